Background: an optimization exercise with open tools, aiming at small area. Do not read the settings as production practice. Where RTL was checked, it was by simulation tests only, not by an equivalence proof against the original. Runs are listed by start time; runs that overlapped did not see each other's results, and the first one shown may already differ from the original design. The series may have gaps, and a smaller design here may also do less where the tests do not look. For runs 6 to 8, 14 and 16, only the layout was checked, not whether the RTL still works. Power is estimated from default activity; no workload was simulated.

<file path="flow/config.mk">
export PLATFORM = sky130hd
export DESIGN_NAME = Attention_top
export DESIGN_NICKNAME = Attention_top
export VERILOG_FILES = /design/flow/design.v
export SDC_FILE = /design/flow/constraint.sdc
export NUM_CORES = 4
export LEC_CHECK = 0
export CAP_MARGIN = 20
export CORE_MARGIN = 2
export CORE_UTILIZATION = 40
export SLEW_MARGIN = 20
</file>
<file path="flow/run.sh">
#!/bin/bash
# synth_recipe.tcl (not shown) runs the flow's synth.tcl, then flattens the netlist and writes it again
# the make line also repeats each setting of config.mk as NAME=value (left out here)
make -C /OpenROAD-flow-scripts/flow DESIGN_CONFIG=/design/flow/config.mk WORK_HOME=/design/flow/orfs CLKGATE_MAP_FILE= SYNTH_SCRIPT=/design/flow/synth_recipe.tcl finish
</file>
<file path="flow/design.v">
module Booth_Encoder #(
    parameter radix = 3
) (
    input [radix-1:0] input_num,
    output reg [5-1:0] NUM_CODE  
);
    always @(*) begin
        case (input_num)
            3'b000, 3'b111: NUM_CODE = 5'b10000;
            3'b001, 3'b010: NUM_CODE = 5'b00010;
            3'b101, 3'b110: NUM_CODE = 5'b00001;
            3'b011: NUM_CODE = 5'b01000;
            3'b100: NUM_CODE = 5'b00100;
        endcase
    end
endmodule
`timescale 1ns / 1ps
module Booth_MUL #(
    parameter INPUT_WIDTH = 8,
    parameter NUM_CODE_WIDTH = 5,
    parameter MATRIX_SIZE = 3,
    parameter OUTPUT_WIDTH=$clog2(MATRIX_SIZE*(2**INPUT_WIDTH))-1
) (
    input clk,reset_n,
    input signed [INPUT_WIDTH-1:0] input_q,
    input [NUM_CODE_WIDTH-1:0] NUM_CODE,
    input signed [OUTPUT_WIDTH-1:0] input_partialmul,
    output signed [OUTPUT_WIDTH-1:0] partialmul_out,
    output signed [INPUT_WIDTH-1:0] input_q_next
);
    wire signed [OUTPUT_WIDTH-1:0] input_partialmul_opshift;
    assign input_partialmul_opshift = input_partialmul <<< 2;
    reg signed [OUTPUT_WIDTH-1:0] pipeline_reg_input_partialmul_opshift;
    reg signed [INPUT_WIDTH-1:0] pipeline_reg_input_q;
    reg [NUM_CODE_WIDTH-1:0] pipeline_reg_NUM_CODE;
    reg signed [OUTPUT_WIDTH-1:0] partialmul_out_inner;
    wire signed [OUTPUT_WIDTH-1:0] q_ext, q_rev_ext;
    assign q_ext = pipeline_reg_input_q;
    assign q_rev_ext = -q_ext;
    always @(posedge clk or negedge reset_n) begin
        if (!reset_n)begin
            pipeline_reg_input_partialmul_opshift<=0;
            pipeline_reg_input_q<=0;
            pipeline_reg_NUM_CODE<=0;
        end
        else begin
            pipeline_reg_input_partialmul_opshift<=input_partialmul_opshift;
            pipeline_reg_input_q<=input_q;
            pipeline_reg_NUM_CODE<=NUM_CODE;
        end
    end
    reg signed [INPUT_WIDTH-1:0] input_q_state2;
    always @(posedge clk or negedge reset_n) begin
        if (!reset_n) begin
            partialmul_out_inner<=0;
            input_q_state2<=0;
        end
        else begin
            case (pipeline_reg_NUM_CODE)
                5'b01000:partialmul_out_inner<=(q_ext<<<1)+pipeline_reg_input_partialmul_opshift;
                5'b00100:partialmul_out_inner<=(q_rev_ext<<<1)+pipeline_reg_input_partialmul_opshift;
                5'b00010:partialmul_out_inner<=q_ext+pipeline_reg_input_partialmul_opshift;
                5'b00001:partialmul_out_inner<=q_rev_ext+pipeline_reg_input_partialmul_opshift;
                default:partialmul_out_inner<=pipeline_reg_input_partialmul_opshift;
            endcase
            input_q_state2<=pipeline_reg_input_q;
        end
    end
    assign input_q_next=input_q_state2;
    assign partialmul_out=partialmul_out_inner;
endmodule
`timescale 1ns / 1ps
module Booth_top #(
    parameter INPUT_WIDTH = 8,
    parameter NUM_CODE_WIDTH = 5,
    parameter MATRIX_SIZE = 3,
    parameter OUTPUT_WIDTH=$clog2(MATRIX_SIZE*(2**INPUT_WIDTH))-1
) (
    input clk,
    input reset_n,
    input signed [INPUT_WIDTH-1:0] input_q,
    input signed [INPUT_WIDTH-1:0] input_k,
    input signed [OUTPUT_WIDTH-1:0] left_final_partialmul_out,  
    output reg signed [OUTPUT_WIDTH-1:0] final_partialmul_out
);
    wire [NUM_CODE_WIDTH-1:0] NUM_CODE_0, NUM_CODE_1, NUM_CODE_2, NUM_CODE_3;
    wire signed [OUTPUT_WIDTH-1:0] partialmul_out_0;
    wire signed [OUTPUT_WIDTH-1:0] partialmul_out_1;
    wire signed [OUTPUT_WIDTH-1:0] partialmul_out_2;
    wire signed [OUTPUT_WIDTH-1:0] partialmul_out_3;
    wire signed [INPUT_WIDTH-1:0] q_next_0;
    wire signed [INPUT_WIDTH-1:0] q_next_1;
    wire signed [INPUT_WIDTH-1:0] q_next_2;
    Booth_Encoder booth_enc0 (
        .input_num($unsigned(input_k[7:5])),
        .NUM_CODE(NUM_CODE_0)
    );
    Booth_Encoder booth_enc1 (
        .input_num($unsigned(input_k[5:3])),
        .NUM_CODE(NUM_CODE_1)
    );
    Booth_Encoder booth_enc2 (
        .input_num($unsigned(input_k[3:1])),
        .NUM_CODE(NUM_CODE_2)
    );
    Booth_Encoder booth_enc3 (
        .input_num({$unsigned(input_k[1:0]), 1'b0}),
        .NUM_CODE(NUM_CODE_3)
    );
    Booth_MUL #(.MATRIX_SIZE(MATRIX_SIZE), .OUTPUT_WIDTH(OUTPUT_WIDTH),
                .INPUT_WIDTH(INPUT_WIDTH), .NUM_CODE_WIDTH(NUM_CODE_WIDTH)) Booth_MUL_0 (
        .clk(clk),
        .reset_n(reset_n),
        .input_q(input_q),
        .NUM_CODE(NUM_CODE_0),
        .input_partialmul({OUTPUT_WIDTH{1'b0}}),
        .partialmul_out(partialmul_out_0),
        .input_q_next(q_next_0)
    );
    Booth_MUL #(.MATRIX_SIZE(MATRIX_SIZE), .OUTPUT_WIDTH(OUTPUT_WIDTH),
                .INPUT_WIDTH(INPUT_WIDTH), .NUM_CODE_WIDTH(NUM_CODE_WIDTH)) Booth_MUL_1 (
        .clk(clk),
        .reset_n(reset_n),
        .input_q(q_next_0),
        .NUM_CODE(NUM_CODE_1),
        .input_partialmul(partialmul_out_0),
        .partialmul_out(partialmul_out_1),
        .input_q_next(q_next_1)
    );
    Booth_MUL #(.MATRIX_SIZE(MATRIX_SIZE), .OUTPUT_WIDTH(OUTPUT_WIDTH),
                .INPUT_WIDTH(INPUT_WIDTH), .NUM_CODE_WIDTH(NUM_CODE_WIDTH)) Booth_MUL_2 (
        .clk(clk),
        .reset_n(reset_n),
        .input_q(q_next_1),
        .NUM_CODE(NUM_CODE_2),
        .input_partialmul(partialmul_out_1),
        .partialmul_out(partialmul_out_2),
        .input_q_next(q_next_2)
    );
    Booth_MUL #(.MATRIX_SIZE(MATRIX_SIZE), .OUTPUT_WIDTH(OUTPUT_WIDTH),
                .INPUT_WIDTH(INPUT_WIDTH), .NUM_CODE_WIDTH(NUM_CODE_WIDTH)) Booth_MUL_3 (
        .clk(clk),
        .reset_n(reset_n),
        .input_q(q_next_2),
        .NUM_CODE(NUM_CODE_3),
        .input_partialmul(partialmul_out_2),
        .partialmul_out(partialmul_out_3),
        .input_q_next()
    );
    always @(posedge clk or negedge reset_n) begin
        if (!reset_n) final_partialmul_out <= 0;
        else final_partialmul_out <= partialmul_out_3 + left_final_partialmul_out;
    end
endmodule
module PE_Array #(
    parameter INPUT_WIDTH = 8,
    parameter NUM_CODE_WIDTH = 5,
    parameter MATRIX_SIZE = 3,
    parameter OUTPUT_WIDTH=$clog2(MATRIX_SIZE*(2**INPUT_WIDTH))-1
)(
    input clk,
    input reset_n,
    input [INPUT_WIDTH*MATRIX_SIZE-1:0] input_q,  
    input [INPUT_WIDTH*MATRIX_SIZE*MATRIX_SIZE-1:0] input_k,  
    output [OUTPUT_WIDTH*MATRIX_SIZE-1:0] final_partialmul_out   
);
    wire [OUTPUT_WIDTH*MATRIX_SIZE*(MATRIX_SIZE+1)-1:0] psum;
    genvar i, j;
    generate
        for (i = 0; i < MATRIX_SIZE; i = i + 1) begin : row
            assign psum[OUTPUT_WIDTH*(i*(MATRIX_SIZE+1))+:OUTPUT_WIDTH] = {OUTPUT_WIDTH{1'b0}};
            for (j = 0; j < MATRIX_SIZE; j = j + 1) begin : col
                Booth_top #(
                    .INPUT_WIDTH(INPUT_WIDTH),
                    .NUM_CODE_WIDTH(NUM_CODE_WIDTH),
                    .MATRIX_SIZE(MATRIX_SIZE),
                    .OUTPUT_WIDTH(OUTPUT_WIDTH)
                ) pe (
                    .clk(clk),
                    .reset_n(reset_n),
                    .input_q(input_q[INPUT_WIDTH*(MATRIX_SIZE-j)-1-:INPUT_WIDTH]),  
                    .input_k(input_k[INPUT_WIDTH*(MATRIX_SIZE*MATRIX_SIZE-MATRIX_SIZE*i-j)-1-:INPUT_WIDTH]),  
                    .left_final_partialmul_out(psum[OUTPUT_WIDTH*(i*(MATRIX_SIZE+1)+j)+:OUTPUT_WIDTH]),  
                    .final_partialmul_out(psum[OUTPUT_WIDTH*(i*(MATRIX_SIZE+1)+j+1)+:OUTPUT_WIDTH])  
                );
                if(j==MATRIX_SIZE-1) assign final_partialmul_out[(MATRIX_SIZE-i)*OUTPUT_WIDTH-1-:OUTPUT_WIDTH]=psum[OUTPUT_WIDTH*(i*(MATRIX_SIZE+1)+j+1)+:OUTPUT_WIDTH];
            end
        end
    endgenerate
endmodule
module Array_control#(
    parameter INPUT_WIDTH = 8,
    parameter NUM_CODE_WIDTH = 5,
    parameter MATRIX_SIZE = 3,
    parameter ADDR_WIDTH = $clog2(MATRIX_SIZE**2<<2),
    parameter OUTPUT_WIDTH=$clog2(MATRIX_SIZE*(2**INPUT_WIDTH))-1
)(
    input start,clk,reset_n,
    input        [INPUT_WIDTH*MATRIX_SIZE-1:0]      buffer_input_q, 
    input        [INPUT_WIDTH*MATRIX_SIZE*MATRIX_SIZE-1:0]           buffer_input_k,
    output       job_start,
    output reg         buffer_read_K_EN,
    output             buffer_read_Q_EN,
    output reg      write_enable,
    output reg     [ADDR_WIDTH-1:0]        write_addr,
    output     [ADDR_WIDTH-1:0]        buffer_Q_addr,
    output   [MATRIX_SIZE*OUTPUT_WIDTH-1:0]             QK_RESULT
);
localparam IDLE=1'b0;
localparam ROLLING=1'b1;
localparam PIPE_LATENCY = 1 + 2*4 + 1 + (MATRIX_SIZE-1);
localparam LAST_CNT = PIPE_LATENCY + MATRIX_SIZE - 1;
reg state;
reg [5:0] cnt;
assign job_start = (state==IDLE) & start;
assign buffer_read_Q_EN = (state==ROLLING) && (cnt < 2*MATRIX_SIZE-1);
assign buffer_Q_addr = cnt[ADDR_WIDTH-1:0];
wire [OUTPUT_WIDTH*MATRIX_SIZE-1:0] final_partialmul_out;
    PE_Array #(
        .INPUT_WIDTH(INPUT_WIDTH),
        .NUM_CODE_WIDTH(NUM_CODE_WIDTH),
        .MATRIX_SIZE(MATRIX_SIZE),
        .OUTPUT_WIDTH(OUTPUT_WIDTH)
    ) pe_array_inst (
        .clk(clk),
        .reset_n(reset_n),
        .input_q(buffer_input_q),
        .input_k(buffer_input_k),
        .final_partialmul_out(final_partialmul_out)
    );
assign QK_RESULT=final_partialmul_out;
always @(posedge clk or negedge reset_n) begin
    if(!reset_n)begin
        state<=IDLE;
        cnt<=0;
        buffer_read_K_EN<=0;
        write_enable<=0;
        write_addr<=0;
    end
    else case (state)
    IDLE: begin
        write_enable<=0;
        if(start) begin
            state<=ROLLING;
            cnt<=0;
            buffer_read_K_EN<=1;
        end
    end
    ROLLING:begin
        cnt<=cnt+1;
        buffer_read_K_EN<=0;
        if(cnt>=PIPE_LATENCY-1 && cnt<LAST_CNT) begin
            write_enable<=1;
            write_addr<=cnt-(PIPE_LATENCY-1);
        end
        else write_enable<=0;
        if(cnt==LAST_CNT-1) state<=IDLE;
    end
    endcase
end
endmodule
module matrix_buffer #(
    parameter INPUT_WIDTH = 8,
    parameter MATRIX_SIZE = 3,
    parameter ADDR_WIDTH = $clog2(MATRIX_SIZE**2 << 2)
)(
    input clk,
    input reset_n,
    input K_V_read_EN, K_V_write_EN, K_V_clear,
    input signed [INPUT_WIDTH*MATRIX_SIZE-1:0] MATRIX_INPUT,
    output reg signed [INPUT_WIDTH*MATRIX_SIZE*MATRIX_SIZE-1:0] MATRIX_OUTPUT  
);
    integer i, j;
    reg signed [INPUT_WIDTH*MATRIX_SIZE-1:0] BUFFER [MATRIX_SIZE-1:0];
    reg [ADDR_WIDTH-1:0] K_offset;
    always @(posedge clk or negedge reset_n) begin
        if (~reset_n) begin
            MATRIX_OUTPUT <= 0;
            K_offset <= 0;
           for (j = 0; j < MATRIX_SIZE; j = j + 1) begin
               BUFFER[j] <= {MATRIX_SIZE*INPUT_WIDTH{1'b0}};
           end
        end
        else begin
            if (K_V_read_EN) begin
                for (i = 0; i < MATRIX_SIZE; i = i + 1) begin
                    MATRIX_OUTPUT[(MATRIX_SIZE-i) * INPUT_WIDTH * MATRIX_SIZE -1 -: MATRIX_SIZE * INPUT_WIDTH] <= BUFFER[i];
                end
            end
            if (K_V_clear) K_offset <= 0;
            else if (K_V_write_EN) begin
                if (K_offset < MATRIX_SIZE) BUFFER[K_offset] <= MATRIX_INPUT;
                K_offset <= K_offset + 1;  
            end
        end
    end
endmodule
module row_buffer #(
    parameter INPUT_WIDTH = 8,          
    parameter MATRIX_SIZE = 3,          
    parameter ADDR_WIDTH = $clog2(MATRIX_SIZE**2<<2)  
)(
    input clk,
    input reset_n,
    input write_en, clear,                            
    input [MATRIX_SIZE*INPUT_WIDTH-1:0] ROW_INPUT,
    input read_en,                                      
    input [ADDR_WIDTH-1:0] read_addr,                   
    output reg [MATRIX_SIZE*INPUT_WIDTH-1:0] read_data       
);
    localparam DEPTH = 2*MATRIX_SIZE-1;
    reg [MATRIX_SIZE*INPUT_WIDTH-1:0] buffer_data [DEPTH-1:0];  
    reg [ADDR_WIDTH-1:0] offset;
    integer j;
    always @(posedge clk or negedge  reset_n) begin
        if (~reset_n) begin
           for (j = 0; j < DEPTH; j = j + 1) begin
               buffer_data[j] <= {MATRIX_SIZE*INPUT_WIDTH{1'b0}};
           end
            offset <= 0;
            read_data <= {MATRIX_SIZE*INPUT_WIDTH{1'b0}};
        end
        else begin
            if (clear) offset <= 0;
            else if (write_en) begin
                for (j = 0; j < MATRIX_SIZE; j = j + 1) begin
                    if (offset + j < DEPTH)
                        buffer_data[offset + j][(MATRIX_SIZE - j) * INPUT_WIDTH - 1 -: INPUT_WIDTH]
                            <= ROW_INPUT[(MATRIX_SIZE - j) * INPUT_WIDTH - 1 -: INPUT_WIDTH];
                end
                offset <= offset + 1;  
            end
            if (read_en) begin
                if (read_addr < DEPTH) read_data <= buffer_data[read_addr];
            end
        end
    end
endmodule
module OutputBuffer #(
    parameter MATRIX_SIZE = 3,
    parameter INPUT_WIDTH=8,
    parameter ADDR_WIDTH = $clog2(MATRIX_SIZE**2<<2),
    parameter OUTPUT_WIDTH = $clog2(MATRIX_SIZE*(2**INPUT_WIDTH))-1
)(
    input clk,
    input reset_n,
    input read_en,
    input [ADDR_WIDTH-1:0] READ_ADDR,
    input write_enable,
    input [ADDR_WIDTH-1:0] write_addr,
    input [OUTPUT_WIDTH*MATRIX_SIZE-1:0] QK_RESULT ,  
    output reg [MATRIX_SIZE*OUTPUT_WIDTH-1:0] QK_RESULT_READ
);
reg [OUTPUT_WIDTH-1:0] BUFFER [MATRIX_SIZE-1:0][MATRIX_SIZE-1:0];  
integer i,j;
always @(posedge clk or negedge  reset_n) begin
    if (~reset_n) begin
        QK_RESULT_READ<=0;
        for(i=0;i<MATRIX_SIZE;i=i+1) for(j=0;j<MATRIX_SIZE;j=j+1) BUFFER[i][j]<=0;
    end else begin
        if(write_enable) begin
            for(i=0;i<MATRIX_SIZE;i=i+1)
                if(write_addr<MATRIX_SIZE)
                    BUFFER[i][write_addr]<=QK_RESULT[(MATRIX_SIZE-i)*OUTPUT_WIDTH-1-:OUTPUT_WIDTH];
        end
        if(read_en && READ_ADDR<MATRIX_SIZE) begin
            for (i = 0; i < MATRIX_SIZE; i = i + 1) begin
                QK_RESULT_READ[(MATRIX_SIZE-i) * OUTPUT_WIDTH -1 -: OUTPUT_WIDTH] <= BUFFER[READ_ADDR][i]; 
            end
        end
    end
end
endmodule
module Attention_top #(
    parameter INPUT_WIDTH = 8,
    parameter NUM_CODE_WIDTH = 5,
    parameter MATRIX_SIZE = 3,
    parameter ADDR_WIDTH = $clog2(MATRIX_SIZE**2<<2),
    parameter OUTPUT_WIDTH = $clog2(MATRIX_SIZE*(2**INPUT_WIDTH))-1
)(
    input clk,
    input reset_n,
    input start,
    input softmax_req,DATA_write_EN,
    input  [INPUT_WIDTH*MATRIX_SIZE-1:0] Q_INPUT,
    input [INPUT_WIDTH*MATRIX_SIZE-1:0] MATRIX_INPUT,
    output reg [MATRIX_SIZE*OUTPUT_WIDTH-1:0] Output_RESULT,
    input output_req
);
wire [ADDR_WIDTH-1:0] Q_S_addr, write_addr;
wire [MATRIX_SIZE*OUTPUT_WIDTH-1:0] QK_RESULT;
wire write_enable;
wire job_start;
wire [INPUT_WIDTH*MATRIX_SIZE*MATRIX_SIZE-1:0] MATRIX_OUTPUT;
wire [OUTPUT_WIDTH*MATRIX_SIZE-1:0] output_buffer_READ_VALUE;
wire [INPUT_WIDTH*MATRIX_SIZE-1:0] Q_S_date;
wire K_V_read_EN;
wire Q_S_read_EN;
reg output_buffer_READ_EN;
reg [ADDR_WIDTH-1:0] output_buffer_READ_ADDR;
reg [ADDR_WIDTH-1:0] output_READ_ADDR;
    Array_control #(
        .INPUT_WIDTH(INPUT_WIDTH),
        .NUM_CODE_WIDTH(NUM_CODE_WIDTH),
        .MATRIX_SIZE(MATRIX_SIZE),
        .ADDR_WIDTH(ADDR_WIDTH),
        .OUTPUT_WIDTH(OUTPUT_WIDTH)
    ) array_control_inst (
        .start(start),
        .clk(clk),
        .reset_n(reset_n),
        .buffer_input_q(Q_S_date),
        .buffer_input_k(MATRIX_OUTPUT),
        .job_start(job_start),
        .buffer_read_K_EN(K_V_read_EN),
        .buffer_read_Q_EN(Q_S_read_EN),
        .write_enable(write_enable),
        .write_addr(write_addr),
        .buffer_Q_addr(Q_S_addr),
        .QK_RESULT(QK_RESULT)
    );
    matrix_buffer #(
        .INPUT_WIDTH(INPUT_WIDTH),
        .MATRIX_SIZE(MATRIX_SIZE),
        .ADDR_WIDTH(ADDR_WIDTH)
    ) matrix_buffer_inst (
        .clk(clk),
        .reset_n(reset_n),
        .K_V_read_EN(K_V_read_EN),
        .K_V_write_EN(DATA_write_EN),
        .K_V_clear(job_start),
        .MATRIX_INPUT(MATRIX_INPUT),
        .MATRIX_OUTPUT(MATRIX_OUTPUT)
    );
    row_buffer #(
        .INPUT_WIDTH(INPUT_WIDTH),
        .MATRIX_SIZE(MATRIX_SIZE),
        .ADDR_WIDTH(ADDR_WIDTH)
    ) row_buffer_inst (
        .clk(clk),
        .reset_n(reset_n),
        .write_en(DATA_write_EN),
        .clear(job_start),
        .ROW_INPUT(Q_INPUT),
        .read_en(Q_S_read_EN),
        .read_addr(Q_S_addr),
        .read_data(Q_S_date)
    );
    OutputBuffer #(
        .MATRIX_SIZE(MATRIX_SIZE),
        .INPUT_WIDTH(INPUT_WIDTH),
        .ADDR_WIDTH(ADDR_WIDTH),
        .OUTPUT_WIDTH(OUTPUT_WIDTH)
    ) output_buffer_inst (
        .clk(clk),
        .reset_n(reset_n),
        .write_enable(write_enable),
        .write_addr(write_addr),
        .QK_RESULT(QK_RESULT),
        .read_en(output_buffer_READ_EN),
        .READ_ADDR(output_buffer_READ_ADDR),
        .QK_RESULT_READ(output_buffer_READ_VALUE)
    );
    always @(posedge clk or negedge reset_n) begin
        if(~reset_n) begin
            output_READ_ADDR<=0;
            output_buffer_READ_EN<=0;
            output_buffer_READ_ADDR<=0;
            Output_RESULT<=0;
        end
        else if(output_req) begin
            output_buffer_READ_EN<=1;
            output_buffer_READ_ADDR<=output_READ_ADDR;
            output_READ_ADDR<=output_READ_ADDR+1;
            Output_RESULT<=output_buffer_READ_VALUE;
        end
        else begin
            output_READ_ADDR<=0;
            output_buffer_READ_EN<=0;
            Output_RESULT<=0;
        end
    end
endmodule
</file>
<file path="flow/constraint.sdc">
create_clock -name core_clock -period 5.0 [get_ports {clk}]
set_input_delay 1.0000 -clock core_clock [delete_from_list [all_inputs] [get_ports {clk}]]
set_output_delay 1.0000 -clock core_clock [all_outputs]
set_load 0.01 [all_outputs]
</file>
==> results.json, run 1 <==
{
  "num_rows": 139,
  "tightest_slew_ns": 1.05,
  "powerDensity_nw_per_um2": 681,
  "synth.net_count": 5567,
  "yosys_register_bits": 1234,
  "cp_max_fo": 18,
  "wirelength_um": 137000,
  "synth_common_cells": "dfrtp_1, nand2_1, nor2_1",
  "synth_area_leaders": "dfrtp_1, mux2_2, ha_1",
  "path_clk_slew_ns": 0.06,
  "via_per_inst": 5.42,
  "timing.rr.start": "output_buffer_READ_ADDR[0]",
  "crit_slowest_cell": "ha_1",
  "die_w_um": 385,
  "yosysWarningCount": 11,
  "slew_headroom_pct": 30.1,
  "cp.required_ns": 5.62,
  "core-area_sq_um": 144000,
  "cts_tree": "yes",
  "status": "timing/DRC/antenna clean",
  "synth_top_area_share_pct": 53.2,
  "nFillCells": 13100,
  "ant_nets": 0,
  "grt_pass1_vias": 39600,
  "critical-path-top-delay-family": "adder cells",
  "diodes": 0,
  "globalRouteOverflowTotal": 0,
  "dp_cells": 7079,
  "worst_ep_arrival_time_ns": 4.65,
  "holdCritPathClass": "in -> async",
  "grt_pass1_wl_um": 221000,
  "dp_hpwl_um": 98900,
  "synth_cell_type_count": 88,
  "grt_util_all_layers_pct": 18.6,
  "fmax_mhz": 248,
  "setup_viol": 0,
  "grt_max_degree": 139,
  "ir_worst_vdd_mv": 0.368,
  "skew_ns": 0.0568,
  "grt-busiest-layer": "met2",
  "syn_to_final_growth_pct": 14.0,
  "end_kind": "register",
  "design_area_sq_um": 66200,
  "grt_use_met1_pct": 24.3,
  "cts_hold_buf": 0,
  "rsz0062_at_grt": "no",
  "routabilityCongestion": 0.913,
  "drcViolationCount": 0,
  "drive_gt1_share_pct": 13.1,
  "insertion_delay_ns": 0.80,
  "finalCritPeriodShare_pct": 80.7,
  "yosys.area.top_type": "dfrtp_1",
  "htreeDepth": 4,
  "hold_viol": 0,
  "synthFlopType": "dfrtp_1",
  "first_pass_iters": 12,
  "syn-cell-area_sq_um": 58100,
  "netlist_instances": 5229,
  "wire_per_inst_um": 18.6,
  "antenna_found_initial": 5,
  "cts_buffer_depth": 3,
  "syn_area_per_cell_sq_um": 11.1,
  "path_class": "reg -> reg",
  "slowest_delay_ns": 0.59,
  "start_kind": "register",
  "clockRootBuffer": "clkbuf_16",
  "post-route-min-period_ns": 4.03,
  "whs_ns": 0.278,
  "first_iter_violations": 2870,
  "stdcell_count": 7332,
  "crit_chain": "inv_1, ha_1, inv_1, fa_1, ha_1, buf_4, nor2b_1, a21boi_0, a31oi_1, o41ai_1, nand3_1, nor3_1, o22ai_1",
  "die_h_um": 385,
  "yosysMostFrequentCell": "dfrtp_1",
  "die_area_sq_um": 148000,
  "worst-path-buf-inv": 3,
  "ioPinCount": 81,
  "dpl_cell_area_sq_um": 61200,
  "ys_seq_area_share_pct": 53.2,
  "multi_input_area_sq_um": 25400,
  "grt_use_met2_pct": 31.4,
  "cts_sinks": 1234,
  "report.final.slew_viol_count": 0,
  "start_util_pct": 40.4,
  "seqCellArea_sq_um": 30900,
  "cts_buffers": 137,
  "via_count": 39800,
  "synth_edf_count": 0,
  "cts_setup_buffers": 0,
  "startpoint": "output_buffer_READ_ADDR[0]",
  "cts_resized": 0,
  "p_leak_uw": 0.0303,
  "io_buffers": 79,
  "grtUsageMet3_pct": 2.99,
  "nets": 5653,
  "postSynth.asyncResetShare_pct": 100,
  "maxCapViolCount": 0,
  "setup_tns_ns": 0
}
final timing paths:
path	to	slack [ns]	cells after the start
max	output_buffer_inst.QK_RESULT_READ[24]	0.97	13
min	asynchronous set/reset pin	0.28	1
max reg2reg	output_buffer_inst.QK_RESULT_READ[24]	0.97	13
min reg2reg	register	0.33	0
max in group asynchronous	asynchronous set/reset pin	3.52	2
min in group core_clock	register	0.33	0
power by group:
group / internal, uW / switching, uW
registers: 14000 / 3830
logic: 7240 / 9280
clock network: 6450 / 4310
kinds of logic after synthesis:
family          count (synthesis)  synth area share (%)
compound gates               1259                  14.4
xor+xnor                      244                  3.86
fa+ha+maj                     284                  6.56
buf+inv                       468                  3.14
flops                        1234                  53.2
mux                           350                  6.72
simple gates                 1390                  12.2
final cells by class:
class	count	share of cell area, %
clock inverter	66	1.67
clock buffer	187	5.91
inverter	254	1.44
multi-input combinational	3527	38.4
timing repair buffer	161	2.37
sequential	1234	46.6
tap	1903	3.60
per-stage QoR:
stage	util (%)	total power (uW)	setup WS [ns]
after floorplan	-	29200	1.64
after global placement	42.5	34000	1.01
after detailed placement	42.5	34500	1.00
after CTS	46.0	45400	0.996
after global routing	46.0	48500	0.628
final	46.0	45100	0.967
per-layer routing:
layer | vias up | part of all wire [%]
li1 | 18900 | -
met3 | 247 | 4.2
met5 | - | 0.034
met1 | 19700 | 44
met2 | 965 | 49
met4 | 8 | 3.1
placed cells by master, fill, tap and decap left out, types with 38 or more instances in the layout:
master / instances
a21o_1: 66
a21oi_1: 364
a221o_1: 42
a221oi_1: 47
a222oi_1: 53
a22o_1: 38
a22oi_1: 108
a31oi_1: 55
and2_1: 112
buf_4: 70
clkbuf_16: 137
clkdlybuf4s50_1: 78
dfrtp_1: 1233
ha_1: 249
inv_1: 254
mux2_2: 320
nand2_1: 397
nand3_1: 92
nor2_1: 366
nor2b_1: 97
nor3_1: 50
nor4_1: 40
o21ai_0: 217
o22ai_1: 55
xnor2_1: 157
xor2_1: 79
==> run 2, diff against run 1 <==
==> flow/design.v (replaced) <==
module Attention_top #(
    parameter INPUT_WIDTH = 8,
    parameter NUM_CODE_WIDTH = 5,
    parameter MATRIX_SIZE = 3,
    parameter ADDR_WIDTH = $clog2(MATRIX_SIZE**2<<2),
    parameter OUTPUT_WIDTH = $clog2(MATRIX_SIZE*(2**INPUT_WIDTH))-1
)(
    input clk,
    input reset_n,
    input start,
    input softmax_req,DATA_write_EN,
    input  [INPUT_WIDTH*MATRIX_SIZE-1:0] Q_INPUT,
    input [INPUT_WIDTH*MATRIX_SIZE-1:0] MATRIX_INPUT,
    output [MATRIX_SIZE*OUTPUT_WIDTH-1:0] Output_RESULT,
    input output_req
);
    reg [3:0] cnt;           
    reg [2:0] ph;            
    reg       oreq_d;
    reg [2:0] osel;          
    wire [2:0] jsel;
    assign jsel[0] = (cnt == 4'd1) | (cnt == 4'd2) | (cnt == 4'd3);
    assign jsel[1] = (cnt == 4'd4) | (cnt == 4'd5) | (cnt == 4'd6);
    assign jsel[2] = (cnt == 4'd7) | (cnt == 4'd8) | (cnt == 4'd9);
    wire clr = jsel[0];
    always @(posedge clk or negedge reset_n) begin
        if (!reset_n) begin
            cnt <= 4'd0;
            oreq_d <= 1'b0;
        end else begin
            if (start) cnt <= 4'd1;
            else if (cnt == 4'd9) cnt <= 4'd0;
            else if (cnt != 4'd0) cnt <= cnt + 4'd1;
            oreq_d <= output_req;
        end
    end
    always @(posedge clk) begin
        ph <= start ? 3'b100 : {ph[1:0], ph[2]};
        if (output_req & ~oreq_d) osel <= ph;
    end
    reg [23:0] qw0, qw1, qw2;
    always @(posedge clk) begin
        if (DATA_write_EN) begin
            qw0 <= Q_INPUT;
            qw1 <= qw0;
            qw2 <= qw1;
        end
    end
    reg [7:0] kc0 [0:2];    
    reg [7:0] kc1 [0:2];
    reg [7:0] kc2 [0:2];
    always @(posedge clk) begin
        if (DATA_write_EN | jsel[0]) begin
            kc0[0] <= kc0[1]; kc0[1] <= kc0[2]; kc0[2] <= MATRIX_INPUT[23:16];
        end
        if (DATA_write_EN | jsel[1]) begin
            kc1[0] <= kc1[1]; kc1[1] <= kc1[2]; kc1[2] <= MATRIX_INPUT[15:8];
        end
        if (DATA_write_EN | jsel[2]) begin
            kc2[0] <= kc2[1]; kc2[1] <= kc2[2]; kc2[2] <= MATRIX_INPUT[7:0];
        end
    end
    wire [7:0] kop = ({8{jsel[0]}} & kc0[0]) | ({8{jsel[1]}} & kc1[0]) | ({8{jsel[2]}} & kc2[0]);
    function [7:0] qsel;
        input [23:0] w;
        input [2:0] s;
        qsel = ({8{s[0]}} & w[23:16]) | ({8{s[1]}} & w[15:8]) | ({8{s[2]}} & w[7:0]);
    endfunction
    wire [7:0] q0op = qsel(qw2, jsel);
    wire [7:0] q1op = qsel(qw1, jsel);
    wire [7:0] q2op = qsel(qw0, jsel);
    reg [26:0] rs0, rs1, rs2;
    wire [8:0] a0 = rs2[26:18] & {9{~clr}};
    wire [8:0] a1 = rs2[17:9]  & {9{~clr}};
    wire [8:0] a2 = rs2[8:0]   & {9{~clr}};
    wire signed [8:0] ks  = {kop[7], kop};
    wire signed [8:0] q0s = {q0op[7], q0op};
    wire signed [8:0] q1s = {q1op[7], q1op};
    wire signed [8:0] q2s = {q2op[7], q2op};
    wire [8:0] p0 = ks * q0s;
    wire [8:0] p1 = ks * q1s;
    wire [8:0] p2 = ks * q2s;
    always @(posedge clk) begin
        rs0 <= {a0 + p0, a1 + p1, a2 + p2};
        rs1 <= rs0;
        rs2 <= rs1;
    end
    assign Output_RESULT = ({27{osel[0]}} & rs0) | ({27{osel[1]}} & rs1) | ({27{osel[2]}} & rs2);
endmodule
--- a/flow/config.mk
+++ b/flow/config.mk
@@ -5,7 +5,8 @@
 export SDC_FILE = /design/flow/constraint.sdc
 export NUM_CORES = 4
 export LEC_CHECK = 0
+export ABC_AREA = 1
 export CAP_MARGIN = 20
 export CORE_MARGIN = 2
-export CORE_UTILIZATION = 40
+export CORE_UTILIZATION = 60
 export SLEW_MARGIN = 20
==> results.json, run 2 <==
{
  "status": "finished with violations",
  "so_faults": "negative setup slack",
  "cp.required_ns": 5.42,
  "grt_pass1_vias": 8109,
  "die_w_um": 145,
  "finalCritPeriodShare_pct": 106,
  "crit_chain": "nor2_4, nor2_4, buf_12, buf_8, a22o_1, a21oi_2, buf_6, buf_4, nand2_1, fa_1, fa_1, inv_1, fa_1, fa_1, fa_1, ha_4, a21oi_4, xor2_2, inv_1, nand2_1, nand2_1, nand2_1, nand2_1, xor2_1",
  "first_pass_iters": 5,
  "crit_slowest_cell": "fa_1",
  "first_iter_violations": 390,
  "insertion_delay_ns": 0.53,
  "synth.net_count": 1364,
  "path_clk_slew_ns": 0.06,
  "dpl_cell_area_sq_um": 13800,
  "synthFlopType": "edfxtp_1",
  "maxCapViolCount": 0,
  "post-route-min-period_ns": 5.31,
  "grt_max_degree": 73,
  "powerDensity_nw_per_um2": 584,
  "cts_buffers": 24,
  "core-area_sq_um": 19500,
  "rsz0062_at_grt": "yes",
  "cp_max_fo": 8,
  "syn_to_final_growth_pct": 25.1,
  "ys_seq_area_share_pct": 51.9,
  "design_area_sq_um": 15000,
  "globalRouteOverflowTotal": 0,
  "syn-cell-area_sq_um": 12000,
  "cts_buffer_depth": 3,
  "skew_ns": 0.0149,
  "slew_headroom_pct": 28.6,
  "drive_gt1_share_pct": 16.7,
  "path_class": "reg -> reg",
  "synth_common_cells": "nand2_1, inv_1, edfxtp_1",
  "dp_cells": 1588,
  "netlist_instances": 1169,
  "synth_edf_count": 147,
  "end_kind": "register",
  "synth_cell_type_count": 37,
  "stdcell_count": 1641,
  "nets": 1555,
  "via_count": 8121,
  "fin_ws_ns": -0.312,
  "layout_common_cells": "nand2_1, inv_1, edfxtp_1, buf_4, dfxtp_1",
  "num_rows": 51,
  "ant_nets": 0,
  "routabilityCongestion": 0.870,
  "cts_tree": "yes",
  "synth_area_leaders": "edfxtp_1, dfxtp_1, fa_1",
  "dp_hpwl_um": 17600,
  "layout_commonest_cell": "nand2_1",
  "largest_registers": "rs0 (27), rs1 (27), rs2 (27)",
  "grt_util_all_layers_pct": 23.5,
  "synth_top_area_share_pct": 36.9,
  "fmax_mhz": 188,
  "ir_worst_vdd_mv": 0.360,
  "syn_area_per_cell_sq_um": 10.2,
  "via_per_inst": 4.95,
  "clockRootBuffer": "clkbuf_16",
  "yosys_register_bits": 236,
  "fin_total_pwr_uw": 8750,
  "start_kind": "register",
  "reg2reg_slack_ns": -0.31,
  "ioPinCount": 81,
  "die_h_um": 145,
  "report.final.slew_viol_count": 0,
  "cts_sinks": 236,
  "drcViolationCount": 0,
  "die_area_sq_um": 21100,
  "tightest_slew_ns": 1.07,
  "antenna_found_initial": 0,
  "wire_per_inst_um": 14.9,
  "setup_viol": 2,
  "yosys.area.top_type": "edfxtp_1",
  "start_util_pct": 61.3,
  "diodes": 0,
  "io_buffers": 79,
  "yosysMostFrequentCell": "nand2_1",
  "slowest_delay_ns": 0.58,
  "pre_cts_ws_ns": -0.335,
  "worst_ep_arrival_time_ns": 5.74,
  "yosysWarningCount": 4,
  "wirelength_um": 24400,
  "hold_viol": 0,
  "p_leak_uw": 0.00715,
  "holdCritPathClass": "reg -> reg",
  "htreeDepth": 1,
  "grt_pass1_wl_um": 39700,
  "postSynth.asyncResetShare_pct": 2.12
}
run 2: what timing repair did:
| item | CTS | global route |
|---|---|---|
| pin swaps | 12 | 27 |
| gates resized for setup | 36 | 42 |
| setup endpoints to repair | 3 | 4 |
| endpoints found under the hold margin | 0 | 0 |
| hold buffers | 0 | 0 |
| gates cloned | 1 | 0 |
| buffers inserted | 6 | 5 |
run 2: area by class of cell:
class | count | area (sq um)
inverter | 194 | 737
clock buffer | 31 | 627
clock inverter | 11 | 109
multi-input combinational | 711 | 5220
timing repair buffer | 193 | 1740
fill | 1377 | 4540
tap | 265 | 332
sequential | 236 | 6220
run 2: worst paths after layout:
check                      startpoint  endpoint  depth (start not counted)
min                           rs1[17]   rs2[17]                          0
min reg2reg                   rs1[17]   rs2[17]                          0
max in group asynchronous     reset_n    cnt[1]                          1
min in group asynchronous     reset_n    oreq_d                          1
max reg2reg                    cnt[0]   rs0[26]                         24
max                            cnt[0]   rs0[26]                         24
run 2: through the flow:
| step | hold WS (ns) | util [%] | TNS (ns) |
|---|---|---|---|
| 2_1_floorplan | 0.331 | - | -0.00556 |
| 3_3_place_gp | 0.332 | 70.6 | -0.666 |
| 3_5_place_dp | 0.336 | 70.6 | -0.914 |
| 4_1_cts | 0.350 | 75.6 | -0.512 |
| 5_1_grt | 0.354 | 76.8 | -1.16 |
| 6_report | 0.346 | 76.8 | -0.597 |
run 2: power by group:
group	leakage (uW)	switching [uW]	internal, uW
Clock	0.000362	716	945
Combinational	0.00457	2250	2050
Sequential	0.00222	213	2570
Total	0.00715	3180	5570
run 2: layer usage:
metal | GRT usage [%] | vias up | share of wire [%]
met4 | 6.08 | 0 | 2.4
met5 | 0 | - | 0
met3 | 3.46 | 48 | 5.3
li1 | - | 4027 | -
met2 | 40.9 | 211 | 50
met1 | 31.2 | 3835 | 42
run 2: critical path: cells and delay by family (launching register included):
family,cells,cell delay [ns]
xor gates and xnor gates,2,0.32
adders and majority gates,6,2.74
DFF,1,0.46
buffers and inverters,6,0.63
AOI/OAI and AO/OA,3,0.57
and+or+nand+nor,7,0.49
run 2: cell families after synthesis:
| kind of cell | synth area share, % |
|---|---|
| XOR/XNOR | 1.68 |
| AO/OA/AOI/OAI | 0.783 |
| AND/OR/NAND/NOR | 18.8 |
| adder cells (fa/ha/maj) | 19.6 |
| buffers and inverters | 7.23 |
| flip-flops | 51.9 |
==> run 3, diff against run 2 <==
--- a/flow/design.v
+++ b/flow/design.v
@@ -1,3 +1,153 @@
+module mac_lane (
+    input  [8:0] a,
+    input  [7:0] k,
+    input  [7:0] q,
+    output [8:0] y
+);
+    wire t1 = k[0] & q[0];
+    wire t2 = k[0] & q[1];
+    wire t3 = k[1] & q[0];
+    wire t4 = k[0] & q[2];
+    wire t5 = k[1] & q[1];
+    wire t6 = k[2] & q[0];
+    wire t7 = k[0] & q[3];
+    wire t8 = k[1] & q[2];
+    wire t9 = k[2] & q[1];
+    wire t10 = k[3] & q[0];
+    wire t11 = k[0] & q[4];
+    wire t12 = k[1] & q[3];
+    wire t13 = k[2] & q[2];
+    wire t14 = k[3] & q[1];
+    wire t15 = k[4] & q[0];
+    wire t16 = k[0] & q[5];
+    wire t17 = k[1] & q[4];
+    wire t18 = k[2] & q[3];
+    wire t19 = k[3] & q[2];
+    wire t20 = k[4] & q[1];
+    wire t21 = k[5] & q[0];
+    wire t22 = k[0] & q[6];
+    wire t23 = k[1] & q[5];
+    wire t24 = k[2] & q[4];
+    wire t25 = k[3] & q[3];
+    wire t26 = k[4] & q[2];
+    wire t27 = k[5] & q[1];
+    wire t28 = k[6] & q[0];
+    wire t29 = k[0] & q[7];
+    wire t30 = k[1] & q[6];
+    wire t31 = k[2] & q[5];
+    wire t32 = k[3] & q[4];
+    wire t33 = k[4] & q[3];
+    wire t34 = k[5] & q[2];
+    wire t35 = k[6] & q[1];
+    wire t36 = k[0] & q[7];
+    wire t37 = k[1] & q[7];
+    wire t38 = k[2] & q[6];
+    wire t39 = k[3] & q[5];
+    wire t40 = k[4] & q[4];
+    wire t41 = k[5] & q[3];
+    wire t42 = k[6] & q[2];
+    wire t43 = k[7] & q[0];
+    wire t44 = k[7] & (q[1] ^ q[0]);
+    wire t45 = a[1] ^ t2;
+    wire t46 = a[1] & t2;
+    wire t47 = a[2] ^ t4 ^ t5;
+    wire t48 = (a[2] & t4) | (a[2] & t5) | (t4 & t5);
+    wire t49 = t6 ^ t46;
+    wire t50 = t6 & t46;
+    wire t51 = a[3] ^ t7 ^ t8;
+    wire t52 = (a[3] & t7) | (a[3] & t8) | (t7 & t8);
+    wire t53 = t9 ^ t10 ^ t48;
+    wire t54 = (t9 & t10) | (t9 & t48) | (t10 & t48);
+    wire t55 = t50 ^ t51;
+    wire t56 = t50 & t51;
+    wire t57 = a[4] ^ t11 ^ t12;
+    wire t58 = (a[4] & t11) | (a[4] & t12) | (t11 & t12);
+    wire t59 = t13 ^ t14 ^ t15;
+    wire t60 = (t13 & t14) | (t13 & t15) | (t14 & t15);
+    wire t61 = t52 ^ t57 ^ t59;
+    wire t62 = (t52 & t57) | (t52 & t59) | (t57 & t59);
+    wire t63 = t56 ^ t54;
+    wire t64 = t56 & t54;
+    wire t65 = a[5] ^ t16 ^ t17;
+    wire t66 = (a[5] & t16) | (a[5] & t17) | (t16 & t17);
+    wire t67 = t18 ^ t19 ^ t20;
+    wire t68 = (t18 & t19) | (t18 & t20) | (t19 & t20);
+    wire t69 = t21 ^ t58 ^ t60;
+    wire t70 = (t21 & t58) | (t21 & t60) | (t58 & t60);
+    wire t71 = t65 ^ t67 ^ t62;
+    wire t72 = (t65 & t67) | (t65 & t62) | (t67 & t62);
+    wire t73 = t69 ^ t64;
+    wire t74 = t69 & t64;
+    wire t75 = a[6] ^ t22 ^ t23;
+    wire t76 = (a[6] & t22) | (a[6] & t23) | (t22 & t23);
+    wire t77 = t24 ^ t25 ^ t26;
+    wire t78 = (t24 & t25) | (t24 & t26) | (t25 & t26);
+    wire t79 = t27 ^ t28 ^ t66;
+    wire t80 = (t27 & t28) | (t27 & t66) | (t28 & t66);
+    wire t81 = t68 ^ t75 ^ t77;
+    wire t82 = (t68 & t75) | (t68 & t77) | (t75 & t77);
+    wire t83 = t79 ^ t70 ^ t81;
+    wire t84 = (t79 & t70) | (t79 & t81) | (t70 & t81);
+    wire t85 = t74 ^ t72;
+    wire t86 = t74 & t72;
+    wire t87 = a[7] ^ t29 ^ t30;
+    wire t88 = (a[7] & t29) | (a[7] & t30) | (t29 & t30);
+    wire t89 = t31 ^ t32 ^ t33;
+    wire t90 = (t31 & t32) | (t31 & t33) | (t32 & t33);
+    wire t91 = t34 ^ t35 ^ t43;
+    wire t92 = (t34 & t35) | (t34 & t43) | (t35 & t43);
+    wire t93 = t76 ^ t78 ^ t87;
+    wire t94 = (t76 & t78) | (t76 & t87) | (t78 & t87);
+    wire t95 = t89 ^ t91 ^ t80;
+    wire t96 = (t89 & t91) | (t89 & t80) | (t91 & t80);
+    wire t97 = t82 ^ t93 ^ t95;
+    wire t98 = (t82 & t93) | (t82 & t95) | (t93 & t95);
+    wire t99 = t84 ^ t86;
+    wire t100 = t84 & t86;
+    wire t101 = a[8] ^ t36 ^ t37;
+    wire t102 = t38 ^ t39 ^ t40;
+    wire t103 = t41 ^ t42 ^ t44;
+    wire t104 = t88 ^ t90 ^ t92;
+    wire t105 = t101 ^ t102 ^ t103;
+    wire t106 = t94 ^ t104 ^ t105;
+    wire t107 = t96 ^ t106 ^ t98;
+    wire t108 = a[0] & t1;
+    wire t109 = a[0] ^ t1;
+    wire t110 = t3 & t45;
+    wire t111 = t3 ^ t45;
+    wire t112 = t47 & t49;
+    wire t113 = t47 ^ t49;
+    wire t114 = t55 & t53;
+    wire t115 = t55 ^ t53;
+    wire t116 = t61 & t63;
+    wire t117 = t61 ^ t63;
+    wire t118 = t71 & t73;
+    wire t119 = t71 ^ t73;
+    wire t120 = t83 & t85;
+    wire t121 = t83 ^ t85;
+    wire t122 = t97 & t99;
+    wire t123 = t97 ^ t99;
+    wire t124 = t100 & t107;
+    wire t125 = t100 ^ t107;
+    wire t126 = t108 | (t109 & 1'b0);
+    wire t127 = t110 | (t111 & t126);
+    wire t128 = t112 | (t113 & t127);
+    wire t129 = t114 | (t115 & t128);
+    wire t130 = t116 | (t117 & t129);
+    wire t131 = t118 | (t119 & t130);
+    wire t132 = t120 | (t121 & t131);
+    wire t133 = t122 | (t123 & t132);
+    wire t134 = t109 ^ 1'b0;
+    wire t135 = t111 ^ t126;
+    wire t136 = t113 ^ t127;
+    wire t137 = t115 ^ t128;
+    wire t138 = t117 ^ t129;
+    wire t139 = t119 ^ t130;
+    wire t140 = t121 ^ t131;
+    wire t141 = t123 ^ t132;
+    wire t142 = t125 ^ t133;
+    assign y = {t142, t141, t140, t139, t138, t137, t136, t135, t134};
+endmodule
 module Attention_top #(
     parameter INPUT_WIDTH = 8,
     parameter NUM_CODE_WIDTH = 5,
@@ -14,23 +164,18 @@
     output [MATRIX_SIZE*OUTPUT_WIDTH-1:0] Output_RESULT,
     input output_req
 );
-    reg [3:0] cnt;           
+    reg [2:0] jsel;          
     reg [2:0] ph;            
     reg       oreq_d;
     reg [2:0] osel;          
-    wire [2:0] jsel;
-    assign jsel[0] = (cnt == 4'd1) | (cnt == 4'd2) | (cnt == 4'd3);
-    assign jsel[1] = (cnt == 4'd4) | (cnt == 4'd5) | (cnt == 4'd6);
-    assign jsel[2] = (cnt == 4'd7) | (cnt == 4'd8) | (cnt == 4'd9);
     wire clr = jsel[0];
     always @(posedge clk or negedge reset_n) begin
         if (!reset_n) begin
-            cnt <= 4'd0;
+            jsel <= 3'b000;
             oreq_d <= 1'b0;
         end else begin
-            if (start) cnt <= 4'd1;
-            else if (cnt == 4'd9) cnt <= 4'd0;
-            else if (cnt != 4'd0) cnt <= cnt + 4'd1;
+            if (start) jsel <= 3'b001;
+            else if (ph[1]) jsel <= {jsel[1:0], 1'b0};
             oreq_d <= output_req;
         end
     end
@@ -73,15 +218,12 @@
     wire [8:0] a0 = rs2[26:18] & {9{~clr}};
     wire [8:0] a1 = rs2[17:9]  & {9{~clr}};
     wire [8:0] a2 = rs2[8:0]   & {9{~clr}};
-    wire signed [8:0] ks  = {kop[7], kop};
-    wire signed [8:0] q0s = {q0op[7], q0op};
-    wire signed [8:0] q1s = {q1op[7], q1op};
-    wire signed [8:0] q2s = {q2op[7], q2op};
-    wire [8:0] p0 = ks * q0s;
-    wire [8:0] p1 = ks * q1s;
-    wire [8:0] p2 = ks * q2s;
-    always @(posedge clk) begin
-        rs0 <= {a0 + p0, a1 + p1, a2 + p2};
+    wire [8:0] y0, y1, y2;
+    mac_lane lane0 (.a(a0), .k(kop), .q(q0op), .y(y0));
+    mac_lane lane1 (.a(a1), .k(kop), .q(q1op), .y(y1));
+    mac_lane lane2 (.a(a2), .k(kop), .q(q2op), .y(y2));
+    always @(posedge clk) begin
+        rs0 <= {y0, y1, y2};
         rs1 <= rs0;
         rs2 <= rs1;
     end
--- a/flow/config.mk
+++ b/flow/config.mk
@@ -6,7 +6,8 @@
 export NUM_CORES = 4
 export LEC_CHECK = 0
 export ABC_AREA = 1
-export CAP_MARGIN = 20
+export CAP_MARGIN = 0
 export CORE_MARGIN = 2
-export CORE_UTILIZATION = 60
-export SLEW_MARGIN = 20
+export CORE_UTILIZATION = 70
+export CTS_BUF_LIST = sky130_fd_sc_hd__clkbuf_4
+export SLEW_MARGIN = 0
==> results.json, run 3 <==
{
  "start_util_pct": 71.9,
  "cts_hold_buf": 0,
  "syn_to_final_growth_pct": 20.9,
  "die_h_um": 132,
  "finalCritPeriodShare_pct": 98.0,
  "slowest_delay_ns": 0.51,
  "path_clk_slew_ns": 0.08,
  "wire_per_inst_um": 16.0,
  "reg2reg_slack_ns": 0.10,
  "first_iter_violations": 529,
  "critical-path-top-delay-family": "adder cells",
  "core-area_sq_um": 16000,
  "path_class": "reg -> reg",
  "ir_worst_vdd_mv": 0.328,
  "post-route-min-period_ns": 4.90,
  "maxCapViolCount": 0,
  "htreeDepth": 2,
  "yosysMostFrequentCell": "nand2_1",
  "via_per_inst": 5.18,
  "worst_ep_arrival_time_ns": 5.48,
  "routabilityCongestion": 0.894,
  "powerDensity_nw_per_um2": 454,
  "switching_share_pct": 33.2,
  "nets": 1422,
  "r2r_cells": 23,
  "synth_edf_count": 147,
  "ys_seq_area_share_pct": 53.9,
  "grt_max_degree": 41,
  "nFillCells": 814,
  "setup_viol": 0,
  "drcViolationCount": 0,
  "ioPinCount": 81,
  "rsz0062_at_grt": "yes",
  "end_kind": "register",
  "timing.rr.start": "jsel[0]",
  "wirelength_um": 24400,
  "cts_buffers": 55,
  "drive_gt1_share_pct": 17.4,
  "p_int_uw": 4210,
  "p_leak_uw": 0.00664,
  "synthFlopType": "edfxtp_1",
  "start_kind": "register",
  "cp.required_ns": 5.58,
  "layout_commonest_cell": "nand2_1",
  "rr_endpoint": "rs0[17]",
  "skew_ns": 0.0552,
  "yosysWarningCount": 4,
  "synth.net_count": 1258,
  "io_buffers": 79,
  "synth_common_cells": "nand2_1, inv_1, edfxtp_1",
  "yosys_register_bits": 235,
  "ant_nets": 0,
  "cts_tree": "yes",
  "largest_registers": "rs0 (27), rs1 (27), rs2 (27)",
  "netlist_instances": 1096,
  "insertion_delay_ns": 0.70,
  "clockRootBuffer": "clkbuf_4",
  "p_clk_share_pct": 24.6,
  "grt_util_all_layers_pct": 28.1,
  "seq_power_share_pct": 42.8,
  "crit_slowest_cell": "dfrtp_2",
  "slew_headroom_pct": 27.5,
  "tightest_slew_ns": 1.09,
  "fmax_mhz": 204,
  "synth_area_leaders": "edfxtp_1, dfxtp_1, fa_1",
  "fin_util_pct": 86.9,
  "layout_common_cells": "nand2_1, inv_1, edfxtp_1, dfxtp_1, clkbuf_4",
  "fin_total_pwr_uw": 6310,
  "comb_power_share_pct": 32.7,
  "first_pass_iters": 4,
  "via_count": 7881,
  "globalRouteOverflowTotal": 0,
  "num_rows": 46,
  "postSynth.asyncResetShare_pct": 1.70,
  "syn-cell-area_sq_um": 11500,
  "grt_pass1_vias": 8171,
  "status": "timing/DRC/antenna clean",
  "die_w_um": 132,
  "worst-path-buf-inv": 5,
  "startpoint": "jsel[0]",
  "crit_chain": "buf_12, buf_12, nand2_4, nand3_4, nand2_2, inv_2, ha_4, fa_2, fa_2, fa_2, fa_2, fa_2, fa_2, fa_2, xnor2_2, xor2_2, inv_1, nand2_1, nand3_1, nand2_1, inv_1, nand3_1, nand2_1",
  "cpMostUsedCell": "fa_2",
  "cp_max_fo": 7,
  "antenna_found_initial": 1,
  "hold_viol": 0,
  "holdCritPathClass": "reg -> reg",
  "report.final.slew_viol_count": 0,
  "path_depth": 23,
  "grt_pass1_wl_um": 38400,
  "yosys.area.top_type": "edfxtp_1",
  "synth_top_area_share_pct": 38.4,
  "p_sw_uw": 2100,
  "die_area_sq_um": 17500,
  "cts_buffer_depth": 3,
  "cts_sinks": 235,
  "endpoint": "rs0[17]",
  "syn_area_per_cell_sq_um": 10.5,
  "synth_cell_type_count": 30,
  "dp_hpwl_um": 16400
}
-- run 3: what timing repair did --
action | CTS | global route
endpoints found under the setup margin | 3 | 3
setup buffers | 3 | 11
gates cloned | 0 | 2
gates resized for setup | 16 | 42
pin swaps | 11 | 34
-- run 3: area by class of cell --
type | count | area (sq um) | area share (%)
diodes | 2 | 5.00 | 0.0360
well taps | 216 | 270 | 1.94
multi-input cells | 637 | 4570 | 32.9
clock buffers | 81 | 608 | 4.37
inverters | 190 | 716 | 5.15
clock inverters | 20 | 116 | 0.837
repair buffers | 141 | 1410 | 10.2
flip-flops and latches | 235 | 6200 | 44.6
-- run 3: metal layers --
metal,vias up,share of wire [%],GRT usage (%)
met5,-,0,0
met4,0,2.3,10.8
met3,50,7.7,6.34
met2,304,51,48.2
met1,3795,39,35.2
li1,3732,-,-
-- run 3: how the worst min path moves through the flow --
stage	cells past startpoint	start	slack, ns	to
2_1_floorplan	0	rs0[0]	0.33	rs1[0]
4_1_cts	0	rs1[2]	0.34	rs2[2]
5_1_grt	0	rs1[15]	0.35	rs2[15]
3_3_place_gp	0	rs1[14]	0.33	rs2[14]
6_report	0	rs0[1]	0.34	rs1[1]
3_5_place_dp	0	rs0[3]	0.34	rs1[3]
-- run 3: cell families after synthesis --
| family | after synthesis | synth area share, % |
|---|---|---|
| DFF | 235 | 53.9 |
| buffers and inverters | 224 | 8.12 |
| and+or+nand+nor | 503 | 18.9 |
| xor gates and xnor gates | 22 | 1.68 |
| AOI/OAI and AO/OA | 4 | 0.196 |
| adders and majority gates | 108 | 17.2 |
-- run 3: stage by stage --
stage                     TNS [ns]  worst slack, ns  cells  area (sq um)  hold WS, ns
after floorplan                  0          0.00915   1096         11500        0.331
after global placement      -0.320           -0.143   1404         12800        0.332
after detailed placement    -0.577           -0.289   1404         12800        0.336
after CTS                        0           0.0123   1508         13600        0.343
after global routing       -0.0727          -0.0528   1522         13900        0.351
final                            0            0.101   1522         13900        0.341
-- run 3: power by group through the flow --
stage / combinational, uW / sequential [uW] / clock, uW
2_1_floorplan: 1320 / 2650 / 0
3_3_place_gp: 1830 / 2700 / 0
3_5_place_dp: 1920 / 2730 / 0
4_1_cts: 1970 / 2690 / 1580
5_1_grt: 2350 / 2740 / 1680
6_report: 2060 / 2700 / 1550
==> run 4, diff against run 3 <==
--- a/flow/config.mk
+++ b/flow/config.mk
@@ -6,8 +6,7 @@
 export NUM_CORES = 4
 export LEC_CHECK = 0
 export ABC_AREA = 1
-export CAP_MARGIN = 0
+export CAP_MARGIN = 20
 export CORE_MARGIN = 2
-export CORE_UTILIZATION = 70
-export CTS_BUF_LIST = sky130_fd_sc_hd__clkbuf_4
-export SLEW_MARGIN = 0
+export CORE_UTILIZATION = 60
+export SLEW_MARGIN = 20
==> results.json, run 4 <==
{
  "reg2reg_slack_ns": 0.18,
  "netlist_instances": 1096,
  "slew_headroom_pct": 30.5,
  "core-area_sq_um": 18800,
  "wire_per_inst_um": 14.8,
  "r2r_cells": 22,
  "dp_cells": 1424,
  "nets": 1380,
  "cts_sinks": 235,
  "drcViolationCount": 0,
  "yosysMostFrequentCell": "nand2_1",
  "syn_area_per_cell_sq_um": 10.5,
  "grt_pass1_vias": 7275,
  "syn-cell-area_sq_um": 11500,
  "cts_buffers": 24,
  "die_w_um": 142,
  "end_kind": "register",
  "path_clk_slew_ns": 0.06,
  "first_iter_violations": 337,
  "holdCritPathClass": "reg -> reg",
  "setup_viol": 0,
  "start_kind": "register",
  "yosys.area.top_type": "edfxtp_1",
  "io_buffers": 79,
  "synth.net_count": 1258,
  "grt_max_degree": 42,
  "clockRootBuffer": "clkbuf_16",
  "path_class": "reg -> reg",
  "num_rows": 50,
  "synth_common_cells": "nand2_1, inv_1, edfxtp_1",
  "report.final.slew_viol_count": 0,
  "ant_nets": 0,
  "nFillCells": 1379,
  "wirelength_um": 21800,
  "startpoint": "jsel[0]",
  "postSynth.asyncResetShare_pct": 1.70,
  "globalRouteOverflowTotal": 0,
  "skew_ns": 0.0107,
  "diodes": 0,
  "routabilityCongestion": 0.876,
  "whs_path_depth": 0,
  "yosys_register_bits": 235,
  "rr_endpoint": "rs0[17]",
  "rsz0062_at_grt": "yes",
  "status": "timing/DRC/antenna clean",
  "grt_pass1_wl_um": 35700,
  "hold_viol": 0,
  "cp_max_fo": 8,
  "tightest_slew_ns": 1.04,
  "maxCapViolCount": 0,
  "die_h_um": 142,
  "dp_hpwl_um": 15700,
  "p_leak_uw": 0.00649,
  "via_per_inst": 4.96,
  "synth_top_area_share_pct": 38.4,
  "fin_ws_ns": 0.181,
  "timing.rr.start": "jsel[0]",
  "drive_gt1_share_pct": 12.0,
  "insertion_delay_ns": 0.51,
  "yosysWarningCount": 4,
  "fin_util_pct": 73.2,
  "synth_edf_count": 147,
  "powerDensity_nw_per_um2": 470,
  "ys_seq_area_share_pct": 53.9,
  "ir_worst_vdd_mv": 0.369,
  "via_count": 7285,
  "synth_area_leaders": "edfxtp_1, dfxtp_1, fa_1",
  "cts_hold_buf": 0,
  "synthFlopType": "edfxtp_1",
  "cts_buffer_depth": 3,
  "synth_cell_type_count": 30,
  "start_util_pct": 61.3,
  "post-route-min-period_ns": 4.82,
  "cts_tree": "yes",
  "worst_ep_arrival_time_ns": 5.22,
  "syn_to_final_growth_pct": 19.5,
  "layout_common_cells": "nand2_1, inv_1, edfxtp_1, dfxtp_1, clkdlybuf4s50_1",
  "antenna_found_initial": 0,
  "pre_cts_ws_ns": -0.198,
  "finalCritPeriodShare_pct": 96.4,
  "die_area_sq_um": 20300,
  "grt_util_all_layers_pct": 22.7,
  "cp.required_ns": 5.40,
  "stdcell_count": 1469,
  "first_pass_iters": 6,
  "whs_ns": 0.347,
  "fmax_mhz": 208,
  "layout_commonest_cell": "nand2_1",
  "ioPinCount": 81,
  "largest_registers": "rs0 (27), rs1 (27), rs2 (27)",
  "htreeDepth": 1,
  "endpoint": "rs0[17]"
}
## run 4: metal layers
layer,track usage (%),part of all wire [%],vias to the layer above
li1,-,-,3603
met5,0,0,-
met3,3.57,5.7,28
met4,5.16,1.8,0
met1,31.3,44,3488
met2,38.4,48,166
## run 4: how the worst min path moves through the flow
stage            start      end  slack (ns)
2_1_floorplan   rs0[0]   rs1[0]        0.33
5_1_grt        rs1[13]  rs2[13]        0.35
3_3_place_gp   rs1[11]  rs2[11]        0.33
3_5_place_dp   rs0[10]  rs1[10]        0.34
4_1_cts        rs0[10]  rs1[10]        0.35
6_report       rs0[10]  rs1[10]        0.35
## run 4: logic make-up after synthesis
kind of cell	synth area share [%]
AO/OA/AOI/OAI	0.196
AND/OR/NAND/NOR	18.9
XOR/XNOR	1.68
adder cells (fa/ha/maj)	17.2
flip-flops	53.9
buffers and inverters	8.12
## run 4: power by group
group / switching [uW] / leakage (uW) / internal, uW
combinational: 1100 / 0.00389 / 898
sequential: 191 / 0.00221 / 2490
clock: 696 / 0.000384 / 1080
total: 1990 / 0.00649 / 4470
## run 4: timing repair
item,4_1_cts,5_1_grt
pin swaps,5,17
setup endpoints to repair,3,3
resized for setup,15,20
hold endpoints to repair,0,0
setup buffers,3,0
## run 4: stage by stage
step	setup TNS, ns	instance area, sq um	power, uW
2_1_floorplan	0	11500	3970
3_3_place_gp	-0.336	12800	4560
3_5_place_dp	-0.508	12800	4650
4_1_cts	0	13700	6490
5_1_grt	-0.0463	13700	6950
6_report	0	13700	6460
## run 4: area by class of cell
cell class | count | area [sq um] | share of cell area [%]
Clock buffer | 31 | 658 | 4.79
Clock inverter | 12 | 139 | 1.01
Inverter | 190 | 713 | 5.19
Multi-Input combinational cell | 637 | 4500 | 32.8
Sequential cell | 235 | 6200 | 45.1
Tap cell | 234 | 293 | 2.13
Timing Repair Buffer | 130 | 1240 | 9.00
## run 4: critical path, cell delays in order, from the launching register on
cell,delay [ns]
dfrtp_2,0.47
buf_6,0.17
nand2_1,0.10
nand3_4,0.09
buf_4,0.17
nand2_1,0.06
inv_1,0.05
fa_1,0.49
fa_2,0.42
fa_2,0.39
fa_2,0.36
fa_2,0.39
fa_2,0.36
fa_2,0.37
xnor2_2,0.15
xor2_1,0.22
inv_1,0.06
nand2_1,0.08
nand3_1,0.08
nand2_2,0.09
inv_1,0.04
nand3_1,0.05
nand2_1,0.05
==> run 5, diff against run 4 <==
--- a/flow/config.mk
+++ b/flow/config.mk
@@ -6,7 +6,8 @@
 export NUM_CORES = 4
 export LEC_CHECK = 0
 export ABC_AREA = 1
-export CAP_MARGIN = 20
+export CAP_MARGIN = 0
 export CORE_MARGIN = 2
 export CORE_UTILIZATION = 60
-export SLEW_MARGIN = 20
+export GPL_TIMING_DRIVEN = 0
+export SLEW_MARGIN = 0
==> results.json, run 5 <==
{
  "postSynth.asyncResetShare_pct": 1.70,
  "synth.net_count": 1258,
  "clockRootBuffer": "clkbuf_16",
  "cts_tree": "yes",
  "path_class": "reg -> reg",
  "synth_common_cells": "nand2_1, inv_1, edfxtp_1",
  "ir_worst_vdd_mv": 0.405,
  "drcViolationCount": 0,
  "wire_per_inst_um": 15.2,
  "setup_tns_ns": 0,
  "via_per_inst": 4.99,
  "layout_commonest_cell": "nand2_1",
  "netlist_instances": 1096,
  "die_h_um": 142,
  "setup_viol": 0,
  "num_rows": 50,
  "grt_util_all_layers_pct": 22.9,
  "powerDensity_nw_per_um2": 472,
  "synthFlopType": "edfxtp_1",
  "io_buffers": 79,
  "dp_hpwl_um": 15900,
  "yosysWarningCount": 4,
  "dp_cells": 1409,
  "cp_max_fo": 6,
  "start_kind": "register",
  "cts_buffers": 24,
  "wirelength_um": 22100,
  "rsz0062_at_grt": "yes",
  "ioPinCount": 81,
  "synth_cell_type_count": 30,
  "nets": 1374,
  "start_util_pct": 61.3,
  "insertion_delay_ns": 0.53,
  "grt_pass1_vias": 7234,
  "core-area_sq_um": 18800,
  "nFillCells": 1322,
  "syn_to_final_growth_pct": 19.4,
  "synth_edf_count": 147,
  "report.final.slew_viol_count": 0,
  "multi_input_area_sq_um": 4560,
  "path_clk_slew_ns": 0.06,
  "antenna_found_initial": 0,
  "synth_top_area_share_pct": 38.4,
  "fmax_mhz": 204,
  "design_area_sq_um": 13700,
  "globalRouteOverflowTotal": 0,
  "p_leak_uw": 0.00641,
  "cpMostUsedCell": "fa_2",
  "first_iter_violations": 399,
  "slew_headroom_pct": 31.0,
  "holdCritPathClass": "reg -> reg",
  "seqCellArea_sq_um": 6200,
  "yosys_register_bits": 235,
  "synth_area_leaders": "edfxtp_1, dfxtp_1, fa_1",
  "status": "timing/DRC/antenna clean",
  "stdcell_count": 1461,
  "layout_common_cells": "nand2_1, inv_1, edfxtp_1, dfxtp_1, clkdlybuf4s50_1",
  "diodes": 0,
  "largest_registers": "rs0 (27), rs1 (27), rs2 (27)",
  "cp.required_ns": 5.42,
  "finalCritPeriodShare_pct": 97.8,
  "tightest_slew_ns": 1.03,
  "syn_area_per_cell_sq_um": 10.5,
  "worst_ep_arrival_time_ns": 5.32,
  "crit_slowest_cell": "dfrtp_1",
  "yosys.area.top_type": "edfxtp_1",
  "yosysMostFrequentCell": "nand2_1",
  "slowest_delay_ns": 0.37,
  "post-route-min-period_ns": 4.89,
  "hold_viol": 0,
  "ys_seq_area_share_pct": 53.9,
  "fin_util_pct": 73.2,
  "die_area_sq_um": 20300,
  "htreeDepth": 1,
  "cts_hold_buf": 0,
  "dpl_cell_area_sq_um": 12600,
  "via_count": 7285,
  "first_pass_iters": 4,
  "maxCapViolCount": 0,
  "end_kind": "register",
  "die_w_um": 142,
  "cts_sinks": 235,
  "cts_buffer_depth": 3,
  "routabilityCongestion": 0.827,
  "grt_max_degree": 74,
  "ant_nets": 0,
  "grt_pass1_wl_um": 35800,
  "syn-cell-area_sq_um": 11500,
  "drive_gt1_share_pct": 12.1,
  "skew_ns": 0.00987
}
-- run 5: cell counts after synthesis --
Identical to the previous run, type by type.
-- run 5: cell type report --
type	instances	area share, %
plain buffers	30	2.00
clock inverters	13	1.21
repair buffers	94	6.70
clock buffers	28	4.48
flip-flops and latches	235	45.1
multi-input cells	637	33.2
well taps	234	2.13
inverters	190	5.19
-- run 5: stage by stage --
stage	power, uW	hold WS (ns)	setup WS (ns)
6_report	6480	0.348	0.109
5_1_grt	6940	0.349	-0.115
4_1_cts	6450	0.347	0.00818
3_5_place_dp	4610	0.336	-0.681
3_3_place_gp	4540	0.332	-0.646
2_1_floorplan	3970	0.331	0.00915
-- run 5: timing repair --
item                       in CTS  in global routing
pin swaps                      19                 28
gates resized for setup        34                 38
setup buffers                   6                  9
setup endpoints to repair       3                  3
-- run 5: cell families (layout without fill, tap and decap cells) --
group / count (synthesis) / in the layout / share of synthesized area, %
compound gates: 4 / 4 / 0.196
xor+xnor: 22 / 22 / 1.68
fa+ha+maj: 108 / 108 / 17.2
buf+inv: 224 / 355 / 8.12
flops: 235 / 235 / 53.9
simple gates: 503 / 503 / 18.9
-- run 5: routing by layer --
layer  global-route usage, %  vias to the layer above  routed length, um  share of wire, %
met5                       0                        -                  0                 0
met3                    3.03                       25                923               4.2
met1                    30.4                     3483               9710                44
met4                    6.36                        0                462               2.1
li1                        -                     3603                  -                 -
met2                    40.1                      174              11000                50
-- run 5: path summary, 6_finish.rpt --
check | startpoint | to | slack (ns) | cells after the start
worst max-delay path | jsel[0] | rs0[17] | 0.11 | 25
worst max register to register | jsel[0] | rs0[17] | 0.11 | 25
min in group asynchronous | reset_n | oreq_d | 0.68 | 1
worst min register to register | rs0[21] | rs1[21] | 0.35 | 0
worst min-delay path | rs0[21] | rs1[21] | 0.35 | 0
max in group asynchronous | reset_n | jsel[1] | 4.14 | 1
-- run 5: worst max-delay path: cells and delay by family (launching register included) --
kind	cells	cell delay, ns
buf+inv	6	0.71
xor+xnor	2	0.40
flops	1	0.37
fa+ha+maj	8	2.63
simple gates	9	0.67
-- run 5: where the power goes --
part	internal (uW)	switching [uW]	leakage (uW)	total, uW
logic	898	1160	0.00382	2050
clock network	1040	716	0.000377	1760
registers	2490	180	0.00221	2670
==> run 6, diff against run 5 <==
==> flow/design.v (replaced) <==
module booth_enc4 (
    input  [7:0] k,
    output [3:0] one,
    output [3:0] two,
    output [3:0] neg
);
    wire [8:0] kx = {k, 1'b0};
    genvar i;
    generate
        for (i = 0; i < 4; i = i + 1) begin : dig
            wire b0 = kx[2*i];
            wire b1 = kx[2*i+1];
            wire b2 = kx[2*i+2];
            assign one[i] = b1 ^ b0;
            assign two[i] = (b2 & ~b1 & ~b0) | (~b2 & b1 & b0);
            assign neg[i] = b2;
        end
    endgenerate
endmodule
module mac_lane (
    input  [8:0] a,
    input  [3:0] one,
    input  [3:0] two,
    input  [3:0] neg,
    input  [7:0] q,
    output [8:0] y
);
    wire t1 = (one[0] & q[0]) ^ neg[0];
    wire t2 = ((one[0] & q[1]) | (two[0] & q[0])) ^ neg[0];
    wire t3 = ((one[0] & q[2]) | (two[0] & q[1])) ^ neg[0];
    wire t4 = ((one[0] & q[3]) | (two[0] & q[2])) ^ neg[0];
    wire t5 = ((one[0] & q[4]) | (two[0] & q[3])) ^ neg[0];
    wire t6 = ((one[0] & q[5]) | (two[0] & q[4])) ^ neg[0];
    wire t7 = ((one[0] & q[6]) | (two[0] & q[5])) ^ neg[0];
    wire t8 = ((one[0] & q[7]) | (two[0] & q[6])) ^ neg[0];
    wire t9 = ((one[0] & q[7]) | (two[0] & q[7])) ^ neg[0];
    wire t10 = (one[1] & q[0]) ^ neg[1];
    wire t11 = ((one[1] & q[1]) | (two[1] & q[0])) ^ neg[1];
    wire t12 = ((one[1] & q[2]) | (two[1] & q[1])) ^ neg[1];
    wire t13 = ((one[1] & q[3]) | (two[1] & q[2])) ^ neg[1];
    wire t14 = ((one[1] & q[4]) | (two[1] & q[3])) ^ neg[1];
    wire t15 = ((one[1] & q[5]) | (two[1] & q[4])) ^ neg[1];
    wire t16 = ((one[1] & q[6]) | (two[1] & q[5])) ^ neg[1];
    wire t17 = (one[2] & q[0]) ^ neg[2];
    wire t18 = ((one[2] & q[1]) | (two[2] & q[0])) ^ neg[2];
    wire t19 = ((one[2] & q[2]) | (two[2] & q[1])) ^ neg[2];
    wire t20 = ((one[2] & q[3]) | (two[2] & q[2])) ^ neg[2];
    wire t21 = ((one[2] & q[4]) | (two[2] & q[3])) ^ neg[2];
    wire t22 = (one[3] & q[0]) ^ neg[3];
    wire t23 = ((one[3] & q[1]) | (two[3] & q[0])) ^ neg[3];
    wire t24 = ((one[3] & q[2]) | (two[3] & q[1])) ^ neg[3];
    wire t25 = a[0] ^ neg[0];
    wire t26 = a[0] & neg[0];
    wire t27 = a[1] ^ t26;
    wire t28 = a[1] & t26;
    wire t29 = a[2] ^ neg[1] ^ t3;
    wire t30 = (a[2] & neg[1]) | (a[2] & t3) | (neg[1] & t3);
    wire t31 = t10 ^ t28;
    wire t32 = t10 & t28;
    wire t33 = a[3] ^ t4 ^ t11;
    wire t34 = (a[3] & t4) | (a[3] & t11) | (t4 & t11);
    wire t35 = t32 ^ t30;
    wire t36 = t32 & t30;
    wire t37 = a[4] ^ neg[2] ^ t5;
    wire t38 = (a[4] & neg[2]) | (a[4] & t5) | (neg[2] & t5);
    wire t39 = t12 ^ t17 ^ t37;
    wire t40 = (t12 & t17) | (t12 & t37) | (t17 & t37);
    wire t41 = t34 ^ t36;
    wire t42 = t34 & t36;
    wire t43 = a[5] ^ t6 ^ t13;
    wire t44 = (a[5] & t6) | (a[5] & t13) | (t6 & t13);
    wire t45 = t18 ^ t38 ^ t43;
    wire t46 = (t18 & t38) | (t18 & t43) | (t38 & t43);
    wire t47 = t40 ^ t42;
    wire t48 = t40 & t42;
    wire t49 = a[6] ^ neg[3] ^ t7;
    wire t50 = (a[6] & neg[3]) | (a[6] & t7) | (neg[3] & t7);
    wire t51 = t14 ^ t19 ^ t22;
    wire t52 = (t14 & t19) | (t14 & t22) | (t19 & t22);
    wire t53 = t49 ^ t44 ^ t51;
    wire t54 = (t49 & t44) | (t49 & t51) | (t44 & t51);
    wire t55 = t46 ^ t53;
    wire t56 = t46 & t53;
    wire t57 = a[7] ^ t8 ^ t15;
    wire t58 = (a[7] & t8) | (a[7] & t15) | (t8 & t15);
    wire t59 = t20 ^ t23 ^ t50;
    wire t60 = (t20 & t23) | (t20 & t50) | (t23 & t50);
    wire t61 = t52 ^ t57 ^ t59;
    wire t62 = (t52 & t57) | (t52 & t59) | (t57 & t59);
    wire t63 = t54 ^ t56;
    wire t64 = t54 & t56;
    wire t65 = a[8] ^ t9 ^ t16;
    wire t66 = t21 ^ t24 ^ t58;
    wire t67 = t65 ^ t66 ^ t60;
    wire t68 = t62 ^ t67;
    wire t69 = t1 ^ t25;
    wire t70 = t1 & t25;
    wire t71 = t2 ^ t27 ^ t70;
    wire t72 = (t2 & t27) | (t2 & t70) | (t27 & t70);
    wire t73 = t29 ^ t31 ^ t72;
    wire t74 = (t29 & t31) | (t29 & t72) | (t31 & t72);
    wire t75 = t33 ^ t35 ^ t74;
    wire t76 = (t33 & t35) | (t33 & t74) | (t35 & t74);
    wire t77 = t39 ^ t41 ^ t76;
    wire t78 = (t39 & t41) | (t39 & t76) | (t41 & t76);
    wire t79 = t45 ^ t47 ^ t78;
    wire t80 = (t45 & t47) | (t45 & t78) | (t47 & t78);
    wire t81 = t48 ^ t55 ^ t80;
    wire t82 = (t48 & t55) | (t48 & t80) | (t55 & t80);
    wire t83 = t61 ^ t63 ^ t82;
    wire t84 = (t61 & t63) | (t61 & t82) | (t63 & t82);
    wire t85 = t64 ^ t68 ^ t84;
    assign y = {t85, t83, t81, t79, t77, t75, t73, t71, t69};
endmodule
module Attention_top #(
    parameter INPUT_WIDTH = 8,
    parameter NUM_CODE_WIDTH = 5,
    parameter MATRIX_SIZE = 3,
    parameter ADDR_WIDTH = $clog2(MATRIX_SIZE**2<<2),
    parameter OUTPUT_WIDTH = $clog2(MATRIX_SIZE*(2**INPUT_WIDTH))-1
)(
    input clk,
    input reset_n,
    input start,
    input softmax_req,DATA_write_EN,
    input  [INPUT_WIDTH*MATRIX_SIZE-1:0] Q_INPUT,
    input [INPUT_WIDTH*MATRIX_SIZE-1:0] MATRIX_INPUT,
    output [MATRIX_SIZE*OUTPUT_WIDTH-1:0] Output_RESULT,
    input output_req
);
    reg [2:0] jsel;          
    reg [2:0] ph;            
    reg       oreq_d;
    reg [2:0] osel;          
    wire clr = jsel[0];
    always @(posedge clk or negedge reset_n) begin
        if (!reset_n) begin
            jsel <= 3'b000;
            oreq_d <= 1'b0;
        end else begin
            if (start) jsel <= 3'b001;
            else if (ph[1]) jsel <= {jsel[1:0], 1'b0};
            oreq_d <= output_req;
        end
    end
    always @(posedge clk) begin
        ph <= start ? 3'b100 : {ph[1:0], ph[2]};
        if (output_req & ~oreq_d) osel <= ph;
    end
    reg [23:0] qw0, qw1, qw2;
    always @(posedge clk) begin
        if (DATA_write_EN) begin
            qw0 <= Q_INPUT;
            qw1 <= qw0;
            qw2 <= qw1;
        end
    end
    reg [7:0] kc0 [0:2];    
    reg [7:0] kc1 [0:2];
    reg [7:0] kc2 [0:2];
    always @(posedge clk) begin
        if (DATA_write_EN | jsel[0]) begin
            kc0[0] <= kc0[1]; kc0[1] <= kc0[2]; kc0[2] <= MATRIX_INPUT[23:16];
        end
        if (DATA_write_EN | jsel[1]) begin
            kc1[0] <= kc1[1]; kc1[1] <= kc1[2]; kc1[2] <= MATRIX_INPUT[15:8];
        end
        if (DATA_write_EN | jsel[2]) begin
            kc2[0] <= kc2[1]; kc2[1] <= kc2[2]; kc2[2] <= MATRIX_INPUT[7:0];
        end
    end
    wire [7:0] kop = ({8{jsel[0]}} & kc0[0]) | ({8{jsel[1]}} & kc1[0]) | ({8{jsel[2]}} & kc2[0]);
    function [7:0] qsel;
        input [23:0] w;
        input [2:0] s;
        qsel = ({8{s[0]}} & w[23:16]) | ({8{s[1]}} & w[15:8]) | ({8{s[2]}} & w[7:0]);
    endfunction
    wire [7:0] q0op = qsel(qw2, jsel);
    wire [7:0] q1op = qsel(qw1, jsel);
    wire [7:0] q2op = qsel(qw0, jsel);
    reg [26:0] rs0, rs1, rs2;
    wire [8:0] a0 = rs2[26:18] & {9{~clr}};
    wire [8:0] a1 = rs2[17:9]  & {9{~clr}};
    wire [8:0] a2 = rs2[8:0]   & {9{~clr}};
    wire [8:0] y0, y1, y2;
    wire [3:0] b_one, b_two, b_neg;
    booth_enc4 kenc (.k(kop), .one(b_one), .two(b_two), .neg(b_neg));
    mac_lane lane0 (.a(a0), .one(b_one), .two(b_two), .neg(b_neg), .q(q0op), .y(y0));
    mac_lane lane1 (.a(a1), .one(b_one), .two(b_two), .neg(b_neg), .q(q1op), .y(y1));
    mac_lane lane2 (.a(a2), .one(b_one), .two(b_two), .neg(b_neg), .q(q2op), .y(y2));
    always @(posedge clk) begin
        rs0 <= {y0, y1, y2};
        rs1 <= rs0;
        rs2 <= rs1;
    end
    assign Output_RESULT = ({27{osel[0]}} & rs0) | ({27{osel[1]}} & rs1) | ({27{osel[2]}} & rs2);
endmodule
--- a/flow/config.mk
+++ b/flow/config.mk
@@ -6,8 +6,9 @@
 export NUM_CORES = 4
 export LEC_CHECK = 0
 export ABC_AREA = 1
-export CAP_MARGIN = 0
+export CAP_MARGIN = 20
 export CORE_MARGIN = 2
 export CORE_UTILIZATION = 60
-export GPL_TIMING_DRIVEN = 0
-export SLEW_MARGIN = 0
+export CTS_CLUSTER_DIAMETER = 100
+export CTS_CLUSTER_SIZE = 30
+export SLEW_MARGIN = 20
==> results.json, run 6 <==
{
  "p_leak_uw": 0.00586,
  "insertion_delay_ns": 0.48,
  "postSynth.asyncResetShare_pct": 1.70,
  "post-route-min-period_ns": 4.79,
  "yosys.area.top_type": "edfxtp_1",
  "cts_sinks": 235,
  "syn_area_per_cell_sq_um": 10.7,
  "cp.required_ns": 5.43,
  "setup_viol": 0,
  "synth.net_count": 1186,
  "cts_buffers": 11,
  "first_iter_violations": 382,
  "maxCapViolCount": 0,
  "rsz0062_at_grt": "yes",
  "rr_endpoint": "rs0[8]",
  "drcViolationCount": 0,
  "start_kind": "register",
  "seq_power_share_pct": 40.5,
  "hold_viol": 0,
  "wire_per_inst_um": 17.0,
  "synth_fa_ha_area_share_pct": 13.2,
  "core-area_sq_um": 18100,
  "largest_registers": "rs0 (27), rs1 (27), rs2 (27)",
  "synthXorXnorAreaFrac_pct": 4.62,
  "clockRootBuffer": "clkbuf_16",
  "ys_seq_area_share_pct": 55.3,
  "htreeDepth": 1,
  "grt_pass1_vias": 7288,
  "via_per_inst": 5.28,
  "multi_input_area_sq_um": 4500,
  "timing.rr.start": "jsel[0]",
  "cts_buffer_depth": 3,
  "fmax_mhz": 209,
  "p_sw_uw": 2460,
  "grt_max_degree": 73,
  "path_class": "reg -> reg",
  "dp_hpwl_um": 17000,
  "routabilityCongestion": 0.913,
  "setup_tns_ns": 0,
  "end_kind": "register",
  "layout_common_cells": "nand2_1, edfxtp_1, inv_1, dfxtp_1, clkdlybuf4s50_1",
  "cts_hold_buf": 0,
  "yosys_register_bits": 235,
  "ir_worst_vdd_mv": 0.276,
  "num_rows": 49,
  "first_pass_iters": 5,
  "skew_ns": 0.0186,
  "die_h_um": 141,
  "die_area_sq_um": 19800,
  "die_w_um": 141,
  "report.final.slew_viol_count": 0,
  "diodes": 0,
  "synth_top_area_share_pct": 39.4,
  "holdCritPathClass": "reg -> reg",
  "grt_util_all_layers_pct": 23.8,
  "finalCritPeriodShare_pct": 95.8,
  "synth_common_cells": "nand2_1, edfxtp_1, inv_1",
  "nets": 1314,
  "powerDensity_nw_per_um2": 511,
  "layout_commonest_cell": "nand2_1",
  "via_count": 7430,
  "ioPinCount": 81,
  "pre_cts_ws_ns": -0.0378,
  "tightest_slew_ns": 1.01,
  "synthFlopType": "edfxtp_1",
  "slew_headroom_pct": 32.8,
  "antenna_found_initial": 0,
  "p_clk_share_pct": 14.7,
  "ant_nets": 0,
  "comb_power_share_pct": 44.8,
  "yosysMostFrequentCell": "nand2_1",
  "synthMuxAreaShare_pct": 0,
  "globalRouteOverflowTotal": 0,
  "hold_path.startpoint": "rs0[12]",
  "wirelength_um": 23900,
  "fin_ws_ns": 0.209,
  "grt_pass1_wl_um": 36700,
  "drive_gt1_share_pct": 15.8,
  "seqCellArea_sq_um": 6200,
  "path_clk_slew_ns": 0.11,
  "yosysWarningCount": 4,
  "synth-simple-area-share_pct": 16.1,
  "netlist_instances": 1048,
  "syn-cell-area_sq_um": 11200,
  "syn_to_final_growth_pct": 19.2,
  "switching_share_pct": 36.0,
  "p_int_uw": 4370,
  "r2r_cells": 27,
  "cts_tree": "yes",
  "synth_edf_count": 147,
  "status": "timing/DRC/antenna clean",
  "io_buffers": 79,
  "start_util_pct": 61.8,
  "whs_path_depth": 0,
  "synth-compound-area-share_pct": 4.24,
  "hold_end": "rs1[12]",
  "synth_top_family_by_area": "simple AND/OR/NAND/NOR gates",
  "reg2reg_slack_ns": 0.21,
  "nFillCells": 1287,
  "synth_area_leaders": "edfxtp_1, dfxtp_1, fa_1",
  "cp_max_fo": 8,
  "worst_ep_arrival_time_ns": 5.22,
  "synth_cell_type_count": 32
}
-- run 6: power groups by stage --
stage / Sequential [uW] / Combinational [uW] / Clock (uW)
after floorplan: 2730 / 2000 / 0
after global placement: 2780 / 2700 / 0
after detailed placement: 2800 / 2810 / 0
after CTS: 2760 / 2850 / 1020
after global routing: 2810 / 3510 / 1080
final: 2760 / 3060 / 1000
-- run 6: what timing repair did --
action,in CTS,in global routing
buffers inserted,0,18
pin swaps,0,27
resized for setup,4,86
gates cloned,0,5
setup endpoints to repair,2,3
-- run 6: worst max-delay path, stage by stage (launching register included) --
cell and delay [ns]:
dfrtp_2 0.54, nand2_2 0.13, nand3_4 0.12, buf_12 0.17, buf_4 0.16, o211ai_1 0.19, o21ai_2 0.11, fa_2 0.56
inv_1 0.05, fa_2 0.38, fa_2 0.34, inv_2 0.07, fa_2 0.20, fa_2 0.19, inv_2 0.03, fa_2 0.32
inv_2 0.07, fa_2 0.22, xnor2_2 0.12, xor2_1 0.23, inv_1 0.08, nand2_2 0.07, nand2_1 0.06, nand2_1 0.07
nand2_2 0.06, nand2_1 0.06, inv_1 0.03, nor2_1 0.09
-- run 6: through the flow --
step                      cell area [sq um]  utilization, %  power [uW]  cells  hold slack, ns
after floorplan                       11200               -        4730   1048           0.331
after global placement                12500            68.9        5480   1369           0.332
after detailed placement              12500            68.9        5610   1369           0.335
after CTS                             12800            70.7        6630   1385           0.348
after global routing                  13400            73.6        7400   1408           0.356
final                                 13400            73.6        6830   1408           0.349
-- run 6: cells by family (layout without fill, tap and decap cells) --
logic type	Yosys count	after routing
buffers and inverters	175	306
adders and majority gates	84	84
DFF	235	235
AOI/OAI and AO/OA	76	76
and+or+nand+nor	421	421
xor gates and xnor gates	57	57
-- run 6: how the worst max path moves through the flow --
stage | from | endpoint | slack (ns) | depth (start not counted)
after floorplan | jsel[0] | rs0[17] | 0.20 | 28
after global placement | jsel[0] | rs0[17] | 0.10 | 26
after detailed placement | jsel[0] | rs0[26] | -0.04 | 24
after CTS | jsel[0] | rs0[26] | 0.01 | 24
after global routing | jsel[0] | rs0[8] | -0.04 | 26
final | jsel[0] | rs0[8] | 0.21 | 27
-- run 6: area by class of cell --
class / instances / area share [%]
Sequential cell: 235 / 46.4
Inverter: 137 / 3.91
Tap cell: 229 / 2.14
Clock buffer: 16 / 2.36
Timing Repair Buffer: 153 / 11.5
Multi-Input combinational cell: 638 / 33.7
-- run 6: per-layer routing --
metal  up-vias  track usage (%)  part of all wire (%)
met5         -                0                     0
met4         0             6.84                   2.6
met3        36             4.55                   5.6
met2       215             40.0                    48
met1      3552             32.0                    43
li1       3627                -                     -
==> run 7, diff against run 6 <==
--- a/flow/design.v
+++ b/flow/design.v
@@ -132,7 +132,7 @@
     reg [2:0] ph;            
     reg       oreq_d;
     reg [2:0] osel;          
-    wire clr = jsel[0];
+    wire clr = start | (jsel[0] & ~ph[1]);
     always @(posedge clk or negedge reset_n) begin
         if (!reset_n) begin
             jsel <= 3'b000;
@@ -179,9 +179,9 @@
     wire [7:0] q1op = qsel(qw1, jsel);
     wire [7:0] q2op = qsel(qw0, jsel);
     reg [26:0] rs0, rs1, rs2;
-    wire [8:0] a0 = rs2[26:18] & {9{~clr}};
-    wire [8:0] a1 = rs2[17:9]  & {9{~clr}};
-    wire [8:0] a2 = rs2[8:0]   & {9{~clr}};
+    wire [8:0] a0 = rs2[26:18];
+    wire [8:0] a1 = rs2[17:9];
+    wire [8:0] a2 = rs2[8:0];
     wire [8:0] y0, y1, y2;
     wire [3:0] b_one, b_two, b_neg;
     booth_enc4 kenc (.k(kop), .one(b_one), .two(b_two), .neg(b_neg));
@@ -191,7 +191,7 @@
     always @(posedge clk) begin
         rs0 <= {y0, y1, y2};
         rs1 <= rs0;
-        rs2 <= rs1;
+        rs2 <= rs1 & {27{~clr}};
     end
     assign Output_RESULT = ({27{osel[0]}} & rs0) | ({27{osel[1]}} & rs1) | ({27{osel[2]}} & rs2);
 endmodule
==> results.json, run 7 <==
{
  "hold_end": "rs1[4]",
  "start_kind": "register",
  "reg2reg_slack_ns": 0.23,
  "cts_sinks": 235,
  "largest_registers": "rs0 (27), rs1 (27), rs2 (27)",
  "report.final.slew_viol_count": 0,
  "stdcell_count": 1419,
  "hold_path.startpoint": "rs0[4]",
  "diodes": 0,
  "nets": 1325,
  "grt_pass1_vias": 7085,
  "first_iter_violations": 518,
  "end_kind": "register",
  "path_class": "reg -> reg",
  "syn-cell-area_sq_um": 11100,
  "maxCapViolCount": 0,
  "dp_cells": 1386,
  "fmax_mhz": 209,
  "via_per_inst": 5.21,
  "yosysMostFrequentCell": "nand2_1",
  "antenna_found_initial": 0,
  "routabilityCongestion": 0.938,
  "slew_headroom_pct": 29.4,
  "wire_per_inst_um": 16.0,
  "synth_cell_type_count": 28,
  "htreeDepth": 1,
  "whs_path_depth": 0,
  "cts_buffers": 11,
  "dp_hpwl_um": 16500,
  "cpMostUsedCell": "inv_1",
  "finalCritPeriodShare_pct": 95.5,
  "slowest_delay_ns": 0.54,
  "wirelength_um": 22700,
  "tightest_slew_ns": 1.06,
  "syn_area_per_cell_sq_um": 10.6,
  "ant_nets": 0,
  "die_h_um": 140,
  "cp_max_fo": 8,
  "num_rows": 49,
  "worst_ep_arrival_time_ns": 5.17,
  "r2r_cells": 24,
  "status": "timing/DRC/antenna clean",
  "holdCritPathClass": "reg -> reg",
  "cts_tree": "yes",
  "synth.net_count": 1190,
  "cp.required_ns": 5.39,
  "skew_ns": 0.0324,
  "cts_hold_buf": 0,
  "crit_chain": "nand2_2, nand3_4, buf_12, buf_6, buf_4, buf_4, o21ai_2, fa_1, inv_1, fa_1, inv_1, fa_2, fa_1, inv_1, fa_1, inv_1, fa_2, xnor2_2, xor2_1, nand3_1, nand2_2, inv_1, nand3_1, nand2_1",
  "ir_worst_vdd_mv": 0.310,
  "syn_to_final_growth_pct": 18.9,
  "clockRootBuffer": "clkbuf_16",
  "first_pass_iters": 18,
  "design_area_sq_um": 13200,
  "yosysWarningCount": 4,
  "p_leak_uw": 0.00591,
  "layout_commonest_cell": "nand2_1",
  "powerDensity_nw_per_um2": 489,
  "synth_common_cells": "nand2_1, edfxtp_1, inv_1",
  "path_clk_slew_ns": 0.11,
  "synthFlopType": "edfxtp_1",
  "grt_util_all_layers_pct": 23.2,
  "grt_max_degree": 73,
  "io_buffers": 79,
  "netlist_instances": 1052,
  "globalRouteOverflowTotal": 0,
  "die_area_sq_um": 19600,
  "rr_endpoint": "rs0[17]",
  "via_count": 7397,
  "insertion_delay_ns": 0.49,
  "dpl_cell_area_sq_um": 12500,
  "drive_gt1_share_pct": 12.5,
  "setup_viol": 0,
  "synth_top_area_share_pct": 39.7,
  "ioPinCount": 81,
  "yosys_register_bits": 235,
  "drcViolationCount": 0,
  "hold_viol": 0,
  "timing.rr.start": "jsel[2]",
  "post-route-min-period_ns": 4.77,
  "layout_common_cells": "nand2_1, edfxtp_1, inv_1, dfxtp_1, clkdlybuf4s50_1",
  "start_util_pct": 61.5,
  "grt_pass1_wl_um": 36100,
  "yosys.area.top_type": "edfxtp_1",
  "cts_buffer_depth": 3,
  "postSynth.asyncResetShare_pct": 1.70,
  "synth_area_leaders": "edfxtp_1, dfxtp_1, fa_1",
  "crit_slowest_cell": "dfrtp_2",
  "synth_edf_count": 147,
  "core-area_sq_um": 18100,
  "die_w_um": 140,
  "ys_seq_area_share_pct": 55.7
}
-- run 7: layout make-up --
cell class              instances  area (sq um)
clock buffers                  15           290
clock inverters                 1          6.26
fillers                      1304          4860
inverters                     143           539
multi-input cells             643          4400
flip-flops and latches        235          6200
well taps                     229           287
repair buffers                153          1500
-- run 7: through the flow --
stage	setup TNS [ns]	hold WS (ns)	setup slack [ns]	total power, uW	util [%]
detailed placement	0	0.337	0.00204	5410	69.4
global route	-0.0418	0.346	-0.0260	7050	73.1
finish	0	0.346	0.226	6470	73.1
floorplan	0	0.331	0.0940	4580	-
global placement	0	0.333	0.0328	5320	69.4
CTS	0	0.348	0.0123	6370	71.1
-- run 7: kinds of logic after synthesis --
family	count (synthesis)	share of synthesized area (%)
AO/OA/AOI/OAI	66	3.77
AND/OR/NAND/NOR	433	16.2
XOR/XNOR	59	4.65
buffers and inverters	175	6.36
adder cells (fa/ha/maj)	84	13.3
flip-flops	235	55.7
-- run 7: how the worst max path moves through the flow --
stage | from | end | slack, ns | cells past startpoint
6_report | jsel[2] | rs0[17] | 0.23 | 24
5_1_grt | jsel[2] | rs0[17] | -0.03 | 24
4_1_cts | jsel[2] | rs0[8] | 0.01 | 24
3_5_place_dp | jsel[2] | rs0[26] | 0.002 | 25
3_3_place_gp | jsel[1] | rs0[17] | 0.03 | 24
2_1_floorplan | jsel[2] | rs0[17] | 0.09 | 24
-- run 7: metal layers --
layer  up-vias  global-route usage (%)  routed length (um)
met5         -                       0                   0
met4         0                    4.89                 620
li1       3653                       -                   -
met1      3489                    32.7                9820
met2       210                    38.9               11000
met3        45                    3.76                1220
-- run 7: worst max-delay path, delay by kind of cell, from the launching register on --
| family | cells | cell delay [ns] |
|---|---|---|
| AOI/OAI and AO/OA | 1 | 0.07 |
| xor gates and xnor gates | 2 | 0.39 |
| adders and majority gates | 6 | 2.33 |
| buffers and inverters | 9 | 0.78 |
| DFF | 1 | 0.54 |
| and+or+nand+nor | 6 | 0.56 |
-- run 7: power by group --
| part | switching (uW) | total [uW] | internal [uW] | leakage (uW) |
|---|---|---|---|---|
| Clock | 537 | 951 | 414 | 0.000145 |
| Combinational | 1590 | 2890 | 1310 | 0.00356 |
| Sequential | 166 | 2620 | 2460 | 0.00220 |
-- run 7: repair_timing --
item	CTS	global route
buffers inserted	0	13
pin swaps	0	18
cloned	0	4
gates resized for setup	4	55
endpoints found under the hold margin	0	0
setup endpoints to repair	3	3
==> run 8, diff against run 7 <==
==> flow/flow/run.sh (new file) <==
#!/bin/bash
# Own layout flow: the standard ORFS flow (standard.sh, unchanged synthesis),
# with the port buffers made of the smallest buffer cell (sky130_fd_sc_hd__buf_1)
# instead of the default choice. Every input and output port still gets a buffer.
set -euo pipefail
cd "$(dirname "$0")/.."
bash standard.sh "BUFFER_PORTS_ARGS=-buffer_cell sky130_fd_sc_hd__buf_1" finish > flow_standard.log 2>&1
==> flow/standard.sh (new file) <==
#!/bin/bash
# synth_recipe.tcl (not shown) runs the flow's synth.tcl, then flattens the netlist and writes it again
# the make line also repeats each setting of config.mk as NAME=value (left out here)
make -C /OpenROAD-flow-scripts/flow DESIGN_CONFIG=/design/flow/config.mk WORK_HOME=/design/flow/orfs CLKGATE_MAP_FILE= SYNTH_SCRIPT=/design/flow/synth_recipe.tcl "${@:-finish}"
removed: flow/run.sh
==> results.json, run 8 <==
{
  "io_buffers": 79,
  "netlist_instances": 1052,
  "via_count": 7327,
  "layout_commonest_cell": "nand2_1",
  "hold_viol": 0,
  "grt_use_met1_pct": 32.3,
  "start_util_pct": 61.5,
  "cp.required_ns": 5.38,
  "ir_worst_vdd_mv": 0.365,
  "ioPinCount": 81,
  "synth_edf_count": 147,
  "die_h_um": 140,
  "postSynth.asyncResetShare_pct": 1.70,
  "die_w_um": 140,
  "p_leak_uw": 0.00571,
  "clockRootBuffer": "clkbuf_16",
  "worst_ep_arrival_time_ns": 5.20,
  "wirelength_um": 22100,
  "cts_buffer_depth": 3,
  "maxCapViolCount": 0,
  "nets": 1327,
  "report.final.slew_viol_count": 0,
  "fin_util_pct": 70.4,
  "grt_use_met2_pct": 38.6,
  "finalCritPeriodShare_pct": 96.4,
  "skew_ns": 0.0201,
  "status": "timing/DRC/antenna clean",
  "fmax_mhz": 207,
  "whs_ns": 0.347,
  "drive_gt1_share_pct": 12.7,
  "yosys.area.top_type": "edfxtp_1",
  "start_kind": "register",
  "holdCritPathClass": "in -> async",
  "ant_nets": 0,
  "powerDensity_nw_per_um2": 499,
  "num_rows": 49,
  "path_clk_slew_ns": 0.11,
  "dpl_cell_area_sq_um": 12000,
  "cp_max_fo": 8,
  "layout_common_cells": "nand2_1, edfxtp_1, inv_1, dfxtp_1, buf_1",
  "synth_common_cells": "nand2_1, edfxtp_1, inv_1",
  "yosys_register_bits": 235,
  "diodes": 0,
  "cts_sinks": 235,
  "post-route-min-period_ns": 4.82,
  "first_iter_violations": 511,
  "synthFlopType": "edfxtp_1",
  "globalRouteOverflowTotal": 0,
  "insertion_delay_ns": 0.48,
  "core-area_sq_um": 18100,
  "pre_cts_ws_ns": -0.0828,
  "routabilityCongestion": 0.934,
  "tightest_slew_ns": 1.02,
  "setup_viol": 0,
  "design_area_sq_um": 12700,
  "path_class": "reg -> reg",
  "grt_pass1_wl_um": 35000,
  "htreeDepth": 1,
  "grt-busiest-layer": "met2",
  "grt_util_all_layers_pct": 22.7,
  "antenna_found_initial": 0,
  "syn_to_final_growth_pct": 14.5,
  "nFillCells": 1429,
  "slew_headroom_pct": 31.9,
  "grt_max_degree": 73,
  "synth.net_count": 1190,
  "grt_pass1_vias": 6885,
  "fin_ws_ns": 0.179,
  "ys_seq_area_share_pct": 55.7,
  "cts_tree": "yes",
  "yosysWarningCount": 4,
  "wire_per_inst_um": 15.6,
  "yosysMostFrequentCell": "nand2_1",
  "drcViolationCount": 0,
  "syn_area_per_cell_sq_um": 10.6,
  "synth_cell_type_count": 28,
  "first_pass_iters": 22,
  "end_kind": "register",
  "fin_total_pwr_uw": 6350,
  "dp_hpwl_um": 16200,
  "synth_top_area_share_pct": 39.7,
  "grtUsageMet3_pct": 2.39,
  "largest_registers": "rs0 (27), rs1 (27), rs2 (27)",
  "cts_buffers": 11,
  "die_area_sq_um": 19600,
  "via_per_inst": 5.15,
  "syn-cell-area_sq_um": 11100,
  "synth_area_leaders": "edfxtp_1, dfxtp_1, fa_1"
}
-- run 8: cell counts after synthesis --
No cell type changed its count.
-- run 8: cell families after synthesis --
logic type | after synthesis | share of synthesized area [%]
AND/OR/NAND/NOR | 433 | 16.2
buffers and inverters | 175 | 6.36
AO/OA/AOI/OAI | 66 | 3.77
XOR/XNOR | 59 | 4.65
adder cells (fa/ha/maj) | 84 | 13.3
flip-flops | 235 | 55.7
-- run 8: through the flow --
step	cells	setup TNS, ns
6_report	1422	0
2_1_floorplan	1052	0
4_1_cts	1406	0
5_1_grt	1422	-0.0614
3_5_place_dp	1389	-0.122
3_3_place_gp	1389	0
-- run 8: critical path, cell delays in order (launching register included) --
cell	delay, ns
dfrtp_2	0.57
buf_12	0.17
nand2_1	0.07
nand3_2	0.12
inv_1	0.07
o211ai_1	0.20
o21ai_2	0.11
fa_1	0.50
inv_1	0.04
fa_1	0.48
inv_1	0.06
fa_2	0.39
fa_1	0.38
inv_1	0.08
fa_1	0.16
inv_1	0.05
fa_1	0.38
xnor2_1	0.15
xnor2_1	0.23
xor2_1	0.21
nand3_1	0.09
nand2_1	0.09
inv_1	0.04
nand2_1	0.05
nand2_1	0.06
-- run 8: area by class of cell --
class / instances / area, sq um / area share (%)
multi-input combinational: 642 / 4380 / 34.4
tap: 229 / 287 / 2.25
clock buffer: 16 / 304 / 2.39
timing repair buffer: 156 / 1010 / 7.94
sequential: 235 / 6200 / 48.7
inverter: 143 / 542 / 4.26
clock inverter: 1 / 5.00 / 0.0393
-- run 8: final timing paths --
check | endpoint | slack [ns] | cells after the start | start
worst min-delay path | oreq_d | 0.35 | 1 | reset_n
worst max register to register | rs0[8] | 0.18 | 24 | jsel[2]
max in group asynchronous | jsel[0] | 4.43 | 1 | reset_n
min in group core_clock | rs1[19] | 0.36 | 0 | rs0[19]
worst max-delay path | rs0[8] | 0.18 | 24 | jsel[2]
worst min register to register | rs1[19] | 0.36 | 0 | rs0[19]
-- run 8: metal layers --
layer	wire, um	vias to the layer above
met3	885	20
li1	-	3656
met1	10100	3486
met2	10800	165
met5	0	-
met4	357	0
-- run 8: what timing repair did --
action,4_1_cts,5_1_grt
cloned,0,3
pin swaps,0,17
setup endpoints to repair,3,3
resized for setup,3,54
setup buffers,0,13
hold buffers,0,0
-- run 8: power by group --
part	total [uW]	leakage [uW]	switching, uW	internal (uW)
combinational	2760	0.00335	1580	1180
clock	973	0.000151	544	429
sequential	2620	0.00220	159	2460
total	6350	0.00571	2280	4060
==> run 9, diff against run 8 <==
--- a/flow/design.v
+++ b/flow/design.v
@@ -2,7 +2,7 @@
     input  [7:0] k,
     output [3:0] one,
     output [3:0] two,
-    output [3:0] neg
+    output [3:0] negn
 );
     wire [8:0] kx = {k, 1'b0};
     genvar i;
@@ -13,7 +13,7 @@
             wire b2 = kx[2*i+2];
             assign one[i] = b1 ^ b0;
             assign two[i] = (b2 & ~b1 & ~b0) | (~b2 & b1 & b0);
-            assign neg[i] = b2;
+            assign negn[i] = ~b2;
         end
     endgenerate
 endmodule
@@ -184,14 +184,14 @@
     wire [8:0] a2 = rs2[8:0];
     wire [8:0] y0, y1, y2;
     wire [3:0] b_one, b_two, b_neg;
-    booth_enc4 kenc (.k(kop), .one(b_one), .two(b_two), .neg(b_neg));
+    booth_enc4 kenc (.k(kop), .one(b_one), .two(b_two), .negn(b_neg));
     mac_lane lane0 (.a(a0), .one(b_one), .two(b_two), .neg(b_neg), .q(q0op), .y(y0));
     mac_lane lane1 (.a(a1), .one(b_one), .two(b_two), .neg(b_neg), .q(q1op), .y(y1));
     mac_lane lane2 (.a(a2), .one(b_one), .two(b_two), .neg(b_neg), .q(q2op), .y(y2));
     always @(posedge clk) begin
         rs0 <= {y0, y1, y2};
         rs1 <= rs0;
-        rs2 <= rs1 & {27{~clr}};
+        rs2 <= rs1 | {27{clr}};
     end
-    assign Output_RESULT = ({27{osel[0]}} & rs0) | ({27{osel[1]}} & rs1) | ({27{osel[2]}} & rs2);
+    assign Output_RESULT = ~(({27{osel[0]}} & rs0) | ({27{osel[1]}} & rs1) | ({27{osel[2]}} & rs2));
 endmodule
==> flow/run.sh (new file) <==
#!/bin/bash
# synth_recipe.tcl (not shown) runs the flow's synth.tcl, then flattens the netlist and writes it again
# the make line also repeats each setting of config.mk as NAME=value (left out here)
make -C /OpenROAD-flow-scripts/flow DESIGN_CONFIG=/design/flow/config.mk WORK_HOME=/design/flow/orfs CLKGATE_MAP_FILE= SYNTH_SCRIPT=/design/flow/synth_recipe.tcl finish
removed: flow/flow/run.sh
removed: flow/standard.sh
==> results.json, run 9 <==
{
  "yosysWarningCount": 4,
  "yosys_register_bits": 235,
  "end_kind": "register",
  "p_sw_uw": 2720,
  "ys_seq_area_share_pct": 55.6,
  "htreeDepth": 1,
  "path_clk_slew_ns": 0.10,
  "p_int_uw": 4620,
  "slew_headroom_pct": 30.9,
  "cp_max_fo": 15,
  "setup_viol": 0,
  "tightest_slew_ns": 1.03,
  "diodes": 0,
  "fin_util_pct": 76.6,
  "synth_common_cells": "nand2_1, edfxtp_1, inv_1",
  "num_rows": 49,
  "drcViolationCount": 0,
  "syn_area_per_cell_sq_um": 11.2,
  "start_util_pct": 61.6,
  "dp_hpwl_um": 16800,
  "cts_buffer_depth": 3,
  "fin_total_pwr_uw": 7340,
  "die_h_um": 140,
  "start_kind": "register",
  "p_clk_share_pct": 14.5,
  "comb_power_share_pct": 49.6,
  "layout_commonest_cell": "nand2_1",
  "largest_registers": "rs0 (27), rs1 (27), rs2 (27)",
  "fmax_mhz": 207,
  "ioPinCount": 81,
  "routabilityCongestion": 0.926,
  "drive_gt1_share_pct": 25.1,
  "yosysMostFrequentCell": "nand2_1",
  "dpl_cell_area_sq_um": 12800,
  "syn_to_final_growth_pct": 24.3,
  "grt_pass1_vias": 7319,
  "slowest_delay_ns": 0.56,
  "syn-cell-area_sq_um": 11100,
  "yosys.area.top_type": "edfxtp_1",
  "rsz0062_at_grt": "yes",
  "maxCapViolCount": 0,
  "grt_max_degree": 73,
  "via_per_inst": 5.23,
  "grtUsageMet3_pct": 4.55,
  "via_count": 7296,
  "path_class": "reg -> reg",
  "synth_cell_type_count": 33,
  "cts_buffers": 12,
  "switching_share_pct": 37.1,
  "grt_use_met2_pct": 39.3,
  "synth_area_leaders": "edfxtp_1, dfxtp_1, fa_1",
  "die_area_sq_um": 19700,
  "cp.required_ns": 5.37,
  "core-area_sq_um": 18100,
  "postSynth.asyncResetShare_pct": 1.70,
  "grt_pass1_wl_um": 36400,
  "cts_tree": "yes",
  "clockRootBuffer": "clkbuf_16",
  "first_pass_iters": 5,
  "cts_hold_buf": 0,
  "nFillCells": 1224,
  "ant_nets": 0,
  "finalCritPeriodShare_pct": 96.5,
  "first_iter_violations": 410,
  "wire_per_inst_um": 16.3,
  "hold_viol": 0,
  "insertion_delay_ns": 0.49,
  "worst_ep_arrival_time_ns": 5.20,
  "powerDensity_nw_per_um2": 530,
  "skew_ns": 0.0251,
  "synthFlopType": "edfxtp_1",
  "nets": 1299,
  "layout_common_cells": "nand2_1, edfxtp_1, inv_1, dfxtp_1, buf_4",
  "crit_slowest_cell": "fa_1",
  "globalRouteOverflowTotal": 0,
  "grt_use_met1_pct": 31.1,
  "setup_tns_ns": 0,
  "cts_sinks": 235,
  "whs_ns": 0.353,
  "report.final.slew_viol_count": 0,
  "grt_util_all_layers_pct": 23.6,
  "antenna_found_initial": 0,
  "synth_top_area_share_pct": 39.6,
  "die_w_um": 140,
  "seq_power_share_pct": 35.9,
  "synth.net_count": 1134,
  "synth_edf_count": 147,
  "post-route-min-period_ns": 4.82,
  "netlist_instances": 996,
  "wirelength_um": 22700,
  "status": "timing/DRC/antenna clean",
  "holdCritPathClass": "reg -> reg",
  "cpMostUsedCell": "nand2_1",
  "p_leak_uw": 0.00600,
  "io_buffers": 79,
  "ir_worst_vdd_mv": 0.437,
  "design_area_sq_um": 13900,
  "grt-busiest-layer": "met2"
}
[run 9: what timing repair did]
item | 4_1_cts | 5_1_grt
pin swaps | 6 | 74
gates resized for setup | 46 | 136
setup buffers | 4 | 10
setup endpoints to repair | 3 | 3
[run 9: kinds of logic after synthesis]
kind of cell,after synthesis,share of synthesized area [%]
and+or+nand+nor,341,13.7
DFF,235,55.6
buffers and inverters,154,5.59
AOI/OAI and AO/OA,113,6.46
adders and majority gates,84,13.3
xor gates and xnor gates,68,5.34
muxes,1,0.0898
[run 9: per-layer routing]
metal,vias up,wire (um)
li1,3602,-
met1,3474,9660
met2,174,11000
met3,46,1190
met4,0,840
met5,-,0
[run 9: area by class of cell]
type	count	area [sq um]	area share [%]
clock buffer	17	340	2.46
clock inverter	3	21.3	0.153
inverter	121	459	3.31
multi-input combinational	607	4830	34.8
sequential	235	6200	44.7
tap	229	287	2.07
timing repair buffer	184	1720	12.4
[run 9: path summary, 6_finish.rpt]
| kind | startpoint | to | cells past startpoint | slack (ns) |
|---|---|---|---|---|
| worst max-delay path | jsel[2] | rs0[8] | 28 | 0.18 |
| worst min-delay path | rs0[23] | rs1[23] | 0 | 0.35 |
| worst max register to register | jsel[2] | rs0[8] | 28 | 0.18 |
| worst min register to register | rs0[23] | rs1[23] | 0 | 0.35 |
| max in group asynchronous | reset_n | jsel[0] | 1 | 4.09 |
| min in group asynchronous | reset_n | jsel[1] | 1 | 0.71 |
[run 9: critical path: cells and delay by family, from the launching register on]
family,cells,cell delay [ns]
xor gates and xnor gates,3,0.53
buffers and inverters,6,0.61
AOI/OAI and AO/OA,1,0.08
DFF,1,0.47
adders and majority gates,6,2.10
and+or+nand+nor,12,0.93
[run 9: through the flow]
stage,instances,setup slack (ns)
floorplan,996,0.0823
global placement,1364,-0.231
detailed placement,1364,-0.397
CTS,1388,0.0000449
global route,1396,-0.121
finish,1396,0.177
[run 9: power groups by stage]
stage	Sequential, uW	Clock, uW	Combinational, uW
6_report	2640	1060	3640
5_1_grt	2680	1150	4190
4_1_cts	2640	1090	3380
3_5_place_dp	2670	0	3240
3_3_place_gp	2670	0	3150
2_1_floorplan	2620	0	2330
==> run 10, diff against run 9 <==
--- a/flow/design.v
+++ b/flow/design.v
@@ -54,39 +54,39 @@
     wire t27 = a[1] ^ t26;
     wire t28 = a[1] & t26;
     wire t29 = a[2] ^ neg[1] ^ t3;
-    wire t30 = (a[2] & neg[1]) | (a[2] & t3) | (neg[1] & t3);
+    wire t30 = (a[2] & neg[1]) | (t3 & (a[2] ^ neg[1]));
     wire t31 = t10 ^ t28;
     wire t32 = t10 & t28;
     wire t33 = a[3] ^ t4 ^ t11;
-    wire t34 = (a[3] & t4) | (a[3] & t11) | (t4 & t11);
+    wire t34 = (a[3] & t4) | (t11 & (a[3] ^ t4));
     wire t35 = t32 ^ t30;
     wire t36 = t32 & t30;
     wire t37 = a[4] ^ neg[2] ^ t5;
-    wire t38 = (a[4] & neg[2]) | (a[4] & t5) | (neg[2] & t5);
+    wire t38 = (a[4] & neg[2]) | (t5 & (a[4] ^ neg[2]));
     wire t39 = t12 ^ t17 ^ t37;
-    wire t40 = (t12 & t17) | (t12 & t37) | (t17 & t37);
+    wire t40 = (t12 & t17) | (t37 & (t12 ^ t17));
     wire t41 = t34 ^ t36;
     wire t42 = t34 & t36;
     wire t43 = a[5] ^ t6 ^ t13;
-    wire t44 = (a[5] & t6) | (a[5] & t13) | (t6 & t13);
+    wire t44 = (a[5] & t6) | (t13 & (a[5] ^ t6));
     wire t45 = t18 ^ t38 ^ t43;
-    wire t46 = (t18 & t38) | (t18 & t43) | (t38 & t43);
+    wire t46 = (t18 & t38) | (t43 & (t18 ^ t38));
     wire t47 = t40 ^ t42;
     wire t48 = t40 & t42;
     wire t49 = a[6] ^ neg[3] ^ t7;
-    wire t50 = (a[6] & neg[3]) | (a[6] & t7) | (neg[3] & t7);
+    wire t50 = (a[6] & neg[3]) | (t7 & (a[6] ^ neg[3]));
     wire t51 = t14 ^ t19 ^ t22;
-    wire t52 = (t14 & t19) | (t14 & t22) | (t19 & t22);
+    wire t52 = (t14 & t19) | (t22 & (t14 ^ t19));
     wire t53 = t49 ^ t44 ^ t51;
-    wire t54 = (t49 & t44) | (t49 & t51) | (t44 & t51);
+    wire t54 = (t49 & t44) | (t51 & (t49 ^ t44));
     wire t55 = t46 ^ t53;
     wire t56 = t46 & t53;
     wire t57 = a[7] ^ t8 ^ t15;
-    wire t58 = (a[7] & t8) | (a[7] & t15) | (t8 & t15);
+    wire t58 = (a[7] & t8) | (t15 & (a[7] ^ t8));
     wire t59 = t20 ^ t23 ^ t50;
-    wire t60 = (t20 & t23) | (t20 & t50) | (t23 & t50);
+    wire t60 = (t20 & t23) | (t50 & (t20 ^ t23));
     wire t61 = t52 ^ t57 ^ t59;
-    wire t62 = (t52 & t57) | (t52 & t59) | (t57 & t59);
+    wire t62 = (t52 & t57) | (t59 & (t52 ^ t57));
     wire t63 = t54 ^ t56;
     wire t64 = t54 & t56;
     wire t65 = a[8] ^ t9 ^ t16;
@@ -96,19 +96,19 @@
     wire t69 = t1 ^ t25;
     wire t70 = t1 & t25;
     wire t71 = t2 ^ t27 ^ t70;
-    wire t72 = (t2 & t27) | (t2 & t70) | (t27 & t70);
+    wire t72 = (t2 & t27) | (t70 & (t2 ^ t27));
     wire t73 = t29 ^ t31 ^ t72;
-    wire t74 = (t29 & t31) | (t29 & t72) | (t31 & t72);
+    wire t74 = (t29 & t31) | (t72 & (t29 ^ t31));
     wire t75 = t33 ^ t35 ^ t74;
-    wire t76 = (t33 & t35) | (t33 & t74) | (t35 & t74);
+    wire t76 = (t33 & t35) | (t74 & (t33 ^ t35));
     wire t77 = t39 ^ t41 ^ t76;
-    wire t78 = (t39 & t41) | (t39 & t76) | (t41 & t76);
+    wire t78 = (t39 & t41) | (t76 & (t39 ^ t41));
     wire t79 = t45 ^ t47 ^ t78;
-    wire t80 = (t45 & t47) | (t45 & t78) | (t47 & t78);
+    wire t80 = (t45 & t47) | (t78 & (t45 ^ t47));
     wire t81 = t48 ^ t55 ^ t80;
-    wire t82 = (t48 & t55) | (t48 & t80) | (t55 & t80);
+    wire t82 = (t48 & t55) | (t80 & (t48 ^ t55));
     wire t83 = t61 ^ t63 ^ t82;
-    wire t84 = (t61 & t63) | (t61 & t82) | (t63 & t82);
+    wire t84 = (t61 & t63) | (t82 & (t61 ^ t63));
     wire t85 = t64 ^ t68 ^ t84;
     assign y = {t85, t83, t81, t79, t77, t75, t73, t71, t69};
 endmodule
==> flow/flow/run.sh (new file) <==
#!/bin/bash
# Own layout flow: the standard ORFS flow (standard.sh, unchanged synthesis),
# with the port buffers made of the smallest buffer cell (sky130_fd_sc_hd__buf_1)
# instead of the default choice. Every input and output port still gets a buffer.
set -euo pipefail
cd "$(dirname "$0")/.."
bash standard.sh "BUFFER_PORTS_ARGS=-buffer_cell sky130_fd_sc_hd__buf_1" finish > flow_standard.log 2>&1
==> flow/standard.sh (new file) <==
#!/bin/bash
# synth_recipe.tcl (not shown) runs the flow's synth.tcl, then flattens the netlist and writes it again
# the make line also repeats each setting of config.mk as NAME=value (left out here)
make -C /OpenROAD-flow-scripts/flow DESIGN_CONFIG=/design/flow/config.mk WORK_HOME=/design/flow/orfs CLKGATE_MAP_FILE= SYNTH_SCRIPT=/design/flow/synth_recipe.tcl "${@:-finish}"
removed: flow/run.sh
==> results.json, run 10 <==
{
  "skew_ns": 0.0247,
  "diodes": 0,
  "fmax_mhz": 207,
  "design_area_sq_um": 12600,
  "syn_to_final_growth_pct": 13.9,
  "synth-compound-area-share_pct": 7.05,
  "clockRootBuffer": "clkbuf_16",
  "worst_ep_arrival_time_ns": 5.27,
  "synth_cell_type_count": 35,
  "ys_seq_area_share_pct": 56.1,
  "first_iter_violations": 397,
  "ioPinCount": 81,
  "synth-simple-area-share_pct": 12.7,
  "cp.required_ns": 5.43,
  "yosys_register_bits": 235,
  "antenna_found_initial": 0,
  "grt_util_all_layers_pct": 22.5,
  "yosysWarningCount": 4,
  "grt_max_degree": 73,
  "insertion_delay_ns": 0.48,
  "setup_tns_ns": 0,
  "cp_max_fo": 15,
  "synth_fa_ha_area_share_pct": 13.4,
  "syn_area_per_cell_sq_um": 11.3,
  "routabilityCongestion": 0.901,
  "grt_pass1_vias": 6793,
  "start_kind": "register",
  "cts_buffers": 11,
  "synthFlopType": "edfxtp_1",
  "num_rows": 49,
  "status": "timing/DRC/antenna clean",
  "ant_nets": 0,
  "cts_sinks": 235,
  "htreeDepth": 1,
  "synth_area_leaders": "edfxtp_1, dfxtp_1, fa_1",
  "synth_top_family_by_area": "adder cells",
  "die_h_um": 140,
  "synth_edf_count": 147,
  "dp_hpwl_um": 16100,
  "layout_commonest_cell": "nand2_1",
  "dpl_cell_area_sq_um": 12000,
  "path_class": "reg -> reg",
  "post-route-min-period_ns": 4.84,
  "nets": 1243,
  "syn-cell-area_sq_um": 11000,
  "start_util_pct": 61.3,
  "grt_pass1_wl_um": 34700,
  "report.final.slew_viol_count": 0,
  "wirelength_um": 21600,
  "hold_viol": 0,
  "stdcell_count": 1338,
  "synth_top_area_share_pct": 40.0,
  "core-area_sq_um": 18000,
  "yosys.area.top_type": "edfxtp_1",
  "wire_per_inst_um": 16.1,
  "end_kind": "register",
  "path_clk_slew_ns": 0.11,
  "cts_hold_buf": 0,
  "largest_registers": "rs0 (27), rs1 (27), rs2 (27)",
  "synth_common_cells": "nand2_1, edfxtp_1, inv_1",
  "setup_viol": 0,
  "netlist_instances": 977,
  "powerDensity_nw_per_um2": 520,
  "finalCritPeriodShare_pct": 96.8,
  "slew_headroom_pct": 31.0,
  "synth.net_count": 1115,
  "tightest_slew_ns": 1.03,
  "die_w_um": 140,
  "first_pass_iters": 5,
  "ir_worst_vdd_mv": 0.488,
  "cts_buffer_depth": 3,
  "globalRouteOverflowTotal": 0,
  "drive_gt1_share_pct": 16.2,
  "maxCapViolCount": 0,
  "rsz0062_at_grt": "yes",
  "die_area_sq_um": 19500,
  "via_count": 7023,
  "postSynth.asyncResetShare_pct": 1.70,
  "cts_tree": "yes",
  "synthMuxAreaShare_pct": 0,
  "dp_cells": 1314,
  "synthXorXnorAreaFrac_pct": 4.75,
  "p_leak_uw": 0.00551,
  "yosysMostFrequentCell": "nand2_1",
  "io_buffers": 79,
  "layout_common_cells": "nand2_1, edfxtp_1, inv_1, dfxtp_1, buf_1",
  "holdCritPathClass": "in -> async",
  "drcViolationCount": 0,
  "via_per_inst": 5.25
}
## run 10: cell families after synthesis
group	Yosys count
and+or+nand+nor	322
DFF	235
buffers and inverters	159
AOI/OAI and AO/OA	118
adders and majority gates	84
xor gates and xnor gates	59
## run 10: layer usage
layer | global-route usage, % | wire length, um | vias to the layer above
met3 | 3.37 | 1110 | 46
li1 | - | - | 3490
met5 | 0 | 0 | -
met2 | 36.4 | 10000 | 197
met1 | 31.6 | 9610 | 3290
met4 | 7.58 | 802 | 0
## run 10: repair_timing
action	CTS	global route
buffers inserted	2	4
pin swaps	14	25
resized for setup	21	47
cloned	0	1
setup endpoints to repair	3	3
## run 10: per-stage QoR
stage	utilization (%)	setup WS [ns]	power [uW]	hold WS (ns)
2_1_floorplan	-	0.00748	4760	0.331
3_3_place_gp	66.3	-0.152	5380	0.336
3_5_place_dp	66.3	-0.237	5490	0.339
4_1_cts	68.5	0.0196	6540	0.325
5_1_grt	69.8	-0.0787	7170	0.321
6_report	69.8	0.161	6540	0.330
## run 10: worst paths after layout
path | slack [ns] | end | cells after the start | from
setup / recovery | 0.16 | rs0[17] | 25 | jsel[1]
hold / removal | 0.33 | oreq_d | 1 | reset_n
setup reg to reg | 0.16 | rs0[17] | 25 | jsel[1]
hold reg to reg | 0.36 | rs1[10] | 0 | rs0[10]
max in group asynchronous | 4.44 | jsel[1] | 1 | reset_n
min in group core_clock | 0.36 | rs1[10] | 0 | rs0[10]
## run 10: final cells by class
class	count	area, sq um
flip-flops and latches	235	6200
fillers	1351	5440
multi-input cells	583	4390
repair buffers	146	902
inverters	128	485
clock buffers	17	319
well taps	229	287
## run 10: report_power, final
| group | total (uW) | leakage (uW) | internal [uW] | switching (uW) |
|---|---|---|---|---|
| clock network | 997 | 0.000154 | 447 | 550 |
| registers | 2640 | 0.00220 | 2470 | 165 |
| logic | 2900 | 0.00315 | 1260 | 1640 |
| total | 6540 | 0.00551 | 4180 | 2360 |
## run 10: worst max-delay path, stage by stage, from the launching register on
cell and delay, ns:
dfrtp_2 0.50, buf_4 0.16, buf_4 0.12, nand2_1 0.10
nand3_4 0.13, inv_2 0.10, nand2_2 0.07, nand2_2 0.11
buf_4 0.24, o22ai_2 0.09, xor2_1 0.16, fa_1 0.51
inv_1 0.05, fa_2 0.34, fa_2 0.40, fa_1 0.43
inv_1 0.09, fa_1 0.16, inv_1 0.05, fa_1 0.37
xor2_1 0.19, xor2_1 0.20, inv_1 0.06, nand3_1 0.07
nand2_1 0.05, inv_1 0.04
==> run 11, diff against run 10 <==
--- a/flow/config.mk
+++ b/flow/config.mk
@@ -8,7 +8,7 @@
 export ABC_AREA = 1
 export CAP_MARGIN = 20
 export CORE_MARGIN = 2
-export CORE_UTILIZATION = 60
+export CORE_UTILIZATION = 75
 export CTS_CLUSTER_DIAMETER = 100
 export CTS_CLUSTER_SIZE = 30
 export SLEW_MARGIN = 20
==> results.json, run 11 <==
{
  "syn_area_per_cell_sq_um": 11.3,
  "die_area_sq_um": 15700,
  "whs_ns": 0.340,
  "grt_pass1_vias": 7603,
  "ys_seq_area_share_pct": 56.1,
  "p_int_uw": 4160,
  "tightest_slew_ns": 1.04,
  "worst_ep_arrival_time_ns": 5.24,
  "pre_cts_ws_ns": -0.209,
  "p_leak_uw": 0.00549,
  "start_util_pct": 76.3,
  "seq_power_share_pct": 40.1,
  "antenna_found_initial": 0,
  "drcViolationCount": 0,
  "maxCapViolCount": 0,
  "setup_tns_ns": 0,
  "slowest_delay_ns": 0.47,
  "globalRouteOverflowTotal": 0,
  "yosys_register_bits": 235,
  "htreeDepth": 1,
  "cts_hold_buf": 0,
  "syn-cell-area_sq_um": 11000,
  "cts_tree": "yes",
  "slew_headroom_pct": 30.4,
  "wirelength_um": 25100,
  "ir_worst_vdd_mv": 0.432,
  "drive_gt1_share_pct": 15.9,
  "synth_common_cells": "nand2_1, edfxtp_1, inv_1",
  "skew_ns": 0.0156,
  "powerDensity_nw_per_um2": 531,
  "synth_area_leaders": "edfxtp_1, dfxtp_1, fa_1",
  "rsz0062_at_grt": "yes",
  "hold_viol": 0,
  "insertion_delay_ns": 0.48,
  "wire_per_inst_um": 19.4,
  "setup_viol": 0,
  "p_sw_uw": 2460,
  "cts_buffer_depth": 3,
  "num_rows": 44,
  "die_w_um": 125,
  "nets": 1241,
  "diodes": 0,
  "end_kind": "register",
  "grt_max_degree": 73,
  "yosysWarningCount": 4,
  "synth_top_area_share_pct": 40.0,
  "p_clk_share_pct": 14.8,
  "clockRootBuffer": "clkbuf_16",
  "finalCritPeriodShare_pct": 97.3,
  "path_clk_slew_ns": 0.11,
  "holdCritPathClass": "in -> async",
  "ioPinCount": 81,
  "io_buffers": 79,
  "cpMostUsedCell": "fa_2",
  "via_per_inst": 5.90,
  "yosysMostFrequentCell": "nand2_1",
  "status": "timing/DRC/antenna clean",
  "layout_common_cells": "nand2_1, edfxtp_1, inv_1, dfxtp_1, buf_1",
  "dp_cells": 1264,
  "netlist_instances": 977,
  "fmax_mhz": 206,
  "fin_ws_ns": 0.137,
  "dp_hpwl_um": 17100,
  "ant_nets": 0,
  "synth_edf_count": 147,
  "synthFlopType": "edfxtp_1",
  "first_iter_violations": 714,
  "largest_registers": "rs0 (27), rs1 (27), rs2 (27)",
  "die_h_um": 125,
  "crit_chain": "nand2_2, nand2_2, nor2_4, buf_12, buf_12, ha_4, ha_1, fa_2, fa_2, fa_2, fa_2, fa_2, inv_2, fa_1, inv_1, fa_2, xor2_1, xor2_1, xnor2_1, nand2_1, nand2_2, inv_1, nand2_1, nand2_1",
  "yosys.area.top_type": "edfxtp_1",
  "post-route-min-period_ns": 4.86,
  "synth.net_count": 1115,
  "stdcell_count": 1291,
  "cts_sinks": 235,
  "syn_to_final_growth_pct": 13.1,
  "routabilityCongestion": 0.981,
  "grt_pass1_wl_um": 39600,
  "layout_commonest_cell": "nand2_1",
  "postSynth.asyncResetShare_pct": 1.70,
  "report.final.slew_viol_count": 0,
  "core-area_sq_um": 14500,
  "first_pass_iters": 8,
  "cp.required_ns": 5.38,
  "grt_util_all_layers_pct": 32.5,
  "comb_power_share_pct": 45.2,
  "cp_max_fo": 5,
  "path_class": "reg -> reg",
  "cts_buffers": 11,
  "synth_cell_type_count": 35,
  "via_count": 7623,
  "start_kind": "register",
  "crit_slowest_cell": "dfrtp_2",
  "switching_share_pct": 37.2
}
-- run 11: cell count changes in the layout (fill, tap and decap cells not counted), moves of 3 or more --
cell	previous run	this run
o22ai_2	10	6
buf_4	56	51
buf_6	3	6
nand2_4	1	4
o21ai_2	6	3
o21ai_0	6	9
nand2_1	192	189
buf_12	4	7
o22ai_1	28	32
-- run 11: worst paths after layout --
kind | startpoint | endpoint | slack [ns] | cells past startpoint
worst min-delay path | reset_n | jsel[1] | 0.34 | 1
worst max-delay path | jsel[1] | rs0[26] | 0.14 | 24
worst min register to register | rs0[4] | rs1[4] | 0.36 | 0
worst max register to register | jsel[1] | rs0[26] | 0.14 | 24
min in group core_clock | rs0[4] | rs1[4] | 0.36 | 0
max in group asynchronous | reset_n | jsel[0] | 4.44 | 1
-- run 11: metal layers --
layer	share of wire [%]	routed length [um]	up-vias	GRT usage, %
met4	3.4	864	0	9.08
met2	51	12700	403	57.0
met1	38	9540	3664	42.3
met5	0	0	-	0
li1	-	-	3480	-
met3	7.8	1950	76	5.86
-- run 11: timing repair --
item | 4_1_cts | 5_1_grt
endpoints found under the setup margin | 2 | 3
resized for setup | 15 | 50
pin swaps | 12 | 28
setup buffers | 2 | 8
gates cloned | 1 | 0
-- run 11: cell type report --
class                           count  area [sq um]
Clock buffer                       16           294
Multi-Input combinational cell    583          4370
Sequential cell                   235          6200
Clock inverter                      1          7.51
Fill cell                         708          1990
Tap cell                          184           230
Timing Repair Buffer              144           903
Inverter                          128           485
-- run 11: critical path: cells and delay by family, from the launching register on --
family | cells | cell delay [ns]
buffers and inverters | 5 | 0.40
AND/OR/NAND/NOR | 7 | 0.47
XOR/XNOR | 3 | 0.61
adder cells (fa/ha/maj) | 9 | 2.82
flip-flops | 1 | 0.47
-- run 11: power by group through the flow --
stage	registers, uW	clock network, uW	logic [uW]
after floorplan	2620	0	2140
after global placement	2660	0	2670
after detailed placement	2680	0	2830
after CTS	2650	982	2900
after global routing	2690	1040	3480
final	2660	979	2990
-- run 11: logic make-up after synthesis --
group | share of synthesized area, %
AND/OR/NAND/NOR | 12.7
buffers and inverters | 6.02
flip-flops | 56.1
AO/OA/AOI/OAI | 7.05
adder cells (fa/ha/maj) | 13.4
XOR/XNOR | 4.75
-- run 11: metrics by stage --
step | total power, uW | area [sq um] | utilization [%]
after CTS | 6530 | 12300 | 84.6
after global placement | 5330 | 11900 | 82.1
after detailed placement | 5510 | 11900 | 82.1
after global routing | 7210 | 12500 | 86.3
after floorplan | 4760 | 11100 | -
final | 6630 | 12500 | 86.3
==> run 12, diff against run 11 <==
==> flow/flow/run.sh (replaced) <==
#!/bin/bash
# Own layout flow: the standard ORFS flow (standard.sh, unchanged synthesis),
# with the port buffers made of the smallest buffer cell (sky130_fd_sc_hd__buf_1)
# instead of the default choice. Every input and output port still gets a buffer.
set -euo pipefail
cd "$(dirname "$0")/.."
bash standard.sh "BUFFER_PORTS_ARGS=-buffer_cell sky130_fd_sc_hd__buf_1" RECOVER_POWER=100 finish > flow_standard.log 2>&1
==> results.json, run 12 <==
{
  "fmax_mhz": 206,
  "holdCritPathClass": "in -> async",
  "drcViolationCount": 0,
  "crit_slowest_cell": "fa_1",
  "start_util_pct": 76.3,
  "synth.net_count": 1115,
  "cts_sinks": 235,
  "ir_worst_vdd_mv": 0.439,
  "insertion_delay_ns": 0.48,
  "htreeDepth": 1,
  "reg2reg_slack_ns": 0.14,
  "die_h_um": 125,
  "start_kind": "register",
  "diodes": 0,
  "globalRouteOverflowTotal": 0,
  "clockRootBuffer": "clkbuf_16",
  "yosysMostFrequentCell": "nand2_1",
  "yosys.area.top_type": "edfxtp_1",
  "cts_buffer_depth": 3,
  "finalCritPeriodShare_pct": 97.3,
  "die_area_sq_um": 15700,
  "cts_tree": "yes",
  "rr_endpoint": "rs0[26]",
  "syn_area_per_cell_sq_um": 11.3,
  "worst_ep_arrival_time_ns": 5.24,
  "fin_util_pct": 86.2,
  "fin_total_pwr_uw": 6630,
  "powerDensity_nw_per_um2": 531,
  "tightest_slew_ns": 1.06,
  "post-route-min-period_ns": 4.86,
  "slew_headroom_pct": 29.4,
  "netlist_instances": 977,
  "die_w_um": 125,
  "cts_buffers": 11,
  "yosys_register_bits": 235,
  "num_rows": 44,
  "layout_commonest_cell": "nand2_1",
  "first_iter_violations": 768,
  "ioPinCount": 81,
  "report.final.slew_viol_count": 0,
  "setup_viol": 0,
  "grt_pass1_wl_um": 39600,
  "syn-cell-area_sq_um": 11000,
  "io_buffers": 79,
  "skew_ns": 0.0186,
  "largest_registers": "rs0 (27), rs1 (27), rs2 (27)",
  "synth_common_cells": "nand2_1, edfxtp_1, inv_1",
  "cp.required_ns": 5.38,
  "timing.rr.start": "jsel[1]",
  "nets": 1241,
  "grt_util_all_layers_pct": 32.5,
  "antenna_found_initial": 0,
  "maxCapViolCount": 0,
  "synthFlopType": "edfxtp_1",
  "cp_max_fo": 5,
  "first_pass_iters": 6,
  "status": "timing/DRC/antenna clean",
  "syn_to_final_growth_pct": 13.1,
  "p_leak_uw": 0.00549,
  "dp_hpwl_um": 17100,
  "layout_common_cells": "nand2_1, edfxtp_1, inv_1, dfxtp_1, buf_1",
  "core-area_sq_um": 14500,
  "cpMostUsedCell": "fa_2",
  "r2r_cells": 26,
  "drive_gt1_share_pct": 15.7,
  "postSynth.asyncResetShare_pct": 1.70,
  "stdcell_count": 1291,
  "dp_cells": 1264,
  "wirelength_um": 25100,
  "yosysWarningCount": 4,
  "fin_ws_ns": 0.137,
  "path_class": "reg -> reg",
  "synth_area_leaders": "edfxtp_1, dfxtp_1, fa_1",
  "via_per_inst": 5.88,
  "ys_seq_area_share_pct": 56.1,
  "rsz0062_at_grt": "yes",
  "hold_viol": 0,
  "slowest_delay_ns": 0.57,
  "end_kind": "register",
  "via_count": 7595,
  "grt_pass1_vias": 7603,
  "grt_max_degree": 73,
  "wire_per_inst_um": 19.5,
  "pre_cts_ws_ns": -0.209,
  "ant_nets": 0,
  "synth_top_area_share_pct": 40.0,
  "path_clk_slew_ns": 0.11,
  "routabilityCongestion": 0.981,
  "setup_tns_ns": 0,
  "synth_edf_count": 147,
  "synth_cell_type_count": 35
}
-- run 12: repair_timing --
item / CTS / global route
pin swaps: 12 / 28
gates cloned: 1 / 0
setup buffers: 2 / 8
setup endpoints to repair: 2 / 3
hold buffers: 0 / 0
gates resized for setup: 15 / 50
-- run 12: how the worst max path moves through the flow --
stage,startpoint,cells past startpoint,to
after floorplan,jsel[1],23,rs0[17]
after global routing,jsel[1],26,rs0[26]
after global placement,jsel[1],22,rs0[17]
final,jsel[1],26,rs0[26]
after CTS,jsel[0],21,rs0[17]
after detailed placement,jsel[1],22,rs0[17]
-- run 12: layer usage --
layer / GRT usage (%) / routed length (um) / vias to the layer above
met2: 57.0 / 12800 / 383
met1: 42.3 / 9570 / 3659
met5: 0 / 0 / -
met4: 9.08 / 811 / 0
met3: 5.86 / 1970 / 72
li1: - / - / 3481
-- run 12: per-stage QoR --
step | hold WS, ns | instance area [sq um]
after floorplan | 0.331 | 11100
after global placement | 0.336 | 11900
after detailed placement | 0.338 | 11900
after CTS | 0.338 | 12300
after global routing | 0.342 | 12500
final | 0.338 | 12500
-- run 12: kinds of logic (layout without fill, tap and decap cells) --
group / count (synthesis) / after routing / synth area share [%]
compound gates: 118 / 118 / 7.05
buf+inv: 159 / 289 / 6.02
fa+ha+maj: 84 / 84 / 13.4
flops: 235 / 235 / 56.1
simple gates: 322 / 322 / 12.7
xor+xnor: 59 / 59 / 4.75
-- run 12: power by group --
group | switching (uW) | internal (uW)
registers | 181 | 2470
clock network | 564 | 417
logic | 1720 | 1270
total | 2460 | 4160
-- run 12: cell type report --
class / count / area [sq um]
clock buffer: 16 / 294
clock inverter: 1 / 7.51
fill: 710 / 1990
inverter: 128 / 485
multi-input combinational: 583 / 4370
sequential: 235 / 6200
tap: 184 / 230
timing repair buffer: 144 / 902
-- run 12: worst max-delay path, delay by kind of cell, from the launching register on --
kind	cells	cell delay (ns)
adders and majority gates	6	2.18
buffers and inverters	7	0.58
xor gates and xnor gates	4	0.80
DFF	1	0.49
AOI/OAI and AO/OA	1	0.08
and+or+nand+nor	8	0.62
==> run 13, diff against run 12 <==
--- a/flow/design.v
+++ b/flow/design.v
@@ -101,16 +101,33 @@
     wire t74 = (t29 & t31) | (t72 & (t29 ^ t31));
     wire t75 = t33 ^ t35 ^ t74;
     wire t76 = (t33 & t35) | (t74 & (t33 ^ t35));
-    wire t77 = t39 ^ t41 ^ t76;
-    wire t78 = (t39 & t41) | (t76 & (t39 ^ t41));
-    wire t79 = t45 ^ t47 ^ t78;
-    wire t80 = (t45 & t47) | (t78 & (t45 ^ t47));
-    wire t81 = t48 ^ t55 ^ t80;
-    wire t82 = (t48 & t55) | (t80 & (t48 ^ t55));
-    wire t83 = t61 ^ t63 ^ t82;
-    wire t84 = (t61 & t63) | (t82 & (t61 ^ t63));
-    wire t85 = t64 ^ t68 ^ t84;
-    assign y = {t85, t83, t81, t79, t77, t75, t73, t71, t69};
+    wire t77 = t39 ^ t41;
+    wire t78 = t39 & t41;
+    wire t79 = t45 ^ t47;
+    wire t80 = t45 & t47;
+    wire t81 = t48 ^ t55;
+    wire t82 = t48 & t55;
+    wire t83 = t61 ^ t63;
+    wire t84 = t61 & t63;
+    wire t85 = t64 ^ t68;
+    wire t86 = t80 | (t79 & t78);
+    wire t87 = t79 & t77;
+    wire t88 = t84 | (t83 & t82);
+    wire t89 = t83 & t81;
+    wire t90 = t82 | (t81 & t86);
+    wire t91 = t81 & t87;
+    wire t92 = t88 | (t89 & t86);
+    wire t93 = t89 & t87;
+    wire t94 = t78 | (t77 & t76);
+    wire t95 = t86 | (t87 & t76);
+    wire t96 = t90 | (t91 & t76);
+    wire t97 = t92 | (t93 & t76);
+    wire t98 = t77 ^ t76;
+    wire t99 = t79 ^ t94;
+    wire t100 = t81 ^ t95;
+    wire t101 = t83 ^ t96;
+    wire t102 = t85 ^ t97;
+    assign y = {t102, t101, t100, t99, t98, t75, t73, t71, t69};
 endmodule
 module Attention_top #(
     parameter INPUT_WIDTH = 8,
==> flow/flow/run.sh (replaced) <==
#!/bin/bash
# Own layout flow: the standard ORFS flow (standard.sh, unchanged synthesis),
# with the port buffers made of the smallest buffer cell (sky130_fd_sc_hd__buf_1)
# instead of the default choice. Every input and output port still gets a buffer.
set -euo pipefail
cd "$(dirname "$0")/.."
bash standard.sh "BUFFER_PORTS_ARGS=-buffer_cell sky130_fd_sc_hd__buf_1" finish > flow_standard.log 2>&1
==> results.json, run 13 <==
{
  "status": "timing/DRC/antenna clean",
  "holdCritPathClass": "in -> async",
  "via_per_inst": 5.82,
  "seq_power_share_pct": 38.2,
  "core-area_sq_um": 14600,
  "path_clk_slew_ns": 0.11,
  "ant_nets": 0,
  "synth_cell_type_count": 38,
  "slew_headroom_pct": 30.8,
  "io_buffers": 79,
  "whs_ns": 0.338,
  "yosysMostFrequentCell": "nand2_1",
  "htreeDepth": 1,
  "diodes": 0,
  "wirelength_um": 22400,
  "synthFlopType": "edfxtp_1",
  "synth.net_count": 1163,
  "largest_registers": "rs0 (27), rs1 (27), rs2 (27)",
  "yosys_register_bits": 235,
  "via_count": 7499,
  "post-route-min-period_ns": 4.70,
  "maxCapViolCount": 0,
  "num_rows": 44,
  "worst_ep_arrival_time_ns": 5.09,
  "synth_common_cells": "nand2_1, edfxtp_1, inv_1",
  "die_w_um": 126,
  "synth_area_leaders": "edfxtp_1, dfxtp_1, fa_1",
  "syn-cell-area_sq_um": 11300,
  "syn_to_final_growth_pct": 7.35,
  "postSynth.asyncResetShare_pct": 1.70,
  "cp_max_fo": 19,
  "drive_gt1_share_pct": 6.97,
  "cp.required_ns": 5.39,
  "grt_util_all_layers_pct": 28.9,
  "layout_commonest_cell": "nand2_1",
  "finalCritPeriodShare_pct": 93.9,
  "dpl_cell_area_sq_um": 11800,
  "first_iter_violations": 626,
  "grt_pass1_wl_um": 36200,
  "cts_buffer_depth": 3,
  "insertion_delay_ns": 0.48,
  "yosys.area.top_type": "edfxtp_1",
  "clockRootBuffer": "clkbuf_16",
  "netlist_instances": 1022,
  "ir_worst_vdd_mv": 0.355,
  "reg2reg_slack_ns": 0.30,
  "start_util_pct": 77.1,
  "antenna_found_initial": 0,
  "cts_tree": "yes",
  "ioPinCount": 81,
  "p_int_uw": 4300,
  "p_sw_uw": 2650,
  "routabilityCongestion": 0.960,
  "fin_total_pwr_uw": 6950,
  "synthMuxAreaShare_pct": 0,
  "path_class": "reg -> reg",
  "first_pass_iters": 6,
  "fin_util_pct": 82.8,
  "cts_buffers": 11,
  "rsz0062_at_grt": "no",
  "syn_area_per_cell_sq_um": 11.0,
  "fmax_mhz": 213,
  "die_h_um": 126,
  "globalRouteOverflowTotal": 0,
  "hold_viol": 0,
  "end_kind": "register",
  "yosysWarningCount": 4,
  "setup_tns_ns": 0,
  "grt_pass1_vias": 7193,
  "cts_sinks": 235,
  "ys_seq_area_share_pct": 55.1,
  "nets": 1242,
  "synth-compound-area-share_pct": 6.73,
  "tightest_slew_ns": 1.04,
  "wire_per_inst_um": 17.4,
  "synth_top_family_by_area": "simple AND/OR/NAND/NOR gates",
  "synth-simple-area-share_pct": 14.8,
  "report.final.slew_viol_count": 0,
  "synth_top_area_share_pct": 39.2,
  "drcViolationCount": 0,
  "powerDensity_nw_per_um2": 575,
  "cts_setup_buffers": 0,
  "start_kind": "register",
  "die_area_sq_um": 16000,
  "p_clk_share_pct": 14.0,
  "synth_fa_ha_area_share_pct": 12.9,
  "switching_share_pct": 38.1,
  "setup_viol": 0,
  "design_area_sq_um": 12100,
  "dp_hpwl_um": 15900,
  "grt_max_degree": 73,
  "layout_common_cells": "nand2_1, edfxtp_1, inv_1, dfxtp_1, buf_1",
  "comb_power_share_pct": 47.8,
  "skew_ns": 0.0236,
  "cts_hold_buf": 0,
  "p_leak_uw": 0.00529,
  "synthXorXnorAreaFrac_pct": 5.53,
  "cts_resized": 0,
  "synth_edf_count": 147
}
==> run 13: cell types whose count changed in the layout (fill, tap and decap cells not counted), moves of 7 or more <==
| cell | previous run | this run |
|---|---|---|
| buf_12 | 7 | 0 |
| nand3_1 | 48 | 66 |
| nand2_1 | 190 | 227 |
| inv_2 | 10 | 1 |
| o21ai_0 | 9 | 16 |
| fa_2 | 11 | 0 |
| xor2_1 | 54 | 68 |
| buf_4 | 51 | 17 |
| nand2_2 | 14 | 4 |
| ha_1 | 25 | 39 |
==> run 13: routing by layer <==
layer / vias up / GRT usage [%] / part of all wire, %
met5: - / 0 / 0
met4: 0 / 8.92 / 3.0
met3: 57 / 3.84 / 6.6
met2: 316 / 49.5 / 50
met1: 3569 / 39.2 / 41
li1: 3557 / - / -
==> run 13: power by group through the flow <==
stage          clock network [uW]  logic (uW)  registers, uW
6_report                      972        3320           2650
5_1_grt                      1050        3850           2690
4_1_cts                       990        3340           2650
3_5_place_dp                    0        3310           2690
3_3_place_gp                    0        3140           2670
2_1_floorplan                   0        2640           2620
==> run 13: final timing paths <==
check | from | to | depth (start not counted)
max | jsel[1] | rs0[8] | 22
min | reset_n | jsel[2] | 1
max reg2reg | jsel[1] | rs0[8] | 22
min reg2reg | rs0[6] | rs1[6] | 0
max in group asynchronous | reset_n | jsel[0] | 1
min in group core_clock | rs0[6] | rs1[6] | 0
==> run 13: layout make-up <==
| cell class | instances | area [sq um] |
|---|---|---|
| clock buffers | 16 | 304 |
| inverters | 112 | 420 |
| fillers | 786 | 2510 |
| repair buffers | 96 | 425 |
| flip-flops and latches | 235 | 6200 |
| multi-input cells | 645 | 4500 |
| well taps | 184 | 230 |
| clock inverters | 1 | 5.00 |
==> run 13: cell families (layout without fill, tap and decap cells) <==
kind of cell	Yosys count	after routing
xor+xnor	71	71
buf+inv	142	225
flops	235	235
simple gates	367	367
fa+ha+maj	87	87
compound gates	120	120
==> run 13: worst max-delay path, cell delays in order, from the launching register on <==
cell and delay, ns:
dfrtp_1 0.50, buf_4 0.30, nand2_1 0.12, nand3_2 0.12, nor2_4 0.05, inv_1 0.35, o21ai_0 0.22, xor2_1 0.19
fa_1 0.52, inv_1 0.06, fa_1 0.47, ha_1 0.20, ha_1 0.27, ha_1 0.34, a21oi_1 0.17, nand3_1 0.15
inv_1 0.09, nand2_1 0.05, nand2_1 0.07, xor2_1 0.20, inv_1 0.06, nand2_1 0.06, nand2_1 0.04
==> run 13: metrics by stage <==
step,setup slack [ns],std cells
after floorplan,0.911,1022
after global placement,0.525,1272
after detailed placement,0.340,1272
after CTS,0.295,1289
after global routing,0.00371,1289
final,0.304,1289
==> run 14, diff against run 13 <==
--- a/flow/design.v
+++ b/flow/design.v
@@ -49,85 +49,75 @@
     wire t22 = (one[3] & q[0]) ^ neg[3];
     wire t23 = ((one[3] & q[1]) | (two[3] & q[0])) ^ neg[3];
     wire t24 = ((one[3] & q[2]) | (two[3] & q[1])) ^ neg[3];
-    wire t25 = a[0] ^ neg[0];
-    wire t26 = a[0] & neg[0];
-    wire t27 = a[1] ^ t26;
-    wire t28 = a[1] & t26;
-    wire t29 = a[2] ^ neg[1] ^ t3;
-    wire t30 = (a[2] & neg[1]) | (t3 & (a[2] ^ neg[1]));
-    wire t31 = t10 ^ t28;
-    wire t32 = t10 & t28;
-    wire t33 = a[3] ^ t4 ^ t11;
-    wire t34 = (a[3] & t4) | (t11 & (a[3] ^ t4));
-    wire t35 = t32 ^ t30;
-    wire t36 = t32 & t30;
-    wire t37 = a[4] ^ neg[2] ^ t5;
-    wire t38 = (a[4] & neg[2]) | (t5 & (a[4] ^ neg[2]));
-    wire t39 = t12 ^ t17 ^ t37;
-    wire t40 = (t12 & t17) | (t37 & (t12 ^ t17));
-    wire t41 = t34 ^ t36;
-    wire t42 = t34 & t36;
-    wire t43 = a[5] ^ t6 ^ t13;
-    wire t44 = (a[5] & t6) | (t13 & (a[5] ^ t6));
-    wire t45 = t18 ^ t38 ^ t43;
-    wire t46 = (t18 & t38) | (t43 & (t18 ^ t38));
-    wire t47 = t40 ^ t42;
-    wire t48 = t40 & t42;
-    wire t49 = a[6] ^ neg[3] ^ t7;
-    wire t50 = (a[6] & neg[3]) | (t7 & (a[6] ^ neg[3]));
-    wire t51 = t14 ^ t19 ^ t22;
-    wire t52 = (t14 & t19) | (t22 & (t14 ^ t19));
-    wire t53 = t49 ^ t44 ^ t51;
-    wire t54 = (t49 & t44) | (t51 & (t49 ^ t44));
-    wire t55 = t46 ^ t53;
-    wire t56 = t46 & t53;
-    wire t57 = a[7] ^ t8 ^ t15;
-    wire t58 = (a[7] & t8) | (t15 & (a[7] ^ t8));
-    wire t59 = t20 ^ t23 ^ t50;
-    wire t60 = (t20 & t23) | (t50 & (t20 ^ t23));
-    wire t61 = t52 ^ t57 ^ t59;
-    wire t62 = (t52 & t57) | (t59 & (t52 ^ t57));
-    wire t63 = t54 ^ t56;
-    wire t64 = t54 & t56;
-    wire t65 = a[8] ^ t9 ^ t16;
-    wire t66 = t21 ^ t24 ^ t58;
-    wire t67 = t65 ^ t66 ^ t60;
-    wire t68 = t62 ^ t67;
-    wire t69 = t1 ^ t25;
-    wire t70 = t1 & t25;
-    wire t71 = t2 ^ t27 ^ t70;
-    wire t72 = (t2 & t27) | (t70 & (t2 ^ t27));
-    wire t73 = t29 ^ t31 ^ t72;
-    wire t74 = (t29 & t31) | (t72 & (t29 ^ t31));
-    wire t75 = t33 ^ t35 ^ t74;
-    wire t76 = (t33 & t35) | (t74 & (t33 ^ t35));
-    wire t77 = t39 ^ t41;
-    wire t78 = t39 & t41;
-    wire t79 = t45 ^ t47;
-    wire t80 = t45 & t47;
-    wire t81 = t48 ^ t55;
-    wire t82 = t48 & t55;
-    wire t83 = t61 ^ t63;
-    wire t84 = t61 & t63;
-    wire t85 = t64 ^ t68;
-    wire t86 = t80 | (t79 & t78);
-    wire t87 = t79 & t77;
-    wire t88 = t84 | (t83 & t82);
-    wire t89 = t83 & t81;
-    wire t90 = t82 | (t81 & t86);
-    wire t91 = t81 & t87;
-    wire t92 = t88 | (t89 & t86);
-    wire t93 = t89 & t87;
-    wire t94 = t78 | (t77 & t76);
-    wire t95 = t86 | (t87 & t76);
-    wire t96 = t90 | (t91 & t76);
-    wire t97 = t92 | (t93 & t76);
-    wire t98 = t77 ^ t76;
-    wire t99 = t79 ^ t94;
-    wire t100 = t81 ^ t95;
-    wire t101 = t83 ^ t96;
-    wire t102 = t85 ^ t97;
-    assign y = {t102, t101, t100, t99, t98, t75, t73, t71, t69};
+    wire t25 = a[4] ^ neg[2];
+    wire t26 = a[4] & neg[2];
+    wire t27 = a[5] ^ t6;
+    wire t28 = a[5] & t6;
+    wire t29 = a[6] ^ neg[3] ^ t7;
+    wire t30 = (a[6] & neg[3]) | (t7 & (a[6] ^ neg[3]));
+    wire t31 = t14 ^ t19;
+    wire t32 = t14 & t19;
+    wire t33 = a[7] ^ t8 ^ t15;
+    wire t34 = (a[7] & t8) | (t15 & (a[7] ^ t8));
+    wire t35 = t20 ^ t23;
+    wire t36 = t20 & t23;
+    wire t37 = a[8] ^ t9 ^ t16;
+    wire t38 = t21 ^ t24;
+    wire t39 = a[2] ^ neg[1];
+    wire t40 = a[2] & neg[1];
+    wire t41 = a[3] ^ t4;
+    wire t42 = a[3] & t4;
+    wire t43 = t5 ^ t12 ^ t17;
+    wire t44 = (t5 & t12) | (t17 & (t5 ^ t12));
+    wire t45 = t26 ^ t13 ^ t18;
+    wire t46 = (t26 & t13) | (t18 & (t26 ^ t13));
+    wire t47 = t22 ^ t28 ^ t31;
+    wire t48 = (t22 & t28) | (t31 & (t22 ^ t28));
+    wire t49 = t32 ^ t35 ^ t30;
+    wire t50 = (t32 & t35) | (t30 & (t32 ^ t35));
+    wire t51 = t36 ^ t38 ^ t34;
+    wire t52 = a[0] ^ neg[0];
+    wire t53 = a[0] & neg[0];
+    wire t54 = a[1] ^ t2;
+    wire t55 = a[1] & t2;
+    wire t56 = t3 ^ t10 ^ t39;
+    wire t57 = (t3 & t10) | (t39 & (t3 ^ t10));
+    wire t58 = t40 ^ t11 ^ t41;
+    wire t59 = (t40 & t11) | (t41 & (t40 ^ t11));
+    wire t60 = t25 ^ t42 ^ t43;
+    wire t61 = (t25 & t42) | (t43 & (t25 ^ t42));
+    wire t62 = t27 ^ t44 ^ t45;
+    wire t63 = (t27 & t44) | (t45 & (t27 ^ t44));
+    wire t64 = t46 ^ t29 ^ t47;
+    wire t65 = (t46 & t29) | (t47 & (t46 ^ t29));
+    wire t66 = t33 ^ t48 ^ t49;
+    wire t67 = (t33 & t48) | (t49 & (t33 ^ t48));
+    wire t68 = t37 ^ t50 ^ t51;
+    wire t69 = t1 ^ t52;
+    wire t70 = t1 & t52;
+    wire t71 = t53 ^ t54 ^ t70;
+    wire t72 = (t53 & t54) | (t70 & (t53 ^ t54));
+    wire t73 = t55 ^ t56 ^ t72;
+    wire t74 = (t55 & t56) | (t72 & (t55 ^ t56));
+    wire t75 = t57 ^ t58 ^ t74;
+    wire t76 = (t57 & t58) | (t74 & (t57 ^ t58));
+    wire t77 = t59 ^ t60 ^ t76;
+    wire t78 = (t59 & t60) | (t76 & (t59 ^ t60));
+    wire t79 = t61 ^ t62 ^ t78;
+    wire t80 = (t61 & t62) | (t78 & (t61 ^ t62));
+    wire t81 = t63 ^ t64;
+    wire t82 = t63 & t64;
+    wire t83 = t65 ^ t66;
+    wire t84 = t65 & t66;
+    wire t85 = t67 ^ t68;
+    wire t86 = t84 | (t83 & t82);
+    wire t87 = t83 & t81;
+    wire t88 = t82 | (t81 & t80);
+    wire t89 = t86 | (t87 & t80);
+    wire t90 = t81 ^ t80;
+    wire t91 = t83 ^ t88;
+    wire t92 = t85 ^ t89;
+    assign y = {t92, t91, t90, t79, t77, t75, t73, t71, t69};
 endmodule
 module Attention_top #(
     parameter INPUT_WIDTH = 8,
==> results.json, run 14 <==
{
  "grt_util_all_layers_pct": 29.3,
  "p_leak_uw": 0.00542,
  "holdCritPathClass": "in -> async",
  "rr_endpoint": "rs0[17]",
  "slew_headroom_pct": 30.7,
  "yosysMostFrequentCell": "nand2_1",
  "fin_ws_ns": 0.232,
  "yosys_register_bits": 235,
  "die_area_sq_um": 16000,
  "seq_power_share_pct": 36.9,
  "switching_share_pct": 38.8,
  "fmax_mhz": 210,
  "wirelength_um": 23400,
  "grt_max_degree": 73,
  "cp_max_fo": 9,
  "cpMostUsedCell": "nand2_1",
  "ant_nets": 0,
  "antenna_found_initial": 0,
  "cp.required_ns": 5.37,
  "path_class": "reg -> reg",
  "dp_cells": 1282,
  "report.final.slew_viol_count": 0,
  "syn_area_per_cell_sq_um": 11.0,
  "grt_pass1_wl_um": 36500,
  "p_int_uw": 4390,
  "nFillCells": 804,
  "via_count": 7608,
  "post-route-min-period_ns": 4.77,
  "insertion_delay_ns": 0.49,
  "die_w_um": 126,
  "cts_sinks": 235,
  "drcViolationCount": 0,
  "status": "timing/DRC/antenna clean",
  "synth_top_area_share_pct": 39.3,
  "tightest_slew_ns": 1.04,
  "yosysWarningCount": 4,
  "core-area_sq_um": 14600,
  "start_util_pct": 76.9,
  "netlist_instances": 1017,
  "start_kind": "register",
  "ioPinCount": 81,
  "comb_power_share_pct": 49.7,
  "first_iter_violations": 554,
  "dp_hpwl_um": 16500,
  "htreeDepth": 1,
  "r2r_cells": 27,
  "wire_per_inst_um": 17.9,
  "synth_common_cells": "nand2_1, edfxtp_1, inv_1",
  "drive_gt1_share_pct": 10.5,
  "setup_viol": 0,
  "ys_seq_area_share_pct": 55.2,
  "slowest_delay_ns": 0.51,
  "ir_worst_vdd_mv": 0.438,
  "via_per_inst": 5.83,
  "largest_registers": "rs0 (27), rs1 (27), rs2 (27)",
  "maxCapViolCount": 0,
  "cts_tree": "yes",
  "postSynth.asyncResetShare_pct": 1.70,
  "grt_pass1_vias": 7462,
  "pre_cts_ws_ns": 0.0127,
  "finalCritPeriodShare_pct": 95.4,
  "skew_ns": 0.0389,
  "stdcell_count": 1304,
  "syn_to_final_growth_pct": 9.79,
  "nets": 1258,
  "layout_commonest_cell": "nand2_1",
  "synth_cell_type_count": 35,
  "yosys.area.top_type": "edfxtp_1",
  "syn-cell-area_sq_um": 11200,
  "synth_area_leaders": "edfxtp_1, dfxtp_1, fa_1",
  "fin_total_pwr_uw": 7180,
  "p_clk_share_pct": 13.5,
  "critical-path-top-delay-family": "adder cells",
  "clockRootBuffer": "clkbuf_16",
  "synth_edf_count": 147,
  "timing.rr.start": "jsel[1]",
  "hold_viol": 0,
  "reg2reg_slack_ns": 0.23,
  "layout_common_cells": "nand2_1, edfxtp_1, inv_1, dfxtp_1, buf_1",
  "die_h_um": 126,
  "setup_tns_ns": 0,
  "cts_buffer_depth": 3,
  "crit_slowest_cell": "fa_1",
  "path_clk_slew_ns": 0.12,
  "worst-path-buf-inv": 7,
  "end_kind": "register",
  "cts_buffers": 11,
  "globalRouteOverflowTotal": 0,
  "synth.net_count": 1158,
  "io_buffers": 79,
  "worst_ep_arrival_time_ns": 5.14,
  "synthFlopType": "edfxtp_1",
  "first_pass_iters": 5,
  "routabilityCongestion": 0.908,
  "p_sw_uw": 2790,
  "diodes": 0,
  "powerDensity_nw_per_um2": 583,
  "num_rows": 44
}
==> run 14: kinds of logic after synthesis <==
group,synth area share (%)
simple gates,14.4
flops,55.2
xor+xnor,5.07
compound gates,6.41
fa+ha+maj,13.3
buf+inv,5.59
==> run 14: area by class of cell <==
type | instances | area [sq um] | share of cell area, %
inverters | 127 | 480 | 3.90
flip-flops and latches | 235 | 6200 | 50.3
clock inverters | 1 | 6.26 | 0.0508
well taps | 184 | 230 | 1.87
repair buffers | 117 | 626 | 5.08
multi-input cells | 625 | 4490 | 36.4
clock buffers | 15 | 290 | 2.36
==> run 14: power groups by stage <==
stage	logic (uW)	clock network, uW	registers (uW)
final	3570	967	2650
after global routing	4110	1040	2680
after CTS	3430	979	2650
after detailed placement	3400	0	2690
after global placement	3190	0	2670
after floorplan	2640	0	2620
==> run 14: routing by layer <==
metal	GRT usage, %	share of wire (%)	vias to the layer above
met5	0	0	-
met4	9.44	4.7	0
met3	4.51	7.9	79
met2	51.3	49	366
met1	38.1	39	3618
li1	-	-	3545
==> run 14: repair_timing <==
item,CTS,global route
setup buffers,0,4
hold endpoints to repair,0,0
setup endpoints to repair,2,3
pin swaps,0,2
resized for setup,3,38
hold buffers,0,0
==> run 14: stage by stage <==
| stage | hold WS (ns) | utilization (%) | area [sq um] |
|---|---|---|---|
| floorplan | 0.331 | - | 11200 |
| global placement | 0.332 | 81.2 | 11800 |
| detailed placement | 0.338 | 81.2 | 11800 |
| CTS | 0.320 | 83.2 | 12100 |
| global route | 0.326 | 84.4 | 12300 |
| finish | 0.314 | 84.4 | 12300 |
==> run 14: worst max-delay path by stage <==
stage,startpoint,cells past startpoint,to,slack [ns]
final,jsel[1],27,rs0[17],0.23
after global routing,jsel[0],26,rs0[26],-0.009
after CTS,jsel[0],26,rs0[26],0.008
after detailed placement,jsel[0],26,rs0[26],0.01
after global placement,jsel[0],27,rs0[17],0.10
after floorplan,jsel[0],24,rs0[26],0.29
==> run 15, diff against run 14 <==
==> flow/design.v: back to that of run 13 <==
--- a/flow/config.mk
+++ b/flow/config.mk
@@ -9,6 +9,7 @@
 export CAP_MARGIN = 20
 export CORE_MARGIN = 2
 export CORE_UTILIZATION = 75
-export CTS_CLUSTER_DIAMETER = 100
-export CTS_CLUSTER_SIZE = 30
+export CTS_BUF_LIST = sky130_fd_sc_hd__clkbuf_8
+export CTS_CLUSTER_DIAMETER = 60
+export CTS_CLUSTER_SIZE = 18
 export SLEW_MARGIN = 20
==> results.json, run 15 <==
{
  "status": "timing/DRC/antenna clean",
  "synth.net_count": 1163,
  "multi_input_area_sq_um": 4500,
  "holdCritPathClass": "in -> async",
  "yosysWarningCount": 4,
  "cts_buffer_depth": 3,
  "synth_cell_type_count": 38,
  "post-route-min-period_ns": 4.68,
  "via_count": 7497,
  "synth_top_area_share_pct": 39.2,
  "cts_tree": "yes",
  "routabilityCongestion": 0.960,
  "cp.required_ns": 5.43,
  "syn_area_per_cell_sq_um": 11.0,
  "drcViolationCount": 0,
  "htreeDepth": 1,
  "netlist_instances": 1022,
  "seqCellArea_sq_um": 6200,
  "cts_sinks": 235,
  "fmax_mhz": 214,
  "wire_per_inst_um": 17.5,
  "cp_max_fo": 19,
  "dpl_cell_area_sq_um": 11800,
  "io_buffers": 79,
  "tightest_slew_ns": 1.03,
  "maxCapViolCount": 0,
  "end_kind": "register",
  "syn_to_final_growth_pct": 7.42,
  "diodes": 0,
  "timing.rr.start": "jsel[1]",
  "report.final.slew_viol_count": 0,
  "nets": 1248,
  "yosysMostFrequentCell": "nand2_1",
  "ys_seq_area_share_pct": 55.1,
  "die_area_sq_um": 16000,
  "die_w_um": 126,
  "ioPinCount": 81,
  "yosys.area.top_type": "edfxtp_1",
  "num_rows": 44,
  "r2r_cells": 22,
  "setup_viol": 0,
  "drive_gt1_share_pct": 7.52,
  "worst_ep_arrival_time_ns": 5.12,
  "fin_ws_ns": 0.318,
  "globalRouteOverflowTotal": 0,
  "antenna_found_initial": 0,
  "fin_total_pwr_uw": 6910,
  "grt_util_all_layers_pct": 29.2,
  "syn-cell-area_sq_um": 11300,
  "core-area_sq_um": 14600,
  "die_h_um": 126,
  "rsz0062_at_grt": "no",
  "synth_common_cells": "nand2_1, edfxtp_1, inv_1",
  "dp_hpwl_um": 15900,
  "path_class": "reg -> reg",
  "insertion_delay_ns": 0.53,
  "first_iter_violations": 622,
  "cts_buffers": 17,
  "grt_max_degree": 73,
  "start_kind": "register",
  "synth_edf_count": 147,
  "grt_pass1_vias": 7319,
  "layout_commonest_cell": "nand2_1",
  "slew_headroom_pct": 31.3,
  "wirelength_um": 22700,
  "yosys_register_bits": 235,
  "finalCritPeriodShare_pct": 93.6,
  "reg2reg_slack_ns": 0.32,
  "pre_cts_ws_ns": 0.340,
  "grt_pass1_wl_um": 36600,
  "nFillCells": 792,
  "whs_ns": 0.290,
  "design_area_sq_um": 12100,
  "largest_registers": "rs0 (27), rs1 (27), rs2 (27)",
  "first_pass_iters": 6,
  "cts_hold_buf": 0,
  "rr_endpoint": "rs0[8]",
  "layout_common_cells": "nand2_1, edfxtp_1, inv_1, dfxtp_1, buf_1",
  "powerDensity_nw_per_um2": 572,
  "skew_ns": 0.0312,
  "synth_area_leaders": "edfxtp_1, dfxtp_1, fa_1",
  "start_util_pct": 77.1,
  "synthFlopType": "edfxtp_1",
  "hold_viol": 0,
  "ir_worst_vdd_mv": 0.388,
  "path_clk_slew_ns": 0.11,
  "postSynth.asyncResetShare_pct": 1.70,
  "p_leak_uw": 0.00534,
  "setup_tns_ns": 0,
  "ant_nets": 0,
  "via_per_inst": 5.76,
  "clockRootBuffer": "clkbuf_8"
}
==> run 15: changes by cell type after synthesis, moves of 4 or more <==
cell     before  now
nand4_1       3    7
o21ai_0      21   16
ha_1         33   39
nand3_1      56   66
inv_1       125  110
fa_1         54   48
xor2_1       60   68
a21oi_1      32   38
==> run 15: what timing repair did <==
item                       in CTS  in global routing
setup endpoints to repair       0                  2
buffers inserted                0                  0
resized for setup               0                  1
hold endpoints to repair        0                  0
==> run 15: cell families (layout without fill, tap and decap cells) <==
kind of cell / after synthesis / count (layout) / share of synthesized area, %
AND/OR/NAND/NOR: 367 / 367 / 14.8
flip-flops: 235 / 235 / 55.1
buffers and inverters: 142 / 237 / 5.03
AO/OA/AOI/OAI: 120 / 120 / 6.73
adder cells (fa/ha/maj): 87 / 87 / 12.9
XOR/XNOR: 71 / 71 / 5.53
==> run 15: critical path, cell delays in order, from the launching register on <==
cell	delay [ns]
dfrtp_1	0.50
buf_4	0.30
nand2_1	0.12
nand3_2	0.12
nor2_4	0.05
inv_1	0.34
o21ai_0	0.21
xor2_1	0.19
fa_1	0.51
inv_1	0.06
fa_1	0.47
ha_1	0.20
ha_1	0.27
ha_1	0.34
a21oi_1	0.17
nand3_1	0.15
inv_1	0.09
nand2_1	0.05
nand2_1	0.07
xor2_1	0.19
inv_1	0.06
nand2_1	0.06
nand2_1	0.04
==> run 15: worst max path at each step <==
stage / endpoint / cells past startpoint / slack, ns / from
6_report: rs0[8] / 22 / 0.32 / jsel[1]
5_1_grt: rs0[8] / 22 / 0.01 / jsel[0]
4_1_cts: rs0[8] / 22 / 0.31 / jsel[0]
3_5_place_dp: rs0[8] / 22 / 0.34 / jsel[0]
3_3_place_gp: rs0[8] / 20 / 0.52 / jsel[0]
2_1_floorplan: rs0[8] / 22 / 0.91 / jsel[1]
==> run 15: area by class of cell <==
cell class                      instances  area share, %
Multi-Input combinational cell        645           37.2
Tap cell                              184           1.90
Inverter                              112           3.48
Clock buffer                           18           2.05
Timing Repair Buffer                   96           3.52
Clock inverter                         11          0.559
Sequential cell                       235           51.3
==> run 15: metrics by stage <==
step	std cells	util, %
2_1_floorplan	1022	-
3_3_place_gp	1272	80.6
3_5_place_dp	1272	80.6
4_1_cts	1301	82.8
5_1_grt	1301	82.8
6_report	1301	82.8
==> run 15: metal layers <==
layer	track usage, %	part of all wire, %
met5	0	0
met4	9.24	2.9
met3	4.09	7.2
met2	50.4	50
met1	38.9	40
==> run 15: where the power goes <==
group / switching (uW) / total [uW] / leakage (uW) / internal [uW]
Sequential: 172 / 2650 / 0.00221 / 2480
Combinational: 1920 / 3310 / 0.00293 / 1390
Clock: 577 / 944 / 0.000197 / 368
==> run 16, diff against run 15 <==
==> flow/design.v (replaced) <==
module booth_enc4 (
    input  [7:0] k,
    output [3:0] one,
    output [3:0] two,
    output [3:0] neg
);
    wire [8:0] kx = {k, 1'b0};
    genvar i;
    generate
        for (i = 0; i < 4; i = i + 1) begin : dig
            wire b0 = kx[2*i];
            wire b1 = kx[2*i+1];
            wire b2 = kx[2*i+2];
            assign one[i] = b1 ^ b0;
            assign two[i] = (b2 & ~b1 & ~b0) | (~b2 & b1 & b0);
            assign neg[i] = b2;
        end
    endgenerate
endmodule
module dot3 (
    input  [3:0] one0, two0, neg0,
    input  [3:0] one1, two1, neg1,
    input  [3:0] one2, two2, neg2,
    input  [7:0] q0, q1, q2,
    output [8:0] y
);
    wire t1 = (one0[0] & q0[0]) ^ neg0[0];
    wire t2 = ((one0[0] & q0[1]) | (two0[0] & q0[0])) ^ neg0[0];
    wire t3 = ((one0[0] & q0[2]) | (two0[0] & q0[1])) ^ neg0[0];
    wire t4 = ((one0[0] & q0[3]) | (two0[0] & q0[2])) ^ neg0[0];
    wire t5 = ((one0[0] & q0[4]) | (two0[0] & q0[3])) ^ neg0[0];
    wire t6 = ((one0[0] & q0[5]) | (two0[0] & q0[4])) ^ neg0[0];
    wire t7 = ((one0[0] & q0[6]) | (two0[0] & q0[5])) ^ neg0[0];
    wire t8 = ((one0[0] & q0[7]) | (two0[0] & q0[6])) ^ neg0[0];
    wire t9 = ((one0[0] & q0[7]) | (two0[0] & q0[7])) ^ neg0[0];
    wire t10 = (one0[1] & q0[0]) ^ neg0[1];
    wire t11 = ((one0[1] & q0[1]) | (two0[1] & q0[0])) ^ neg0[1];
    wire t12 = ((one0[1] & q0[2]) | (two0[1] & q0[1])) ^ neg0[1];
    wire t13 = ((one0[1] & q0[3]) | (two0[1] & q0[2])) ^ neg0[1];
    wire t14 = ((one0[1] & q0[4]) | (two0[1] & q0[3])) ^ neg0[1];
    wire t15 = ((one0[1] & q0[5]) | (two0[1] & q0[4])) ^ neg0[1];
    wire t16 = ((one0[1] & q0[6]) | (two0[1] & q0[5])) ^ neg0[1];
    wire t17 = (one0[2] & q0[0]) ^ neg0[2];
    wire t18 = ((one0[2] & q0[1]) | (two0[2] & q0[0])) ^ neg0[2];
    wire t19 = ((one0[2] & q0[2]) | (two0[2] & q0[1])) ^ neg0[2];
    wire t20 = ((one0[2] & q0[3]) | (two0[2] & q0[2])) ^ neg0[2];
    wire t21 = ((one0[2] & q0[4]) | (two0[2] & q0[3])) ^ neg0[2];
    wire t22 = (one0[3] & q0[0]) ^ neg0[3];
    wire t23 = ((one0[3] & q0[1]) | (two0[3] & q0[0])) ^ neg0[3];
    wire t24 = ((one0[3] & q0[2]) | (two0[3] & q0[1])) ^ neg0[3];
    wire t25 = (one1[0] & q1[0]) ^ neg1[0];
    wire t26 = ((one1[0] & q1[1]) | (two1[0] & q1[0])) ^ neg1[0];
    wire t27 = ((one1[0] & q1[2]) | (two1[0] & q1[1])) ^ neg1[0];
    wire t28 = ((one1[0] & q1[3]) | (two1[0] & q1[2])) ^ neg1[0];
    wire t29 = ((one1[0] & q1[4]) | (two1[0] & q1[3])) ^ neg1[0];
    wire t30 = ((one1[0] & q1[5]) | (two1[0] & q1[4])) ^ neg1[0];
    wire t31 = ((one1[0] & q1[6]) | (two1[0] & q1[5])) ^ neg1[0];
    wire t32 = ((one1[0] & q1[7]) | (two1[0] & q1[6])) ^ neg1[0];
    wire t33 = ((one1[0] & q1[7]) | (two1[0] & q1[7])) ^ neg1[0];
    wire t34 = (one1[1] & q1[0]) ^ neg1[1];
    wire t35 = ((one1[1] & q1[1]) | (two1[1] & q1[0])) ^ neg1[1];
    wire t36 = ((one1[1] & q1[2]) | (two1[1] & q1[1])) ^ neg1[1];
    wire t37 = ((one1[1] & q1[3]) | (two1[1] & q1[2])) ^ neg1[1];
    wire t38 = ((one1[1] & q1[4]) | (two1[1] & q1[3])) ^ neg1[1];
    wire t39 = ((one1[1] & q1[5]) | (two1[1] & q1[4])) ^ neg1[1];
    wire t40 = ((one1[1] & q1[6]) | (two1[1] & q1[5])) ^ neg1[1];
    wire t41 = (one1[2] & q1[0]) ^ neg1[2];
    wire t42 = ((one1[2] & q1[1]) | (two1[2] & q1[0])) ^ neg1[2];
    wire t43 = ((one1[2] & q1[2]) | (two1[2] & q1[1])) ^ neg1[2];
    wire t44 = ((one1[2] & q1[3]) | (two1[2] & q1[2])) ^ neg1[2];
    wire t45 = ((one1[2] & q1[4]) | (two1[2] & q1[3])) ^ neg1[2];
    wire t46 = (one1[3] & q1[0]) ^ neg1[3];
    wire t47 = ((one1[3] & q1[1]) | (two1[3] & q1[0])) ^ neg1[3];
    wire t48 = ((one1[3] & q1[2]) | (two1[3] & q1[1])) ^ neg1[3];
    wire t49 = (one2[0] & q2[0]) ^ neg2[0];
    wire t50 = ((one2[0] & q2[1]) | (two2[0] & q2[0])) ^ neg2[0];
    wire t51 = ((one2[0] & q2[2]) | (two2[0] & q2[1])) ^ neg2[0];
    wire t52 = ((one2[0] & q2[3]) | (two2[0] & q2[2])) ^ neg2[0];
    wire t53 = ((one2[0] & q2[4]) | (two2[0] & q2[3])) ^ neg2[0];
    wire t54 = ((one2[0] & q2[5]) | (two2[0] & q2[4])) ^ neg2[0];
    wire t55 = ((one2[0] & q2[6]) | (two2[0] & q2[5])) ^ neg2[0];
    wire t56 = ((one2[0] & q2[7]) | (two2[0] & q2[6])) ^ neg2[0];
    wire t57 = ((one2[0] & q2[7]) | (two2[0] & q2[7])) ^ neg2[0];
    wire t58 = (one2[1] & q2[0]) ^ neg2[1];
    wire t59 = ((one2[1] & q2[1]) | (two2[1] & q2[0])) ^ neg2[1];
    wire t60 = ((one2[1] & q2[2]) | (two2[1] & q2[1])) ^ neg2[1];
    wire t61 = ((one2[1] & q2[3]) | (two2[1] & q2[2])) ^ neg2[1];
    wire t62 = ((one2[1] & q2[4]) | (two2[1] & q2[3])) ^ neg2[1];
    wire t63 = ((one2[1] & q2[5]) | (two2[1] & q2[4])) ^ neg2[1];
    wire t64 = ((one2[1] & q2[6]) | (two2[1] & q2[5])) ^ neg2[1];
    wire t65 = (one2[2] & q2[0]) ^ neg2[2];
    wire t66 = ((one2[2] & q2[1]) | (two2[2] & q2[0])) ^ neg2[2];
    wire t67 = ((one2[2] & q2[2]) | (two2[2] & q2[1])) ^ neg2[2];
    wire t68 = ((one2[2] & q2[3]) | (two2[2] & q2[2])) ^ neg2[2];
    wire t69 = ((one2[2] & q2[4]) | (two2[2] & q2[3])) ^ neg2[2];
    wire t70 = (one2[3] & q2[0]) ^ neg2[3];
    wire t71 = ((one2[3] & q2[1]) | (two2[3] & q2[0])) ^ neg2[3];
    wire t72 = ((one2[3] & q2[2]) | (two2[3] & q2[1])) ^ neg2[3];
    wire t73 = neg0[0] ^ neg1[0] ^ neg2[0];
    wire t74 = (neg0[0] & neg1[0]) | (neg2[0] & (neg0[0] ^ neg1[0]));
    wire t75 = t1 ^ t25 ^ t49;
    wire t76 = (t1 & t25) | (t49 & (t1 ^ t25));
    wire t77 = t2 ^ t26 ^ t50;
    wire t78 = (t2 & t26) | (t50 & (t2 ^ t26));
    wire t79 = t74 ^ t76;
    wire t80 = t74 & t76;
    wire t81 = neg0[1] ^ neg1[1] ^ neg2[1];
    wire t82 = (neg0[1] & neg1[1]) | (neg2[1] & (neg0[1] ^ neg1[1]));
    wire t83 = t3 ^ t10 ^ t27;
    wire t84 = (t3 & t10) | (t27 & (t3 ^ t10));
    wire t85 = t34 ^ t51 ^ t58;
    wire t86 = (t34 & t51) | (t58 & (t34 ^ t51));
    wire t87 = t81 ^ t78 ^ t83;
    wire t88 = (t81 & t78) | (t83 & (t81 ^ t78));
    wire t89 = t85 ^ t80;
    wire t90 = t85 & t80;
    wire t91 = t4 ^ t11 ^ t28;
    wire t92 = (t4 & t11) | (t28 & (t4 ^ t11));
    wire t93 = t35 ^ t52 ^ t59;
    wire t94 = (t35 & t52) | (t59 & (t35 ^ t52));
    wire t95 = t82 ^ t84 ^ t86;
    wire t96 = (t82 & t84) | (t86 & (t82 ^ t84));
    wire t97 = t91 ^ t93 ^ t90;
    wire t98 = (t91 & t93) | (t90 & (t91 ^ t93));
    wire t99 = t88 ^ t95;
    wire t100 = t88 & t95;
    wire t101 = neg0[2] ^ neg1[2] ^ neg2[2];
    wire t102 = (neg0[2] & neg1[2]) | (neg2[2] & (neg0[2] ^ neg1[2]));
    wire t103 = t5 ^ t12 ^ t17;
    wire t104 = (t5 & t12) | (t17 & (t5 ^ t12));
    wire t105 = t29 ^ t36 ^ t41;
    wire t106 = (t29 & t36) | (t41 & (t29 ^ t36));
    wire t107 = t53 ^ t60 ^ t65;
    wire t108 = (t53 & t60) | (t65 & (t53 ^ t60));
    wire t109 = t101 ^ t92 ^ t94;
    wire t110 = (t101 & t92) | (t94 & (t101 ^ t92));
    wire t111 = t103 ^ t105 ^ t107;
    wire t112 = (t103 & t105) | (t107 & (t103 ^ t105));
    wire t113 = t96 ^ t109 ^ t111;
    wire t114 = (t96 & t109) | (t111 & (t96 ^ t109));
    wire t115 = t100 ^ t98;
    wire t116 = t100 & t98;
    wire t117 = t6 ^ t13 ^ t18;
    wire t118 = (t6 & t13) | (t18 & (t6 ^ t13));
    wire t119 = t30 ^ t37 ^ t42;
    wire t120 = (t30 & t37) | (t42 & (t30 ^ t37));
    wire t121 = t54 ^ t61 ^ t66;
    wire t122 = (t54 & t61) | (t66 & (t54 ^ t61));
    wire t123 = t102 ^ t104 ^ t106;
    wire t124 = (t102 & t104) | (t106 & (t102 ^ t104));
    wire t125 = t108 ^ t117 ^ t119;
    wire t126 = (t108 & t117) | (t119 & (t108 ^ t117));
    wire t127 = t121 ^ t110 ^ t112;
    wire t128 = (t121 & t110) | (t112 & (t121 ^ t110));
    wire t129 = t123 ^ t125 ^ t127;
    wire t130 = (t123 & t125) | (t127 & (t123 ^ t125));
    wire t131 = t114 ^ t116;
    wire t132 = t114 & t116;
    wire t133 = neg0[3] ^ neg1[3] ^ neg2[3];
    wire t134 = (neg0[3] & neg1[3]) | (neg2[3] & (neg0[3] ^ neg1[3]));
    wire t135 = t7 ^ t14 ^ t19;
    wire t136 = (t7 & t14) | (t19 & (t7 ^ t14));
    wire t137 = t22 ^ t31 ^ t38;
    wire t138 = (t22 & t31) | (t38 & (t22 ^ t31));
    wire t139 = t43 ^ t46 ^ t55;
    wire t140 = (t43 & t46) | (t55 & (t43 ^ t46));
    wire t141 = t62 ^ t67 ^ t70;
    wire t142 = (t62 & t67) | (t70 & (t62 ^ t67));
    wire t143 = t133 ^ t118 ^ t120;
    wire t144 = (t133 & t118) | (t120 & (t133 ^ t118));
    wire t145 = t122 ^ t135 ^ t137;
    wire t146 = (t122 & t135) | (t137 & (t122 ^ t135));
    wire t147 = t139 ^ t141 ^ t124;
    wire t148 = (t139 & t141) | (t124 & (t139 ^ t141));
    wire t149 = t126 ^ t143 ^ t145;
    wire t150 = (t126 & t143) | (t145 & (t126 ^ t143));
    wire t151 = t147 ^ t128 ^ t149;
    wire t152 = (t147 & t128) | (t149 & (t147 ^ t128));
    wire t153 = t132 ^ t130;
    wire t154 = t132 & t130;
    wire t155 = t8 ^ t15 ^ t20;
    wire t156 = (t8 & t15) | (t20 & (t8 ^ t15));
    wire t157 = t23 ^ t32 ^ t39;
    wire t158 = (t23 & t32) | (t39 & (t23 ^ t32));
    wire t159 = t44 ^ t47 ^ t56;
    wire t160 = (t44 & t47) | (t56 & (t44 ^ t47));
    wire t161 = t63 ^ t68 ^ t71;
    wire t162 = (t63 & t68) | (t71 & (t63 ^ t68));
    wire t163 = t134 ^ t136 ^ t138;
    wire t164 = (t134 & t136) | (t138 & (t134 ^ t136));
    wire t165 = t140 ^ t142 ^ t155;
    wire t166 = (t140 & t142) | (t155 & (t140 ^ t142));
    wire t167 = t157 ^ t159 ^ t161;
    wire t168 = (t157 & t159) | (t161 & (t157 ^ t159));
    wire t169 = t144 ^ t146 ^ t163;
    wire t170 = (t144 & t146) | (t163 & (t144 ^ t146));
    wire t171 = t165 ^ t167 ^ t148;
    wire t172 = (t165 & t167) | (t148 & (t165 ^ t167));
    wire t173 = t150 ^ t169 ^ t171;
    wire t174 = (t150 & t169) | (t171 & (t150 ^ t169));
    wire t175 = t152 ^ t154;
    wire t176 = t152 & t154;
    wire t177 = t9 ^ t16 ^ t21;
    wire t178 = t24 ^ t33 ^ t40;
    wire t179 = t45 ^ t48 ^ t57;
    wire t180 = t64 ^ t69 ^ t72;
    wire t181 = t156 ^ t158 ^ t160;
    wire t182 = t162 ^ t177 ^ t178;
    wire t183 = t179 ^ t180 ^ t164;
    wire t184 = t166 ^ t168 ^ t181;
    wire t185 = t182 ^ t183 ^ t170;
    wire t186 = t184 ^ t172 ^ t185;
    wire t187 = t174 ^ t186;
    wire t188 = t73 ^ t75;
    wire t189 = t73 & t75;
    wire t190 = t77 ^ t79;
    wire t191 = t77 & t79;
    wire t192 = t87 ^ t89;
    wire t193 = t87 & t89;
    wire t194 = t99 ^ t97;
    wire t195 = t99 & t97;
    wire t196 = t113 ^ t115;
    wire t197 = t113 & t115;
    wire t198 = t129 ^ t131;
    wire t199 = t129 & t131;
    wire t200 = t151 ^ t153;
    wire t201 = t151 & t153;
    wire t202 = t173 ^ t175;
    wire t203 = t173 & t175;
    wire t204 = t176 ^ t187;
    wire t205 = t193 | (t192 & t191);
    wire t206 = t192 & t190;
    wire t207 = t197 | (t196 & t195);
    wire t208 = t196 & t194;
    wire t209 = t201 | (t200 & t199);
    wire t210 = t200 & t198;
    wire t211 = t195 | (t194 & t205);
    wire t212 = t194 & t206;
    wire t213 = t207 | (t208 & t205);
    wire t214 = t208 & t206;
    wire t215 = t203 | (t202 & t209);
    wire t216 = t202 & t210;
    wire t217 = t199 | (t198 & t213);
    wire t218 = t198 & t214;
    wire t219 = t209 | (t210 & t213);
    wire t220 = t210 & t214;
    wire t221 = t215 | (t216 & t213);
    wire t222 = t216 & t214;
    wire t223 = t191 | (t190 & t189);
    wire t224 = t205 | (t206 & t189);
    wire t225 = t211 | (t212 & t189);
    wire t226 = t213 | (t214 & t189);
    wire t227 = t217 | (t218 & t189);
    wire t228 = t219 | (t220 & t189);
    wire t229 = t221 | (t222 & t189);
    wire t230 = t190 ^ t189;
    wire t231 = t192 ^ t223;
    wire t232 = t194 ^ t224;
    wire t233 = t196 ^ t225;
    wire t234 = t198 ^ t226;
    wire t235 = t200 ^ t227;
    wire t236 = t202 ^ t228;
    wire t237 = t204 ^ t229;
    assign y = {t237, t236, t235, t234, t233, t232, t231, t230, t188};
endmodule
module Attention_top #(
    parameter INPUT_WIDTH = 8,
    parameter NUM_CODE_WIDTH = 5,
    parameter MATRIX_SIZE = 3,
    parameter ADDR_WIDTH = $clog2(MATRIX_SIZE**2<<2),
    parameter OUTPUT_WIDTH = $clog2(MATRIX_SIZE*(2**INPUT_WIDTH))-1
)(
    input clk,
    input reset_n,
    input start,
    input softmax_req,DATA_write_EN,
    input  [INPUT_WIDTH*MATRIX_SIZE-1:0] Q_INPUT,
    input [INPUT_WIDTH*MATRIX_SIZE-1:0] MATRIX_INPUT,
    output [MATRIX_SIZE*OUTPUT_WIDTH-1:0] Output_RESULT,
    input output_req
);
    reg [2:0] csel;          
    reg [2:0] ph;            
    reg       oreq_d;
    reg [2:0] osel;          
    wire act = csel[0] | csel[1] | csel[2];
    wire last = act & ph[1];   
    always @(posedge clk or negedge reset_n) begin
        if (!reset_n) begin
            csel <= 3'b000;
            oreq_d <= 1'b0;
        end else begin
            if (start) csel <= 3'b001;
            else if (ph[1]) csel <= {csel[1:0], 1'b0};
            oreq_d <= output_req;
        end
    end
    always @(posedge clk) begin
        ph <= start ? 3'b100 : {ph[1:0], ph[2]};
        if (output_req & ~oreq_d) osel <= ph;
    end
    reg [23:0] qw0, qw1, qw2;
    always @(posedge clk) begin
        if (DATA_write_EN | last) begin
            qw0 <= Q_INPUT;
            qw1 <= qw0;
            qw2 <= qw1;
        end
    end
    reg [7:0] kc0 [0:2];    
    reg [7:0] kc1 [0:2];
    reg [7:0] kc2 [0:2];
    always @(posedge clk) begin
        if (DATA_write_EN | act) begin
            kc0[0] <= kc0[1]; kc0[1] <= kc0[2];
            kc0[2] <= DATA_write_EN ? MATRIX_INPUT[23:16] : kc0[0];
            kc1[0] <= kc1[1]; kc1[1] <= kc1[2];
            kc1[2] <= DATA_write_EN ? MATRIX_INPUT[15:8] : kc1[0];
            kc2[0] <= kc2[1]; kc2[1] <= kc2[2];
            kc2[2] <= DATA_write_EN ? MATRIX_INPUT[7:0] : kc2[0];
        end
    end
    wire [3:0] one0, two0, neg0, one1, two1, neg1, one2, two2, neg2;
    booth_enc4 kenc0 (.k(kc0[0]), .one(one0), .two(two0), .neg(neg0));
    booth_enc4 kenc1 (.k(kc1[0]), .one(one1), .two(two1), .neg(neg1));
    booth_enc4 kenc2 (.k(kc2[0]), .one(one2), .two(two2), .neg(neg2));
    wire [8:0] y;
    dot3 unit (
        .one0(one0), .two0(two0), .neg0(neg0),
        .one1(one1), .two1(two1), .neg1(neg1),
        .one2(one2), .two2(two2), .neg2(neg2),
        .q0(qw2[23:16]), .q1(qw2[15:8]), .q2(qw2[7:0]),
        .y(y)
    );
    reg [26:0] rs0, rs1, rs2;
    always @(posedge clk) begin
        rs0 <= {csel[0] ? y : rs2[26:18], csel[1] ? y : rs2[17:9], csel[2] ? y : rs2[8:0]};
        rs1 <= rs0;
        rs2 <= rs1;
    end
    assign Output_RESULT = ({27{osel[0]}} & rs0) | ({27{osel[1]}} & rs1) | ({27{osel[2]}} & rs2);
endmodule
--- a/flow/config.mk
+++ b/flow/config.mk
@@ -9,7 +9,6 @@
 export CAP_MARGIN = 20
 export CORE_MARGIN = 2
 export CORE_UTILIZATION = 75
-export CTS_BUF_LIST = sky130_fd_sc_hd__clkbuf_8
-export CTS_CLUSTER_DIAMETER = 60
-export CTS_CLUSTER_SIZE = 18
+export CTS_CLUSTER_DIAMETER = 100
+export CTS_CLUSTER_SIZE = 30
 export SLEW_MARGIN = 20
==> results.json, run 16 <==
{
  "num_rows": 43,
  "via_per_inst": 5.63,
  "nFillCells": 761,
  "io_buffers": 79,
  "tightest_slew_ns": 1.01,
  "netlist_instances": 1011,
  "layout_commonest_cell": "nand2_1",
  "report.final.slew_viol_count": 0,
  "syn-cell-area_sq_um": 10800,
  "wire_per_inst_um": 17.2,
  "layout_common_cells": "nand2_1, edfxtp_1, inv_1, dfxtp_1, buf_1",
  "clockRootBuffer": "clkbuf_16",
  "syn_to_final_growth_pct": 10.3,
  "insertion_delay_ns": 0.47,
  "ant_nets": 0,
  "rr_endpoint": "rs0[25]",
  "synth_area_leaders": "edfxtp_1, dfxtp_1, nand2_1",
  "drcViolationCount": 0,
  "grt_pass1_wl_um": 33900,
  "htreeDepth": 1,
  "finalCritPeriodShare_pct": 96.3,
  "cts_sinks": 235,
  "grt_util_all_layers_pct": 29.1,
  "diodes": 0,
  "skew_ns": 0.0191,
  "worst_ep_arrival_time_ns": 5.16,
  "yosysWarningCount": 7,
  "wirelength_um": 22300,
  "path_class": "reg -> reg",
  "synth_cell_type_count": 32,
  "yosysMostFrequentCell": "nand2_1",
  "synth.net_count": 1126,
  "cpMostUsedCell": "inv_1",
  "grt_pass1_vias": 7107,
  "core-area_sq_um": 13900,
  "dp_cells": 1261,
  "globalRouteOverflowTotal": 0,
  "crit_slowest_cell": "edfxtp_1",
  "cp_max_fo": 5,
  "stdcell_count": 1298,
  "grt_max_degree": 55,
  "cts_hold_buf": 0,
  "path_clk_slew_ns": 0.11,
  "slew_headroom_pct": 32.8,
  "start_util_pct": 77.3,
  "die_area_sq_um": 15300,
  "cts_tree": "yes",
  "die_h_um": 124,
  "drive_gt1_share_pct": 10.3,
  "slowest_delay_ns": 0.52,
  "reg2reg_slack_ns": 0.18,
  "timing.rr.start": "kc1[0][1]",
  "start_kind": "register",
  "postSynth.asyncResetShare_pct": 1.70,
  "seqCellArea_sq_um": 6200,
  "synth_common_cells": "nand2_1, edfxtp_1, inv_1",
  "maxCapViolCount": 0,
  "holdCritPathClass": "in -> async",
  "ioPinCount": 81,
  "status": "timing/DRC/antenna clean",
  "syn_area_per_cell_sq_um": 10.6,
  "multi_input_area_sq_um": 4080,
  "synth_edf_count": 147,
  "yosys_register_bits": 235,
  "yosys.area.top_type": "edfxtp_1",
  "nets": 1229,
  "setup_tns_ns": 0,
  "ys_seq_area_share_pct": 57.6,
  "antenna_found_initial": 0,
  "post-route-min-period_ns": 4.82,
  "cp.required_ns": 5.34,
  "cts_buffer_depth": 3,
  "end_kind": "register",
  "synthFlopType": "edfxtp_1",
  "crit_chain": "nand2_2, inv_1, nor2_4, inv_2, o22ai_1, xor2_1, fa_1, fa_1, inv_1, fa_1, inv_1, ha_1, inv_1, nor3_1, a21oi_1, o21ai_0, a21oi_1, xor2_1, o21ai_0",
  "dp_hpwl_um": 15400,
  "synth_top_area_share_pct": 41.0,
  "setup_viol": 0,
  "via_count": 7312,
  "r2r_cells": 19,
  "first_iter_violations": 655,
  "first_pass_iters": 5,
  "die_w_um": 124,
  "largest_registers": "rs0 (27), rs1 (27), rs2 (27)",
  "routabilityCongestion": 0.945,
  "hold_viol": 0,
  "fmax_mhz": 208,
  "cts_buffers": 11
}
[run 16: changes by cell type after synthesis, moves of 11 or more]
cell / previous run / this run
nand2_1: 228 / 284
or2_2: 27 / 0
o21ai_0: 16 / 36
buf_2: 11 / 0
o21ai_1: 1 / 16
o22ai_1: 31 / 44
a21oi_1: 38 / 5
a22o_1: 27 / 0
ha_1: 39 / 15
[run 16: what timing repair did]
item | CTS | global route
endpoints found under the hold margin | 0 | 0
endpoints found under the setup margin | 0 | 6
setup buffers | 0 | 20
gates resized for setup | 0 | 32
[run 16: cells by family after synthesis]
group / count (synthesis) / share of synthesized area, %
AO/OA/AOI/OAI: 108 / 5.74
XOR/XNOR: 71 / 5.78
adder cells (fa/ha/maj): 61 / 10.3
buffers and inverters: 153 / 5.88
flip-flops: 235 / 57.6
AND/OR/NAND/NOR: 383 / 14.7
[run 16: worst max path at each step]
stage               cells after the start  slack (ns)  endpoint      start
floorplan                              27        0.40   rs0[26]  kc0[0][1]
global placement                       26        0.20   rs0[17]  kc0[0][3]
detailed placement                     27        0.15   rs0[17]  kc0[0][3]
CTS                                    27        0.02   rs0[26]  kc1[0][1]
global route                           19       -0.18   rs0[25]  kc1[0][1]
finish                                 19        0.18   rs0[25]  kc1[0][1]
[run 16: final cells by class]
type,instances,share of cell area (%)
inverters,128,4.13
clock inverters,1,0.0737
clock buffers,16,2.48
repair buffers,115,4.95
well taps,180,1.90
multi-input cells,623,34.3
flip-flops and latches,235,52.2
[run 16: critical path: cells and delay by family (launching register included)]
kind / cells / cell delay, ns
simple gates: 3 / 0.61
buf+inv: 5 / 0.31
compound gates: 5 / 0.96
xor+xnor: 2 / 0.51
flops: 1 / 0.52
fa+ha+maj: 4 / 1.77
[run 16: through the flow]
step                      instance area [sq um]  hold slack (ns)  utilization (%)  setup slack, ns
after floorplan                           10800            0.331                -            0.399
after global placement                    11300            0.332             81.0            0.200
after detailed placement                  11300            0.336             81.0            0.153
after CTS                                 11600            0.353             83.2           0.0232
after global routing                      11900            0.361             85.2           -0.182
final                                     11900            0.349             85.2            0.184
[run 16: layer usage]
metal	up-vias	share of wire, %	track usage [%]
li1	3492	-	-
met1	3492	40	37.2
met2	266	51	51.3
met3	62	5.3	3.48
met4	0	3.7	10.9
met5	-	0	0
Power of run 16 is not shown: default switching activity piles up to over one toggle a cycle in this logic, so the estimate is an artifact.
==> run 17, diff against run 16 <==
--- a/flow/design.v
+++ b/flow/design.v
@@ -213,8 +213,8 @@
     wire t187 = t174 ^ t186;
     wire t188 = t73 ^ t75;
     wire t189 = t73 & t75;
-    wire t190 = t77 ^ t79;
-    wire t191 = t77 & t79;
+    wire t190 = t77 ^ t79 ^ t189;
+    wire t191 = (t77 & t79) | (t189 & (t77 ^ t79));
     wire t192 = t87 ^ t89;
     wire t193 = t87 & t89;
     wire t194 = t99 ^ t97;
@@ -228,40 +228,34 @@
     wire t202 = t173 ^ t175;
     wire t203 = t173 & t175;
     wire t204 = t176 ^ t187;
-    wire t205 = t193 | (t192 & t191);
-    wire t206 = t192 & t190;
-    wire t207 = t197 | (t196 & t195);
-    wire t208 = t196 & t194;
-    wire t209 = t201 | (t200 & t199);
-    wire t210 = t200 & t198;
-    wire t211 = t195 | (t194 & t205);
-    wire t212 = t194 & t206;
+    wire t205 = t195 | (t194 & t193);
+    wire t206 = t194 & t192;
+    wire t207 = t199 | (t198 & t197);
+    wire t208 = t198 & t196;
+    wire t209 = t203 | (t202 & t201);
+    wire t210 = t202 & t200;
+    wire t211 = t197 | (t196 & t205);
+    wire t212 = t196 & t206;
     wire t213 = t207 | (t208 & t205);
     wire t214 = t208 & t206;
-    wire t215 = t203 | (t202 & t209);
-    wire t216 = t202 & t210;
-    wire t217 = t199 | (t198 & t213);
-    wire t218 = t198 & t214;
-    wire t219 = t209 | (t210 & t213);
-    wire t220 = t210 & t214;
-    wire t221 = t215 | (t216 & t213);
-    wire t222 = t216 & t214;
-    wire t223 = t191 | (t190 & t189);
-    wire t224 = t205 | (t206 & t189);
-    wire t225 = t211 | (t212 & t189);
-    wire t226 = t213 | (t214 & t189);
-    wire t227 = t217 | (t218 & t189);
-    wire t228 = t219 | (t220 & t189);
-    wire t229 = t221 | (t222 & t189);
-    wire t230 = t190 ^ t189;
-    wire t231 = t192 ^ t223;
-    wire t232 = t194 ^ t224;
-    wire t233 = t196 ^ t225;
-    wire t234 = t198 ^ t226;
-    wire t235 = t200 ^ t227;
-    wire t236 = t202 ^ t228;
-    wire t237 = t204 ^ t229;
-    assign y = {t237, t236, t235, t234, t233, t232, t231, t230, t188};
+    wire t215 = t201 | (t200 & t213);
+    wire t216 = t200 & t214;
+    wire t217 = t209 | (t210 & t213);
+    wire t218 = t210 & t214;
+    wire t219 = t193 | (t192 & t191);
+    wire t220 = t205 | (t206 & t191);
+    wire t221 = t211 | (t212 & t191);
+    wire t222 = t213 | (t214 & t191);
+    wire t223 = t215 | (t216 & t191);
+    wire t224 = t217 | (t218 & t191);
+    wire t225 = t192 ^ t191;
+    wire t226 = t194 ^ t219;
+    wire t227 = t196 ^ t220;
+    wire t228 = t198 ^ t221;
+    wire t229 = t200 ^ t222;
+    wire t230 = t202 ^ t223;
+    wire t231 = t204 ^ t224;
+    assign y = {t231, t230, t229, t228, t227, t226, t225, t190, t188};
 endmodule
 module Attention_top #(
     parameter INPUT_WIDTH = 8,
==> results.json, run 17 <==
{
  "syn_to_final_growth_pct": 8.67,
  "timing.rr.start": "kc1[0][3]",
  "htreeDepth": 1,
  "postSynth.asyncResetShare_pct": 1.70,
  "synth_common_cells": "nand2_1, edfxtp_1, inv_1",
  "rr_endpoint": "rs0[8]",
  "hold_viol": 0,
  "maxCapViolCount": 0,
  "crit_chain": "clkinv_4, nand2_1, nand2_1, nand2_1, o22ai_1, xor2_1, fa_1, fa_1, fa_1, fa_2, xor2_1, xnor2_1, xor2_1, nand3_1, nand2_1, inv_1, nand2_1, nand2_1, nand2_1, nand2_2, nand2_1, nand2_1",
  "cp_max_fo": 9,
  "cts_hold_buf": 0,
  "largest_registers": "rs0 (27), rs1 (27), rs2 (27)",
  "end_kind": "register",
  "synth.net_count": 1089,
  "num_rows": 43,
  "worst_ep_arrival_time_ns": 5.16,
  "grt_util_all_layers_pct": 27.4,
  "worst-path-buf-inv": 2,
  "cts_buffers": 11,
  "yosys.area.top_type": "edfxtp_1",
  "insertion_delay_ns": 0.48,
  "synth_top_area_share_pct": 41.4,
  "wire_per_inst_um": 16.4,
  "io_buffers": 79,
  "netlist_instances": 974,
  "core-area_sq_um": 13900,
  "grt_pass1_wl_um": 31500,
  "synth_edf_count": 147,
  "first_pass_iters": 6,
  "start_util_pct": 76.9,
  "cp.required_ns": 5.37,
  "path_class": "reg -> reg",
  "start_kind": "register",
  "reg2reg_slack_ns": 0.21,
  "status": "timing/DRC/antenna clean",
  "cts_tree": "yes",
  "syn-cell-area_sq_um": 10700,
  "cts_sinks": 235,
  "via_per_inst": 5.66,
  "syn_area_per_cell_sq_um": 11.0,
  "first_iter_violations": 641,
  "ioPinCount": 81,
  "layout_common_cells": "nand2_1, edfxtp_1, inv_1, dfxtp_1, buf_1",
  "fmax_mhz": 209,
  "diodes": 0,
  "ys_seq_area_share_pct": 58.0,
  "synthFlopType": "edfxtp_1",
  "antenna_found_initial": 0,
  "finalCritPeriodShare_pct": 95.8,
  "layout_commonest_cell": "nand2_1",
  "setup_viol": 0,
  "tightest_slew_ns": 0.974,
  "cpMostUsedCell": "nand2_1",
  "ant_nets": 0,
  "crit_slowest_cell": "fa_1",
  "die_area_sq_um": 15200,
  "die_w_um": 123,
  "skew_ns": 0.0185,
  "globalRouteOverflowTotal": 0,
  "die_h_um": 123,
  "yosysMostFrequentCell": "nand2_1",
  "wirelength_um": 20600,
  "routabilityCongestion": 0.881,
  "post-route-min-period_ns": 4.79,
  "via_count": 7081,
  "setup_tns_ns": 0,
  "holdCritPathClass": "in -> async",
  "clockRootBuffer": "clkbuf_16",
  "dp_hpwl_um": 14700,
  "grt_pass1_vias": 6436,
  "slowest_delay_ns": 0.57,
  "drive_gt1_share_pct": 7.28,
  "drcViolationCount": 0,
  "yosysWarningCount": 7,
  "report.final.slew_viol_count": 0,
  "path_clk_slew_ns": 0.11,
  "grt_max_degree": 58,
  "cts_buffer_depth": 3,
  "r2r_cells": 22,
  "critical-path-top-delay-family": "adder cells",
  "synth_area_leaders": "edfxtp_1, dfxtp_1, nand2_1",
  "synth_cell_type_count": 35,
  "slew_headroom_pct": 35.0,
  "nets": 1182,
  "yosys_register_bits": 235
}
run 17: final cells by class:
class | instances | area (sq um)
clock inverter | 1 | 6.26
timing repair buffer | 106 | 513
tap | 180 | 225
clock buffer | 16 | 294
fill | 762 | 2280
inverter | 112 | 445
multi-input combinational | 601 | 3920
sequential | 235 | 6200
run 17: cell families (layout without fill, tap and decap cells):
kind of cell,count (synthesis),in the layout,synth area share (%)
AND/OR/NAND/NOR,356,356,13.8
XOR/XNOR,74,74,6.21
AO/OA/AOI/OAI,110,110,5.88
adder cells (fa/ha/maj),61,61,10.5
buffers and inverters,138,235,5.65
flip-flops,235,235,58.0
run 17: per-stage QoR:
stage	instance area (sq um)	setup WS (ns)	hold slack (ns)	std cells	util, %
2_1_floorplan	10700	0.474	0.331	974	-
4_1_cts	11500	0.0810	0.349	1238	82.6
5_1_grt	11600	-0.0580	0.357	1251	83.6
3_5_place_dp	11200	0.135	0.335	1221	80.5
3_3_place_gp	11200	0.217	0.331	1221	80.5
6_report	11600	0.208	0.350	1251	83.6
run 17: how the worst max path moves through the flow:
| stage | slack (ns) | endpoint | cells after the start | startpoint |
|---|---|---|---|---|
| 3_3_place_gp | 0.22 | rs0[8] | 23 | kc0[0][3] |
| 3_5_place_dp | 0.13 | rs0[8] | 22 | kc0[0][3] |
| 5_1_grt | -0.06 | rs0[8] | 22 | kc1[0][3] |
| 2_1_floorplan | 0.47 | rs0[26] | 24 | kc0[0][1] |
| 4_1_cts | 0.08 | rs0[8] | 23 | kc0[0][3] |
| 6_report | 0.21 | rs0[8] | 22 | kc1[0][3] |
run 17: metal layers:
layer  wire length, um  up-vias  track usage (%)
met1              8720     3345             39.3
li1                  -     3388                -
met4               593        0             6.89
met3              1250       61             3.04
met5                 0        -                0
met2             10000      287             45.6
run 17: repair_timing:
action | CTS | global route
resized for setup | 0 | 11
hold endpoints to repair | 0 | 0
setup endpoints to repair | 0 | 7
setup buffers | 0 | 13
Power of run 17 is left out for the same reason.
==> run 18, diff against run 17 <==
--- a/flow/design.v
+++ b/flow/design.v
@@ -275,23 +275,20 @@
 );
     reg [2:0] csel;          
     reg [2:0] ph;            
-    reg       oreq_d;
     reg [2:0] osel;          
     wire act = csel[0] | csel[1] | csel[2];
     wire last = act & ph[1];   
     always @(posedge clk or negedge reset_n) begin
         if (!reset_n) begin
             csel <= 3'b000;
-            oreq_d <= 1'b0;
         end else begin
             if (start) csel <= 3'b001;
             else if (ph[1]) csel <= {csel[1:0], 1'b0};
-            oreq_d <= output_req;
         end
     end
     always @(posedge clk) begin
         ph <= start ? 3'b100 : {ph[1:0], ph[2]};
-        if (output_req & ~oreq_d) osel <= ph;
+        if (~output_req) osel <= {ph[1:0], ph[2]};
     end
     reg [23:0] qw0, qw1, qw2;
     always @(posedge clk) begin
==> results.json, run 18 <==
{
  "status": "timing/DRC/antenna clean",
  "cts_sinks": 234,
  "grt_pass1_wl_um": 30600,
  "synth.net_count": 1112,
  "cp_max_fo": 5,
  "io_buffers": 79,
  "die_w_um": 123,
  "globalRouteOverflowTotal": 0,
  "layout_commonest_cell": "nand2_1",
  "whs_ns": 0.352,
  "finalCritPeriodShare_pct": 94.1,
  "syn-cell-area_sq_um": 10700,
  "ant_nets": 0,
  "first_pass_iters": 6,
  "path_class": "reg -> reg",
  "synth_common_cells": "nand2_1, edfxtp_1, inv_1",
  "antenna_found_initial": 0,
  "postSynth.asyncResetShare_pct": 1.28,
  "critical-path-top-delay-family": "adder cells",
  "yosys.area.top_type": "edfxtp_1",
  "clockRootBuffer": "clkbuf_16",
  "grt_pass1_vias": 6400,
  "cp.required_ns": 5.37,
  "start_util_pct": 77.0,
  "layout_common_cells": "nand2_1, edfxtp_1, inv_1, dfxtp_1, buf_1",
  "synth_area_leaders": "edfxtp_1, dfxtp_1, nand2_1",
  "synth_edf_count": 147,
  "wire_per_inst_um": 15.6,
  "path_clk_slew_ns": 0.11,
  "insertion_delay_ns": 0.47,
  "end_kind": "register",
  "yosysWarningCount": 7,
  "syn_to_final_growth_pct": 7.95,
  "synth_cell_type_count": 35,
  "slowest_delay_ns": 0.57,
  "drive_gt1_share_pct": 6.55,
  "start_kind": "register",
  "fmax_mhz": 213,
  "cts_tree": "yes",
  "holdCritPathClass": "in -> async",
  "yosysMostFrequentCell": "nand2_1",
  "crit_chain": "nand2_1, inv_1, nor2_2, inv_1, o22ai_1, xor2_1, fa_1, fa_1, inv_1, fa_1, inv_1, fa_1, ha_1, ha_1, nand2_1, inv_1, nor2_1, inv_1, nand3_2, nand2_1, nand2_1, nand2_2, nand2_1, nand2_1",
  "htreeDepth": 1,
  "grt_util_all_layers_pct": 26.3,
  "yosys_register_bits": 234,
  "synthFlopType": "edfxtp_1",
  "die_area_sq_um": 15200,
  "synth_top_area_share_pct": 41.3,
  "ys_seq_area_share_pct": 57.7,
  "cts_buffer_depth": 3,
  "fin_util_pct": 83.1,
  "num_rows": 43,
  "nFillCells": 798,
  "setup_viol": 0,
  "ioPinCount": 81,
  "largest_registers": "rs0 (27), rs1 (27), rs2 (27)",
  "drcViolationCount": 0,
  "maxCapViolCount": 0,
  "routabilityCongestion": 0.906,
  "worst-path-buf-inv": 6,
  "via_per_inst": 5.54,
  "core-area_sq_um": 13900,
  "worst_ep_arrival_time_ns": 5.07,
  "crit_slowest_cell": "fa_1",
  "cts_hold_buf": 0,
  "diodes": 0,
  "die_h_um": 123,
  "first_iter_violations": 474,
  "tightest_slew_ns": 0.999,
  "netlist_instances": 997,
  "hold_viol": 0,
  "report.final.slew_viol_count": 0,
  "cts_buffers": 11,
  "post-route-min-period_ns": 4.70,
  "slew_headroom_pct": 33.1,
  "wirelength_um": 19700,
  "skew_ns": 0.0153,
  "grt_max_degree": 45,
  "dp_hpwl_um": 14500,
  "nets": 1197,
  "syn_area_per_cell_sq_um": 10.7,
  "via_count": 7000
}
-- run 18: cell count changes in the layout (fill, tap and decap cells not counted), moves of 4 or more --
cell     before  now
buf_4        26   17
o21ai_1       8    4
inv_4         7    2
nand2_1     265  283
inv_1        98  113
inv_2         4    9
nor2_2        1    5
-- run 18: final cells by class --
class	instances	area (sq um)	area share, %
flip-flops and latches	234	6170	53.5
multi-input cells	611	3910	33.9
inverters	127	487	4.22
repair buffers	97	445	3.86
clock buffers	14	287	2.48
well taps	180	225	1.95
clock inverters	1	8.76	0.0759
-- run 18: what timing repair did --
| item | CTS | global route |
|---|---|---|
| buffers inserted | 0 | 7 |
| endpoints found under the setup margin | 0 | 3 |
| gates resized for setup | 0 | 6 |
-- run 18: logic make-up after synthesis --
logic type | after synthesis | share of synthesized area [%]
buffers and inverters | 152 | 5.89
AND/OR/NAND/NOR | 378 | 14.8
AO/OA/AOI/OAI | 103 | 5.48
XOR/XNOR | 69 | 5.66
flip-flops | 234 | 57.7
adder cells (fa/ha/maj) | 61 | 10.4
-- run 18: path summary, 6_finish.rpt --
path                       cells past startpoint  startpoint  endpoint  slack [ns]
min in group core_clock                        0     rs0[11]   rs1[11]        0.35
max                                           24   kc2[0][2]   rs0[17]        0.30
max reg2reg                                   24   kc2[0][2]   rs0[17]        0.30
min reg2reg                                    0     rs0[11]   rs1[11]        0.35
max in group asynchronous                      1     reset_n   csel[0]        4.44
min                                            1     reset_n   csel[2]        0.35
-- run 18: worst register-to-register path, cell delays in order (launching register included) --
cell	delay, ns
edfxtp_1	0.48
nand2_1	0.16
inv_1	0.07
nor2_2	0.16
inv_1	0.12
o22ai_1	0.20
xor2_1	0.12
fa_1	0.45
fa_1	0.57
inv_1	0.06
fa_1	0.48
inv_1	0.05
fa_1	0.36
ha_1	0.31
ha_1	0.31
nand2_1	0.08
inv_1	0.04
nor2_1	0.14
inv_1	0.07
nand3_2	0.08
nand2_1	0.05
nand2_1	0.06
nand2_2	0.07
nand2_1	0.08
nand2_1	0.06
-- run 18: routing by layer --
layer  GRT usage [%]  part of all wire, %  up-vias
li1                -                    -     3399
met1            35.1                   42     3285
met2            44.3                   48      266
met3            3.55                  6.1       50
met4            10.4                  4.0        0
met5               0                    0        -
-- run 18: per-stage QoR --
| step | instance area (sq um) | TNS, ns | instances | setup slack, ns |
|---|---|---|---|---|
| 2_1_floorplan | 10700 | 0 | 997 | 0.566 |
| 5_1_grt | 11500 | -0.00650 | 1264 | -0.00650 |
| 3_3_place_gp | 11200 | 0 | 1242 | 0.386 |
| 6_report | 11500 | 0 | 1264 | 0.296 |
| 4_1_cts | 11500 | 0 | 1257 | 0.219 |
| 3_5_place_dp | 11200 | 0 | 1242 | 0.299 |
Power of run 18 is left out for the same reason.
==> run 19, diff against run 18 <==
==> flow/flow/run.sh (replaced) <==
#!/bin/bash
# Own layout flow: the standard ORFS flow (standard.sh, unchanged synthesis),
# with the port buffers made of the smallest buffer cell (sky130_fd_sc_hd__buf_1)
# instead of the default choice, and clock tree synthesis without dummy loads.
# Every input and output port still gets a buffer.
set -euo pipefail
cd "$(dirname "$0")/.."
bash standard.sh "BUFFER_PORTS_ARGS=-buffer_cell sky130_fd_sc_hd__buf_1" \
  "CTS_ARGS=-sink_clustering_enable -repair_clock_nets -sink_clustering_size 30 -sink_clustering_max_diameter 100 -dont_use_dummy_load" \
  finish > flow_standard.log 2>&1
==> results.json, run 19 <==
{
  "via_per_inst": 5.52,
  "synth_fa_ha_area_share_pct": 10.4,
  "wirelength_um": 19700,
  "start_kind": "register",
  "end_kind": "register",
  "nets": 1197,
  "synth-compound-area-share_pct": 5.48,
  "pre_cts_ws_ns": 0.299,
  "globalRouteOverflowTotal": 0,
  "first_pass_iters": 5,
  "tightest_slew_ns": 1.00,
  "synth_area_leaders": "edfxtp_1, dfxtp_1, nand2_1",
  "hold_viol": 0,
  "synth.net_count": 1112,
  "antenna_found_initial": 0,
  "grt_pass1_vias": 6394,
  "nFillCells": 799,
  "yosysMostFrequentCell": "nand2_1",
  "skew_ns": 0.0240,
  "slew_headroom_pct": 32.8,
  "cts_tree": "yes",
  "num_rows": 43,
  "worst_ep_arrival_time_ns": 5.08,
  "cp.required_ns": 5.37,
  "startpoint": "kc2[0][2]",
  "ys_seq_area_share_pct": 57.7,
  "cts_buffers": 11,
  "status": "timing/DRC/antenna clean",
  "diodes": 0,
  "synth_top_area_share_pct": 41.3,
  "syn_to_final_growth_pct": 7.76,
  "routabilityCongestion": 0.906,
  "grt_pass1_wl_um": 30700,
  "design_area_sq_um": 11500,
  "grt_max_degree": 45,
  "ant_nets": 0,
  "timing.rr.start": "kc2[0][2]",
  "netlist_instances": 997,
  "die_h_um": 123,
  "htreeDepth": 1,
  "synth_top_family_by_area": "simple AND/OR/NAND/NOR gates",
  "drive_gt1_share_pct": 6.48,
  "core-area_sq_um": 13900,
  "synth_common_cells": "nand2_1, edfxtp_1, inv_1",
  "layout_commonest_cell": "nand2_1",
  "synth_cell_type_count": 35,
  "die_area_sq_um": 15200,
  "synthFlopType": "edfxtp_1",
  "ioPinCount": 81,
  "setup_viol": 0,
  "path_class": "reg -> reg",
  "finalCritPeriodShare_pct": 94.2,
  "fin_ws_ns": 0.291,
  "largest_registers": "rs0 (27), rs1 (27), rs2 (27)",
  "synth_edf_count": 147,
  "yosysWarningCount": 7,
  "maxCapViolCount": 0,
  "first_iter_violations": 497,
  "post-route-min-period_ns": 4.71,
  "synthXorXnorAreaFrac_pct": 5.66,
  "insertion_delay_ns": 0.47,
  "wire_per_inst_um": 15.7,
  "clockRootBuffer": "clkbuf_16",
  "syn-cell-area_sq_um": 10700,
  "grt_util_all_layers_pct": 26.4,
  "cp_max_fo": 5,
  "yosys_register_bits": 234,
  "start_util_pct": 77.0,
  "synthMuxAreaShare_pct": 0,
  "yosys.area.top_type": "edfxtp_1",
  "layout_common_cells": "nand2_1, edfxtp_1, inv_1, dfxtp_1, buf_1",
  "die_w_um": 123,
  "via_count": 6956,
  "io_buffers": 79,
  "postSynth.asyncResetShare_pct": 1.28,
  "dp_hpwl_um": 14500,
  "cts_sinks": 234,
  "synth-simple-area-share_pct": 14.8,
  "path_clk_slew_ns": 0.10,
  "syn_area_per_cell_sq_um": 10.7,
  "fmax_mhz": 212,
  "cts_buffer_depth": 3,
  "report.final.slew_viol_count": 0,
  "dpl_cell_area_sq_um": 11200,
  "drcViolationCount": 0,
  "holdCritPathClass": "in -> async"
}
-- run 19: cell counts after synthesis --
Identical to the previous run, type by type.
-- run 19: area by class of cell --
type	count	area (sq um)	area share, %
Clock buffer	11	275	2.39
Inverter	127	487	4.23
Multi-Input combinational cell	611	3910	34.0
Sequential cell	234	6170	53.6
Tap cell	180	225	1.96
Timing Repair Buffer	97	445	3.87
-- run 19: cell families (layout without fill, tap and decap cells) --
family / count (synthesis) / in the layout
buffers and inverters: 152 / 235
AO/OA/AOI/OAI: 103 / 103
flip-flops: 234 / 234
AND/OR/NAND/NOR: 378 / 378
XOR/XNOR: 69 / 69
adder cells (fa/ha/maj): 61 / 61
-- run 19: worst paths after layout --
| kind | endpoint | slack (ns) | depth (start not counted) |
|---|---|---|---|
| max in group asynchronous | csel[0] | 4.43 | 1 |
| min in group core_clock | rs1[11] | 0.36 | 0 |
| max | rs0[26] | 0.29 | 24 |
| min reg2reg | rs1[11] | 0.36 | 0 |
| min | csel[2] | 0.36 | 1 |
| max reg2reg | rs0[26] | 0.29 | 24 |
-- run 19: timing repair --
| action | in CTS | in global routing |
|---|---|---|
| setup endpoints to repair | 0 | 3 |
| hold buffers | 0 | 0 |
| buffers inserted | 0 | 7 |
| resized for setup | 0 | 6 |
-- run 19: worst max-delay path, cell delays in order (launching register included) --
cell      delay (ns)
edfxtp_1        0.49
nand2_1         0.16
inv_1           0.07
nor2_2          0.16
inv_1           0.12
o22ai_1         0.20
xor2_1          0.12
fa_1            0.45
fa_1            0.57
inv_1           0.06
fa_1            0.48
inv_1           0.05
fa_1            0.36
ha_1            0.31
ha_1            0.31
nand2_1         0.08
inv_1           0.04
nor2_1          0.14
inv_1           0.07
nand3_2         0.08
nand2_1         0.05
nand2_1         0.06
nand2_2         0.07
nand2_1         0.08
nand2_1         0.05
-- run 19: metal layers --
| metal | share of wire, % | wire [um] | up-vias | GRT usage (%) |
|---|---|---|---|---|
| li1 | - | - | 3393 | - |
| met2 | 48 | 9450 | 248 | 44.1 |
| met4 | 4.2 | 823 | 0 | 10.4 |
| met3 | 5.7 | 1130 | 53 | 3.64 |
| met5 | 0 | 0 | - | 0 |
| met1 | 42 | 8340 | 3262 | 35.3 |
-- run 19: per-stage QoR --
step                      std cells  utilization, %  hold WS (ns)   TNS, ns
after floorplan                 997               -         0.331         0
after global placement         1242            80.5         0.331         0
after detailed placement       1242            80.5         0.335         0
after CTS                      1253            82.5         0.347         0
after global routing           1260            83.0         0.344  -0.00350
final                          1260            83.0         0.355         0
Power of run 19 is left out for the same reason.

==> separate check: timing with driven ports <==
The results above use ideal ports. As a check the final layouts listed here were re-extracted and re-timed, cells and wires unchanged. Step 1: set_driving_cell puts a clkbuf_16 on clk and a buf_2 on each other input, an assumption about the parent block. Step 2 times the ports against the registers' clock, not the clock port: input delays grow and output delays shrink by t, the midpoint of the rising clock arrivals with the driver on. a / b / c = ideal ports / drivers / drivers and shift; a / b = the first two.
run	shift t [ns]	slack for setup (ns)	slew at the worst register clock pin (ns)
run 1	0.849	0.967 / 0.967 / 0.967	0.06 / 0.06
run 2	0.573	-0.312 / -0.312 / -0.312	0.06 / 0.06
run 3	0.715	0.101 / 0.101 / 0.101	0.08 / 0.08
run 4	0.552	0.181 / 0.181 / 0.181	0.06 / 0.06
run 5	0.572	0.109 / 0.109 / 0.109	0.06 / 0.06
run 6	0.514	0.209 / 0.209 / 0.209	0.11 / 0.11
run 7	0.518	0.226 / 0.226 / 0.226	0.11 / 0.11
run 8	0.517	0.179 / 0.179 / 0.179	0.11 / 0.11
run 9	0.521	0.177 / 0.176 / 0.176	0.11 / 0.11
run 10	0.510	0.161 / 0.161 / 0.161	0.11 / 0.11
run 11	0.512	0.137 / 0.137 / 0.137	0.11 / 0.11
run 12	0.512	0.137 / 0.137 / 0.137	0.11 / 0.11
run 13	0.515	0.304 / 0.304 / 0.304	0.11 / 0.11
run 14	0.514	0.232 / 0.232 / 0.232	0.12 / 0.12
run 15	0.551	0.318 / 0.318 / 0.318	0.11 / 0.11
run 16	0.507	0.184 / 0.184 / 0.184	0.11 / 0.11
run 17	0.504	0.208 / 0.208 / 0.208	0.11 / 0.11
run 18	0.506	0.296 / 0.296 / 0.296	0.11 / 0.11
run 19	0.497	0.291 / 0.291 / 0.291	0.11 / 0.11
For run 9, which loses most, drivers alone change the setup slack by -0.001 ns; drivers and shift together by -0.001 ns.
